This is an optimization exercise on Yosys and OpenROAD, whose aim is small area, not a production implementation. Only simulation tests tie the RTL to the original design; equivalence was not proved. The runs stand in the order in which they began. Some may have run side by side, so a run need not build on the results above it, and the first need not be the original design. The series may have gaps, and a smaller design here may also do less where the tests do not look. No activity file was given, so power comes from the tool's default toggle rates.

## flow/design.v

```verilog
`timescale 1ns / 1ns
`timescale 1ns / 1ns
module can_register
( data_in,
  data_out,
  we,
  clk
);
parameter WIDTH = 8;  
input [WIDTH-1:0] data_in;
input             we;
input             clk;
output [WIDTH-1:0] data_out;
reg    [WIDTH-1:0] data_out;
always @ (posedge clk)
begin
  if (we)                         
    data_out<= data_in;
end
endmodule
`timescale 1ns / 1ns
module can_register_asyn
( data_in,
  data_out,
  we,
  clk,
  rst
);
parameter WIDTH = 8;  
parameter RESET_VALUE = 0;
input [WIDTH-1:0] data_in;
input             we;
input             clk;
input             rst;
output [WIDTH-1:0] data_out;
reg    [WIDTH-1:0] data_out;
always @ (posedge clk or posedge rst)
begin
  if (rst)                             
    data_out<= RESET_VALUE;
  else if (we)                         
    data_out<= data_in;
end
endmodule
`timescale 1ns / 1ns
module can_register_asyn_syn
( data_in,
  data_out,
  we,
  clk,
  rst,
  rst_sync
);
parameter WIDTH = 8;  
parameter RESET_VALUE = 0;
input [WIDTH-1:0] data_in;
input             we;
input             clk;
input             rst;
input             rst_sync;
output [WIDTH-1:0] data_out;
reg    [WIDTH-1:0] data_out;
always @ (posedge clk or posedge rst)
begin
  if(rst)
    data_out<= RESET_VALUE;
  else if (rst_sync)                   
    data_out<= RESET_VALUE;
  else if (we)                         
    data_out<= data_in;
end
endmodule
`timescale 1ns / 1ns
module can_registers
( 
  clk,
  rst,
  cs,
  we,
  addr,
  data_in,
  data_out,
  irq_n,
  sample_point,
  transmitting,
  set_reset_mode,
  node_bus_off,
  error_status,
  rx_err_cnt,
  tx_err_cnt,
  transmit_status,
  receive_status,
  tx_successful,
  need_to_tx,
  overrun,
  info_empty,
  set_bus_error_irq,
  set_arbitration_lost_irq,
  arbitration_lost_capture,
  node_error_passive,
  node_error_active,
  rx_message_counter,
  reset_mode,
  listen_only_mode,
  acceptance_filter_mode,
  self_test_mode,
  clear_data_overrun,
  release_buffer,
  abort_tx,
  tx_request,
  self_rx_request,
  single_shot_transmission,
  tx_state,
  tx_state_q,
  overload_request,
  overload_frame,
  read_arbitration_lost_capture_reg,
  read_error_code_capture_reg,
  error_capture_code,
  baud_r_presc,
  sync_jump_width,
  time_segment1,
  time_segment2,
  triple_sampling,
  error_warning_limit,
  we_rx_err_cnt,
  we_tx_err_cnt,
  extended_mode,
  clkout,
  acceptance_code_0,
  acceptance_mask_0,
  acceptance_code_1,
  acceptance_code_2,
  acceptance_code_3,
  acceptance_mask_1,
  acceptance_mask_2,
  acceptance_mask_3,
  tx_data_0,
  tx_data_1,
  tx_data_2,
  tx_data_3,
  tx_data_4,
  tx_data_5,
  tx_data_6,
  tx_data_7,
  tx_data_8,
  tx_data_9,
  tx_data_10,
  tx_data_11,
  tx_data_12
);
parameter Tp = 1;
input         clk;
input         rst;
input         cs;
input         we;
input   [7:0] addr;
input   [7:0] data_in;
output  [7:0] data_out;
reg     [7:0] data_out;
output        irq_n;
input         sample_point;
input         transmitting;
input         set_reset_mode;
input         node_bus_off;
input         error_status;
input   [7:0] rx_err_cnt;
input   [7:0] tx_err_cnt;
input         transmit_status;
input         receive_status;
input         tx_successful;
input         need_to_tx;
input         overrun;
input         info_empty;
input         set_bus_error_irq;
input         set_arbitration_lost_irq;
input   [4:0] arbitration_lost_capture;
input         node_error_passive;
input         node_error_active;
input   [6:0] rx_message_counter;
output        reset_mode;
output        listen_only_mode;
output        acceptance_filter_mode;
output        self_test_mode;
output        clear_data_overrun;
output        release_buffer;
output        abort_tx;
output        tx_request;
output        self_rx_request;
output        single_shot_transmission;
input         tx_state;
input         tx_state_q;
output        overload_request;
input         overload_frame;
output        read_arbitration_lost_capture_reg;
output        read_error_code_capture_reg;
input   [7:0] error_capture_code;
output  [5:0] baud_r_presc;
output  [1:0] sync_jump_width;
output  [3:0] time_segment1;
output  [2:0] time_segment2;
output        triple_sampling;
output  [7:0] error_warning_limit;
output        we_rx_err_cnt;
output        we_tx_err_cnt;
output        extended_mode;
output        clkout;
output  [7:0] acceptance_code_0;
output  [7:0] acceptance_mask_0;
output  [7:0] acceptance_code_1;
output  [7:0] acceptance_code_2;
output  [7:0] acceptance_code_3;
output  [7:0] acceptance_mask_1;
output  [7:0] acceptance_mask_2;
output  [7:0] acceptance_mask_3;
output  [7:0] tx_data_0;
output  [7:0] tx_data_1;
output  [7:0] tx_data_2;
output  [7:0] tx_data_3;
output  [7:0] tx_data_4;
output  [7:0] tx_data_5;
output  [7:0] tx_data_6;
output  [7:0] tx_data_7;
output  [7:0] tx_data_8;
output  [7:0] tx_data_9;
output  [7:0] tx_data_10;
output  [7:0] tx_data_11;
output  [7:0] tx_data_12;
reg           tx_successful_q;
reg           overrun_q;
reg           overrun_status;
reg           transmission_complete;
reg           transmit_buffer_status_q;
reg           receive_buffer_status;
reg           error_status_q;
reg           node_bus_off_q;
reg           node_error_passive_q;
reg           transmit_buffer_status;
reg           single_shot_transmission;
reg           self_rx_request;
reg           irq_n;
wire          data_overrun_irq_en;
wire          error_warning_irq_en;
wire          transmit_irq_en;
wire          receive_irq_en;
wire    [7:0] irq_reg;
wire          irq;
wire we_mode                  = cs & we & (addr == 8'd0);
wire we_command               = cs & we & (addr == 8'd1);
wire we_bus_timing_0          = cs & we & (addr == 8'd6) & reset_mode;
wire we_bus_timing_1          = cs & we & (addr == 8'd7) & reset_mode;
wire we_clock_divider_low     = cs & we & (addr == 8'd31);
wire we_clock_divider_hi      = we_clock_divider_low & reset_mode;
wire read = cs & (~we);
wire read_irq_reg = read & (addr == 8'd3);
assign read_arbitration_lost_capture_reg = read & extended_mode & (addr == 8'd11);
assign read_error_code_capture_reg = read & extended_mode & (addr == 8'd12);
wire we_acceptance_code_0       = cs & we &   reset_mode  & ((~extended_mode) & (addr == 8'd4)  | extended_mode & (addr == 8'd16));
wire we_acceptance_mask_0       = cs & we &   reset_mode  & ((~extended_mode) & (addr == 8'd5)  | extended_mode & (addr == 8'd20));
wire we_tx_data_0               = cs & we & (~reset_mode) & ((~extended_mode) & (addr == 8'd10) | extended_mode & (addr == 8'd16)) & transmit_buffer_status;
wire we_tx_data_1               = cs & we & (~reset_mode) & ((~extended_mode) & (addr == 8'd11) | extended_mode & (addr == 8'd17)) & transmit_buffer_status;
wire we_tx_data_2               = cs & we & (~reset_mode) & ((~extended_mode) & (addr == 8'd12) | extended_mode & (addr == 8'd18)) & transmit_buffer_status;
wire we_tx_data_3               = cs & we & (~reset_mode) & ((~extended_mode) & (addr == 8'd13) | extended_mode & (addr == 8'd19)) & transmit_buffer_status;
wire we_tx_data_4               = cs & we & (~reset_mode) & ((~extended_mode) & (addr == 8'd14) | extended_mode & (addr == 8'd20)) & transmit_buffer_status;
wire we_tx_data_5               = cs & we & (~reset_mode) & ((~extended_mode) & (addr == 8'd15) | extended_mode & (addr == 8'd21)) & transmit_buffer_status;
wire we_tx_data_6               = cs & we & (~reset_mode) & ((~extended_mode) & (addr == 8'd16) | extended_mode & (addr == 8'd22)) & transmit_buffer_status;
wire we_tx_data_7               = cs & we & (~reset_mode) & ((~extended_mode) & (addr == 8'd17) | extended_mode & (addr == 8'd23)) & transmit_buffer_status;
wire we_tx_data_8               = cs & we & (~reset_mode) & ((~extended_mode) & (addr == 8'd18) | extended_mode & (addr == 8'd24)) & transmit_buffer_status;
wire we_tx_data_9               = cs & we & (~reset_mode) & ((~extended_mode) & (addr == 8'd19) | extended_mode & (addr == 8'd25)) & transmit_buffer_status;
wire we_tx_data_10              = cs & we & (~reset_mode) & (                                     extended_mode & (addr == 8'd26)) & transmit_buffer_status;
wire we_tx_data_11              = cs & we & (~reset_mode) & (                                     extended_mode & (addr == 8'd27)) & transmit_buffer_status;
wire we_tx_data_12              = cs & we & (~reset_mode) & (                                     extended_mode & (addr == 8'd28)) & transmit_buffer_status;
wire   we_interrupt_enable      = cs & we & (addr == 8'd4)  & extended_mode;
wire   we_error_warning_limit   = cs & we & (addr == 8'd13) & reset_mode & extended_mode;
assign we_rx_err_cnt            = cs & we & (addr == 8'd14) & reset_mode & extended_mode;
assign we_tx_err_cnt            = cs & we & (addr == 8'd15) & reset_mode & extended_mode;
wire   we_acceptance_code_1     = cs & we & (addr == 8'd17) & reset_mode & extended_mode;
wire   we_acceptance_code_2     = cs & we & (addr == 8'd18) & reset_mode & extended_mode;
wire   we_acceptance_code_3     = cs & we & (addr == 8'd19) & reset_mode & extended_mode;
wire   we_acceptance_mask_1     = cs & we & (addr == 8'd21) & reset_mode & extended_mode;
wire   we_acceptance_mask_2     = cs & we & (addr == 8'd22) & reset_mode & extended_mode;
wire   we_acceptance_mask_3     = cs & we & (addr == 8'd23) & reset_mode & extended_mode;
always @ (posedge clk)
begin
  tx_successful_q           <= tx_successful;
  overrun_q                 <= overrun;
  transmit_buffer_status_q  <= transmit_buffer_status;
  error_status_q            <= error_status;
  node_bus_off_q            <= node_bus_off;
  node_error_passive_q      <= node_error_passive;
end
wire   [0:0] mode;
wire   [4:1] mode_basic;
wire   [3:1] mode_ext;
wire         receive_irq_en_basic;
wire         transmit_irq_en_basic;
wire         error_irq_en_basic;
wire         overrun_irq_en_basic;
can_register_asyn_syn #(1, 1'h1) MODE_REG0
( .data_in(data_in[0]),
  .data_out(mode[0]),
  .we(we_mode),
  .clk(clk),
  .rst(rst),
  .rst_sync(set_reset_mode)
);
can_register_asyn #(4, 0) MODE_REG_BASIC
( .data_in(data_in[4:1]),
  .data_out(mode_basic[4:1]),
  .we(we_mode),
  .clk(clk),
  .rst(rst)
);
can_register_asyn #(3, 0) MODE_REG_EXT
( .data_in(data_in[3:1]),
  .data_out(mode_ext[3:1]),
  .we(we_mode & reset_mode),
  .clk(clk),
  .rst(rst)
);
assign reset_mode             = mode[0];
assign listen_only_mode       = extended_mode & mode_ext[1];
assign self_test_mode         = extended_mode & mode_ext[2];
assign acceptance_filter_mode = extended_mode & mode_ext[3];
assign receive_irq_en_basic  = mode_basic[1];
assign transmit_irq_en_basic = mode_basic[2];
assign error_irq_en_basic    = mode_basic[3];
assign overrun_irq_en_basic  = mode_basic[4];
wire   [4:0] command;
can_register_asyn_syn #(1, 1'h0) COMMAND_REG0
( .data_in(data_in[0]),
  .data_out(command[0]),
  .we(we_command),
  .clk(clk),
  .rst(rst),
  .rst_sync(command[0] & sample_point | reset_mode)
);
can_register_asyn_syn #(1, 1'h0) COMMAND_REG1
( .data_in(data_in[1]),
  .data_out(command[1]),
  .we(we_command),
  .clk(clk),
  .rst(rst),
  .rst_sync(sample_point & (tx_request | (abort_tx & ~transmitting)) | reset_mode)
);
can_register_asyn_syn #(2, 2'h0) COMMAND_REG
( .data_in(data_in[3:2]),
  .data_out(command[3:2]),
  .we(we_command),
  .clk(clk),
  .rst(rst),
  .rst_sync(|command[3:2] | reset_mode)
);
can_register_asyn_syn #(1, 1'h0) COMMAND_REG4
( .data_in(data_in[4]),
  .data_out(command[4]),
  .we(we_command),
  .clk(clk),
  .rst(rst),
  .rst_sync(command[4] & sample_point | reset_mode)
);
always @ (posedge clk or posedge rst)
begin
  if (rst)
    self_rx_request <= 1'b0;
  else if (command[4] & (~command[0]))
    self_rx_request <= 1'b1;
  else if ((~tx_state) & tx_state_q)
    self_rx_request <= 1'b0;
end
assign clear_data_overrun = command[3];
assign release_buffer = command[2];
assign tx_request = command[0] | command[4];
assign abort_tx = command[1] & (~tx_request);
always @ (posedge clk or posedge rst)
begin
  if (rst)
    single_shot_transmission <= 1'b0;
  else if (tx_request & command[1] & sample_point)
    single_shot_transmission <= 1'b1;
  else if ((~tx_state) & tx_state_q)
    single_shot_transmission <= 1'b0;
end
assign overload_request = 0;   
wire   [7:0] status;
assign status[7] = node_bus_off;
assign status[6] = error_status;
assign status[5] = transmit_status;
assign status[4] = receive_status;
assign status[3] = transmission_complete;
assign status[2] = transmit_buffer_status;
assign status[1] = overrun_status;
assign status[0] = receive_buffer_status;
always @ (posedge clk or posedge rst)
begin
  if (rst)
    transmission_complete <= 1'b1;
  else if (tx_successful & (~tx_successful_q) | abort_tx)
    transmission_complete <= 1'b1;
  else if (tx_request)
    transmission_complete <= 1'b0;
end
always @ (posedge clk or posedge rst)
begin
  if (rst)
    transmit_buffer_status <= 1'b1;
  else if (tx_request)
    transmit_buffer_status <= 1'b0;
  else if (reset_mode || !need_to_tx)
    transmit_buffer_status <= 1'b1;
end
always @ (posedge clk or posedge rst)
begin
  if (rst)
    overrun_status <= 1'b0;
  else if (overrun & (~overrun_q))
    overrun_status <= 1'b1;
  else if (reset_mode || clear_data_overrun)
    overrun_status <= 1'b0;
end
always @ (posedge clk or posedge rst)
begin
  if (rst)
    receive_buffer_status <= 1'b0;
  else if (reset_mode || release_buffer)
    receive_buffer_status <= 1'b0;
  else if (~info_empty)
    receive_buffer_status <= 1'b1;
end
wire   [7:0] irq_en_ext;
wire         bus_error_irq_en;
wire         arbitration_lost_irq_en;
wire         error_passive_irq_en;
wire         data_overrun_irq_en_ext;
wire         error_warning_irq_en_ext;
wire         transmit_irq_en_ext;
wire         receive_irq_en_ext;
can_register #(8) IRQ_EN_REG
( .data_in(data_in),
  .data_out(irq_en_ext),
  .we(we_interrupt_enable),
  .clk(clk)
);
assign bus_error_irq_en             = irq_en_ext[7];
assign arbitration_lost_irq_en      = irq_en_ext[6];
assign error_passive_irq_en         = irq_en_ext[5];
assign data_overrun_irq_en_ext      = irq_en_ext[3];
assign error_warning_irq_en_ext     = irq_en_ext[2];
assign transmit_irq_en_ext          = irq_en_ext[1];
assign receive_irq_en_ext           = irq_en_ext[0];
wire   [7:0] bus_timing_0;
can_register #(8) BUS_TIMING_0_REG
( .data_in(data_in),
  .data_out(bus_timing_0),
  .we(we_bus_timing_0),
  .clk(clk)
);
assign baud_r_presc = bus_timing_0[5:0];
assign sync_jump_width = bus_timing_0[7:6];
wire   [7:0] bus_timing_1;
can_register #(8) BUS_TIMING_1_REG
( .data_in(data_in),
  .data_out(bus_timing_1),
  .we(we_bus_timing_1),
  .clk(clk)
);
assign time_segment1 = bus_timing_1[3:0];
assign time_segment2 = bus_timing_1[6:4];
assign triple_sampling = bus_timing_1[7];
can_register_asyn #(8, 96) ERROR_WARNING_REG
( .data_in(data_in),
  .data_out(error_warning_limit),
  .we(we_error_warning_limit),
  .clk(clk),
  .rst(rst)
);
wire   [7:0] clock_divider;
wire         clock_off;
wire   [2:0] cd;
reg    [2:0] clkout_div;
reg    [2:0] clkout_cnt;
reg          clkout_tmp;
can_register_asyn #(1, 0) CLOCK_DIVIDER_REG_7
( .data_in(data_in[7]),
  .data_out(clock_divider[7]),
  .we(we_clock_divider_hi),
  .clk(clk),
  .rst(rst)
);
assign clock_divider[6:4] = 3'h0;
can_register_asyn #(1, 0) CLOCK_DIVIDER_REG_3
( .data_in(data_in[3]),
  .data_out(clock_divider[3]),
  .we(we_clock_divider_hi),
  .clk(clk),
  .rst(rst)
);
can_register_asyn #(3, 0) CLOCK_DIVIDER_REG_LOW
( .data_in(data_in[2:0]),
  .data_out(clock_divider[2:0]),
  .we(we_clock_divider_low),
  .clk(clk),
  .rst(rst)
);
assign extended_mode = clock_divider[7];
assign clock_off     = clock_divider[3];
assign cd[2:0]       = clock_divider[2:0];
always @ (cd)
begin
  case (cd)                         
    3'b000 : clkout_div = 3'd0;
    3'b001 : clkout_div = 3'd1;
    3'b010 : clkout_div = 3'd2;
    3'b011 : clkout_div = 3'd3;
    3'b100 : clkout_div = 3'd4;
    3'b101 : clkout_div = 3'd5;
    3'b110 : clkout_div = 3'd6;
    3'b111 : clkout_div = 3'd0;
  endcase
end
always @ (posedge clk or posedge rst)
begin
  if (rst)
    clkout_cnt <= 3'h0;
  else if (clkout_cnt == clkout_div)
    clkout_cnt <= 3'h0;
  else
    clkout_cnt <= clkout_cnt + 1'b1;
end
always @ (posedge clk or posedge rst)
begin
  if (rst)
    clkout_tmp <= 1'b0;
  else if (clkout_cnt == clkout_div)
    clkout_tmp <= ~clkout_tmp;
end
assign clkout = clock_off ? 1'b1 : clkout_tmp;   
can_register #(8) ACCEPTANCE_CODE_REG0
( .data_in(data_in),
  .data_out(acceptance_code_0),
  .we(we_acceptance_code_0),
  .clk(clk)
);
can_register #(8) ACCEPTANCE_MASK_REG0
( .data_in(data_in),
  .data_out(acceptance_mask_0),
  .we(we_acceptance_mask_0),
  .clk(clk)
);
can_register #(8) TX_DATA_REG0
( .data_in(data_in),
  .data_out(tx_data_0),
  .we(we_tx_data_0),
  .clk(clk)
);
can_register #(8) TX_DATA_REG1
( .data_in(data_in),
  .data_out(tx_data_1),
  .we(we_tx_data_1),
  .clk(clk)
);
can_register #(8) TX_DATA_REG2
( .data_in(data_in),
  .data_out(tx_data_2),
  .we(we_tx_data_2),
  .clk(clk)
);
can_register #(8) TX_DATA_REG3
( .data_in(data_in),
  .data_out(tx_data_3),
  .we(we_tx_data_3),
  .clk(clk)
);
can_register #(8) TX_DATA_REG4
( .data_in(data_in),
  .data_out(tx_data_4),
  .we(we_tx_data_4),
  .clk(clk)
);
can_register #(8) TX_DATA_REG5
( .data_in(data_in),
  .data_out(tx_data_5),
  .we(we_tx_data_5),
  .clk(clk)
);
can_register #(8) TX_DATA_REG6
( .data_in(data_in),
  .data_out(tx_data_6),
  .we(we_tx_data_6),
  .clk(clk)
);
can_register #(8) TX_DATA_REG7
( .data_in(data_in),
  .data_out(tx_data_7),
  .we(we_tx_data_7),
  .clk(clk)
);
can_register #(8) TX_DATA_REG8
( .data_in(data_in),
  .data_out(tx_data_8),
  .we(we_tx_data_8),
  .clk(clk)
);
can_register #(8) TX_DATA_REG9
( .data_in(data_in),
  .data_out(tx_data_9),
  .we(we_tx_data_9),
  .clk(clk)
);
can_register #(8) TX_DATA_REG10
( .data_in(data_in),
  .data_out(tx_data_10),
  .we(we_tx_data_10),
  .clk(clk)
);
can_register #(8) TX_DATA_REG11
( .data_in(data_in),
  .data_out(tx_data_11),
  .we(we_tx_data_11),
  .clk(clk)
);
can_register #(8) TX_DATA_REG12
( .data_in(data_in),
  .data_out(tx_data_12),
  .we(we_tx_data_12),
  .clk(clk)
);
can_register #(8) ACCEPTANCE_CODE_REG1
( .data_in(data_in),
  .data_out(acceptance_code_1),
  .we(we_acceptance_code_1),
  .clk(clk)
);
can_register #(8) ACCEPTANCE_CODE_REG2
( .data_in(data_in),
  .data_out(acceptance_code_2),
  .we(we_acceptance_code_2),
  .clk(clk)
);
can_register #(8) ACCEPTANCE_CODE_REG3
( .data_in(data_in),
  .data_out(acceptance_code_3),
  .we(we_acceptance_code_3),
  .clk(clk)
);
can_register #(8) ACCEPTANCE_MASK_REG1
( .data_in(data_in),
  .data_out(acceptance_mask_1),
  .we(we_acceptance_mask_1),
  .clk(clk)
);
can_register #(8) ACCEPTANCE_MASK_REG2
( .data_in(data_in),
  .data_out(acceptance_mask_2),
  .we(we_acceptance_mask_2),
  .clk(clk)
);
can_register #(8) ACCEPTANCE_MASK_REG3
( .data_in(data_in),
  .data_out(acceptance_mask_3),
  .we(we_acceptance_mask_3),
  .clk(clk)
);
always @ ( addr or extended_mode or mode or bus_timing_0 or bus_timing_1 or clock_divider or
           acceptance_code_0 or acceptance_code_1 or acceptance_code_2 or acceptance_code_3 or
           acceptance_mask_0 or acceptance_mask_1 or acceptance_mask_2 or acceptance_mask_3 or
           reset_mode or tx_data_0 or tx_data_1 or tx_data_2 or tx_data_3 or tx_data_4 or 
           tx_data_5 or tx_data_6 or tx_data_7 or tx_data_8 or tx_data_9 or status or 
           error_warning_limit or rx_err_cnt or tx_err_cnt or irq_en_ext or irq_reg or mode_ext or
           arbitration_lost_capture or rx_message_counter or mode_basic or error_capture_code
         )
begin
  case({extended_mode, addr[4:0]})    
    {1'h1, 5'd00} :  data_out = {4'b0000, mode_ext[3:1], mode[0]};       
    {1'h1, 5'd01} :  data_out = 8'h0;                                    
    {1'h1, 5'd02} :  data_out = status;                                  
    {1'h1, 5'd03} :  data_out = irq_reg;                                 
    {1'h1, 5'd04} :  data_out = irq_en_ext;                              
    {1'h1, 5'd06} :  data_out = bus_timing_0;                            
    {1'h1, 5'd07} :  data_out = bus_timing_1;                            
    {1'h1, 5'd11} :  data_out = {3'h0, arbitration_lost_capture[4:0]};   
    {1'h1, 5'd12} :  data_out = error_capture_code;                      
    {1'h1, 5'd13} :  data_out = error_warning_limit;                     
    {1'h1, 5'd14} :  data_out = rx_err_cnt;                              
    {1'h1, 5'd15} :  data_out = tx_err_cnt;                              
    {1'h1, 5'd16} :  data_out = acceptance_code_0;                       
    {1'h1, 5'd17} :  data_out = acceptance_code_1;                       
    {1'h1, 5'd18} :  data_out = acceptance_code_2;                       
    {1'h1, 5'd19} :  data_out = acceptance_code_3;                       
    {1'h1, 5'd20} :  data_out = acceptance_mask_0;                       
    {1'h1, 5'd21} :  data_out = acceptance_mask_1;                       
    {1'h1, 5'd22} :  data_out = acceptance_mask_2;                       
    {1'h1, 5'd23} :  data_out = acceptance_mask_3;                       
    {1'h1, 5'd24} :  data_out = 8'h0;                                    
    {1'h1, 5'd25} :  data_out = 8'h0;                                    
    {1'h1, 5'd26} :  data_out = 8'h0;                                    
    {1'h1, 5'd27} :  data_out = 8'h0;                                    
    {1'h1, 5'd28} :  data_out = 8'h0;                                    
    {1'h1, 5'd29} :  data_out = {1'b0, rx_message_counter};              
    {1'h1, 5'd31} :  data_out = clock_divider;                           
    {1'h0, 5'd00} :  data_out = {3'b001, mode_basic[4:1], mode[0]};      
    {1'h0, 5'd01} :  data_out = 8'hff;                                   
    {1'h0, 5'd02} :  data_out = status;                                  
    {1'h0, 5'd03} :  data_out = {4'he, irq_reg[3:0]};                    
    {1'h0, 5'd04} :  data_out = reset_mode? acceptance_code_0 : 8'hff;   
    {1'h0, 5'd05} :  data_out = reset_mode? acceptance_mask_0 : 8'hff;   
    {1'h0, 5'd06} :  data_out = reset_mode? bus_timing_0 : 8'hff;        
    {1'h0, 5'd07} :  data_out = reset_mode? bus_timing_1 : 8'hff;        
    {1'h0, 5'd10} :  data_out = reset_mode? 8'hff : tx_data_0;           
    {1'h0, 5'd11} :  data_out = reset_mode? 8'hff : tx_data_1;           
    {1'h0, 5'd12} :  data_out = reset_mode? 8'hff : tx_data_2;           
    {1'h0, 5'd13} :  data_out = reset_mode? 8'hff : tx_data_3;           
    {1'h0, 5'd14} :  data_out = reset_mode? 8'hff : tx_data_4;           
    {1'h0, 5'd15} :  data_out = reset_mode? 8'hff : tx_data_5;           
    {1'h0, 5'd16} :  data_out = reset_mode? 8'hff : tx_data_6;           
    {1'h0, 5'd17} :  data_out = reset_mode? 8'hff : tx_data_7;           
    {1'h0, 5'd18} :  data_out = reset_mode? 8'hff : tx_data_8;           
    {1'h0, 5'd19} :  data_out = reset_mode? 8'hff : tx_data_9;           
    {1'h0, 5'd31} :  data_out = clock_divider;                           
    default :  data_out = 8'h0;                                    
  endcase
end
assign data_overrun_irq_en  = extended_mode ? data_overrun_irq_en_ext  : overrun_irq_en_basic;
assign error_warning_irq_en = extended_mode ? error_warning_irq_en_ext : error_irq_en_basic;
assign transmit_irq_en      = extended_mode ? transmit_irq_en_ext      : transmit_irq_en_basic;
assign receive_irq_en       = extended_mode ? receive_irq_en_ext       : receive_irq_en_basic;
reg data_overrun_irq;
always @ (posedge clk or posedge rst)
begin
  if (rst)
    data_overrun_irq <= 1'b0;
  else if (overrun & (~overrun_q) & data_overrun_irq_en)
    data_overrun_irq <= 1'b1;
  else if (reset_mode || read_irq_reg)
    data_overrun_irq <= 1'b0;
end
reg transmit_irq;
always @ (posedge clk or posedge rst)
begin
  if (rst)
    transmit_irq <= 1'b0;
  else if (reset_mode || read_irq_reg)
    transmit_irq <= 1'b0;
  else if (transmit_buffer_status & (~transmit_buffer_status_q) & transmit_irq_en)
    transmit_irq <= 1'b1;
end
reg receive_irq;
always @ (posedge clk or posedge rst)
begin
  if (rst)
    receive_irq <= 1'b0;
  else if ((~info_empty) & (~receive_irq) & receive_irq_en)
    receive_irq <= 1'b1;
  else if (reset_mode || release_buffer)
    receive_irq <= 1'b0;
end
reg error_irq;
always @ (posedge clk or posedge rst)
begin
  if (rst)
    error_irq <= 1'b0;
  else if (((error_status ^ error_status_q) | (node_bus_off ^ node_bus_off_q)) & error_warning_irq_en)
    error_irq <= 1'b1;
  else if (read_irq_reg)
    error_irq <= 1'b0;
end
reg bus_error_irq;
always @ (posedge clk or posedge rst)
begin
  if (rst)
    bus_error_irq <= 1'b0;
  else if (set_bus_error_irq & bus_error_irq_en)
    bus_error_irq <= 1'b1;
  else if (reset_mode || read_irq_reg)
    bus_error_irq <= 1'b0;
end
reg arbitration_lost_irq;
always @ (posedge clk or posedge rst)
begin
  if (rst)
    arbitration_lost_irq <= 1'b0;
  else if (set_arbitration_lost_irq & arbitration_lost_irq_en)
    arbitration_lost_irq <= 1'b1;
  else if (reset_mode || read_irq_reg)
    arbitration_lost_irq <= 1'b0;
end
reg error_passive_irq;
always @ (posedge clk or posedge rst)
begin
  if (rst)
    error_passive_irq <= 1'b0;
  else if ((node_error_passive & (~node_error_passive_q) | (~node_error_passive) & node_error_passive_q & node_error_active) & error_passive_irq_en)
    error_passive_irq <= 1'b1;
  else if (reset_mode || read_irq_reg)
    error_passive_irq <= 1'b0;
end
assign irq_reg = {bus_error_irq, arbitration_lost_irq, error_passive_irq, 1'b0, data_overrun_irq, error_irq, transmit_irq, receive_irq};
assign irq = data_overrun_irq | transmit_irq | receive_irq | error_irq | bus_error_irq | arbitration_lost_irq | error_passive_irq;
always @ (posedge clk or posedge rst)
begin
  if (rst)
    irq_n <= 1'b1;
  else if (read_irq_reg || release_buffer)
    irq_n <= 1'b1;
  else if (irq)
    irq_n <= 1'b0;
end
endmodule
`timescale 1ns / 1ns
module can_btl
( 
  clk,
  rst,
  rx,
  tx,
  baud_r_presc,
  sync_jump_width,
  time_segment1,
  time_segment2,
  triple_sampling,
  sample_point,
  sampled_bit,
  sampled_bit_q,
  tx_point,
  hard_sync,
  rx_idle,
  rx_inter,
  transmitting,
  transmitter,
  go_rx_inter,
  tx_next,
  go_overload_frame,
  go_error_frame,
  go_tx,
  send_ack,
  node_error_passive
);
parameter Tp = 1;
input         clk;
input         rst;
input         rx;
input         tx;
input   [5:0] baud_r_presc;
input   [1:0] sync_jump_width;
input   [3:0] time_segment1;
input   [2:0] time_segment2;
input         triple_sampling;
input         rx_idle;
input         rx_inter;
input         transmitting;
input         transmitter;
input         go_rx_inter;
input         tx_next;
input         go_overload_frame;
input         go_error_frame;
input         go_tx;
input         send_ack;
input         node_error_passive;
output        sample_point;
output        sampled_bit;
output        sampled_bit_q;
output        tx_point;
output        hard_sync;
reg     [6:0] clk_cnt;
reg           clk_en;
reg           clk_en_q;
reg           sync_blocked;
reg           hard_sync_blocked;
reg           sampled_bit;
reg           sampled_bit_q;
reg     [4:0] quant_cnt;
reg     [3:0] delay;
reg           sync;
reg           seg1;
reg           seg2;
reg           resync_latched;
reg           sample_point;
reg     [1:0] sample;
reg           tx_point;
reg           tx_next_sp;
wire          go_sync;
wire          go_seg1;
wire          go_seg2;
wire [7:0]    preset_cnt;
wire          sync_window;
wire          resync;
assign preset_cnt = (baud_r_presc + 1'b1)<<1;         
assign hard_sync  =   (rx_idle | rx_inter)    & (~rx) & sampled_bit & (~hard_sync_blocked);   
assign resync     =  (~rx_idle) & (~rx_inter) & (~rx) & sampled_bit & (~sync_blocked);        
always @ (posedge clk or posedge rst)
begin
  if (rst)
    clk_cnt <= 7'h0;
  else if (clk_cnt >= (preset_cnt-1'b1))
    clk_cnt <= 7'h0;
  else
    clk_cnt <= clk_cnt + 1'b1;
end
always @ (posedge clk or posedge rst)
begin
  if (rst)
    clk_en  <= 1'b0;
  else if ({1'b0, clk_cnt} == (preset_cnt-1'b1))
    clk_en  <= 1'b1;
  else
    clk_en  <= 1'b0;
end
always @ (posedge clk or posedge rst)
begin
  if (rst)
    clk_en_q  <= 1'b0;
  else
    clk_en_q  <= clk_en;
end
assign go_sync = clk_en_q & seg2 & (quant_cnt[2:0] == time_segment2) & (~hard_sync) & (~resync);
assign go_seg1 = clk_en_q & (sync | hard_sync | (resync & seg2 & sync_window) | (resync_latched & sync_window));
assign go_seg2 = clk_en_q & (seg1 & (~hard_sync) & (quant_cnt == (time_segment1 + delay)));
always @ (posedge clk or posedge rst)
begin
  if (rst)
    tx_point <= 1'b0;
  else
    tx_point <= ~tx_point & seg2 & (  clk_en & (quant_cnt[2:0] == time_segment2)
                                       | (clk_en | clk_en_q) & (resync | hard_sync)
                                      );     
end
always @ (posedge clk or posedge rst)
begin
  if (rst)
    resync_latched <= 1'b0;
  else if (resync & seg2 & (~sync_window))
    resync_latched <= 1'b1;
  else if (go_seg1)
    resync_latched <= 1'b0;
end
always @ (posedge clk or posedge rst)
begin
  if (rst)
    sync <= 1'b0;
  else if (clk_en_q)
    sync <= go_sync;
end
always @ (posedge clk or posedge rst)
begin
  if (rst)
    seg1 <= 1'b1;
  else if (go_seg1)
    seg1 <= 1'b1;
  else if (go_seg2)
    seg1 <= 1'b0;
end
always @ (posedge clk or posedge rst)
begin
  if (rst)
    seg2 <= 1'b0;
  else if (go_seg2)
    seg2 <= 1'b1;
  else if (go_sync | go_seg1)
    seg2 <= 1'b0;
end
always @ (posedge clk or posedge rst)
begin
  if (rst)
    quant_cnt <= 5'h0;
  else if (go_sync | go_seg1 | go_seg2)
    quant_cnt <= 5'h0;
  else if (clk_en_q)
    quant_cnt <= quant_cnt + 1'b1;
end
always @ (posedge clk or posedge rst)
begin
  if (rst)
    delay <= 4'h0;
  else if (resync & seg1 & (~transmitting | transmitting & (tx_next_sp | (tx & (~rx)))))   
    delay <= (quant_cnt > {3'h0, sync_jump_width})? ({2'h0, sync_jump_width} + 1'b1) : (quant_cnt + 1'b1);
  else if (go_sync | go_seg1)
    delay <= 4'h0;
end
assign sync_window = ((time_segment2 - quant_cnt[2:0]) < ( sync_jump_width + 1'b1));
always @ (posedge clk or posedge rst)
begin
  if (rst)
    sample <= 2'b11;
  else if (clk_en_q)
    sample <= {sample[0], rx};
end
always @ (posedge clk or posedge rst)
begin
  if (rst)
    begin
      sampled_bit <= 1'b1;
      sampled_bit_q <= 1'b1;
      sample_point <= 1'b0;
    end
  else if (go_error_frame)
    begin
      sampled_bit_q <= sampled_bit;
      sample_point <= 1'b0;
    end
  else if (clk_en_q & (~hard_sync))
    begin
      if (seg1 & (quant_cnt == (time_segment1 + delay)))
        begin
          sample_point <= 1'b1;
          sampled_bit_q <= sampled_bit;
          if (triple_sampling)
            sampled_bit <= (sample[0] & sample[1]) | ( sample[0] & rx) | (sample[1] & rx);
          else
            sampled_bit <= rx;
        end
    end
  else
    sample_point <= 1'b0;
end
always @ (posedge clk or posedge rst)
begin
  if (rst)
    tx_next_sp <= 1'b0;
  else if (go_overload_frame | (go_error_frame & (~node_error_passive)) | go_tx | send_ack)
    tx_next_sp <= 1'b0;
  else if (go_error_frame & node_error_passive)
    tx_next_sp <= 1'b1;
  else if (sample_point)
    tx_next_sp <= tx_next;
end
always @ (posedge clk or posedge rst)
begin
  if (rst)
    sync_blocked <= 1'b1;
  else if (clk_en_q)
    begin
      if (resync)
        sync_blocked <= 1'b1;
      else if (go_seg2)
        sync_blocked <= 1'b0;
    end
end
always @ (posedge clk or posedge rst)
begin
  if (rst)
    hard_sync_blocked <= 1'b0;
  else if (hard_sync & clk_en_q | (transmitting & transmitter | go_tx) & tx_point & (~tx_next))
    hard_sync_blocked <= 1'b1;
  else if (go_rx_inter | (rx_idle | rx_inter) & sample_point & sampled_bit)   
    hard_sync_blocked <= 1'b0;
end
endmodule
`timescale 1ns / 1ns
module can_crc (clk, data, enable, initialize, crc);
parameter Tp = 1;
input         clk;
input         data;
input         enable;
input         initialize;
output [14:0] crc;
reg    [14:0] crc;
wire          crc_next;
wire   [14:0] crc_tmp;
assign crc_next = data ^ crc[14];
assign crc_tmp = {crc[13:0], 1'b0};
always @ (posedge clk)
begin
  if(initialize)
    crc <= 15'h0;
  else if (enable)
    begin
      if (crc_next)
        crc <= crc_tmp ^ 15'h4599;
      else
        crc <= crc_tmp;
    end    
end
endmodule
`timescale 1ns / 1ns
module can_acf
( 
  clk,
  rst,
  id,
  reset_mode,
  acceptance_filter_mode,
  extended_mode,
  acceptance_code_0,
  acceptance_code_1,
  acceptance_code_2,
  acceptance_code_3,
  acceptance_mask_0,
  acceptance_mask_1,
  acceptance_mask_2,
  acceptance_mask_3,
  go_rx_crc_lim,
  go_rx_inter,
  go_error_frame,
  data0,
  data1,
  rtr1,
  rtr2,
  ide,
  no_byte0,
  no_byte1,
  id_ok
);
parameter Tp = 1;
input         clk;
input         rst;
input  [28:0] id;
input         reset_mode;
input         acceptance_filter_mode;
input         extended_mode;
input   [7:0] acceptance_code_0;
input   [7:0] acceptance_code_1;
input   [7:0] acceptance_code_2;
input   [7:0] acceptance_code_3;
input   [7:0] acceptance_mask_0;
input   [7:0] acceptance_mask_1;
input   [7:0] acceptance_mask_2;
input   [7:0] acceptance_mask_3;
input         go_rx_crc_lim;
input         go_rx_inter;
input         go_error_frame;
input   [7:0] data0;
input   [7:0] data1;
input         rtr1;
input         rtr2;
input         ide;
input         no_byte0;
input         no_byte1;
output        id_ok;
reg           id_ok;
wire          match;
wire          match_sf_std;
wire          match_sf_ext;
wire          match_df_std;
wire          match_df_ext;
assign match =        ( (id[3]  == acceptance_code_0[0] | acceptance_mask_0[0] ) &
                        (id[4]  == acceptance_code_0[1] | acceptance_mask_0[1] ) &
                        (id[5]  == acceptance_code_0[2] | acceptance_mask_0[2] ) &
                        (id[6]  == acceptance_code_0[3] | acceptance_mask_0[3] ) &
                        (id[7]  == acceptance_code_0[4] | acceptance_mask_0[4] ) &
                        (id[8]  == acceptance_code_0[5] | acceptance_mask_0[5] ) &
                        (id[9]  == acceptance_code_0[6] | acceptance_mask_0[6] ) &
                        (id[10] == acceptance_code_0[7] | acceptance_mask_0[7] )
                      );
assign match_sf_std = ( (id[3]  == acceptance_code_0[0] | acceptance_mask_0[0] ) &
                        (id[4]  == acceptance_code_0[1] | acceptance_mask_0[1] ) &
                        (id[5]  == acceptance_code_0[2] | acceptance_mask_0[2] ) &
                        (id[6]  == acceptance_code_0[3] | acceptance_mask_0[3] ) &
                        (id[7]  == acceptance_code_0[4] | acceptance_mask_0[4] ) &
                        (id[8]  == acceptance_code_0[5] | acceptance_mask_0[5] ) &
                        (id[9]  == acceptance_code_0[6] | acceptance_mask_0[6] ) &
                        (id[10] == acceptance_code_0[7] | acceptance_mask_0[7] ) &
                        (rtr1   == acceptance_code_1[4] | acceptance_mask_1[4] ) &
                        (id[0]  == acceptance_code_1[5] | acceptance_mask_1[5] ) &
                        (id[1]  == acceptance_code_1[6] | acceptance_mask_1[6] ) &
                        (id[2]  == acceptance_code_1[7] | acceptance_mask_1[7] ) &
                        (data0[0]  == acceptance_code_2[0] | acceptance_mask_2[0] | no_byte0) &
                        (data0[1]  == acceptance_code_2[1] | acceptance_mask_2[1] | no_byte0) &
                        (data0[2]  == acceptance_code_2[2] | acceptance_mask_2[2] | no_byte0) &
                        (data0[3]  == acceptance_code_2[3] | acceptance_mask_2[3] | no_byte0) &
                        (data0[4]  == acceptance_code_2[4] | acceptance_mask_2[4] | no_byte0) &
                        (data0[5]  == acceptance_code_2[5] | acceptance_mask_2[5] | no_byte0) &
                        (data0[6]  == acceptance_code_2[6] | acceptance_mask_2[6] | no_byte0) &
                        (data0[7]  == acceptance_code_2[7] | acceptance_mask_2[7] | no_byte0) &
                        (data1[0]  == acceptance_code_3[0] | acceptance_mask_3[0] | no_byte1) &
                        (data1[1]  == acceptance_code_3[1] | acceptance_mask_3[1] | no_byte1) &
                        (data1[2]  == acceptance_code_3[2] | acceptance_mask_3[2] | no_byte1) &
                        (data1[3]  == acceptance_code_3[3] | acceptance_mask_3[3] | no_byte1) &
                        (data1[4]  == acceptance_code_3[4] | acceptance_mask_3[4] | no_byte1) &
                        (data1[5]  == acceptance_code_3[5] | acceptance_mask_3[5] | no_byte1) &
                        (data1[6]  == acceptance_code_3[6] | acceptance_mask_3[6] | no_byte1) &
                        (data1[7]  == acceptance_code_3[7] | acceptance_mask_3[7] | no_byte1)
                      );
assign match_sf_ext = ( (id[21]  == acceptance_code_0[0] | acceptance_mask_0[0] ) &
                        (id[22]  == acceptance_code_0[1] | acceptance_mask_0[1] ) &
                        (id[23]  == acceptance_code_0[2] | acceptance_mask_0[2] ) &
                        (id[24]  == acceptance_code_0[3] | acceptance_mask_0[3] ) &
                        (id[25]  == acceptance_code_0[4] | acceptance_mask_0[4] ) &
                        (id[26]  == acceptance_code_0[5] | acceptance_mask_0[5] ) &
                        (id[27]  == acceptance_code_0[6] | acceptance_mask_0[6] ) &
                        (id[28]  == acceptance_code_0[7] | acceptance_mask_0[7] ) &
                        (id[13]  == acceptance_code_1[0] | acceptance_mask_1[0] ) &
                        (id[14]  == acceptance_code_1[1] | acceptance_mask_1[1] ) &
                        (id[15]  == acceptance_code_1[2] | acceptance_mask_1[2] ) &
                        (id[16]  == acceptance_code_1[3] | acceptance_mask_1[3] ) &
                        (id[17]  == acceptance_code_1[4] | acceptance_mask_1[4] ) &
                        (id[18]  == acceptance_code_1[5] | acceptance_mask_1[5] ) &
                        (id[19]  == acceptance_code_1[6] | acceptance_mask_1[6] ) &
                        (id[20]  == acceptance_code_1[7] | acceptance_mask_1[7] ) &
                        (id[5]  == acceptance_code_2[0] | acceptance_mask_2[0] ) &
                        (id[6]  == acceptance_code_2[1] | acceptance_mask_2[1] ) &
                        (id[7]  == acceptance_code_2[2] | acceptance_mask_2[2] ) &
                        (id[8]  == acceptance_code_2[3] | acceptance_mask_2[3] ) &
                        (id[9]  == acceptance_code_2[4] | acceptance_mask_2[4] ) &
                        (id[10] == acceptance_code_2[5] | acceptance_mask_2[5] ) &
                        (id[11] == acceptance_code_2[6] | acceptance_mask_2[6] ) &
                        (id[12] == acceptance_code_2[7] | acceptance_mask_2[7] ) &
                        (rtr2   == acceptance_code_3[2] | acceptance_mask_3[2] ) &
                        (id[0]  == acceptance_code_3[3] | acceptance_mask_3[3] ) &
                        (id[1]  == acceptance_code_3[4] | acceptance_mask_3[4] ) &
                        (id[2]  == acceptance_code_3[5] | acceptance_mask_3[5] ) &
                        (id[3]  == acceptance_code_3[6] | acceptance_mask_3[6] ) &
                        (id[4]  == acceptance_code_3[7] | acceptance_mask_3[7] )
                      );
assign match_df_std = (((id[3]  == acceptance_code_0[0] | acceptance_mask_0[0] ) &
                        (id[4]  == acceptance_code_0[1] | acceptance_mask_0[1] ) &
                        (id[5]  == acceptance_code_0[2] | acceptance_mask_0[2] ) &
                        (id[6]  == acceptance_code_0[3] | acceptance_mask_0[3] ) &
                        (id[7]  == acceptance_code_0[4] | acceptance_mask_0[4] ) &
                        (id[8]  == acceptance_code_0[5] | acceptance_mask_0[5] ) &
                        (id[9]  == acceptance_code_0[6] | acceptance_mask_0[6] ) &
                        (id[10] == acceptance_code_0[7] | acceptance_mask_0[7] ) &
                        (rtr1   == acceptance_code_1[4] | acceptance_mask_1[4] ) &
                        (id[0]  == acceptance_code_1[5] | acceptance_mask_1[5] ) &
                        (id[1]  == acceptance_code_1[6] | acceptance_mask_1[6] ) &
                        (id[2]  == acceptance_code_1[7] | acceptance_mask_1[7] ) &
                        (data0[0] == acceptance_code_3[0] | acceptance_mask_3[0] | no_byte0) &
                        (data0[1] == acceptance_code_3[1] | acceptance_mask_3[1] | no_byte0) &
                        (data0[2] == acceptance_code_3[2] | acceptance_mask_3[2] | no_byte0) &
                        (data0[3] == acceptance_code_3[3] | acceptance_mask_3[3] | no_byte0) &
                        (data0[4] == acceptance_code_1[0] | acceptance_mask_1[0] | no_byte0) &
                        (data0[5] == acceptance_code_1[1] | acceptance_mask_1[1] | no_byte0) &
                        (data0[6] == acceptance_code_1[2] | acceptance_mask_1[2] | no_byte0) &
                        (data0[7] == acceptance_code_1[3] | acceptance_mask_1[3] | no_byte0) )
                       |
                       ((id[3]  == acceptance_code_2[0] | acceptance_mask_2[0] ) &
                        (id[4]  == acceptance_code_2[1] | acceptance_mask_2[1] ) &
                        (id[5]  == acceptance_code_2[2] | acceptance_mask_2[2] ) &
                        (id[6]  == acceptance_code_2[3] | acceptance_mask_2[3] ) &
                        (id[7]  == acceptance_code_2[4] | acceptance_mask_2[4] ) &
                        (id[8]  == acceptance_code_2[5] | acceptance_mask_2[5] ) &
                        (id[9]  == acceptance_code_2[6] | acceptance_mask_2[6] ) &
                        (id[10] == acceptance_code_2[7] | acceptance_mask_2[7] ) &
                        (rtr1   == acceptance_code_3[4] | acceptance_mask_3[4] ) &
                        (id[0]  == acceptance_code_3[5] | acceptance_mask_3[5] ) &
                        (id[1]  == acceptance_code_3[6] | acceptance_mask_3[6] ) &
                        (id[2]  == acceptance_code_3[7] | acceptance_mask_3[7] ) )
                      );
assign match_df_ext = (((id[21]  == acceptance_code_0[0] | acceptance_mask_0[0] ) &
                        (id[22]  == acceptance_code_0[1] | acceptance_mask_0[1] ) &
                        (id[23]  == acceptance_code_0[2] | acceptance_mask_0[2] ) &
                        (id[24]  == acceptance_code_0[3] | acceptance_mask_0[3] ) &
                        (id[25]  == acceptance_code_0[4] | acceptance_mask_0[4] ) &
                        (id[26]  == acceptance_code_0[5] | acceptance_mask_0[5] ) &
                        (id[27]  == acceptance_code_0[6] | acceptance_mask_0[6] ) &
                        (id[28]  == acceptance_code_0[7] | acceptance_mask_0[7] ) &
                        (id[13]  == acceptance_code_1[0] | acceptance_mask_1[0] ) &
                        (id[14]  == acceptance_code_1[1] | acceptance_mask_1[1] ) &
                        (id[15]  == acceptance_code_1[2] | acceptance_mask_1[2] ) &
                        (id[16]  == acceptance_code_1[3] | acceptance_mask_1[3] ) &
                        (id[17]  == acceptance_code_1[4] | acceptance_mask_1[4] ) &
                        (id[18]  == acceptance_code_1[5] | acceptance_mask_1[5] ) &
                        (id[19]  == acceptance_code_1[6] | acceptance_mask_1[6] ) &
                        (id[20]  == acceptance_code_1[7] | acceptance_mask_1[7] ) )
                       |
                       ((id[21]  == acceptance_code_2[0] | acceptance_mask_2[0] ) &
                        (id[22]  == acceptance_code_2[1] | acceptance_mask_2[1] ) &
                        (id[23]  == acceptance_code_2[2] | acceptance_mask_2[2] ) &
                        (id[24]  == acceptance_code_2[3] | acceptance_mask_2[3] ) &
                        (id[25]  == acceptance_code_2[4] | acceptance_mask_2[4] ) &
                        (id[26]  == acceptance_code_2[5] | acceptance_mask_2[5] ) &
                        (id[27]  == acceptance_code_2[6] | acceptance_mask_2[6] ) &
                        (id[28]  == acceptance_code_2[7] | acceptance_mask_2[7] ) &
                        (id[13]  == acceptance_code_3[0] | acceptance_mask_3[0] ) &
                        (id[14]  == acceptance_code_3[1] | acceptance_mask_3[1] ) &
                        (id[15]  == acceptance_code_3[2] | acceptance_mask_3[2] ) &
                        (id[16]  == acceptance_code_3[3] | acceptance_mask_3[3] ) &
                        (id[17]  == acceptance_code_3[4] | acceptance_mask_3[4] ) &
                        (id[18]  == acceptance_code_3[5] | acceptance_mask_3[5] ) &
                        (id[19]  == acceptance_code_3[6] | acceptance_mask_3[6] ) &
                        (id[20]  == acceptance_code_3[7] | acceptance_mask_3[7] ) )
                      );
always @ (posedge clk or posedge rst)
begin
  if (rst)
    id_ok <= 1'b0;
  else if (go_rx_crc_lim)                    
    begin
      if (extended_mode)
        begin
          if (~acceptance_filter_mode)       
            begin
              if (ide)                       
                id_ok <= match_df_ext;
              else                           
                id_ok <= match_df_std;
            end           
          else                               
            begin
              if (ide)                       
                id_ok <= match_sf_ext;
              else                           
                id_ok <= match_sf_std;
            end
        end
      else      
        id_ok <= match;
    end
  else if (reset_mode | go_rx_inter | go_error_frame)         
    id_ok <= 1'b0;
end
endmodule
module can_ibo
( 
  di,
  dout
);
input   [7:0] di;
output  [7:0] dout; 
assign dout[0] = di[7];
assign dout[1] = di[6];
assign dout[2] = di[5];
assign dout[3] = di[4];
assign dout[4] = di[3];
assign dout[5] = di[2];
assign dout[6] = di[1];
assign dout[7] = di[0];
endmodule
`timescale 1ns / 1ns
module can_fifo
( 
  clk,
  rst,
  wr,
  data_in,
  addr,
  data_out,
  fifo_selected,
  reset_mode,
  release_buffer,
  extended_mode,
  overrun,
  info_empty,
  info_cnt
);
parameter Tp = 1;
input         clk;
input         rst;
input         wr;
input   [7:0] data_in;
input   [5:0] addr;
input         reset_mode;
input         release_buffer;
input         extended_mode;
input         fifo_selected;
output  [7:0] data_out;
output        overrun;
output        info_empty;
output  [6:0] info_cnt;
  reg     [7:0] fifo [0:63];
  reg     [3:0] length_fifo[0:63];
  reg           overrun_info[0:63];
reg     [5:0] rd_pointer;
reg     [5:0] wr_pointer;
reg     [5:0] read_address;
reg     [5:0] wr_info_pointer;
reg     [5:0] rd_info_pointer;
reg           wr_q;
reg     [3:0] len_cnt;
reg     [6:0] fifo_cnt;
reg     [6:0] info_cnt;
reg           latch_overrun;
reg           initialize_memories;
wire    [3:0] length_info;
wire          write_length_info;
wire          fifo_empty;
wire          fifo_full;
wire          info_full;
assign write_length_info = (~wr) & wr_q;
always @ (posedge clk or posedge rst)
begin
  if (rst)
    wr_q <= 1'b0;
  else if (reset_mode)
    wr_q <= 1'b0;
  else
    wr_q <= wr;
end
always @ (posedge clk or posedge rst)
begin
  if (rst)
    len_cnt <= 4'h0;
  else if (reset_mode | write_length_info)
    len_cnt <= 4'h0;
  else if (wr & (~fifo_full))
    len_cnt <= len_cnt + 1'b1;
end
always @ (posedge clk or posedge rst)
begin
  if (rst)
    wr_info_pointer <= 6'h0;
  else if (write_length_info & (~info_full) | initialize_memories)
    wr_info_pointer <= wr_info_pointer + 1'b1;
  else if (reset_mode)
    wr_info_pointer <= rd_info_pointer;
end
always @ (posedge clk or posedge rst)
begin
  if (rst)
    rd_info_pointer <= 6'h0;
  else if (release_buffer & (~info_full))
    rd_info_pointer <= rd_info_pointer + 1'b1;
end
always @ (posedge clk or posedge rst)
begin
  if (rst)
    rd_pointer <= 5'h0;
  else if (release_buffer & (~fifo_empty))
    rd_pointer <= rd_pointer + {2'h0, length_info};
end
always @ (posedge clk or posedge rst)
begin
  if (rst)
    wr_pointer <= 5'h0;
  else if (reset_mode)
    wr_pointer <= rd_pointer;
  else if (wr & (~fifo_full))
    wr_pointer <= wr_pointer + 1'b1;
end
always @ (posedge clk or posedge rst)
begin
  if (rst)
    latch_overrun <= 1'b0;
  else if (reset_mode | write_length_info)
    latch_overrun <= 1'b0;
  else if (wr & fifo_full)
    latch_overrun <= 1'b1;
end
always @ (posedge clk or posedge rst)
begin
  if (rst)
    fifo_cnt <= 7'h0;
  else if (reset_mode)
    fifo_cnt <= 7'h0;
  else if (wr & (~release_buffer) & (~fifo_full))
    fifo_cnt <= fifo_cnt + 1'b1;
  else if ((~wr) & release_buffer & (~fifo_empty))
    fifo_cnt <= fifo_cnt - {3'h0, length_info};
  else if (wr & release_buffer & (~fifo_full) & (~fifo_empty))
    fifo_cnt <= fifo_cnt - {3'h0, length_info} + 1'b1;
end
assign fifo_full = fifo_cnt == 7'd64;
assign fifo_empty = fifo_cnt == 7'd0;
always @ (posedge clk or posedge rst)
begin
  if (rst)
    info_cnt <= 7'h0;
  else if (reset_mode)
    info_cnt <= 7'h0;
  else if (write_length_info ^ release_buffer)
    begin
      if (release_buffer & (~info_empty))
        info_cnt <= info_cnt - 1'b1;
      else if (write_length_info & (~info_full))
        info_cnt <= info_cnt + 1'b1;
    end
end
assign info_full = info_cnt == 7'd64;
assign info_empty = info_cnt == 7'd0;
always @ (extended_mode or rd_pointer or addr)
begin
  if (extended_mode)       
    read_address = rd_pointer + (addr - 6'd16);
  else                     
    read_address = rd_pointer + (addr - 6'd20);
end
always @ (posedge clk or posedge rst)
begin
  if (rst)
    initialize_memories <= 1'b1;
  else if (&wr_info_pointer)
    initialize_memories <= 1'b0;
end
  always @ (posedge clk)
  begin
    if (wr & (~fifo_full))
      fifo[wr_pointer] <= data_in;
  end
  assign data_out = fifo[read_address];
  always @ (posedge clk)
  begin
    if (write_length_info & (~info_full) | initialize_memories)
      length_fifo[wr_info_pointer] <= len_cnt & {4{~initialize_memories}};
  end
  assign length_info = length_fifo[rd_info_pointer];
  always @ (posedge clk)
  begin
    if (write_length_info & (~info_full) | initialize_memories)
      overrun_info[wr_info_pointer] <= (latch_overrun | (wr & fifo_full)) & (~initialize_memories);
  end
  assign overrun = overrun_info[rd_info_pointer];
endmodule
`timescale 1ns / 1ns
module can_bsp
( 
  clk,
  rst,
  sample_point,
  sampled_bit,
  sampled_bit_q,
  tx_point,
  hard_sync,
  addr,
  data_in,
  data_out,
  fifo_selected,
  reset_mode,
  listen_only_mode,
  acceptance_filter_mode,
  self_test_mode,
  release_buffer,
  tx_request,
  abort_tx,
  self_rx_request,
  single_shot_transmission,
  tx_state,
  tx_state_q,
  overload_request,
  overload_frame,
  read_arbitration_lost_capture_reg,
  read_error_code_capture_reg,
  error_capture_code,
  error_warning_limit,
  we_rx_err_cnt,
  we_tx_err_cnt,
  extended_mode,
  rx_idle,
  transmitting,
  transmitter,
  go_rx_inter,
  not_first_bit_of_inter,
  rx_inter,
  set_reset_mode,
  node_bus_off,
  error_status,
  rx_err_cnt,
  tx_err_cnt,
  transmit_status,
  receive_status,
  tx_successful,
  need_to_tx,
  overrun,
  info_empty,
  set_bus_error_irq,
  set_arbitration_lost_irq,
  arbitration_lost_capture,
  node_error_passive,
  node_error_active,
  rx_message_counter,
  acceptance_code_0,
  acceptance_mask_0,
  acceptance_code_1,
  acceptance_code_2,
  acceptance_code_3,
  acceptance_mask_1,
  acceptance_mask_2,
  acceptance_mask_3,
  tx_data_0,
  tx_data_1,
  tx_data_2,
  tx_data_3,
  tx_data_4,
  tx_data_5,
  tx_data_6,
  tx_data_7,
  tx_data_8,
  tx_data_9,
  tx_data_10,
  tx_data_11,
  tx_data_12,
  tx,
  tx_next,
  bus_off_on,
  go_overload_frame,
  go_error_frame,
  go_tx,
  send_ack
);
parameter Tp = 1;
input         clk;
input         rst;
input         sample_point;
input         sampled_bit;
input         sampled_bit_q;
input         tx_point;
input         hard_sync;
input   [7:0] addr;
input   [7:0] data_in;
output  [7:0] data_out;
input         fifo_selected;
input         reset_mode;
input         listen_only_mode;
input         acceptance_filter_mode;
input         extended_mode;
input         self_test_mode;
input         release_buffer;
input         tx_request;
input         abort_tx;
input         self_rx_request;
input         single_shot_transmission;
output        tx_state;
output        tx_state_q;
input         overload_request;      
output        overload_frame;        
input         read_arbitration_lost_capture_reg;
input         read_error_code_capture_reg;
output  [7:0] error_capture_code;
input   [7:0] error_warning_limit;
input         we_rx_err_cnt;
input         we_tx_err_cnt;
output        rx_idle;
output        transmitting;
output        transmitter;
output        go_rx_inter;
output        not_first_bit_of_inter;
output        rx_inter;
output        set_reset_mode;
output        node_bus_off;
output        error_status;
output  [8:0] rx_err_cnt;
output  [8:0] tx_err_cnt;
output        transmit_status;
output        receive_status;
output        tx_successful;
output        need_to_tx;
output        overrun;
output        info_empty;
output        set_bus_error_irq;
output        set_arbitration_lost_irq;
output  [4:0] arbitration_lost_capture;
output        node_error_passive;
output        node_error_active;
output  [6:0] rx_message_counter;
input   [7:0] acceptance_code_0;
input   [7:0] acceptance_mask_0;
input   [7:0] acceptance_code_1;
input   [7:0] acceptance_code_2;
input   [7:0] acceptance_code_3;
input   [7:0] acceptance_mask_1;
input   [7:0] acceptance_mask_2;
input   [7:0] acceptance_mask_3;
input   [7:0] tx_data_0;
input   [7:0] tx_data_1;
input   [7:0] tx_data_2;
input   [7:0] tx_data_3;
input   [7:0] tx_data_4;
input   [7:0] tx_data_5;
input   [7:0] tx_data_6;
input   [7:0] tx_data_7;
input   [7:0] tx_data_8;
input   [7:0] tx_data_9;
input   [7:0] tx_data_10;
input   [7:0] tx_data_11;
input   [7:0] tx_data_12;
output        tx;
output        tx_next;
output        bus_off_on;
output        go_overload_frame;
output        go_error_frame;
output        go_tx;
output        send_ack;
reg           reset_mode_q;
reg     [5:0] bit_cnt;
reg     [3:0] data_len;
reg    [28:0] id;
reg     [2:0] bit_stuff_cnt;
reg     [2:0] bit_stuff_cnt_tx;
reg           tx_point_q;
reg           rx_idle;
reg           rx_id1;
reg           rx_rtr1;
reg           rx_ide;
reg           rx_id2;
reg           rx_rtr2;
reg           rx_r1;
reg           rx_r0;
reg           rx_dlc;
reg           rx_data;
reg           rx_crc;
reg           rx_crc_lim;
reg           rx_ack;
reg           rx_ack_lim;
reg           rx_eof;
reg           rx_inter;
reg           go_early_tx_latched;
reg           rtr1;
reg           ide;
reg           rtr2;
reg    [14:0] crc_in;
reg     [7:0] tmp_data;
reg     [7:0] tmp_fifo [0:7];
reg           write_data_to_tmp_fifo;
reg     [2:0] byte_cnt;
reg           bit_stuff_cnt_en;
reg           crc_enable;
reg     [2:0] eof_cnt;
reg     [2:0] passive_cnt;
reg           transmitting;
reg           error_frame;
reg           enable_error_cnt2;
reg     [2:0] error_cnt1;
reg     [2:0] error_cnt2;
reg     [2:0] delayed_dominant_cnt;
reg           enable_overload_cnt2;
reg           overload_frame;
reg           overload_frame_blocked;
reg     [1:0] overload_request_cnt;
reg     [2:0] overload_cnt1;
reg     [2:0] overload_cnt2;
reg           tx;
reg           crc_err;
reg           arbitration_lost;
reg           arbitration_lost_q;
reg           arbitration_field_d;
reg     [4:0] arbitration_lost_capture;
reg     [4:0] arbitration_cnt;
reg           arbitration_blocked;
reg           tx_q;
reg           need_to_tx;    
reg     [3:0] data_cnt;      
reg     [2:0] header_cnt;    
reg           wr_fifo;       
reg     [7:0] data_for_fifo; 
reg     [5:0] tx_pointer;
reg           tx_bit;
reg           tx_state;
reg           tx_state_q;
reg           transmitter;
reg           finish_msg;
reg     [8:0] rx_err_cnt;
reg     [8:0] tx_err_cnt;
reg     [3:0] bus_free_cnt;
reg           bus_free_cnt_en;
reg           bus_free;
reg           waiting_for_bus_free;
reg           node_error_passive;
reg           node_bus_off;
reg           node_bus_off_q;
reg           ack_err_latched;
reg           bit_err_latched;
reg           stuff_err_latched;
reg           form_err_latched;
reg           rule3_exc1_1;
reg           rule3_exc1_2;
reg           suspend;
reg           susp_cnt_en;
reg     [2:0] susp_cnt;
reg           error_flag_over_latched;
reg     [7:0] error_capture_code;
reg     [7:6] error_capture_code_type;
reg           error_capture_code_blocked;
reg           tx_next;
reg           first_compare_bit;
wire    [4:0] error_capture_code_segment;
wire          error_capture_code_direction;
wire          bit_de_stuff;
wire          bit_de_stuff_tx;
wire          rule5;
wire          go_rx_idle;
wire          go_rx_id1;
wire          go_rx_rtr1;
wire          go_rx_ide;
wire          go_rx_id2;
wire          go_rx_rtr2;
wire          go_rx_r1;
wire          go_rx_r0;
wire          go_rx_dlc;
wire          go_rx_data;
wire          go_rx_crc;
wire          go_rx_crc_lim;
wire          go_rx_ack;
wire          go_rx_ack_lim;
wire          go_rx_eof;
wire          go_rx_inter;
wire          last_bit_of_inter;
wire          go_crc_enable;
wire          rst_crc_enable;
wire          bit_de_stuff_set;
wire          bit_de_stuff_reset;
wire          go_early_tx;
wire   [14:0] calculated_crc;
wire   [15:0] r_calculated_crc;
wire          remote_rq;
wire    [3:0] limited_data_len;
wire          form_err;
wire          error_frame_ended;
wire          overload_frame_ended;
wire          bit_err;
wire          ack_err;
wire          stuff_err;
wire          id_ok;                 
wire          no_byte0;              
wire          no_byte1;              
wire    [2:0] header_len;
wire          storing_header;
wire    [3:0] limited_data_len_minus1;
wire          reset_wr_fifo;
wire          err;
wire          arbitration_field;
wire   [18:0] basic_chain;
wire   [63:0] basic_chain_data;
wire   [18:0] extended_chain_std;
wire   [38:0] extended_chain_ext;
wire   [63:0] extended_chain_data_std;
wire   [63:0] extended_chain_data_ext;
wire          rst_tx_pointer;
wire    [7:0] r_tx_data_0;
wire    [7:0] r_tx_data_1;
wire    [7:0] r_tx_data_2;
wire    [7:0] r_tx_data_3;
wire    [7:0] r_tx_data_4;
wire    [7:0] r_tx_data_5;
wire    [7:0] r_tx_data_6;
wire    [7:0] r_tx_data_7;
wire    [7:0] r_tx_data_8;
wire    [7:0] r_tx_data_9;
wire    [7:0] r_tx_data_10;
wire    [7:0] r_tx_data_11;
wire    [7:0] r_tx_data_12;
wire          send_ack;
wire          bit_err_exc1;
wire          bit_err_exc2;
wire          bit_err_exc3;
wire          bit_err_exc4;
wire          bit_err_exc5;
wire          bit_err_exc6;
wire          error_flag_over;
wire          overload_flag_over;
wire    [5:0] limited_tx_cnt_ext;
wire    [5:0] limited_tx_cnt_std;
assign go_rx_idle     =                   sample_point &  sampled_bit & last_bit_of_inter | bus_free & (~node_bus_off);
assign go_rx_id1      =                   sample_point &  (~sampled_bit) & (rx_idle | last_bit_of_inter);
assign go_rx_rtr1     = (~bit_de_stuff) & sample_point &  rx_id1  & (bit_cnt[3:0] == 4'd10);
assign go_rx_ide      = (~bit_de_stuff) & sample_point &  rx_rtr1;
assign go_rx_id2      = (~bit_de_stuff) & sample_point &  rx_ide  &   sampled_bit;
assign go_rx_rtr2     = (~bit_de_stuff) & sample_point &  rx_id2  & (bit_cnt[4:0] == 5'd17);
assign go_rx_r1       = (~bit_de_stuff) & sample_point &  rx_rtr2;
assign go_rx_r0       = (~bit_de_stuff) & sample_point & (rx_ide  & (~sampled_bit) | rx_r1);
assign go_rx_dlc      = (~bit_de_stuff) & sample_point &  rx_r0;
assign go_rx_data     = (~bit_de_stuff) & sample_point &  rx_dlc  & (bit_cnt[1:0] == 2'd3) &  (sampled_bit   |   (|data_len[2:0])) & (~remote_rq);
assign go_rx_crc      = (~bit_de_stuff) & sample_point & (rx_dlc  & (bit_cnt[1:0] == 2'd3) & ((~sampled_bit) & (~(|data_len[2:0])) | remote_rq) |
                                                          rx_data & (bit_cnt[5:0] == ((limited_data_len<<3) - 1'b1)));   
assign go_rx_crc_lim  = (~bit_de_stuff) & sample_point &  rx_crc  & (bit_cnt[3:0] == 4'd14);
assign go_rx_ack      = (~bit_de_stuff) & sample_point &  rx_crc_lim;
assign go_rx_ack_lim  =                   sample_point &  rx_ack;
assign go_rx_eof      =                   sample_point &  rx_ack_lim;
assign go_rx_inter    =                 ((sample_point &  rx_eof  & (eof_cnt == 3'd6)) | error_frame_ended | overload_frame_ended) & (~overload_request);
assign go_error_frame = (form_err | stuff_err | bit_err | ack_err | (crc_err & go_rx_eof));
assign error_frame_ended = (error_cnt2 == 3'd7) & tx_point;
assign overload_frame_ended = (overload_cnt2 == 3'd7) & tx_point;
assign go_overload_frame = (     sample_point & ((~sampled_bit) | overload_request) & (rx_eof & (~transmitter) & (eof_cnt == 3'd6) | error_frame_ended | overload_frame_ended) | 
                                 sample_point & (~sampled_bit) & rx_inter & (bit_cnt[1:0] < 2'd2)                                                            |
                                 sample_point & (~sampled_bit) & ((error_cnt2 == 3'd7) | (overload_cnt2 == 3'd7))
                           )
                           & (~overload_frame_blocked)
                           ;
assign go_crc_enable  = hard_sync | go_tx;
assign rst_crc_enable = go_rx_crc;
assign bit_de_stuff_set   = go_rx_id1 & (~go_error_frame);
assign bit_de_stuff_reset = go_rx_ack | go_error_frame | go_overload_frame;
assign remote_rq = ((~ide) & rtr1) | (ide & rtr2);
assign limited_data_len = (data_len < 4'h8)? data_len : 4'h8;
assign ack_err = rx_ack & sample_point & sampled_bit & tx_state & (~self_test_mode);
assign bit_err = (tx_state | error_frame | overload_frame | rx_ack) & sample_point & (tx != sampled_bit) & (~bit_err_exc1) & (~bit_err_exc2) & (~bit_err_exc3) & (~bit_err_exc4) & (~bit_err_exc5) & (~bit_err_exc6) & (~reset_mode);
assign bit_err_exc1 = tx_state & arbitration_field & tx;
assign bit_err_exc2 = rx_ack & tx;
assign bit_err_exc3 = error_frame & node_error_passive & (error_cnt1 < 3'd7);
assign bit_err_exc4 = (error_frame & (error_cnt1 == 3'd7) & (~enable_error_cnt2)) | (overload_frame & (overload_cnt1 == 3'd7) & (~enable_overload_cnt2));
assign bit_err_exc5 = (error_frame & (error_cnt2 == 3'd7)) | (overload_frame & (overload_cnt2 == 3'd7));
assign bit_err_exc6 = (eof_cnt == 3'd6) & rx_eof & (~transmitter); 
assign arbitration_field = rx_id1 | rx_rtr1 | rx_ide | rx_id2 | rx_rtr2;
assign last_bit_of_inter = rx_inter & (bit_cnt[1:0] == 2'd2);
assign not_first_bit_of_inter = rx_inter & (bit_cnt[1:0] != 2'd0);
always @ (posedge clk or posedge rst)
begin
  if (rst)
    rx_idle <= 1'b0;
  else if (go_rx_id1 | go_error_frame)
    rx_idle <= 1'b0;
  else if (go_rx_idle)
    rx_idle <= 1'b1;
end
always @ (posedge clk or posedge rst)
begin
  if (rst)
    rx_id1 <= 1'b0;
  else if (go_rx_rtr1 | go_error_frame)
    rx_id1 <= 1'b0;
  else if (go_rx_id1)
    rx_id1 <= 1'b1;
end
always @ (posedge clk or posedge rst)
begin
  if (rst)
    rx_rtr1 <= 1'b0;
  else if (go_rx_ide | go_error_frame)
    rx_rtr1 <= 1'b0;
  else if (go_rx_rtr1)
    rx_rtr1 <= 1'b1;
end
always @ (posedge clk or posedge rst)
begin
  if (rst)
    rx_ide <= 1'b0;
  else if (go_rx_r0 | go_rx_id2 | go_error_frame)
    rx_ide <= 1'b0;
  else if (go_rx_ide)
    rx_ide <= 1'b1;
end
always @ (posedge clk or posedge rst)
begin
  if (rst)
    rx_id2 <= 1'b0;
  else if (go_rx_rtr2 | go_error_frame)
    rx_id2 <= 1'b0;
  else if (go_rx_id2)
    rx_id2 <= 1'b1;
end
always @ (posedge clk or posedge rst)
begin
  if (rst)
    rx_rtr2 <= 1'b0;
  else if (go_rx_r1 | go_error_frame)
    rx_rtr2 <= 1'b0;
  else if (go_rx_rtr2)
    rx_rtr2 <= 1'b1;
end
always @ (posedge clk or posedge rst)
begin
  if (rst)
    rx_r1 <= 1'b0;
  else if (go_rx_r0 | go_error_frame)
    rx_r1 <= 1'b0;
  else if (go_rx_r1)
    rx_r1 <= 1'b1;
end
always @ (posedge clk or posedge rst)
begin
  if (rst)
    rx_r0 <= 1'b0;
  else if (go_rx_dlc | go_error_frame)
    rx_r0 <= 1'b0;
  else if (go_rx_r0)
    rx_r0 <= 1'b1;
end
always @ (posedge clk or posedge rst)
begin
  if (rst)
    rx_dlc <= 1'b0;
  else if (go_rx_data | go_rx_crc | go_error_frame)
    rx_dlc <= 1'b0;
  else if (go_rx_dlc)
    rx_dlc <= 1'b1;
end
always @ (posedge clk or posedge rst)
begin
  if (rst)
    rx_data <= 1'b0;
  else if (go_rx_crc | go_error_frame)
    rx_data <= 1'b0;
  else if (go_rx_data)
    rx_data <= 1'b1;
end
always @ (posedge clk or posedge rst)
begin
  if (rst)
    rx_crc <= 1'b0;
  else if (go_rx_crc_lim | go_error_frame)
    rx_crc <= 1'b0;
  else if (go_rx_crc)
    rx_crc <= 1'b1;
end
always @ (posedge clk or posedge rst)
begin
  if (rst)
    rx_crc_lim <= 1'b0;
  else if (go_rx_ack | go_error_frame)
    rx_crc_lim <= 1'b0;
  else if (go_rx_crc_lim)
    rx_crc_lim <= 1'b1;
end
always @ (posedge clk or posedge rst)
begin
  if (rst)
    rx_ack <= 1'b0;
  else if (go_rx_ack_lim | go_error_frame)
    rx_ack <= 1'b0;
  else if (go_rx_ack)
    rx_ack <= 1'b1;
end
always @ (posedge clk or posedge rst)
begin
  if (rst)
    rx_ack_lim <= 1'b0;
  else if (go_rx_eof | go_error_frame)
    rx_ack_lim <= 1'b0;
  else if (go_rx_ack_lim)
    rx_ack_lim <= 1'b1;
end
always @ (posedge clk or posedge rst)
begin
  if (rst)
    rx_eof <= 1'b0;
  else if (go_rx_inter | go_error_frame | go_overload_frame)
    rx_eof <= 1'b0;
  else if (go_rx_eof)
    rx_eof <= 1'b1;
end
always @ (posedge clk or posedge rst)
begin
  if (rst)
    rx_inter <= 1'b0;
  else if (go_rx_idle | go_rx_id1 | go_overload_frame | go_error_frame)
    rx_inter <= 1'b0;
  else if (go_rx_inter)
    rx_inter <= 1'b1;
end
always @ (posedge clk or posedge rst)
begin
  if (rst)
    id <= 29'h0;
  else if (sample_point & (rx_id1 | rx_id2) & (~bit_de_stuff))
    id <= {id[27:0], sampled_bit};
end
always @ (posedge clk or posedge rst)
begin
  if (rst)
    rtr1 <= 1'b0;
  else if (sample_point & rx_rtr1 & (~bit_de_stuff))
    rtr1 <= sampled_bit;
end
always @ (posedge clk or posedge rst)
begin
  if (rst)
    rtr2 <= 1'b0;
  else if (sample_point & rx_rtr2 & (~bit_de_stuff))
    rtr2 <= sampled_bit;
end
always @ (posedge clk or posedge rst)
begin
  if (rst)
    ide <= 1'b0;
  else if (sample_point & rx_ide & (~bit_de_stuff))
    ide <= sampled_bit;
end
always @ (posedge clk or posedge rst)
begin
  if (rst)
    data_len <= 4'b0;
  else if (sample_point & rx_dlc & (~bit_de_stuff))
    data_len <= {data_len[2:0], sampled_bit};
end
always @ (posedge clk or posedge rst)
begin
  if (rst)
    tmp_data <= 8'h0;
  else if (sample_point & rx_data & (~bit_de_stuff))
    tmp_data <= {tmp_data[6:0], sampled_bit};
end
always @ (posedge clk or posedge rst)
begin
  if (rst)
    write_data_to_tmp_fifo <= 1'b0;
  else if (sample_point & rx_data & (~bit_de_stuff) & (&bit_cnt[2:0]))
    write_data_to_tmp_fifo <= 1'b1;
  else
    write_data_to_tmp_fifo <= 1'b0;
end
always @ (posedge clk or posedge rst)
begin
  if (rst)
    byte_cnt <= 3'h0;
  else if (write_data_to_tmp_fifo)
    byte_cnt <= byte_cnt + 1'b1;
  else if (sample_point & go_rx_crc_lim)
    byte_cnt <= 3'h0;
end
always @ (posedge clk)
begin
  if (write_data_to_tmp_fifo)
    tmp_fifo[byte_cnt] <= tmp_data;
end
always @ (posedge clk or posedge rst)
begin
  if (rst)
    crc_in <= 15'h0;
  else if (sample_point & rx_crc & (~bit_de_stuff))
    crc_in <= {crc_in[13:0], sampled_bit};
end
always @ (posedge clk or posedge rst)
begin
  if (rst)
    bit_cnt <= 6'd0;
  else if (go_rx_id1 | go_rx_id2 | go_rx_dlc | go_rx_data | go_rx_crc | 
           go_rx_ack | go_rx_eof | go_rx_inter | go_error_frame | go_overload_frame)
    bit_cnt <= 6'd0;
  else if (sample_point & (~bit_de_stuff))
    bit_cnt <= bit_cnt + 1'b1;
end
always @ (posedge clk or posedge rst)
begin
  if (rst)
    eof_cnt <= 3'd0;
  else if (sample_point)
    begin
      if (go_rx_inter | go_error_frame | go_overload_frame)
        eof_cnt <= 3'd0;
      else if (rx_eof)
        eof_cnt <= eof_cnt + 1'b1;
    end
end
always @ (posedge clk or posedge rst)
begin
  if (rst)
    bit_stuff_cnt_en <= 1'b0;
  else if (bit_de_stuff_set)
    bit_stuff_cnt_en <= 1'b1;
  else if (bit_de_stuff_reset)
    bit_stuff_cnt_en <= 1'b0;
end
always @ (posedge clk or posedge rst)
begin
  if (rst)
    bit_stuff_cnt <= 3'h1;
  else if (bit_de_stuff_reset)
    bit_stuff_cnt <= 3'h1;
  else if (sample_point & bit_stuff_cnt_en)
    begin
      if (bit_stuff_cnt == 3'h5)
        bit_stuff_cnt <= 3'h1;
      else if (sampled_bit == sampled_bit_q)
        bit_stuff_cnt <= bit_stuff_cnt + 1'b1;
      else
        bit_stuff_cnt <= 3'h1;
    end
end
always @ (posedge clk or posedge rst)
begin
  if (rst)
    bit_stuff_cnt_tx <= 3'h1;
  else if (reset_mode || bit_de_stuff_reset)
    bit_stuff_cnt_tx <= 3'h1;
  else if (tx_point_q & bit_stuff_cnt_en)
    begin
      if (bit_stuff_cnt_tx == 3'h5)
        bit_stuff_cnt_tx <= 3'h1;
      else if (tx == tx_q)
        bit_stuff_cnt_tx <= bit_stuff_cnt_tx + 1'b1;
      else
        bit_stuff_cnt_tx <= 3'h1;
    end
end
assign bit_de_stuff = bit_stuff_cnt == 3'h5;
assign bit_de_stuff_tx = bit_stuff_cnt_tx == 3'h5;
assign stuff_err = sample_point & bit_stuff_cnt_en & bit_de_stuff & (sampled_bit == sampled_bit_q);
always @ (posedge clk or posedge rst)
begin
  if (rst)
    begin
      reset_mode_q <= 1'b0;
      node_bus_off_q <= 1'b0;
    end
  else
    begin
      reset_mode_q <= reset_mode;
      node_bus_off_q <= node_bus_off;
    end
end
always @ (posedge clk or posedge rst)
begin
  if (rst)
    crc_enable <= 1'b0;
  else if (rst_crc_enable)
    crc_enable <= 1'b0;
  else if (go_crc_enable)
    crc_enable <= 1'b1;
end
always @ (posedge clk or posedge rst)
begin
  if (rst)
    crc_err <= 1'b0;
  else if (reset_mode | error_frame_ended)
    crc_err <= 1'b0;
  else if (go_rx_ack)
    crc_err <= crc_in != calculated_crc;
end
assign form_err = sample_point & ( ((~bit_de_stuff) & rx_crc_lim & (~sampled_bit)                  ) |
                                   (                  rx_ack_lim & (~sampled_bit)                  ) |
                                   ((eof_cnt < 3'd6)& rx_eof     & (~sampled_bit) & (~transmitter) ) |
                                   (                & rx_eof     & (~sampled_bit) &   transmitter  )
                                 );
always @ (posedge clk or posedge rst)
begin
  if (rst)
    ack_err_latched <= 1'b0;
  else if (reset_mode | error_frame_ended | go_overload_frame)
    ack_err_latched <= 1'b0;
  else if (ack_err)
    ack_err_latched <= 1'b1;
end
always @ (posedge clk or posedge rst)
begin
  if (rst)
    bit_err_latched <= 1'b0;
  else if (reset_mode | error_frame_ended | go_overload_frame)
    bit_err_latched <= 1'b0;
  else if (bit_err)
    bit_err_latched <= 1'b1;
end
assign rule5 = bit_err &  ( (~node_error_passive) & error_frame    & (error_cnt1    < 3'd7)
                            | 
                                                    overload_frame & (overload_cnt1 < 3'd7)
                          );
always @ (posedge clk or posedge rst)
begin
  if (rst)
    rule3_exc1_1 <= 1'b0;
  else if (error_flag_over | rule3_exc1_2)
    rule3_exc1_1 <= 1'b0;
  else if (transmitter & node_error_passive & ack_err)
    rule3_exc1_1 <= 1'b1;
end
always @ (posedge clk or posedge rst)
begin
  if (rst)
    rule3_exc1_2 <= 1'b0;
  else if (go_error_frame | rule3_exc1_2)
    rule3_exc1_2 <= 1'b0;
  else if (rule3_exc1_1 & (error_cnt1 < 3'd7) & sample_point & (~sampled_bit))
    rule3_exc1_2 <= 1'b1;
end
always @ (posedge clk or posedge rst)
begin
  if (rst)
    stuff_err_latched <= 1'b0;
  else if (reset_mode | error_frame_ended | go_overload_frame)
    stuff_err_latched <= 1'b0;
  else if (stuff_err)
    stuff_err_latched <= 1'b1;
end
always @ (posedge clk or posedge rst)
begin
  if (rst)
    form_err_latched <= 1'b0;
  else if (reset_mode | error_frame_ended | go_overload_frame)
    form_err_latched <= 1'b0;
  else if (form_err)
    form_err_latched <= 1'b1;
end
can_crc i_can_crc_rx 
(
  .clk(clk),
  .data(sampled_bit),
  .enable(crc_enable & sample_point & (~bit_de_stuff)),
  .initialize(go_crc_enable),
  .crc(calculated_crc)
);
assign no_byte0 = rtr1 | (data_len<4'h1);
assign no_byte1 = rtr1 | (data_len<4'h2);
can_acf i_can_acf
(
  .clk(clk),
  .rst(rst),
  .id(id),
  .reset_mode(reset_mode),
  .acceptance_filter_mode(acceptance_filter_mode),
  .extended_mode(extended_mode),
  .acceptance_code_0(acceptance_code_0),
  .acceptance_mask_0(acceptance_mask_0),
  .acceptance_code_1(acceptance_code_1),
  .acceptance_code_2(acceptance_code_2),
  .acceptance_code_3(acceptance_code_3),
  .acceptance_mask_1(acceptance_mask_1),
  .acceptance_mask_2(acceptance_mask_2),
  .acceptance_mask_3(acceptance_mask_3),
  .go_rx_crc_lim(go_rx_crc_lim),
  .go_rx_inter(go_rx_inter),
  .go_error_frame(go_error_frame),
  .data0(tmp_fifo[0]),
  .data1(tmp_fifo[1]),
  .rtr1(rtr1),
  .rtr2(rtr2),
  .ide(ide),
  .no_byte0(no_byte0),
  .no_byte1(no_byte1),
  .id_ok(id_ok)
);
assign header_len[2:0] = extended_mode ? (ide? (3'h5) : (3'h3)) : 3'h2;
assign storing_header = header_cnt < header_len;
assign limited_data_len_minus1[3:0] = remote_rq? 4'hf : ((data_len < 4'h8)? (data_len -1'b1) : 4'h7);    
assign reset_wr_fifo = (data_cnt == (limited_data_len_minus1 + {1'b0, header_len})) || reset_mode;
assign err = form_err | stuff_err | bit_err | ack_err | form_err_latched | stuff_err_latched | bit_err_latched | ack_err_latched | crc_err;
always @ (posedge clk or posedge rst)
begin
  if (rst)
    wr_fifo <= 1'b0;
  else if (reset_wr_fifo)
    wr_fifo <= 1'b0;
  else if (go_rx_inter & id_ok & (~error_frame_ended) & ((~tx_state) | self_rx_request))
    wr_fifo <= 1'b1;
end
always @ (posedge clk or posedge rst)
begin
  if (rst)
    header_cnt <= 3'h0;
  else if (reset_wr_fifo)
    header_cnt <= 3'h0;
  else if (wr_fifo & storing_header)
    header_cnt <= header_cnt + 1'h1;
end
always @ (posedge clk or posedge rst)
begin
  if (rst)
    data_cnt <= 4'h0;
  else if (reset_wr_fifo)
    data_cnt <= 4'h0;
  else if (wr_fifo)
    data_cnt <= data_cnt + 4'h1;
end
always @ (extended_mode or ide or data_cnt or header_cnt or  header_len or 
          storing_header or id or rtr1 or rtr2 or data_len or
          tmp_fifo[0] or tmp_fifo[2] or tmp_fifo[4] or tmp_fifo[6] or 
          tmp_fifo[1] or tmp_fifo[3] or tmp_fifo[5] or tmp_fifo[7])
begin
  casex ({storing_header, extended_mode, ide, header_cnt})   
    6'b1_1_1_000  : data_for_fifo = {1'b1, rtr2, 2'h0, data_len};   
    6'b1_1_1_001  : data_for_fifo = id[28:21];                      
    6'b1_1_1_010  : data_for_fifo = id[20:13];                      
    6'b1_1_1_011  : data_for_fifo = id[12:5];                       
    6'b1_1_1_100  : data_for_fifo = {id[4:0], 3'h0};                
    6'b1_1_0_000  : data_for_fifo = {1'b0, rtr1, 2'h0, data_len};   
    6'b1_1_0_001  : data_for_fifo = id[10:3];                       
    6'b1_1_0_010  : data_for_fifo = {id[2:0], rtr1, 4'h0};          
    6'b1_0_x_000  : data_for_fifo = id[10:3];                       
    6'b1_0_x_001  : data_for_fifo = {id[2:0], rtr1, data_len};      
    default       : data_for_fifo = tmp_fifo[data_cnt - {1'b0, header_len}];  
  endcase
end
can_fifo i_can_fifo
( 
  .clk(clk),
  .rst(rst),
  .wr(wr_fifo),
  .data_in(data_for_fifo),
  .addr(addr[5:0]),
  .data_out(data_out),
  .fifo_selected(fifo_selected),
  .reset_mode(reset_mode),
  .release_buffer(release_buffer),
  .extended_mode(extended_mode),
  .overrun(overrun),
  .info_empty(info_empty),
  .info_cnt(rx_message_counter)
);
always @ (posedge clk or posedge rst)
begin
  if (rst)
    error_frame <= 1'b0;
  else if (set_reset_mode || error_frame_ended || go_overload_frame)
    error_frame <= 1'b0;
  else if (go_error_frame)
    error_frame <= 1'b1;
end
always @ (posedge clk or posedge rst)
begin
  if (rst)
    error_cnt1 <= 3'd0;
  else if (error_frame_ended | go_error_frame | go_overload_frame)
    error_cnt1 <= 3'd0;
  else if (error_frame & tx_point & (error_cnt1 < 3'd7))
    error_cnt1 <= error_cnt1 + 1'b1;
end
assign error_flag_over = ((~node_error_passive) & sample_point & (error_cnt1 == 3'd7) | node_error_passive  & sample_point & (passive_cnt == 3'h6)) & (~enable_error_cnt2);
always @ (posedge clk or posedge rst)
begin
  if (rst)
    error_flag_over_latched <= 1'b0;
  else if (error_frame_ended | go_error_frame | go_overload_frame)
    error_flag_over_latched <= 1'b0;
  else if (error_flag_over)
    error_flag_over_latched <= 1'b1;
end
always @ (posedge clk or posedge rst)
begin
  if (rst)
    enable_error_cnt2 <= 1'b0;
  else if (error_frame_ended | go_error_frame | go_overload_frame)
    enable_error_cnt2 <= 1'b0;
  else if (error_frame & (error_flag_over & sampled_bit))
    enable_error_cnt2 <= 1'b1;
end
always @ (posedge clk or posedge rst)
begin
  if (rst)
    error_cnt2 <= 3'd0;
  else if (error_frame_ended | go_error_frame | go_overload_frame)
    error_cnt2 <= 3'd0;
  else if (enable_error_cnt2 & tx_point)
    error_cnt2 <= error_cnt2 + 1'b1;
end
always @ (posedge clk or posedge rst)
begin
  if (rst)
    delayed_dominant_cnt <= 3'h0;
  else if (enable_error_cnt2 | go_error_frame | enable_overload_cnt2 | go_overload_frame)
    delayed_dominant_cnt <= 3'h0;
  else if (sample_point & (~sampled_bit) & ((error_cnt1 == 3'd7) | (overload_cnt1 == 3'd7)))
    delayed_dominant_cnt <= delayed_dominant_cnt + 1'b1;
end
always @ (posedge clk or posedge rst)
begin
  if (rst)
    passive_cnt <= 3'h1;
  else if (error_frame_ended | go_error_frame | go_overload_frame | first_compare_bit)
    passive_cnt <= 3'h1;
  else if (sample_point & (passive_cnt < 3'h6))
    begin
      if (error_frame & (~enable_error_cnt2) & (sampled_bit == sampled_bit_q))
        passive_cnt <= passive_cnt + 1'b1;
      else
        passive_cnt <= 3'h1;
    end
end
always @ (posedge clk or posedge rst)
begin
  if (rst)
    first_compare_bit <= 1'b0;
  else if (go_error_frame)
    first_compare_bit <= 1'b1;
  else if (sample_point)
    first_compare_bit <= 1'b0;
end
always @ (posedge clk or posedge rst)
begin
  if (rst)
    overload_frame <= 1'b0;
  else if (overload_frame_ended | go_error_frame)
    overload_frame <= 1'b0;
  else if (go_overload_frame)
    overload_frame <= 1'b1;
end
always @ (posedge clk or posedge rst)
begin
  if (rst)
    overload_cnt1 <= 3'd0;
  else if (overload_frame_ended | go_error_frame | go_overload_frame)
    overload_cnt1 <= 3'd0;
  else if (overload_frame & tx_point & (overload_cnt1 < 3'd7))
    overload_cnt1 <= overload_cnt1 + 1'b1;
end
assign overload_flag_over = sample_point & (overload_cnt1 == 3'd7) & (~enable_overload_cnt2);
always @ (posedge clk or posedge rst)
begin
  if (rst)
    enable_overload_cnt2 <= 1'b0;
  else if (overload_frame_ended | go_error_frame | go_overload_frame)
    enable_overload_cnt2 <= 1'b0;
  else if (overload_frame & (overload_flag_over & sampled_bit))
    enable_overload_cnt2 <= 1'b1;
end
always @ (posedge clk or posedge rst)
begin
  if (rst)
    overload_cnt2 <= 3'd0;
  else if (overload_frame_ended | go_error_frame | go_overload_frame)
    overload_cnt2 <= 3'd0;
  else if (enable_overload_cnt2 & tx_point)
    overload_cnt2 <= overload_cnt2 + 1'b1;
end
always @ (posedge clk or posedge rst)
begin
  if (rst)
    overload_request_cnt <= 2'b0;
  else if (go_error_frame | go_rx_id1)
    overload_request_cnt <= 2'b0;
  else if (overload_request & overload_frame)
    overload_request_cnt <= overload_request_cnt + 1'b1;
end
always @ (posedge clk or posedge rst)
begin
  if (rst)
    overload_frame_blocked <= 1'b0;
  else if (go_error_frame | go_rx_id1)
    overload_frame_blocked <= 1'b0;
  else if (overload_request & overload_frame & overload_request_cnt == 2'h2)    
    overload_frame_blocked <= 1'b1;
end
assign send_ack = (~tx_state) & rx_ack & (~err) & (~listen_only_mode);
always @ (reset_mode or node_bus_off or tx_state or go_tx or bit_de_stuff_tx or tx_bit or tx_q or
          send_ack or go_overload_frame or overload_frame or overload_cnt1 or
          go_error_frame or error_frame or error_cnt1 or node_error_passive)
begin
  if (reset_mode | node_bus_off)                                                 
    tx_next = 1'b1;
  else
    begin
      if (go_error_frame | error_frame)                                          
        begin
          if (error_cnt1 < 3'd6)
            begin
              if (node_error_passive)
                tx_next = 1'b1;
              else
                tx_next = 1'b0;
            end
          else
            tx_next = 1'b1;
        end
      else if (go_overload_frame | overload_frame)                               
        begin
          if (overload_cnt1 < 3'd6)
            tx_next = 1'b0;
          else
            tx_next = 1'b1;
        end
      else if (go_tx | tx_state)                                                         
        tx_next = ((~bit_de_stuff_tx) & tx_bit) | (bit_de_stuff_tx & (~tx_q));
      else if (send_ack)                                                         
        tx_next = 1'b0;
      else
        tx_next = 1'b1;
    end
end
always @ (posedge clk or posedge rst)
begin
  if (rst)
    tx <= 1'b1;
  else if (reset_mode)
    tx <= 1'b1;
  else if (tx_point)
    tx <= tx_next;
end
always @ (posedge clk or posedge rst)
begin
  if (rst)
    tx_q <= 1'b0;
  else if (reset_mode)
    tx_q <= 1'b0;
  else if (tx_point)
    tx_q <= tx & (~go_early_tx_latched);
end
always @ (posedge clk or posedge rst)
begin
  if (rst)
    tx_point_q <= 1'b0;
  else if (reset_mode)
    tx_point_q <= 1'b0;
  else
    tx_point_q <= tx_point;
end
can_ibo i_ibo_tx_data_0  (.di(tx_data_0),  .dout(r_tx_data_0));
can_ibo i_ibo_tx_data_1  (.di(tx_data_1),  .dout(r_tx_data_1));
can_ibo i_ibo_tx_data_2  (.di(tx_data_2),  .dout(r_tx_data_2));
can_ibo i_ibo_tx_data_3  (.di(tx_data_3),  .dout(r_tx_data_3));
can_ibo i_ibo_tx_data_4  (.di(tx_data_4),  .dout(r_tx_data_4));
can_ibo i_ibo_tx_data_5  (.di(tx_data_5),  .dout(r_tx_data_5));
can_ibo i_ibo_tx_data_6  (.di(tx_data_6),  .dout(r_tx_data_6));
can_ibo i_ibo_tx_data_7  (.di(tx_data_7),  .dout(r_tx_data_7));
can_ibo i_ibo_tx_data_8  (.di(tx_data_8),  .dout(r_tx_data_8));
can_ibo i_ibo_tx_data_9  (.di(tx_data_9),  .dout(r_tx_data_9));
can_ibo i_ibo_tx_data_10 (.di(tx_data_10), .dout(r_tx_data_10));
can_ibo i_ibo_tx_data_11 (.di(tx_data_11), .dout(r_tx_data_11));
can_ibo i_ibo_tx_data_12 (.di(tx_data_12), .dout(r_tx_data_12));
can_ibo i_calculated_crc0 (.di(calculated_crc[14:7]), .dout(r_calculated_crc[7:0]));
can_ibo i_calculated_crc1 (.di({calculated_crc[6:0], 1'b0}), .dout(r_calculated_crc[15:8]));
assign basic_chain = {r_tx_data_1[7:4], 2'h0, r_tx_data_1[3:0], r_tx_data_0[7:0], 1'b0};
assign basic_chain_data = {r_tx_data_9, r_tx_data_8, r_tx_data_7, r_tx_data_6, r_tx_data_5, r_tx_data_4, r_tx_data_3, r_tx_data_2};
assign extended_chain_std = {r_tx_data_0[7:4], 2'h0, r_tx_data_0[1], r_tx_data_2[2:0], r_tx_data_1[7:0], 1'b0};
assign extended_chain_ext = {r_tx_data_0[7:4], 2'h0, r_tx_data_0[1], r_tx_data_4[4:0], r_tx_data_3[7:0], r_tx_data_2[7:3], 1'b1, 1'b1, r_tx_data_2[2:0], r_tx_data_1[7:0], 1'b0};
assign extended_chain_data_std = {r_tx_data_10, r_tx_data_9, r_tx_data_8, r_tx_data_7, r_tx_data_6, r_tx_data_5, r_tx_data_4, r_tx_data_3};
assign extended_chain_data_ext = {r_tx_data_12, r_tx_data_11, r_tx_data_10, r_tx_data_9, r_tx_data_8, r_tx_data_7, r_tx_data_6, r_tx_data_5};
always @ (extended_mode or rx_data or tx_pointer or extended_chain_data_std or extended_chain_data_ext or rx_crc or r_calculated_crc or
          r_tx_data_0   or extended_chain_ext or extended_chain_std or basic_chain_data or basic_chain or
          finish_msg)
begin
  if (extended_mode)
    begin
      if (rx_data)   
        if (r_tx_data_0[0])     
          tx_bit = extended_chain_data_ext[tx_pointer];
        else
          tx_bit = extended_chain_data_std[tx_pointer];
      else if (rx_crc)
        tx_bit = r_calculated_crc[tx_pointer];
      else if (finish_msg)
        tx_bit = 1'b1;
      else
        begin
          if (r_tx_data_0[0])     
            tx_bit = extended_chain_ext[tx_pointer];
          else
            tx_bit = extended_chain_std[tx_pointer];
        end
    end
  else   
    begin
      if (rx_data)   
        tx_bit = basic_chain_data[tx_pointer];
      else if (rx_crc)
        tx_bit = r_calculated_crc[tx_pointer];
      else if (finish_msg)
        tx_bit = 1'b1;
      else
        tx_bit = basic_chain[tx_pointer];
    end
end
assign limited_tx_cnt_ext = tx_data_0[3] ? 6'h3f : ((tx_data_0[2:0] <<3) - 1'b1);
assign limited_tx_cnt_std = tx_data_1[3] ? 6'h3f : ((tx_data_1[2:0] <<3) - 1'b1);
assign rst_tx_pointer = ((~bit_de_stuff_tx) & tx_point & (~rx_data) &   extended_mode  &   r_tx_data_0[0]   & tx_pointer == 6'd38             ) |    
                        ((~bit_de_stuff_tx) & tx_point & (~rx_data) &   extended_mode  & (~r_tx_data_0[0])  & tx_pointer == 6'd18             ) |    
                        ((~bit_de_stuff_tx) & tx_point & (~rx_data) & (~extended_mode)                      & tx_pointer == 6'd18             ) |    
                        ((~bit_de_stuff_tx) & tx_point &   rx_data  &   extended_mode                       & tx_pointer == limited_tx_cnt_ext) |    
                        ((~bit_de_stuff_tx) & tx_point &   rx_data  & (~extended_mode)                      & tx_pointer == limited_tx_cnt_std) |    
                        (                     tx_point &   rx_crc_lim                                                                         ) |    
                        (go_rx_idle                                                                                                           ) |    
                        (reset_mode                                                                                                           ) |
                        (overload_frame                                                                                                       ) |
                        (error_frame                                                                                                          ) ;
always @ (posedge clk or posedge rst)
begin
  if (rst)
    tx_pointer <= 6'h0;
  else if (rst_tx_pointer)
    tx_pointer <= 6'h0;
  else if (go_early_tx | (tx_point & (tx_state | go_tx) & (~bit_de_stuff_tx)))
    tx_pointer <= tx_pointer + 1'b1;
end
assign tx_successful = transmitter & go_rx_inter & (~go_error_frame) & (~error_frame_ended) & (~overload_frame_ended) & (~arbitration_lost);
always @ (posedge clk or posedge rst)
begin
  if (rst)
    need_to_tx <= 1'b0;
  else if (tx_successful | reset_mode | (abort_tx & (~transmitting)) | ((~tx_state) & tx_state_q & single_shot_transmission))
    need_to_tx <= 1'h0;
  else if (tx_request & sample_point)
    need_to_tx <= 1'b1;
end
assign go_early_tx = (~listen_only_mode) & need_to_tx & (~tx_state) & (~suspend | (susp_cnt == 3'h7)) & sample_point & (~sampled_bit) & (rx_idle | last_bit_of_inter);
assign go_tx       = (~listen_only_mode) & need_to_tx & (~tx_state) & (~suspend | (sample_point & (susp_cnt == 3'h7))) & (go_early_tx | rx_idle);
always @ (posedge clk or posedge rst)
begin
  if (rst)
    go_early_tx_latched <= 1'b0;
  else if (reset_mode || tx_point)
    go_early_tx_latched <= 1'b0;
  else if (go_early_tx)
    go_early_tx_latched <= 1'b1;
end
always @ (posedge clk or posedge rst)
begin
  if (rst)
    tx_state <= 1'b0;
  else if (reset_mode | go_rx_inter | error_frame | arbitration_lost)
    tx_state <= 1'b0;
  else if (go_tx)
    tx_state <= 1'b1;
end
always @ (posedge clk or posedge rst)
begin
  if (rst)
    tx_state_q <= 1'b0;
  else if (reset_mode)
    tx_state_q <= 1'b0;
  else
    tx_state_q <= tx_state;
end
always @ (posedge clk or posedge rst)
begin
  if (rst)
    transmitter <= 1'b0;
  else if (go_tx)
    transmitter <= 1'b1;
  else if (reset_mode | go_rx_idle | suspend & go_rx_id1)
    transmitter <= 1'b0;
end
always @ (posedge clk or posedge rst)
begin
  if (rst)
    transmitting <= 1'b0;
  else if (go_error_frame | go_overload_frame | go_tx | send_ack)
    transmitting <= 1'b1;
  else if (reset_mode | go_rx_idle | (go_rx_id1 & (~tx_state)) | (arbitration_lost & tx_state))
    transmitting <= 1'b0;
end
always @ (posedge clk or posedge rst)
begin
  if (rst)
    suspend <= 1'b0;
  else if (reset_mode | (sample_point & (susp_cnt == 3'h7)))
    suspend <= 1'b0;
  else if (not_first_bit_of_inter & transmitter & node_error_passive)
    suspend <= 1'b1;
end
always @ (posedge clk or posedge rst)
begin
  if (rst)
    susp_cnt_en <= 1'b0;
  else if (reset_mode | (sample_point & (susp_cnt == 3'h7)))
    susp_cnt_en <= 1'b0;
  else if (suspend & sample_point & last_bit_of_inter)
    susp_cnt_en <= 1'b1;
end
always @ (posedge clk or posedge rst)
begin
  if (rst)
    susp_cnt <= 3'h0;
  else if (reset_mode | (sample_point & (susp_cnt == 3'h7)))
    susp_cnt <= 3'h0;
  else if (susp_cnt_en & sample_point)
    susp_cnt <= susp_cnt + 1'b1;
end
always @ (posedge clk or posedge rst)
begin
  if (rst)
    finish_msg <= 1'b0;
  else if (go_rx_idle | go_rx_id1 | error_frame | reset_mode)
    finish_msg <= 1'b0;
  else if (go_rx_crc_lim)
    finish_msg <= 1'b1;
end
always @ (posedge clk or posedge rst)
begin
  if (rst)
    arbitration_lost <= 1'b0;
  else if (go_rx_idle | error_frame_ended)
    arbitration_lost <= 1'b0;
  else if (transmitter & sample_point & tx & arbitration_field & ~sampled_bit)
    arbitration_lost <= 1'b1;
end
always @ (posedge clk or posedge rst)
begin
  if (rst)
    arbitration_lost_q <= 1'b0;
  else
    arbitration_lost_q <= arbitration_lost;
end
always @ (posedge clk or posedge rst)
begin
  if (rst)
    arbitration_field_d <= 1'b0;
  else if (sample_point)
    arbitration_field_d <= arbitration_field;
end
assign set_arbitration_lost_irq = arbitration_lost & (~arbitration_lost_q) & (~arbitration_blocked);
always @ (posedge clk or posedge rst)
begin
  if (rst)
    arbitration_cnt <= 5'h0;
  else if (sample_point && !bit_de_stuff)
    if (arbitration_field_d)
      arbitration_cnt <= arbitration_cnt + 1'b1;
    else
      arbitration_cnt <= 5'h0;
end
always @ (posedge clk or posedge rst)
begin
  if (rst)
    arbitration_lost_capture <= 5'h0;
  else if (set_arbitration_lost_irq)
    arbitration_lost_capture <= arbitration_cnt;
end
always @ (posedge clk or posedge rst)
begin
  if (rst)
    arbitration_blocked <= 1'b0;
  else if (read_arbitration_lost_capture_reg)
    arbitration_blocked <= 1'b0;
  else if (set_arbitration_lost_irq)
    arbitration_blocked <= 1'b1;
end
always @ (posedge clk or posedge rst)
begin
  if (rst)
    rx_err_cnt <= 9'h0;
  else if (we_rx_err_cnt & (~node_bus_off))
    rx_err_cnt <= {1'b0, data_in};
  else if (set_reset_mode)
    rx_err_cnt <= 9'h0;
  else
    begin
      if ((~listen_only_mode) & (~transmitter | arbitration_lost))
        begin
          if (go_rx_ack_lim & (~go_error_frame) & (~crc_err) & (rx_err_cnt > 9'h0))
            begin
              if (rx_err_cnt > 9'd127)
                rx_err_cnt <= 9'd127;
              else
                rx_err_cnt <= rx_err_cnt - 1'b1;
            end
          else if (rx_err_cnt < 9'd128)
            begin
              if (go_error_frame & (~rule5))                                                                                           
                rx_err_cnt <= rx_err_cnt + 1'b1;
              else if ( (error_flag_over & (~error_flag_over_latched) & sample_point & (~sampled_bit) & (error_cnt1 == 3'd7)     ) |   
                        (go_error_frame & rule5                                                                                  ) |   
                        (sample_point & (~sampled_bit) & (delayed_dominant_cnt == 3'h7)                            )                   
                      )
                rx_err_cnt <= rx_err_cnt + 4'h8;
            end
        end
    end
end
always @ (posedge clk or posedge rst)
begin
  if (rst)
    tx_err_cnt <= 9'h0;
  else if (we_tx_err_cnt)
    tx_err_cnt <= {1'b0, data_in};
  else
    begin
      if (set_reset_mode)
        tx_err_cnt <= 9'd128;
      else if ((tx_err_cnt > 9'd0) & (tx_successful | bus_free))
        tx_err_cnt <= tx_err_cnt - 1'h1;
      else if (transmitter & (~arbitration_lost))
        begin
          if ( (sample_point & (~sampled_bit) & (delayed_dominant_cnt == 3'h7)                                          ) |        
               (go_error_frame & rule5                                                                                  ) |        
               (go_error_frame & (~(transmitter & node_error_passive & ack_err)) & (~(transmitter & stuff_err & 
                arbitration_field & sample_point & tx & (~sampled_bit)))                                                ) |        
               (error_frame & rule3_exc1_2                                                                              )          
             )
            tx_err_cnt <= tx_err_cnt + 4'h8;
        end
    end
end
always @ (posedge clk or posedge rst)
begin
  if (rst)
    node_error_passive <= 1'b0;
  else if ((rx_err_cnt < 128) & (tx_err_cnt < 9'd128))
    node_error_passive <= 1'b0;
  else if (((rx_err_cnt >= 128) | (tx_err_cnt >= 9'd128)) & (error_frame_ended | go_error_frame | (~reset_mode) & reset_mode_q) & (~node_bus_off))
    node_error_passive <= 1'b1;
end
assign node_error_active = ~(node_error_passive | node_bus_off);
always @ (posedge clk or posedge rst)
begin
  if (rst)
    node_bus_off <= 1'b0;
  else if ((rx_err_cnt == 9'h0) & (tx_err_cnt == 9'd0) & (~reset_mode) | (we_tx_err_cnt & (data_in < 8'd255)))
    node_bus_off <= 1'b0;
  else if ((tx_err_cnt >= 9'd256) | (we_tx_err_cnt & (data_in == 8'd255)))
    node_bus_off <= 1'b1;
end
always @ (posedge clk or posedge rst)
begin
  if (rst)
    bus_free_cnt <= 4'h0;
  else if (sample_point)
    begin
      if (sampled_bit & bus_free_cnt_en & (bus_free_cnt < 4'd10))
        bus_free_cnt <= bus_free_cnt + 1'b1;
      else
        bus_free_cnt <= 4'h0;
    end
end
always @ (posedge clk or posedge rst)
begin
  if (rst)
    bus_free_cnt_en <= 1'b0;
  else if ((~reset_mode) & reset_mode_q | node_bus_off_q & (~reset_mode))
    bus_free_cnt_en <= 1'b1;
  else if (sample_point & sampled_bit & (bus_free_cnt==4'd10) & (~node_bus_off))
    bus_free_cnt_en <= 1'b0;
end
always @ (posedge clk or posedge rst)
begin
  if (rst)
    bus_free <= 1'b0;
  else if (sample_point & sampled_bit & (bus_free_cnt==4'd10) && waiting_for_bus_free)
    bus_free <= 1'b1;
  else
    bus_free <= 1'b0;
end
always @ (posedge clk or posedge rst)
begin
  if (rst)
    waiting_for_bus_free <= 1'b1;
  else if (bus_free & (~node_bus_off))
    waiting_for_bus_free <= 1'b0;
  else if (node_bus_off_q & (~reset_mode))
    waiting_for_bus_free <= 1'b1;
end
assign bus_off_on = ~node_bus_off;
assign set_reset_mode = node_bus_off & (~node_bus_off_q);
assign error_status = extended_mode? ((rx_err_cnt >= error_warning_limit) | (tx_err_cnt >= error_warning_limit))    :
                                     ((rx_err_cnt >= 9'd96) | (tx_err_cnt >= 9'd96))                                ;
assign transmit_status = transmitting  || (extended_mode && waiting_for_bus_free);
assign receive_status  = extended_mode ? (waiting_for_bus_free || (!rx_idle) && (!transmitting)) : 
                                         ((!waiting_for_bus_free) && (!rx_idle) && (!transmitting));
always @ (posedge clk or posedge rst)
begin
  if (rst)
    error_capture_code <= 8'h0;
  else if (read_error_code_capture_reg)
    error_capture_code <= 8'h0;
  else if (set_bus_error_irq)
    error_capture_code <= {error_capture_code_type[7:6], error_capture_code_direction, error_capture_code_segment[4:0]};
end
assign error_capture_code_segment[0] = rx_idle | rx_ide | (rx_id2 & (bit_cnt<6'd13)) | rx_r1 | rx_r0 | rx_dlc | rx_ack | rx_ack_lim | error_frame & node_error_active;
assign error_capture_code_segment[1] = rx_idle | rx_id1 | rx_id2 | rx_dlc | rx_data | rx_ack_lim | rx_eof | rx_inter | error_frame & node_error_passive;
assign error_capture_code_segment[2] = (rx_id1 & (bit_cnt>6'd7)) | rx_rtr1 | rx_ide | rx_id2 | rx_rtr2 | rx_r1 | error_frame & node_error_passive | overload_frame;
assign error_capture_code_segment[3] = (rx_id2 & (bit_cnt>6'd4)) | rx_rtr2 | rx_r1 | rx_r0 | rx_dlc | rx_data | rx_crc | rx_crc_lim | rx_ack | rx_ack_lim | rx_eof | overload_frame;
assign error_capture_code_segment[4] = rx_crc_lim | rx_ack | rx_ack_lim | rx_eof | rx_inter | error_frame | overload_frame;
assign error_capture_code_direction  = ~transmitting;
always @ (bit_err or form_err or stuff_err)
begin
  if (bit_err)
    error_capture_code_type[7:6] = 2'b00;
  else if (form_err)
    error_capture_code_type[7:6] = 2'b01;
  else if (stuff_err)
    error_capture_code_type[7:6] = 2'b10;
  else
    error_capture_code_type[7:6] = 2'b11;
end
assign set_bus_error_irq = go_error_frame & (~error_capture_code_blocked);
always @ (posedge clk or posedge rst)
begin
  if (rst)
    error_capture_code_blocked <= 1'b0;
  else if (read_error_code_capture_reg)
    error_capture_code_blocked <= 1'b0;
  else if (set_bus_error_irq)
    error_capture_code_blocked <= 1'b1;
end
endmodule
`timescale 1ns / 1ns
module can_top
( 
    wb_clk_i,
    wb_rst_i,
    wb_dat_i,
    wb_dat_o,
    wb_cyc_i,
    wb_stb_i,
    wb_we_i,
    wb_adr_i,
    wb_ack_o,
  clk_i,
  rx_i,
  tx_o,
  bus_off_on,
  irq_on,
  clkout_o,
  self_test_ctrl_o
);
parameter Tp = 1;
  input        wb_clk_i;
  input        wb_rst_i;
  input  [7:0] wb_dat_i;
  output [7:0] wb_dat_o;
  input        wb_cyc_i;
  input        wb_stb_i;
  input        wb_we_i;
  input  [7:0] wb_adr_i;
  output       wb_ack_o;
  reg          wb_ack_o;
  reg          cs_sync1;
  reg          cs_sync2;
  reg          cs_sync3;
  reg          cs_ack1;
  reg          cs_ack2;
  reg          cs_ack3;
  reg          cs_sync_rst1;
  reg          cs_sync_rst2;
  wire         cs_can_i;
input        clk_i;
input        rx_i;
output       tx_o;
output       bus_off_on;
output       irq_on;
output       clkout_o;
output       self_test_ctrl_o;
reg          data_out_fifo_selected;
wire   [7:0] data_out_fifo;
wire   [7:0] data_out_regs;
wire         reset_mode;
wire         listen_only_mode;
wire         acceptance_filter_mode;
wire         self_test_mode;
wire         release_buffer;
wire         tx_request;
wire         abort_tx;
wire         self_rx_request;
wire         single_shot_transmission;
wire         tx_state;
wire         tx_state_q;
wire         overload_request;
wire         overload_frame;
wire         read_arbitration_lost_capture_reg;
wire         read_error_code_capture_reg;
wire   [7:0] error_capture_code;
wire   [5:0] baud_r_presc;
wire   [1:0] sync_jump_width;
wire   [3:0] time_segment1;
wire   [2:0] time_segment2;
wire         triple_sampling;
wire   [7:0] error_warning_limit;
wire         we_rx_err_cnt;
wire         we_tx_err_cnt;
wire         extended_mode;
wire   [7:0] acceptance_code_0;
wire   [7:0] acceptance_mask_0;
wire   [7:0] acceptance_code_1;
wire   [7:0] acceptance_code_2;
wire   [7:0] acceptance_code_3;
wire   [7:0] acceptance_mask_1;
wire   [7:0] acceptance_mask_2;
wire   [7:0] acceptance_mask_3;
wire   [7:0] tx_data_0;
wire   [7:0] tx_data_1;
wire   [7:0] tx_data_2;
wire   [7:0] tx_data_3;
wire   [7:0] tx_data_4;
wire   [7:0] tx_data_5;
wire   [7:0] tx_data_6;
wire   [7:0] tx_data_7;
wire   [7:0] tx_data_8;
wire   [7:0] tx_data_9;
wire   [7:0] tx_data_10;
wire   [7:0] tx_data_11;
wire   [7:0] tx_data_12;
wire         cs;
wire         sample_point;
wire         sampled_bit;
wire         sampled_bit_q;
wire         tx_point;
wire         hard_sync;
wire         rx_idle;
wire         transmitting;
wire         transmitter;
wire         go_rx_inter;
wire         not_first_bit_of_inter;
wire         set_reset_mode;
wire         node_bus_off;
wire         error_status;
wire   [7:0] rx_err_cnt;
wire   [7:0] tx_err_cnt;
wire         rx_err_cnt_dummy;   
wire         tx_err_cnt_dummy;   
wire         transmit_status;
wire         receive_status;
wire         tx_successful;
wire         need_to_tx;
wire         overrun;
wire         info_empty;
wire         set_bus_error_irq;
wire         set_arbitration_lost_irq;
wire   [4:0] arbitration_lost_capture;
wire         node_error_passive;
wire         node_error_active;
wire   [6:0] rx_message_counter;
wire         tx_next;
wire         go_overload_frame;
wire         go_error_frame;
wire         go_tx;
wire         send_ack;
wire         rst;
wire         we;
wire   [7:0] addr;
wire   [7:0] data_in;
reg    [7:0] data_out;
reg          rx_sync_tmp;
reg          rx_sync;
can_registers i_can_registers
( 
  .clk(clk_i),
  .rst(rst),
  .cs(cs),
  .we(we),
  .addr(addr),
  .data_in(data_in),
  .data_out(data_out_regs),
  .irq_n(irq_on),
  .sample_point(sample_point),
  .transmitting(transmitting),
  .set_reset_mode(set_reset_mode),
  .node_bus_off(node_bus_off),
  .error_status(error_status),
  .rx_err_cnt(rx_err_cnt),
  .tx_err_cnt(tx_err_cnt),
  .transmit_status(transmit_status),
  .receive_status(receive_status),
  .tx_successful(tx_successful),
  .need_to_tx(need_to_tx),
  .overrun(overrun),
  .info_empty(info_empty),
  .set_bus_error_irq(set_bus_error_irq),
  .set_arbitration_lost_irq(set_arbitration_lost_irq),
  .arbitration_lost_capture(arbitration_lost_capture),
  .node_error_passive(node_error_passive),
  .node_error_active(node_error_active),
  .rx_message_counter(rx_message_counter),
  .reset_mode(reset_mode),
  .listen_only_mode(listen_only_mode),
  .acceptance_filter_mode(acceptance_filter_mode),
  .self_test_mode(self_test_mode),
  .clear_data_overrun(),
  .release_buffer(release_buffer),
  .abort_tx(abort_tx),
  .tx_request(tx_request),
  .self_rx_request(self_rx_request),
  .single_shot_transmission(single_shot_transmission),
  .tx_state(tx_state),
  .tx_state_q(tx_state_q),
  .overload_request(overload_request),
  .overload_frame(overload_frame),
  .read_arbitration_lost_capture_reg(read_arbitration_lost_capture_reg),
  .read_error_code_capture_reg(read_error_code_capture_reg),
  .error_capture_code(error_capture_code),
  .baud_r_presc(baud_r_presc),
  .sync_jump_width(sync_jump_width),
  .time_segment1(time_segment1),
  .time_segment2(time_segment2),
  .triple_sampling(triple_sampling),
  .error_warning_limit(error_warning_limit),
  .we_rx_err_cnt(we_rx_err_cnt),
  .we_tx_err_cnt(we_tx_err_cnt),
  .extended_mode(extended_mode),
  .clkout(clkout_o),
  .acceptance_code_0(acceptance_code_0),
  .acceptance_mask_0(acceptance_mask_0),
  .acceptance_code_1(acceptance_code_1),
  .acceptance_code_2(acceptance_code_2),
  .acceptance_code_3(acceptance_code_3),
  .acceptance_mask_1(acceptance_mask_1),
  .acceptance_mask_2(acceptance_mask_2),
  .acceptance_mask_3(acceptance_mask_3),
  .tx_data_0(tx_data_0),
  .tx_data_1(tx_data_1),
  .tx_data_2(tx_data_2),
  .tx_data_3(tx_data_3),
  .tx_data_4(tx_data_4),
  .tx_data_5(tx_data_5),
  .tx_data_6(tx_data_6),
  .tx_data_7(tx_data_7),
  .tx_data_8(tx_data_8),
  .tx_data_9(tx_data_9),
  .tx_data_10(tx_data_10),
  .tx_data_11(tx_data_11),
  .tx_data_12(tx_data_12)
);
can_btl i_can_btl
( 
  .clk(clk_i),
  .rst(rst),
  .rx(rx_sync), 
  .tx(tx_o),
  .baud_r_presc(baud_r_presc),
  .sync_jump_width(sync_jump_width),
  .time_segment1(time_segment1),
  .time_segment2(time_segment2),
  .triple_sampling(triple_sampling),
  .sample_point(sample_point),
  .sampled_bit(sampled_bit),
  .sampled_bit_q(sampled_bit_q),
  .tx_point(tx_point),
  .hard_sync(hard_sync),
  .rx_idle(rx_idle),
  .rx_inter(rx_inter),
  .transmitting(transmitting),
  .transmitter(transmitter),
  .go_rx_inter(go_rx_inter),
  .tx_next(tx_next),
  .go_overload_frame(go_overload_frame),
  .go_error_frame(go_error_frame),
  .go_tx(go_tx),
  .send_ack(send_ack),
  .node_error_passive(node_error_passive)
);
can_bsp i_can_bsp
(
  .clk(clk_i),
  .rst(rst),
  .sample_point(sample_point),
  .sampled_bit(sampled_bit),
  .sampled_bit_q(sampled_bit_q),
  .tx_point(tx_point),
  .hard_sync(hard_sync),
  .addr(addr),
  .data_in(data_in),
  .data_out(data_out_fifo),
  .fifo_selected(data_out_fifo_selected),
  .reset_mode(reset_mode),
  .listen_only_mode(listen_only_mode),
  .acceptance_filter_mode(acceptance_filter_mode),
  .self_test_mode(self_test_mode),
  .release_buffer(release_buffer),
  .tx_request(tx_request),
  .abort_tx(abort_tx),
  .self_rx_request(self_rx_request),
  .single_shot_transmission(single_shot_transmission),
  .tx_state(tx_state),
  .tx_state_q(tx_state_q),
  .overload_request(overload_request),
  .overload_frame(overload_frame),
  .read_arbitration_lost_capture_reg(read_arbitration_lost_capture_reg),
  .read_error_code_capture_reg(read_error_code_capture_reg),
  .error_capture_code(error_capture_code),
  .error_warning_limit(error_warning_limit),
  .we_rx_err_cnt(we_rx_err_cnt),
  .we_tx_err_cnt(we_tx_err_cnt),
  .extended_mode(extended_mode),
  .rx_idle(rx_idle),
  .transmitting(transmitting),
  .transmitter(transmitter),
  .go_rx_inter(go_rx_inter),
  .not_first_bit_of_inter(not_first_bit_of_inter),
  .rx_inter(rx_inter),
  .set_reset_mode(set_reset_mode),
  .node_bus_off(node_bus_off),
  .error_status(error_status),
  .rx_err_cnt({rx_err_cnt_dummy, rx_err_cnt[7:0]}),    
  .tx_err_cnt({tx_err_cnt_dummy, tx_err_cnt[7:0]}),    
  .transmit_status(transmit_status),
  .receive_status(receive_status),
  .tx_successful(tx_successful),
  .need_to_tx(need_to_tx),
  .overrun(overrun),
  .info_empty(info_empty),
  .set_bus_error_irq(set_bus_error_irq),
  .set_arbitration_lost_irq(set_arbitration_lost_irq),
  .arbitration_lost_capture(arbitration_lost_capture),
  .node_error_passive(node_error_passive),
  .node_error_active(node_error_active),
  .rx_message_counter(rx_message_counter),
  .acceptance_code_0(acceptance_code_0),
  .acceptance_mask_0(acceptance_mask_0),
  .acceptance_code_1(acceptance_code_1),
  .acceptance_code_2(acceptance_code_2),
  .acceptance_code_3(acceptance_code_3),
  .acceptance_mask_1(acceptance_mask_1),
  .acceptance_mask_2(acceptance_mask_2),
  .acceptance_mask_3(acceptance_mask_3),
  .tx_data_0(tx_data_0),
  .tx_data_1(tx_data_1),
  .tx_data_2(tx_data_2),
  .tx_data_3(tx_data_3),
  .tx_data_4(tx_data_4),
  .tx_data_5(tx_data_5),
  .tx_data_6(tx_data_6),
  .tx_data_7(tx_data_7),
  .tx_data_8(tx_data_8),
  .tx_data_9(tx_data_9),
  .tx_data_10(tx_data_10),
  .tx_data_11(tx_data_11),
  .tx_data_12(tx_data_12),
  .tx(tx_o),
  .tx_next(tx_next),
  .bus_off_on(bus_off_on),
  .go_overload_frame(go_overload_frame),
  .go_error_frame(go_error_frame),
  .go_tx(go_tx),
  .send_ack(send_ack)
);
assign self_test_ctrl_o = self_rx_request;
always @ (extended_mode or addr or reset_mode)
begin
  if (extended_mode & (~reset_mode) & ((addr >= 8'd16) && (addr <= 8'd28)) | (~extended_mode) & ((addr >= 8'd20) && (addr <= 8'd29)))
    data_out_fifo_selected = 1'b1;
  else
    data_out_fifo_selected = 1'b0;
end
always @ (posedge clk_i)
begin
  if (cs & (~we))
    begin
      if (data_out_fifo_selected)
        data_out <= data_out_fifo;
      else
        data_out <= data_out_regs;
    end
end
always @ (posedge clk_i or posedge rst)
begin
  if (rst)
    begin
      rx_sync_tmp <= 1'b1;
      rx_sync     <= 1'b1;
    end
  else
    begin
      rx_sync_tmp <= rx_i;
      rx_sync     <= rx_sync_tmp;
    end
end
  assign cs_can_i = 1'b1;
  always @ (posedge clk_i or posedge rst)
  begin
    if (rst)
      begin
        cs_sync1     <= 1'b0;
        cs_sync2     <= 1'b0;
        cs_sync3     <= 1'b0;
        cs_sync_rst1 <= 1'b0;
        cs_sync_rst2 <= 1'b0;
      end
    else
      begin
        cs_sync1     <= wb_cyc_i & wb_stb_i & (~cs_sync_rst2) & cs_can_i;
        cs_sync2     <= cs_sync1            & (~cs_sync_rst2);
        cs_sync3     <= cs_sync2            & (~cs_sync_rst2);
        cs_sync_rst1 <= cs_ack3;
        cs_sync_rst2 <= cs_sync_rst1;
      end
  end
  assign cs = wb_stb_i;
  always @ (posedge wb_clk_i)
  begin
    cs_ack1 <= cs_sync3;
    cs_ack2 <= cs_ack1;
    cs_ack3 <= cs_ack2;
  end
  always @ (posedge wb_clk_i)
  begin
    wb_ack_o <= (wb_stb_i & (~cs_sync1));
  end
  assign rst      = wb_rst_i;
  assign we       = wb_we_i;
  assign addr     = wb_adr_i;
  assign data_in  = wb_dat_i;
  assign wb_dat_o = data_out;
endmodule
module can_ctrl
(
  input        clk,
  input        rst,
  input  [7:0] wb_dat_i,
  output [7:0] wb_dat_o,
  input        wb_cyc_i,
  input        wb_stb_i,
  input        wb_we_i,
  input  [7:0] wb_adr_i,
  output       wb_ack_o,
  input        rx_i,
  output       tx_o,
  output       bus_off_on,
  output       irq_on,
  output       clkout_o,
  output       self_test_ctrl_o
);
can_top u_can_top
(
  .wb_clk_i         (clk),
  .wb_rst_i         (rst),
  .wb_dat_i         (wb_dat_i),
  .wb_dat_o         (wb_dat_o),
  .wb_cyc_i         (wb_cyc_i),
  .wb_stb_i         (wb_stb_i),
  .wb_we_i          (wb_we_i),
  .wb_adr_i         (wb_adr_i),
  .wb_ack_o         (wb_ack_o),
  .clk_i            (clk),
  .rx_i             (rx_i),
  .tx_o             (tx_o),
  .bus_off_on       (bus_off_on),
  .irq_on           (irq_on),
  .clkout_o         (clkout_o),
  .self_test_ctrl_o (self_test_ctrl_o)
);
endmodule
```

## flow/run.sh

```bash
#!/bin/bash
# synth_recipe.tcl (not shown) runs the flow's synth.tcl, then flattens the netlist and writes it again
# the make line also repeats each setting of config.mk as NAME=value (left out here)
make -C /OpenROAD-flow-scripts/flow DESIGN_CONFIG=/design/flow/config.mk WORK_HOME=/design/flow/orfs CLKGATE_MAP_FILE= SYNTH_SCRIPT=/design/flow/synth_recipe.tcl finish
```

## flow/config.mk

```make
export PLATFORM = sky130hd
export DESIGN_NAME = can_ctrl
export DESIGN_NICKNAME = can_ctrl
export VERILOG_FILES = /design/flow/design.v
export SDC_FILE = /design/flow/constraint.sdc
export NUM_CORES = 4
export LEC_CHECK = 0
export CAP_MARGIN = 20
export CORE_MARGIN = 2
export CORE_UTILIZATION = 40
export PLACE_DENSITY = 0.6
export SLEW_MARGIN = 20
```

## flow/constraint.sdc

```tcl
create_clock -name core_clock -period 10.0 [get_ports {clk}]
set_input_delay 2.0000 -clock core_clock [delete_from_list [all_inputs] [get_ports {clk}]]
set_output_delay 2.0000 -clock core_clock [all_outputs]
set_load 0.01 [all_outputs]
```

==> impl_metrics.tcl, run 1 <==
set metrics [dict create \
    final_setup_skew_ps 38.79 \
    critPathMaxFanout 47 \
    switching_power_w 0.002877 \
    synthDistinctLibCells 91 \
    finalMaxSlewViolations 0 \
    dpl.hpwl_um 137100 \
    fp.dieW_um 414.3 \
    critical-path-max-stage-delay_ps 920 \
    gr_ovfl_total 0 \
    die_y_um 414.3 \
    synthArstFlopShare_pct 23.06 \
    maximum_number_of_pins_on_one_net_before_global_route_repair 109 \
    ff_latch_area_mm2 0.04186 \
    ioPinCount 36 \
    worst_setup_path_end_kind "flop" \
    drt-initial-drc-count 5029 \
    fp.dieArea_mm2 0.1716 \
    cellLeakagePower_nw 23.79 \
    placeableCoreArea_mm2 0.1672 \
    critical_path_launch_point_type "primary input" \
    seqPwrFrac_pct 50.9 \
    worst-endpoint-arrival_ps 6750 \
    intPower_w 0.009990 \
    global_route_wire_length_before_repair_um 297000 \
    finalCritPeriodShare_pct 62.06 \
    multiInputGateArea_mm2 0.02429 \
    drive_gt1_share_pct 15.74 \
    clk-insertion-delay-late_ps 830 \
    synth_nets 5039 \
    start_util_pct 40.27 \
    htree_num_levels 4 \
    share_comb_of_total_power_pct 3.7 \
    syn_std_cell_area_mm2 0.06734 \
    fill_count 14770 \
    total_power_divided_by_cell_area_mw_per_mm2 170.5 \
    whs_ps 327.6 \
    antenna_violating_nets_post_route 0 \
    power_frac_clock_pct 45.4 \
    cts_tree "yes" \
    drtPass1Iterations 7 \
    ys.flop_type "sky130_fd_sc_hd__edfxtp_1" \
    fin_crit_ps 6206 \
    criticalPathCategory "in -> reg" \
    worstMarginPinSlew_ps 1171 \
    vias_per_cell 6.015 \
    vdd_drop_max_v 0.0001817 \
    fin_nets 5050 \
    synth-seq-cells 1457 \
    clkSinkCount 1457 \
    timing.critical_path.slowest_stage_cell "sky130_fd_sc_hd__ha_4" \
    first_global_vias 42580 \
    area_growth_syn_to_layout_pct 12.06 \
    synth_edf_count 1096 \
    final_sum_of_negative_setup_slack_ps 0 \
    clock_pin_slew_of_the_registers_on_the_worst_case_setup_and_hold_paths_ps 70 \
    cts_root_buf "sky130_fd_sc_hd__clkbuf_16" \
    rsz0062_at_grt "false" \
    finalWirelength_um 201400 \
    maxCapViolCount 0 \
    synth.yosys.warnings 16 \
    grt_use_total_pct 23.26 \
    cts_setup_buffers 0 \
    maxClockFrequency_ghz 0.1611 \
    antenna_found_initial 7 \
    netSwitchingFraction_pct 22.36 \
    largest_buffer_count_on_any_clock_path 3 \
    cts_repair_resize_count 0 \
    seq_area_frac_synth_pct 62.14 \
    routabilityCongestion 1.019 \
    syn_area_per_cell_um2 13.80 \
    run_status "no timing/DRC/antenna violations" \
    route.vias.total 43500 \
    synthCells 4881 \
    worstPathCellList "clkdlybuf4s50_1, ha_4, ha_4, buf_4, mux4_2, and2_1, a211oi_1, a31oi_1, a211o_1, a21oi_1, a31oi_1" \
    finalHoldViolCount 0 \
    cts_hold_buffers 0 \
    setup_viol 0 \
    timing.max_slew.rel_slack_pct 21.62 \
    wl_per_cell_um 27.85 \
    number_of_buffers_added_by_the_clock_tree_synthesis_step 158 \
    post-route-util_pct 45.13 \
    layout_common_cells "sky130_fd_sc_hd__edfxtp_1, sky130_fd_sc_hd__nand2_1, sky130_fd_sc_hd__nor2_1" \
    min_path_type "reg -> reg" \
    core.rowCount 150 \
    leading_cell_type_in_the_layout_fill_and_taps_excluded "sky130_fd_sc_hd__edfxtp_1" \
    port_buffers 35 \
    required_time_at_the_endpoint_of_the_critical_path_ps 10550 \
    drcViolationCount 0 \
]
[flip-flops by register name, indices dropped and copies added (netlist names), 9 cells and up]
signal                                       cells
u_can_top.i_can_bsp.i_can_fifo.length_fifo     256
u_can_top.i_can_bsp.crc_in                      15
u_can_top.i_can_bsp.id                          29
u_can_top.i_can_bsp.tmp_fifo                    64
u_can_top.i_can_bsp.i_can_crc_rx.crc            15
u_can_top.i_can_bsp.rx_err_cnt                   9
u_can_top.i_can_bsp.i_can_fifo.overrun_info     64
u_can_top.i_can_bsp.tx_err_cnt                   9
u_can_top.i_can_bsp.i_can_fifo.fifo            512
[synthesized netlist by cell type, drive strengths merged (9+ instances only)]
master	number	area (µm²)
a211o	10	87.58
a211oi	42	315.3
a21o	21	157.7
a21oi	206	1050
a221oi	25	219.0
a222oi	13	130.1
a22o	24	210.2
a22oi	54	405.4
a311oi	12	105.1
a31oi	45	281.5
a32oi	9	78.83
and2	32	200.2
and3	24	150.1
buf	71	311.5
clkbuf	194	728.2
dfrtp	316	7908
dfstp	20	525.5
dfxtp	25	500.5
edfxtp	1096	32910
fa	9	180.2
ha	127	1589
inv	106	397.9
mux2	86	968.4
mux2i	57	570.6
mux4	300	6756
nand2	429	1610
nand2b	40	250.2
nand3	115	580.6
nand3b	18	135.1
nand4	49	306.5
nor2	435	1645
nor2b	47	294.0
nor3	92	465.5
nor3b	13	97.59
nor4	39	250.2
o211ai	34	255.2
o21a	14	105.1
o21ai	181	905.9
o22ai	54	337.8
o31ai	21	157.7
or2	23	143.9
or3	15	93.84
or4	9	67.56
xnor2	162	1419
xor2	66	578.1
[path summary, 6_finish.rpt]
kind                            cells past startpoint  slack [ps]                 startpoint                                                      to
worst min-delay path                                0         330  u_can_top.cs_ack3$_DFF_P_                        u_can_top.cs_sync_rst1$_DFF_PP0_
worst max-delay path                               11        3790                wb_adr_i[0]                         u_can_top.data_out[3]$_DFFE_PP_
max in group asynchronous                           4        6620                        rst                              asynchronous set/reset pin
worst min register to register                      0         330  u_can_top.cs_ack3$_DFF_P_                        u_can_top.cs_sync_rst1$_DFF_PP0_
worst max register to register                     15        4240                       flop  u_can_top.i_can_bsp.i_can_fifo.fifo_cnt[6]$_DFFE_PP0P_
min in group asynchronous                           2        1440                        rst                            u_can_top.cs_sync1$_DFF_PP0_
[kinds of logic (layout without fill, tap and decap cells)]
| logic type | Yosys count | count (layout) | synth area share, % |
|---|---|---|---|
| other cells | 0 | 4 | 0 |
| flops | 1457 | 1457 | 62.14 |
| simple gates | 1403 | 1403 | 9.651 |
| mux | 443 | 443 | 12.32 |
| fa+ha+maj | 136 | 136 | 2.627 |
| compound gates | 841 | 841 | 8.151 |
| xor+xnor | 228 | 228 | 2.965 |
| buf+inv | 373 | 516 | 2.146 |
[final cells by class]
cell class	instances	share of cell area, %
Multi-Input combinational cell	3051	32.18
Timing Repair Buffer	116	1.278
Sequential cell	1457	55.47
Tap cell	2204	3.654
Clock inverter	102	1.444
Inverter	108	0.5422
Clock buffer	190	5.412
Antenna cell	4	0.01326
[worst max-delay path: cells and delay by family]
kind | cells | cell delay [ps]
buffers and inverters | 2 | 1470
adders and majority gates | 2 | 1320
AOI/OAI and AO/OA | 5 | 1190
muxes | 1 | 560
and+or+nand+nor | 1 | 170
[layer usage]
metal | wire length (µm) | GRT usage [%] | share of wire [%] | vias to the layer above
met3 | 16640 | 4.713 | 8.3 | 385
met2 | 92460 | 36.01 | 46 | 1951
met1 | 84640 | 32.44 | 42 | 22400
met5 | 13 | 0 | 0.0065 | -
met4 | 7688 | 8.679 | 3.8 | 2
li1 | - | - | - | 18760
[power by group through the flow]
stage               registers [W]  logic, W  clock network [W]
detailed placement        0.00667  0.000473                  0
CTS                       0.00655  0.000475            0.00595
finish                    0.00655  0.000473            0.00584
global placement          0.00667  0.000465                  0
global route              0.00655  0.000515            0.00618
floorplan                 0.00665  0.000297                  0
[per-stage QoR]
step / cell area, µm² / setup WS (ps) / total power, W / std cells
global placement: 70240 / 2821 / 0.007139 / 6935
floorplan: 67340 / 3526 / 0.006942 / 4881
detailed placement: 70260 / 2792 / 0.007146 / 6936
global route: 75460 / 3381 / 0.01325 / 7229
finish: 75460 / 3794 / 0.01287 / 7232
CTS: 75430 / 3725 / 0.01297 / 7228
==> run 2, diff against run 1 <==
--- a/flow/config.mk
+++ b/flow/config.mk
@@ -9,4 +9,5 @@
 export CORE_MARGIN = 2
-export CORE_UTILIZATION = 40
-export PLACE_DENSITY = 0.6
+export CORE_UTILIZATION = 70
+export CTS_BUF_LIST = sky130_fd_sc_hd__clkbuf_4 sky130_fd_sc_hd__clkbuf_8
+export PLACE_DENSITY = 0.8
 export SLEW_MARGIN = 20
==> run 2 against run 1 <==
Global-route usage rose by 22 points. Sequential share of layout area rose by 1.2 points. Worst hold slack improved by 6.3 ps. Utilization rose by 33 points. Final cell count fell by 11%. Non-clock buffer count fell by 1. Sequential power barely moved. Largest power group unchanged.
==> impl_metrics.tcl, run 2 <==
set metrics [dict create \
    run_status "no timing/DRC/antenna violations" \
    yosys.cell_count.top_type "sky130_fd_sc_hd__edfxtp_1" \
    timing.max_slew.rel_slack_pct 19.47 \
    netSwitchingFraction_pct 23.40 \
    wl_per_cell_um 34.06 \
    leading_cell_type_in_the_layout_fill_and_taps_excluded "sky130_fd_sc_hd__edfxtp_1" \
    drtPass1Iterations 8 \
    fill_count 5134 \
    final_power_w 0.01236 \
    htree_num_levels 4 \
    synthDistinctLibCells 91 \
    timing.final.ws_setup_ps 3677 \
    largest-register "u_can_top.i_can_bsp.i_can_fifo.fifo" \
    synth_edf_count 1096 \
    placeableCoreArea_mm2 0.09515 \
    synth_nets 5039 \
    criticalPathCategory "reg -> reg" \
    maximum_number_of_pins_on_one_net_before_global_route_repair 164 \
    place_inst 5996 \
    min_to "u_can_top.cs_sync_rst1$_DFF_PP0_" \
    min_path_type "reg -> reg" \
    layout_common_cells "sky130_fd_sc_hd__edfxtp_1, sky130_fd_sc_hd__nand2_1, sky130_fd_sc_hd__nor2_1" \
    cellLeakagePower_nw 23.82 \
    first_global_vias 46860 \
    seq_area_frac_synth_pct 62.14 \
    intPower_w 0.009464 \
    core.rowCount 113 \
    syn_std_cell_area_mm2 0.06734 \
    required_time_at_the_endpoint_of_the_critical_path_ps 10840 \
    finalHoldViolCount 0 \
    worstPathCellList "buf_4, mux4_2, mux4_2, mux4_2, inv_1, ha_1, nor2b_1, o21ai_0, a21boi_0, nor4b_1, mux2i_1, nand4b_1, a311oi_1, a41oi_1, o21ai_1" \
    fin_crit_ps 6323 \
    post_synth_most_frequent_cells "sky130_fd_sc_hd__edfxtp_1, sky130_fd_sc_hd__nor2_1, sky130_fd_sc_hd__nand2_1, sky130_fd_sc_hd__dfrtp_1, sky130_fd_sc_hd__mux4_2" \
    ioPinCount 36 \
    gr_ovfl_total 0 \
    routabilityCongestion 1.074 \
    fp.dieArea_mm2 0.09870 \
    port_buffers 35 \
    r2r_end "u_can_top.i_can_bsp.i_can_fifo.fifo_cnt[6]$_DFFE_PP0P_" \
    clock_pin_slew_of_the_registers_on_the_worst_case_setup_and_hold_paths_ps 60 \
    vdd_drop_max_v 0.0001790 \
    ys_top_cells_by_area "sky130_fd_sc_hd__edfxtp_1, sky130_fd_sc_hd__dfrtp_1, sky130_fd_sc_hd__mux4_2, sky130_fd_sc_hd__nor2_1, sky130_fd_sc_hd__nand2_1" \
    synthCells 4881 \
    final_sum_of_negative_setup_slack_ps 0 \
    worst-r2r-cell-count 15 \
    dp_slack_ps 3186 \
    drive_gt1_share_pct 18.33 \
    cts_repair_resize_count 0 \
    cts_root_buf "sky130_fd_sc_hd__clkbuf_8" \
    vias_per_cell 7.464 \
    seqPwrFrac_pct 53.0 \
    grt_use_total_pct 44.93 \
    route.vias.total 47860 \
    timing.critical_path.slowest_stage_cell "sky130_fd_sc_hd__dfrtp_4" \
    clk-insertion-delay-late_ps 960 \
    maxClockFrequency_ghz 0.1581 \
    fin_nets 5112 \
    share_of_the_synthesized_area_in_the_top_cell_type_pct 48.87 \
    finalCritPeriodShare_pct 63.23 \
    cts_hold_buffers 0 \
    critPathMaxFanout 47 \
    cts_tree "yes" \
    rsz0062_at_grt "false" \
    cts_setup_buffers 0 \
    total_power_divided_by_cell_area_mw_per_mm2 167.1 \
    final_setup_skew_ps 67.01 \
    die_y_um 314.2 \
    setup_viol 0 \
    start_util_pct 70.77 \
    power_frac_clock_pct 43.0 \
    antenna_found_initial 10 \
    switching_power_w 0.002891 \
    synth-seq-cells 1457 \
    worstHoldStart "u_can_top.cs_ack3$_DFF_P_" \
    critical_path_launch_point_type "flop" \
    largest_buffer_count_on_any_clock_path 3 \
    number_of_buffers_added_by_the_clock_tree_synthesis_step 221 \
    rrSetupSlack_ps 3680 \
    maxCapViolCount 0 \
    global_route_wire_length_before_repair_um 319500 \
    drcViolationCount 0 \
    ys.flop_type "sky130_fd_sc_hd__edfxtp_1" \
    finalMaxSlewViolations 0 \
    hold-path-cell-count 0 \
    synth.yosys.warnings 16 \
    dpl.hpwl_um 141600 \
    final_cells 6412 \
    cpMostUsedCell "sky130_fd_sc_hd__mux4_2" \
    syn_area_per_cell_um2 13.80 \
    worst_setup_path_end_kind "flop" \
    worstMarginPinSlew_ps 1201 \
    share_comb_of_total_power_pct 3.9 \
    antenna_violating_nets_post_route 0 \
    area_growth_syn_to_layout_pct 9.777 \
    synthDominantAreaCellType "sky130_fd_sc_hd__edfxtp_1" \
    largest_register_ffs 512 \
    worst-endpoint-arrival_ps 7170 \
    finalWirelength_um 218400 \
    synthArstFlopShare_pct 23.06 \
    critical-path-max-stage-delay_ps 940 \
    reg_top3 "u_can_top.i_can_bsp.i_can_fifo.fifo: 512 flops, u_can_top.i_can_bsp.i_can_fifo.length_fifo: 256 flops" \
    ff_latch_area_mm2 0.04186 \
    drt-initial-drc-count 8496 \
    post-route-util_pct 77.69 \
    multiInputGateArea_mm2 0.02431 \
    clkSinkCount 1457 \
    fp.dieW_um 314.2 \
]
run 2: cell types whose count changed in the layout (fill, tap and decap cells not counted), sizes merged:
cell and change:
buf -1, diode -2, clkinvlp -2, bufinv -4, clkbuf +124, clkinv +4
run 2: power by group through the flow:
stage | registers, W | clock network [W] | logic [W]
2_1_floorplan | 0.00665 | 0 | 0.000297
3_3_place_gp | 0.00667 | 0 | 0.000444
3_5_place_dp | 0.00667 | 0 | 0.000462
4_1_cts | 0.00655 | 0.00531 | 0.000470
5_1_grt | 0.00655 | 0.00554 | 0.000516
6_report | 0.00655 | 0.00532 | 0.000483
run 2: how the worst max path moves through the flow:
stage / endpoint / depth (start not counted)
global placement: u_can_top.data_out[4]$_DFFE_PP_ / 11
global route: u_can_top.i_can_bsp.i_can_fifo.fifo_cnt[6]$_DFFE_PP0P_ / 15
floorplan: u_can_top.cs_sync1$_DFF_PP0_ / 1
finish: u_can_top.i_can_bsp.i_can_fifo.fifo_cnt[6]$_DFFE_PP0P_ / 15
CTS: u_can_top.i_can_bsp.i_can_fifo.fifo_cnt[6]$_DFFE_PP0P_ / 15
detailed placement: u_can_top.data_out[4]$_DFFE_PP_ / 11
run 2: critical path, delay by kind of cell (launching register included):
kind	cells	cell delay, ps
compound gates	5	1020
mux	4	1980
buf+inv	2	1010
simple gates	3	1000
flops	1	940
fa+ha+maj	1	250
run 2: cells by family (layout without fill, tap and decap cells):
kind of cell	count (synthesis)	after routing	share of synthesized area, %
flip-flops	1457	1457	62.14
AND/OR/NAND/NOR	1403	1403	9.651
AO/OA/AOI/OAI	841	841	8.151
multiplexers	443	443	12.32
buffers and inverters	373	637	2.146
XOR/XNOR	228	228	2.965
adder cells (fa/ha/maj)	136	136	2.627
other	0	2	0
run 2: per-layer routing:
layer	global-route usage (%)	routed length, µm	vias to the layer above
met4	25.09	15930	16
met3	10.34	27020	1032
met1	58.56	73340	23430
met5	0	109	-
met2	70.84	102000	4477
li1	-	-	18910
run 2: area by class of cell:
class	instances	area share, %
inverter	108	0.5535
clock buffer	314	5.237
multi-input combinational	3051	32.88
antenna	2	0.006770
timing repair buffer	115	1.368
clock inverter	100	1.185
sequential	1457	56.63
tap	1265	2.141
run 2: stage by stage:
stage          instance area, µm²  hold WS (ps)
6_report                    73920         333.9
5_1_grt                     73920         338.5
4_1_cts                     73880         334.5
2_1_floorplan               67340         309.6
3_5_place_dp                69130         322.5
3_3_place_gp                69080         313.4
==> run 3, diff against run 2 <==
--- a/flow/design.v
+++ b/flow/design.v
@@ -1704,4 +1704,3 @@
 reg           overload_frame;
-reg           overload_frame_blocked;
-reg     [1:0] overload_request_cnt;
+wire          overload_frame_blocked = 1'b0;
 reg     [2:0] overload_cnt1;
@@ -1719,3 +1718,2 @@
 reg     [3:0] data_cnt;      
-reg     [2:0] header_cnt;    
 reg           wr_fifo;       
@@ -2287,3 +2285,3 @@
 assign header_len[2:0] = extended_mode ? (ide? (3'h5) : (3'h3)) : 3'h2;
-assign storing_header = header_cnt < header_len;
+assign storing_header = data_cnt < {1'b0, header_len};    
 assign limited_data_len_minus1[3:0] = remote_rq? 4'hf : ((data_len < 4'h8)? (data_len -1'b1) : 4'h7);    
@@ -2303,11 +2301,2 @@
   if (rst)
-    header_cnt <= 3'h0;
-  else if (reset_wr_fifo)
-    header_cnt <= 3'h0;
-  else if (wr_fifo & storing_header)
-    header_cnt <= header_cnt + 1'h1;
-end
-always @ (posedge clk or posedge rst)
-begin
-  if (rst)
     data_cnt <= 4'h0;
@@ -2318,3 +2307,3 @@
 end
-always @ (extended_mode or ide or data_cnt or header_cnt or  header_len or 
+always @ (extended_mode or ide or data_cnt or header_len or 
           storing_header or id or rtr1 or rtr2 or data_len or
@@ -2323,3 +2312,3 @@
 begin
-  casex ({storing_header, extended_mode, ide, header_cnt})   
+  casex ({storing_header, extended_mode, ide, data_cnt[2:0]})   
     6'b1_1_1_000  : data_for_fifo = {1'b1, rtr2, 2'h0, data_len};   
@@ -2468,20 +2457,2 @@
 end
-always @ (posedge clk or posedge rst)
-begin
-  if (rst)
-    overload_request_cnt <= 2'b0;
-  else if (go_error_frame | go_rx_id1)
-    overload_request_cnt <= 2'b0;
-  else if (overload_request & overload_frame)
-    overload_request_cnt <= overload_request_cnt + 1'b1;
-end
-always @ (posedge clk or posedge rst)
-begin
-  if (rst)
-    overload_frame_blocked <= 1'b0;
-  else if (go_error_frame | go_rx_id1)
-    overload_frame_blocked <= 1'b0;
-  else if (overload_request & overload_frame & overload_request_cnt == 2'h2)    
-    overload_frame_blocked <= 1'b1;
-end
 assign send_ack = (~tx_state) & rx_ack & (~err) & (~listen_only_mode);
@@ -3266,9 +3237,6 @@
 begin
-  if (cs & (~we))
-    begin
-      if (data_out_fifo_selected)
-        data_out <= data_out_fifo;
-      else
-        data_out <= data_out_regs;
-    end
+  if (data_out_fifo_selected)
+    data_out <= data_out_fifo;
+  else
+    data_out <= data_out_regs;
 end
@@ -3287,22 +3255,2 @@
 end
-  assign cs_can_i = 1'b1;
-  always @ (posedge clk_i or posedge rst)
-  begin
-    if (rst)
-      begin
-        cs_sync1     <= 1'b0;
-        cs_sync2     <= 1'b0;
-        cs_sync3     <= 1'b0;
-        cs_sync_rst1 <= 1'b0;
-        cs_sync_rst2 <= 1'b0;
-      end
-    else
-      begin
-        cs_sync1     <= wb_cyc_i & wb_stb_i & (~cs_sync_rst2) & cs_can_i;
-        cs_sync2     <= cs_sync1            & (~cs_sync_rst2);
-        cs_sync3     <= cs_sync2            & (~cs_sync_rst2);
-        cs_sync_rst1 <= cs_ack3;
-        cs_sync_rst2 <= cs_sync_rst1;
-      end
-  end
   assign cs = wb_stb_i;
@@ -3310,9 +3258,3 @@
   begin
-    cs_ack1 <= cs_sync3;
-    cs_ack2 <= cs_ack1;
-    cs_ack3 <= cs_ack2;
-  end
-  always @ (posedge wb_clk_i)
-  begin
-    wb_ack_o <= (wb_stb_i & (~cs_sync1));
+    wb_ack_o <= wb_stb_i;
   end
==> flow/flow/run.sh (new file) <==
#!/bin/bash
# Own layout flow: the standard ORFS flow (standard.sh, with its standard synthesis script
# synth_recipe.tcl) with two changes in how the layout is made:
#  - Yosys's ABC technology-mapping step uses an area-oriented script (flow/abc_map.script)
#    instead of ORFS's delay-oriented abc_speed.script; registers are mapped before ABC runs,
#    so the registers, their names and cell types are those of the standard synthesis;
#  - clock tree synthesis inserts no dummy loads and clusters more sinks per buffer.
# Each tool's full output goes to the ORFS logs under orfs/logs, and make's to make.log.
set -euo pipefail
W=$(pwd)
rm -rf "$W/scripts"
cp -r "$FLOW_HOME/scripts" "$W/scripts"
cp "$W/flow/abc_map.script" "$W/scripts/abc_speed.script"
export CTS_ARGS="-sink_clustering_enable -repair_clock_nets -dont_use_dummy_load -sink_clustering_size 20 -sink_clustering_max_diameter 90 -buf_list sky130_fd_sc_hd__clkbuf_16"
bash "$W/standard.sh" SCRIPTS_DIR="$W/scripts" finish > "$W/make.log" 2>&1
==> flow/flow/abc_map.script (new file) <==
strash
&get -n
&st
&deepsyn -T 60
&put
dch -f
amap
topo
==> flow/standard.sh (new file) <==
#!/bin/bash
# synth_recipe.tcl (not shown) runs the flow's synth.tcl, then flattens the netlist and writes it again
# the make line also repeats each setting of config.mk as NAME=value (left out here)
make -C /OpenROAD-flow-scripts/flow DESIGN_CONFIG=/design/flow/config.mk WORK_HOME=/design/flow/orfs CLKGATE_MAP_FILE= SYNTH_SCRIPT=/design/flow/synth_recipe.tcl "${@:-finish}"
--- a/flow/config.mk
+++ b/flow/config.mk
@@ -9,5 +9,4 @@
 export CORE_MARGIN = 2
-export CORE_UTILIZATION = 70
-export CTS_BUF_LIST = sky130_fd_sc_hd__clkbuf_4 sky130_fd_sc_hd__clkbuf_8
-export PLACE_DENSITY = 0.8
+export CORE_UTILIZATION = 60
+export PLACE_DENSITY = 0.7
 export SLEW_MARGIN = 20
removed: flow/run.sh
==> run 3 against run 2 <==
Routed wire length decreased by 9.6%. Design area decreased by 8.7%. Maximum frequency decreased by 14%. Area after synthesis decreased by 7.4%. Global-route usage decreased by 8.1 points. Register-to-register slack got worse by 50 ps. Clock power decreased by 37%. Critical path depth increased by 5. Final cell count increased by 6.1%. Total power decreased by 17%. Die area increased by 8.0%. Combinational power increased by 0.8%. Critical endpoint is now u_can_top.data_out[3]$_DFF_P_. Largest cell class unchanged. Largest power group unchanged.
==> impl_metrics.tcl, run 3 <==
set metrics [dict create \
    min_to "u_can_top.rx_sync$_DFF_PP1_" \
    drcViolationCount 0 \
    wl_per_cell_um 29.02 \
    route.vias.total 46710 \
    syn_std_cell_area_mm2 0.06239 \
    synthDominantAreaCellType "sky130_fd_sc_hd__edfxtp_1" \
    gr-usage-met3_pct 8.307 \
    cellLeakagePower_nw 20.56 \
    timing.max_slew.rel_slack_pct 15.74 \
    r2r_end "u_can_top.i_can_bsp.i_can_fifo.fifo_cnt[6]$_DFFE_PP0P_" \
    run_status "no timing/DRC/antenna violations" \
    routabilityCongestion 1.036 \
    fill_count 7953 \
    whs_ps 359.5 \
    start_util_pct 60.37 \
    synthDistinctLibCells 61 \
    port_buffers 34 \
    dpl.hpwl_um 137100 \
    vias_per_cell 6.869 \
    antenna_found_initial 12 \
    maxClockFrequency_ghz 0.1365 \
    fin_nets 5574 \
    syn_area_per_cell_um2 12.00 \
    cts_tree "yes" \
    antenna_violating_nets_post_route 0 \
    fp.dieArea_mm2 0.1066 \
    drive_gt1_share_pct 4.394 \
    cts_repair_resize_count 0 \
    worst-r2r-cell-count 20 \
    core.rowCount 118 \
    synth-seq-cells 1446 \
    cts_hold_buffers 0 \
    worstMarginPinSlew_ps 1232 \
    critPathMaxFanout 16 \
    largest_buffer_count_on_any_clock_path 3 \
    finalMaxSlewViolations 0 \
    setup_viol 0 \
    drtPass1Iterations 9 \
    min_path_type "reg -> reg" \
    cts_root_buf "sky130_fd_sc_hd__clkbuf_16" \
    finalCritPeriodShare_pct 73.28 \
    area_growth_syn_to_layout_pct 8.195 \
    cts_setup_buffers 0 \
    ys_top_cells_by_area "sky130_fd_sc_hd__edfxtp_1, sky130_fd_sc_hd__dfrtp_1, sky130_fd_sc_hd__nor2_1, sky130_fd_sc_hd__o22ai_1, sky130_fd_sc_hd__clkinv_1" \
    rsz0062_at_grt "false" \
    grt_use_total_pct 36.79 \
    synth_edf_count 1088 \
    maxCapViolCount 0 \
    layout_common_cells "sky130_fd_sc_hd__edfxtp_1, sky130_fd_sc_hd__nor2_1, sky130_fd_sc_hd__clkinv_1" \
    finalHoldViolCount 0 \
    final_sum_of_negative_setup_slack_ps 0 \
    clkSinkCount 1446 \
    grt_use_met2_pct 54.31 \
    rrSetupSlack_ps 3630 \
    fin_crit_ps 7328 \
    worst-endpoint-arrival_ps 7840 \
    final_power_w 0.01030 \
    vdd_drop_max_v 0.0001852 \
    clock_pin_slew_of_the_registers_on_the_worst_case_setup_and_hold_paths_ps 80 \
    clk-insertion-delay-late_ps 710 \
    synth_nets 5354 \
    synthCells 5198 \
    grt_busiest_layer "met1" \
    critical_path_launch_point_type "primary input" \
    placeableCoreArea_mm2 0.1033 \
    die_y_um 326.5 \
    leading_cell_type_in_the_layout_fill_and_taps_excluded "sky130_fd_sc_hd__edfxtp_1" \
    worst_setup_path_end_kind "flop" \
    largest_register_ffs 512 \
    total_power_divided_by_cell_area_mw_per_mm2 152.6 \
    post_synth_most_frequent_cells "sky130_fd_sc_hd__edfxtp_1, sky130_fd_sc_hd__nor2_1, sky130_fd_sc_hd__clkinv_1, sky130_fd_sc_hd__o22ai_1, sky130_fd_sc_hd__dfrtp_1" \
    gr_ovfl_total 0 \
    ioPinCount 36 \
    reg_top3 "u_can_top.i_can_bsp.i_can_fifo.fifo: 512 flops, u_can_top.i_can_bsp.i_can_fifo.length_fifo: 256 flops" \
    groute.layer.met1.usage_pct 54.43 \
    seq_area_frac_synth_pct 66.53 \
    yosys.cell_count.top_type "sky130_fd_sc_hd__edfxtp_1" \
    required_time_at_the_endpoint_of_the_critical_path_ps 10520 \
    largest-register "u_can_top.i_can_bsp.i_can_fifo.fifo" \
    finalWirelength_um 197300 \
    synthArstFlopShare_pct 22.68 \
    hold-path-cell-count 0 \
    htree_num_levels 3 \
    final_setup_skew_ps 61.56 \
    worstHoldStart "u_can_top.rx_sync_tmp$_DFF_PP1_" \
    global_route_wire_length_before_repair_um 290400 \
    first_global_vias 43930 \
    fp.dieW_um 326.5 \
    ys.flop_type "sky130_fd_sc_hd__edfxtp_1" \
    number_of_buffers_added_by_the_clock_tree_synthesis_step 83 \
    startpoint "wb_adr_i[3]" \
    share_of_the_synthesized_area_in_the_top_cell_type_pct 52.37 \
    drt-initial-drc-count 7174 \
    criticalPathCategory "in -> reg" \
    maximum_number_of_pins_on_one_net_before_global_route_repair 128 \
    synth.yosys.warnings 16 \
]
-- run 3: area by class of cell --
type                            count  area, µm²  share of cell area, %
Antenna cell                        4      10.01                0.01483
Clock buffer                       83       2077                  3.077
Inverter                          589       2218                  3.287
Multi-Input combinational cell   3163      18840                  27.92
Sequential cell                  1446      41500                  61.49
Tap cell                         1380       1727                  2.558
Timing Repair Buffer              135       1119                  1.657
-- run 3: power by group --
group / total [W] / internal (W) / leakage [nW] / switching (W)
Sequential: 0.00648 / 0.00644 / 12.5 / 0.0000478
Combinational: 0.000487 / 0.000153 / 7.04 / 0.000334
Clock: 0.00333 / 0.00148 / 1.02 / 0.00185
Total: 0.0103 / 0.00807 / 20.6 / 0.00224
-- run 3: critical path, cell delays in order --
cell and delay (ps):
sky130_fd_sc_hd__clkdlybuf4s50_1 800, sky130_fd_sc_hd__clkinv_1 450, sky130_fd_sc_hd__ha_1 440, sky130_fd_sc_hd__ha_1 290, sky130_fd_sc_hd__clkinv_1 90, sky130_fd_sc_hd__nor2_1 160
sky130_fd_sc_hd__a21oi_1 60, sky130_fd_sc_hd__o22ai_1 180, sky130_fd_sc_hd__buf_4 270, sky130_fd_sc_hd__clkinv_1 170, sky130_fd_sc_hd__nor2_2 150, sky130_fd_sc_hd__clkinv_1 630
sky130_fd_sc_hd__nor2_1 580, sky130_fd_sc_hd__clkinv_1 340, sky130_fd_sc_hd__nor2_1 170, sky130_fd_sc_hd__nor4_1 80, sky130_fd_sc_hd__o221ai_1 90, sky130_fd_sc_hd__nor3_1 80
sky130_fd_sc_hd__nor3_1 690, sky130_fd_sc_hd__a41oi_1 70
-- run 3: logic make-up (layout without fill, tap and decap cells) --
family | count (synthesis) | in the layout | share of synthesized area [%]
other | 0 | 4 | 0
buffers and inverters | 589 | 807 | 3.544
AOI/OAI and AO/OA | 1435 | 1435 | 15.90
and+or+nand+nor | 1594 | 1594 | 11.23
DFF | 1446 | 1446 | 66.53
adders and majority gates | 134 | 134 | 2.796
-- run 3: worst max-delay path by stage --
stage | to | slack, ps | cells after the start
after CTS | u_can_top.data_out[3]$_DFF_P_ | 2810 | 21
after floorplan | u_can_top.i_can_bsp.ack_err_latched$_DFFE_PP0P_ | 1950 | 1
after global routing | u_can_top.data_out[3]$_DFF_P_ | 2470 | 21
final | u_can_top.data_out[3]$_DFF_P_ | 2670 | 20
after detailed placement | u_can_top.data_out[3]$_DFF_P_ | 2120 | 21
after global placement | u_can_top.data_out[3]$_DFF_P_ | 2210 | 21
-- run 3: routing by layer --
layer | share of wire [%] | wire [µm] | vias to the layer above
met1 | 40 | 78940 | 22890
met5 | 0.057 | 113 | -
met3 | 13 | 24820 | 422
met4 | 3.7 | 7317 | 16
li1 | - | - | 20320
met2 | 44 | 86130 | 3072
-- run 3: stage by stage --
step                worst slack (ps)  area [µm²]  instances  utilization (%)
floorplan                       1945       62390       5198                -
finish                          2672       67500       6800            65.31
global placement                2208       65350       6712            63.23
global route                    2466       67490       6796            65.30
CTS                             2811       67440       6795            65.25
detailed placement              2118       65360       6712            63.24
==> run 4, diff against run 3 <==
--- a/flow/flow/run.sh
+++ b/flow/flow/run.sh
@@ -13,3 +13,3 @@
 cp "$W/flow/abc_map.script" "$W/scripts/abc_speed.script"
-export CTS_ARGS="-sink_clustering_enable -repair_clock_nets -dont_use_dummy_load -sink_clustering_size 20 -sink_clustering_max_diameter 90 -buf_list sky130_fd_sc_hd__clkbuf_16"
+export CTS_ARGS="-sink_clustering_enable -repair_clock_nets -dont_use_dummy_load -sink_clustering_size 18 -sink_clustering_max_diameter 80 -buf_list sky130_fd_sc_hd__clkbuf_16"
 bash "$W/standard.sh" SCRIPTS_DIR="$W/scripts" finish > "$W/make.log" 2>&1
--- a/flow/config.mk
+++ b/flow/config.mk
@@ -7,6 +7,7 @@
 export LEC_CHECK = 0
-export CAP_MARGIN = 20
+export CAP_MARGIN = 10
 export CORE_MARGIN = 2
 export CORE_UTILIZATION = 60
+export GPL_TIMING_DRIVEN = 0
 export PLACE_DENSITY = 0.7
-export SLEW_MARGIN = 20
+export SLEW_MARGIN = 10
==> run 4 against run 3 <==
Still clean on timing, DRC and antenna. Sequential power barely moved. Routed wire length rose by 1.4%. First-iteration DRC count is 1.5% higher. Clock power increased by 5%. Worst setup slack lost 2200 ps. Critical path type unchanged. Highest routed layer unchanged.
==> impl_metrics.tcl, run 4 <==
set metrics [dict create \
    run_status "no timing/DRC/antenna violations" \
    die_y_um 326.5 \
    fp.dieW_um 326.5 \
    synth_nets 5354 \
    post-route-util_pct 65.83 \
    critical_path_launch_point_type "primary input" \
    netSwitchingFraction_pct 21.95 \
    antenna_violating_nets_post_route 0 \
    cts_repair_resize_count 0 \
    intPower_w 0.008191 \
    maxClockFrequency_ghz 0.1051 \
    clkSinkCount 1446 \
    final_power_w 0.01049 \
    route.vias.total 46920 \
    seq_area_frac_synth_pct 66.53 \
    ys_top_cells_by_area "sky130_fd_sc_hd__edfxtp_1, sky130_fd_sc_hd__dfrtp_1, sky130_fd_sc_hd__nor2_1, sky130_fd_sc_hd__o22ai_1, sky130_fd_sc_hd__clkinv_1" \
    yosys.cell_count.top_type "sky130_fd_sc_hd__edfxtp_1" \
    worstMarginPinSlew_ps 1337 \
    synthCells 5198 \
    core.rowCount 118 \
    antenna_found_initial 9 \
    grt_use_total_pct 37.34 \
    area_growth_syn_to_layout_pct 9.051 \
    finalCritPeriodShare_pct 95.12 \
    layout_common_cells "sky130_fd_sc_hd__edfxtp_1, sky130_fd_sc_hd__nor2_1, sky130_fd_sc_hd__clkinv_1" \
    fp.dieArea_mm2 0.1066 \
    start_util_pct 60.37 \
    dpl.hpwl_um 140800 \
    synth_edf_count 1088 \
    synth-seq-cells 1446 \
    vias_per_cell 6.933 \
    htree_num_levels 3 \
    port_buffers 34 \
    ys.flop_type "sky130_fd_sc_hd__edfxtp_1" \
    syn_area_per_cell_um2 12.00 \
    startpoint "wb_adr_i[3]" \
    synthDominantAreaCellType "sky130_fd_sc_hd__edfxtp_1" \
    drtPass1Iterations 9 \
    cts_tree "yes" \
    total_power_divided_by_cell_area_mw_per_mm2 154.2 \
    worst-r2r-cell-count 14 \
    placeableCoreArea_mm2 0.1033 \
    hold-path-cell-count 0 \
    required_time_at_the_endpoint_of_the_critical_path_ps 10370 \
    drt-initial-drc-count 7280 \
    min_path_type "reg -> reg" \
    placement.cell_area_mm2 0.06573 \
    cellLeakagePower_nw 20.66 \
    worst-endpoint-arrival_ps 9880 \
    share_comb_of_total_power_pct 4.8 \
    gr_ovfl_total 0 \
    wl_per_cell_um 29.57 \
    cts_root_buf "sky130_fd_sc_hd__clkbuf_16" \
    synth_xor_xnor_area_share_pct 0 \
    synthDistinctLibCells 61 \
    drive_gt1_share_pct 4.366 \
    number_of_buffers_added_by_the_clock_tree_synthesis_step 90 \
    first_global_vias 44220 \
    synth_top_family_by_area "compound AO/OA/AOI/OAI gates" \
    maxCapViolCount 0 \
    rsz0062_at_grt "false" \
    post_synth_and_or_nand_nor_area_fraction_pct 11.23 \
    worst_setup_path_end_kind "flop" \
    setup_viol 0 \
    syn_std_cell_area_mm2 0.06239 \
    seqPwrFrac_pct 61.8 \
    largest-register "u_can_top.i_can_bsp.i_can_fifo.fifo" \
    multiplexer_area_fraction_after_synthesis_pct 0 \
    finalHoldViolCount 0 \
    global_route_wire_length_before_repair_um 294700 \
    critPathMaxFanout 21 \
    synth-compound-area-share_pct 15.90 \
    synth.yosys.warnings 16 \
    vdd_drop_max_v 0.0001760 \
    fin_crit_ps 9512 \
    synthArstFlopShare_pct 22.68 \
    clock_pin_slew_of_the_registers_on_the_worst_case_setup_and_hold_paths_ps 70 \
    routabilityCongestion 1.026 \
    reg_top3 "u_can_top.i_can_bsp.i_can_fifo.fifo: 512 flops, u_can_top.i_can_bsp.i_can_fifo.length_fifo: 256 flops" \
    clk-insertion-delay-late_ps 700 \
    criticalPathCategory "in -> reg" \
    r2r_end "u_can_top.data_out[3]$_DFF_P_" \
    final_sum_of_negative_setup_slack_ps 0 \
    drcViolationCount 0 \
    ioPinCount 36 \
    cts_setup_buffers 0 \
    power_frac_clock_pct 33.4 \
    worstSetupEndpoint "u_can_top.data_out[3]$_DFF_P_" \
    post-route-cell-area_mm2 0.06803 \
    maximum_number_of_pins_on_one_net_before_global_route_repair 85 \
    timing.max_slew.rel_slack_pct 10.29 \
    leading_cell_type_in_the_layout_fill_and_taps_excluded "sky130_fd_sc_hd__edfxtp_1" \
    switching_power_w 0.002303 \
    rrSetupSlack_ps 1290 \
    whs_ps 364.1 \
    largest_register_ffs 512 \
    post_synth_most_frequent_cells "sky130_fd_sc_hd__edfxtp_1, sky130_fd_sc_hd__nor2_1, sky130_fd_sc_hd__clkinv_1, sky130_fd_sc_hd__o22ai_1, sky130_fd_sc_hd__dfrtp_1" \
    finalWirelength_um 200100 \
    fin_nets 5541 \
    finalMaxSlewViolations 0 \
    largest_buffer_count_on_any_clock_path 3 \
    share_of_the_synthesized_area_in_the_top_cell_type_pct 52.37 \
    final_setup_skew_ps 56.70 \
    cts_hold_buffers 0 \
    synth-adder-area-share_pct 2.796 \
]
-- run 4: worst min-delay path by stage --
stage | to | slack (ps) | start
floorplan | u_can_top.rx_sync$_DFF_PP1_ | 350 | u_can_top.rx_sync_tmp$_DFF_PP1_
global placement | u_can_top.rx_sync$_DFF_PP1_ | 350 | u_can_top.rx_sync_tmp$_DFF_PP1_
detailed placement | u_can_top.rx_sync$_DFF_PP1_ | 350 | u_can_top.rx_sync_tmp$_DFF_PP1_
CTS | u_can_top.rx_sync$_DFF_PP1_ | 360 | u_can_top.rx_sync_tmp$_DFF_PP1_
global route | u_can_top.rx_sync$_DFF_PP1_ | 370 | u_can_top.rx_sync_tmp$_DFF_PP1_
finish | u_can_top.rx_sync$_DFF_PP1_ | 360 | u_can_top.rx_sync_tmp$_DFF_PP1_
-- run 4: power groups by stage --
stage	logic, W	registers (W)	clock network, W
final	0.000503	0.00649	0.00350
after global routing	0.000546	0.00649	0.00371
after CTS	0.000496	0.00649	0.00351
after detailed placement	0.000493	0.00662	0
after global placement	0.000461	0.00662	0
after floorplan	0.000273	0.00660	0
-- run 4: per-layer routing --
metal	track usage (%)	wire, µm
met1	55.94	80580
met2	56.20	89190
met3	7.560	24170
met4	10.14	6150
met5	0	37
-- run 4: layout make-up --
cell class                 instances  area, µm²
sequential                      1446      41510
fill                            7887      35320
multi-input combinational       3163      18910
clock buffer                      90       2252
inverter                         589       2226
tap                             1380       1727
timing repair buffer              95       1404
antenna                            5      12.51
-- run 4: stage by stage --
stage | std cells | setup WS (ps)
after floorplan | 5198 | 1945
after global routing | 6763 | 339.9
after CTS | 6763 | 874.2
final | 6768 | 487.8
after detailed placement | 6673 | 191.4
after global placement | 6612 | -4361
-- run 4: worst max-delay path, cell delays in order --
cell                              delay, ps
sky130_fd_sc_hd__clkdlybuf4s50_1        800
sky130_fd_sc_hd__clkinv_1               510
sky130_fd_sc_hd__ha_1                   460
sky130_fd_sc_hd__ha_1                   290
sky130_fd_sc_hd__clkinv_1                90
sky130_fd_sc_hd__nor2_1                 190
sky130_fd_sc_hd__a21oi_1                 90
sky130_fd_sc_hd__o22ai_2                670
sky130_fd_sc_hd__clkinv_1               380
sky130_fd_sc_hd__nor2_2                 590
sky130_fd_sc_hd__buf_8                  250
sky130_fd_sc_hd__clkinv_1               850
sky130_fd_sc_hd__nor2_1                 720
sky130_fd_sc_hd__clkinv_1               410
sky130_fd_sc_hd__o32ai_1                220
sky130_fd_sc_hd__nor4_1                 120
sky130_fd_sc_hd__nor3_1                 800
sky130_fd_sc_hd__a41oi_1                400
-- run 4: logic make-up (layout without fill, tap and decap cells) --
family	Yosys count	in the layout
flops	1446	1446
simple gates	1594	1594
other cells	0	5
fa+ha+maj	134	134
buf+inv	589	774
compound gates	1435	1435
==> run 5, diff against run 4 <==
==> flow/flow/run.sh (replaced) <==
#!/bin/bash
# Own layout flow: the standard ORFS flow (standard.sh, with its standard synthesis script
# synth_recipe.tcl) with these changes in how the layout is made:
#  - Yosys's ABC technology-mapping step uses an area-oriented script (flow/abc_map.script)
#    instead of ORFS's delay-oriented abc_speed.script, and adders are left to ABC as plain
#    logic (ADDER_MAP_FILE empty) instead of being mapped to half/full-adder cells. Registers
#    are mapped before ABC runs, so the registers, their names and cell types are those of the
#    standard synthesis;
#  - port buffers use the smallest buffer cell (buf_1);
#  - clock tree synthesis inserts no dummy loads and clusters more sinks per buffer.
# Each tool's full output goes to its ORFS log under orfs/logs; make's output goes to make.log.
set -euo pipefail
W=$(pwd)
rm -rf "$W/scripts"
cp -r "$FLOW_HOME/scripts" "$W/scripts"
cp "$W/flow/abc_map.script" "$W/scripts/abc_speed.script"
export BUFFER_PORTS_ARGS="-buffer_cell sky130_fd_sc_hd__buf_1"
export CTS_ARGS="-sink_clustering_enable -repair_clock_nets -dont_use_dummy_load -sink_clustering_size 20 -sink_clustering_max_diameter 90 -buf_list sky130_fd_sc_hd__clkbuf_16"
bash "$W/standard.sh" SCRIPTS_DIR="$W/scripts" ADDER_MAP_FILE= finish > "$W/make.log" 2>&1
==> flow/flow/abc_map.script (replaced) <==
strash
&get -n
&st
&deepsyn -T 60
&dch -f
&nf -R 1000 -p -F 8 -A 4
&put
topo
--- a/flow/config.mk
+++ b/flow/config.mk
@@ -7,7 +7,6 @@
 export LEC_CHECK = 0
-export CAP_MARGIN = 10
+export CAP_MARGIN = 20
 export CORE_MARGIN = 2
 export CORE_UTILIZATION = 60
-export GPL_TIMING_DRIVEN = 0
 export PLACE_DENSITY = 0.7
-export SLEW_MARGIN = 10
+export SLEW_MARGIN = 20
==> run 5 against run 4 <==
Still clean on timing, DRC and antenna. Design area decreased by 4.5%. Sequential cell count is the same. Clock-buffer cell count down 8. Non-clock buffer count up 65. Die area is 3.9% lower. Final cell count shrank 8.8%. Global-route usage fell by 0.26 points. Sequential share of layout area up 2.9 points. Critical path depth down 3. Clock skew down 13 ps. Combinational power is 0.8% lower. Worst setup slack improved by 3100 ps. Critical path type unchanged. Largest power group unchanged.
==> impl_metrics.tcl, run 5 <==
set metrics [dict create \
    run_status "no timing/DRC/antenna violations" \
    finalWirelength_um 190700 \
    path_buf_inv 2 \
    synth-seq-cells 1446 \
    finalMaxSlewViolations 0 \
    syn_std_cell_area_mm2 0.05991 \
    routabilityCongestion 1.023 \
    route.vias.total 44110 \
    post_synth_most_frequent_cells "sky130_fd_sc_hd__edfxtp_1, sky130_fd_sc_hd__nor2_1, sky130_fd_sc_hd__nand2_1, sky130_fd_sc_hd__dfrtp_1, sky130_fd_sc_hd__o22ai_1" \
    yosys.cell_count.top_type "sky130_fd_sc_hd__edfxtp_1" \
    final_power_w 0.01031 \
    ioPinCount 36 \
    number_of_buffers_added_by_the_clock_tree_synthesis_step 82 \
    fin_crit_ps 6375 \
    dpl.hpwl_um 128400 \
    synth_nets 4663 \
    timing.critical_path.slowest_stage_cell "sky130_fd_sc_hd__and2_0" \
    hold-path-cell-count 0 \
    cellLeakagePower_nw 20.01 \
    seq_area_frac_synth_pct 69.27 \
    critical_path_launch_point_type "primary input" \
    drive_gt1_share_pct 5.673 \
    global_route_wire_length_before_repair_um 278000 \
    drcViolationCount 0 \
    worstHoldStart "u_can_top.rx_sync_tmp$_DFF_PP1_" \
    cts_repair_resize_count 0 \
    criticalPathCategory "in -> reg" \
    worst_setup_path_end_kind "flop" \
    core.rowCount 115 \
    intPower_w 0.008058 \
    syn_area_per_cell_um2 12.91 \
    synth.yosys.warnings 16 \
    total_power_divided_by_cell_area_mw_per_mm2 158.7 \
    synthArstFlopShare_pct 22.68 \
    area_growth_syn_to_layout_pct 8.387 \
    leading_cell_type_in_the_layout_fill_and_taps_excluded "sky130_fd_sc_hd__edfxtp_1" \
    min_path_type "reg -> reg" \
    worstPathCellList "buf_1, xor2_1, xnor2_1, o21ai_0, nor3_1, a21oi_1, xor2_1, xnor2_2, buf_4, and2_0, nand2_1, o22ai_1, nor4_1, a211oi_1, nor4_1" \
    synth_edf_count 1088 \
    dp_slack_ps 3021 \
    cts_setup_buffers 0 \
    cts_tree "yes" \
    largest_buffer_count_on_any_clock_path 3 \
    reg_top3 "u_can_top.i_can_bsp.i_can_fifo.fifo: 512 flops, u_can_top.i_can_bsp.i_can_fifo.length_fifo: 256 flops" \
    worstMarginPinSlew_ps 1226 \
    layout_common_cells "sky130_fd_sc_hd__edfxtp_1, sky130_fd_sc_hd__nor2_1, sky130_fd_sc_hd__nand2_1" \
    final_sum_of_negative_setup_slack_ps 0 \
    rsz0062_at_grt "false" \
    antenna_found_initial 6 \
    first_global_vias 40990 \
    switching_power_w 0.002250 \
    power_frac_clock_pct 32.0 \
    timing.max_slew.rel_slack_pct 17.96 \
    setup_viol 0 \
    clock_pin_slew_of_the_registers_on_the_worst_case_setup_and_hold_paths_ps 90 \
    seqPwrFrac_pct 63.2 \
    placeableCoreArea_mm2 0.09871 \
    maximum_number_of_pins_on_one_net_before_global_route_repair 112 \
    finalCritPeriodShare_pct 63.75 \
    cts_hold_buffers 0 \
    die_y_um 320 \
    synthDistinctLibCells 67 \
    maxCapViolCount 0 \
    r2r_end "u_can_top.i_can_bsp.rx_err_cnt[5]$_DFFE_PP0P_" \
    netSwitchingFraction_pct 21.83 \
    grt_use_total_pct 37.07 \
    rrSetupSlack_ps 4090 \
    share_of_the_synthesized_area_in_the_top_cell_type_pct 54.53 \
    maxClockFrequency_ghz 0.1569 \
    required_time_at_the_endpoint_of_the_critical_path_ps 10530 \
    vdd_drop_max_v 0.0001459 \
    final_setup_skew_ps 43.49 \
    largest-register "u_can_top.i_can_bsp.i_can_fifo.fifo" \
    start_util_pct 60.70 \
    drtPass1Iterations 11 \
    ys_top_cells_by_area "sky130_fd_sc_hd__edfxtp_1, sky130_fd_sc_hd__dfrtp_1, sky130_fd_sc_hd__nor2_1, sky130_fd_sc_hd__o22ai_1, sky130_fd_sc_hd__nand2_1" \
    largest_register_ffs 512 \
    share_comb_of_total_power_pct 4.8 \
    r2r_start "u_can_top.i_can_btl.sampled_bit$_DFFE_PP1P_" \
    clkSinkCount 1446 \
    fp.dieArea_mm2 0.1024 \
    finalHoldViolCount 0 \
    drt-initial-drc-count 7753 \
    fp.dieW_um 320 \
    htree_num_levels 3 \
    gr_ovfl_total 0 \
    fin_nets 4907 \
    port_buffers 34 \
    worst-r2r-cell-count 15 \
    dominant_delay_contributor_by_cell_family_on_the_critical_path "simple AND/OR/NAND/NOR gates" \
    cts_root_buf "sky130_fd_sc_hd__clkbuf_16" \
    synthDominantAreaCellType "sky130_fd_sc_hd__edfxtp_1" \
    min_to "u_can_top.rx_sync$_DFF_PP1_" \
    worst-endpoint-arrival_ps 6910 \
    synthCells 4641 \
    critical-path-max-stage-delay_ps 780 \
    vias_per_cell 7.147 \
    clk-insertion-delay-late_ps 690 \
    ys.flop_type "sky130_fd_sc_hd__edfxtp_1" \
    timing.final.ws_setup_ps 3625 \
    wl_per_cell_um 30.90 \
    antenna_violating_nets_post_route 0 \
    critPathMaxFanout 23 \
]
## run 5: worst max path at each step
stage	from	to	slack, ps	depth (start not counted)
after global routing	wb_adr_i[1]	u_can_top.data_out[5]$_DFF_P_	3360	18
after floorplan	rst	u_can_top.i_can_bsp.ack_err_latched$_DFFE_PP0P_	1950	1
after detailed placement	wb_adr_i[1]	u_can_top.data_out[5]$_DFF_P_	3020	16
after CTS	wb_adr_i[1]	u_can_top.data_out[5]$_DFF_P_	3740	18
final	wb_adr_i[2]	u_can_top.data_out[5]$_DFF_P_	3620	15
after global placement	wb_adr_i[1]	u_can_top.data_out[5]$_DFF_P_	3100	16
## run 5: kinds of logic after synthesis
family	after synthesis	share of synthesized area [%]
simple gates	1594	12.22
flops	1446	69.27
compound gates	1319	14.84
xor+xnor	122	1.783
buf+inv	87	0.5451
mux	64	1.186
fa+ha+maj	9	0.1504
## run 5: cell type report
cell class                      instances  area [µm²]
Sequential cell                      1446       41500
Multi-Input combinational cell       3108       18360
Fill cell                            7340       33770
Tap cell                             1287        1610
Antenna cell                            1       2.502
Timing Repair Buffer                  160        1079
Clock buffer                           82        2052
Inverter                               87       334.1
## run 5: layer usage
| layer | part of all wire [%] | routed length (µm) | global-route usage, % | vias up |
|---|---|---|---|---|
| met3 | 14 | 26190 | 9.587 | 408 |
| met5 | 0.012 | 22 | 0 | - |
| met4 | 3.6 | 6827 | 11.35 | 4 |
| met2 | 43 | 81900 | 53.56 | 3113 |
| li1 | - | - | - | 18830 |
| met1 | 40 | 75740 | 55.62 | 21750 |
## run 5: power by group through the flow
stage                     combinational [W]  clock (W)  sequential, W
after global routing               0.000536    0.00351        0.00652
final                              0.000499    0.00330        0.00651
after detailed placement           0.000488          0        0.00664
after CTS                          0.000490    0.00331        0.00651
after floorplan                    0.000287          0        0.00663
after global placement             0.000480          0        0.00664
## run 5: metrics by stage
stage	instance area [µm²]	instances	util (%)	hold slack [ps]
2_1_floorplan	59910	4641	-	345.2
3_3_place_gp	62840	6087	63.66	346.6
3_5_place_dp	62840	6087	63.67	351.1
4_1_cts	64890	6169	65.74	363.5
5_1_grt	64940	6170	65.79	368.6
6_report	64940	6171	65.79	362.1
==> run 6, diff against run 5 <==
--- a/flow/flow/run.sh
+++ b/flow/flow/run.sh
@@ -17,3 +17,3 @@
 export BUFFER_PORTS_ARGS="-buffer_cell sky130_fd_sc_hd__buf_1"
-export CTS_ARGS="-sink_clustering_enable -repair_clock_nets -dont_use_dummy_load -sink_clustering_size 20 -sink_clustering_max_diameter 90 -buf_list sky130_fd_sc_hd__clkbuf_16"
+export CTS_ARGS="-sink_clustering_enable -repair_clock_nets -dont_use_dummy_load -sink_clustering_size 25 -sink_clustering_max_diameter 100 -buf_list sky130_fd_sc_hd__clkbuf_16"
 bash "$W/standard.sh" SCRIPTS_DIR="$W/scripts" ADDER_MAP_FILE= finish > "$W/make.log" 2>&1
==> run 6 against run 5 <==
Total power is 2.8% lower. Largest cell class unchanged. First-iteration DRC count is 2.6% lower. Synthesized cell count stayed put. Sequential power hardly changed. Worst setup slack worse by 150 ps. Critical endpoint unchanged. Still clean on timing, DRC and antenna.
==> impl_metrics.tcl, run 6 <==
set metrics [dict create \
    run_status "no timing/DRC/antenna violations" \
    largest_buffer_count_on_any_clock_path 3 \
    criticalPathCategory "in -> reg" \
    die_y_um 320 \
    layout_common_cells "sky130_fd_sc_hd__edfxtp_1, sky130_fd_sc_hd__nor2_1, sky130_fd_sc_hd__nand2_1" \
    synth_nets 4663 \
    synth.yosys.warnings 16 \
    placeableCoreArea_mm2 0.09871 \
    synthDominantAreaCellType "sky130_fd_sc_hd__edfxtp_1" \
    ys.flop_type "sky130_fd_sc_hd__edfxtp_1" \
    dpl.hpwl_um 128400 \
    fp.dieArea_mm2 0.1024 \
    clock_pin_slew_of_the_registers_on_the_worst_case_setup_and_hold_paths_ps 100 \
    finalWirelength_um 190300 \
    vias_per_cell 7.110 \
    maxCapViolCount 0 \
    hold-path-cell-count 0 \
    setup_viol 0 \
    timing.final.ws_setup_ps 3479 \
    required_time_at_the_endpoint_of_the_critical_path_ps 10530 \
    htree_num_levels 3 \
    finalMaxSlewViolations 0 \
    fin_nets 4893 \
    clkSinkCount 1446 \
    cts_repair_resize_count 0 \
    final_setup_skew_ps 56.10 \
    finalHoldViolCount 0 \
    largest-register "u_can_top.i_can_bsp.i_can_fifo.fifo" \
    startpoint "wb_adr_i[2]" \
    gr_ovfl_total 0 \
    synth_edf_count 1088 \
    drcViolationCount 0 \
    drive_gt1_share_pct 5.402 \
    number_of_buffers_added_by_the_clock_tree_synthesis_step 68 \
    worstHoldStart "u_can_top.rx_sync_tmp$_DFF_PP1_" \
    share_of_the_synthesized_area_in_the_top_cell_type_pct 54.53 \
    cellLeakagePower_nw 19.84 \
    cts_tree "yes" \
    min_path_type "reg -> reg" \
    reg_top3 "u_can_top.i_can_bsp.i_can_fifo.fifo: 512 flops, u_can_top.i_can_bsp.i_can_fifo.length_fifo: 256 flops" \
    yosys.cell_count.top_type "sky130_fd_sc_hd__edfxtp_1" \
    vdd_drop_max_v 0.0001536 \
    critPathMaxFanout 23 \
    grt_use_total_pct 37.01 \
    clk-insertion-delay-late_ps 680 \
    synth-seq-cells 1446 \
    r2r_start "u_can_top.i_can_btl.sampled_bit$_DFFE_PP1P_" \
    synthDistinctLibCells 67 \
    whs_ps 363.4 \
    cts_setup_buffers 0 \
    port_buffers 34 \
    worst_setup_path_end_kind "flop" \
    ioPinCount 36 \
    critical_path_launch_point_type "primary input" \
    route.vias.total 43780 \
    cts_hold_buffers 0 \
    post-route-util_pct 65.44 \
    synthCells 4641 \
    core.rowCount 115 \
    cts_root_buf "sky130_fd_sc_hd__clkbuf_16" \
    drtPass1Iterations 10 \
    drt-initial-drc-count 7554 \
    final_sum_of_negative_setup_slack_ps 0 \
    syn_area_per_cell_um2 12.91 \
    global_route_wire_length_before_repair_um 277300 \
    timing.max_slew.rel_slack_pct 17.38 \
    wl_per_cell_um 30.91 \
    antenna_found_initial 3 \
    start_util_pct 60.70 \
    total_power_divided_by_cell_area_mw_per_mm2 155.1 \
    worst-r2r-cell-count 15 \
    rsz0062_at_grt "false" \
    final_power_w 0.01002 \
    leading_cell_type_in_the_layout_fill_and_taps_excluded "sky130_fd_sc_hd__edfxtp_1" \
    routabilityCongestion 1.023 \
    worstMarginPinSlew_ps 1235 \
    antenna_violating_nets_post_route 0 \
    synthArstFlopShare_pct 22.68 \
    dp_slack_ps 3021 \
    worst-endpoint-arrival_ps 7050 \
    syn_std_cell_area_mm2 0.05991 \
    finalCritPeriodShare_pct 65.21 \
    fin_crit_ps 6521 \
    seq_area_frac_synth_pct 69.27 \
    first_global_vias 40680 \
    maximum_number_of_pins_on_one_net_before_global_route_repair 112 \
    ys_top_cells_by_area "sky130_fd_sc_hd__edfxtp_1, sky130_fd_sc_hd__dfrtp_1, sky130_fd_sc_hd__nor2_1, sky130_fd_sc_hd__o22ai_1, sky130_fd_sc_hd__nand2_1" \
    largest_register_ffs 512 \
    maxClockFrequency_ghz 0.1533 \
    post_synth_most_frequent_cells "sky130_fd_sc_hd__edfxtp_1, sky130_fd_sc_hd__nor2_1, sky130_fd_sc_hd__nand2_1, sky130_fd_sc_hd__dfrtp_1, sky130_fd_sc_hd__o22ai_1" \
    fp.dieW_um 320 \
    area_growth_syn_to_layout_pct 7.806 \
]
run 6: cell counts after synthesis:
No cell type changed its count.
run 6: final timing paths:
kind / end / slack (ps)
min in group asynchronous: u_can_top.i_can_bsp.enable_overload_cnt2$_DFFE_PP0P_ / 1480
hold / removal: u_can_top.rx_sync$_DFF_PP1_ / 360
max in group asynchronous: u_can_top.i_can_bsp.arbitration_lost_capture[3]$_DFFE_PP0P_ / 6670
setup / recovery: u_can_top.data_out[5]$_DFF_P_ / 3480
hold reg to reg: u_can_top.rx_sync$_DFF_PP1_ / 360
setup reg to reg: u_can_top.i_can_bsp.rx_err_cnt[5]$_DFFE_PP0P_ / 4150
run 6: worst max-delay path: stages:
cell                       delay, ps
sky130_fd_sc_hd__buf_1           430
sky130_fd_sc_hd__xor2_1          160
sky130_fd_sc_hd__xnor2_1         400
sky130_fd_sc_hd__o21ai_0         200
sky130_fd_sc_hd__nor3_1          170
sky130_fd_sc_hd__a21oi_1          80
sky130_fd_sc_hd__xor2_1          280
sky130_fd_sc_hd__xnor2_2         150
sky130_fd_sc_hd__buf_4           380
sky130_fd_sc_hd__and2_0          780
sky130_fd_sc_hd__nand2_1         650
sky130_fd_sc_hd__o22ai_1         350
sky130_fd_sc_hd__nor4_1          110
sky130_fd_sc_hd__a211oi_1        720
sky130_fd_sc_hd__nor4_1          160
run 6: power by group:
group / leakage [nW] / switching [W] / total [W] / internal, W
Combinational: 6.44 / 0.000343 / 0.000499 / 0.000156
Sequential: 12.6 / 0.0000700 / 0.00651 / 0.00644
Clock: 0.838 / 0.00178 / 0.00301 / 0.00122
run 6: cells by family after synthesis:
| group | share of synthesized area (%) |
|---|---|
| compound gates | 14.84 |
| simple gates | 12.22 |
| xor+xnor | 1.783 |
| flops | 69.27 |
| buf+inv | 0.5451 |
| mux | 1.186 |
| fa+ha+maj | 0.1504 |
run 6: area by class of cell:
cell class,instances,area (µm²)
clock buffers,68,1702
well taps,1287,1610
inverters,87,334.1
fillers,7368,34120
flip-flops and latches,1446,41500
repair buffers,160,1079
multi-input cells,3108,18360
diodes,2,5.005
run 6: per-layer routing:
layer / up-vias / track usage, % / part of all wire (%)
li1: 18760 / - / -
met1: 21670 / 55.09 / 40
met2: 2963 / 53.16 / 43
met3: 392 / 10.23 / 13
met4: 2 / 11.94 / 3.7
met5: - / 0 / 0.0068
run 6: metrics by stage:
step / area, µm² / std cells
6_report: 64590 / 6158
2_1_floorplan: 59910 / 4641
3_5_place_dp: 62840 / 6087
3_3_place_gp: 62840 / 6087
4_1_cts: 64540 / 6155
5_1_grt: 64590 / 6156
==> run 7, diff against run 6 <==
--- a/flow/design.v
+++ b/flow/design.v
@@ -1319,3 +1319,3 @@
 module can_fifo
-( 
+(
   clk,
@@ -1334,3 +1334,2 @@
 );
-parameter Tp = 1;
 input         clk;
@@ -1348,8 +1347,7 @@
 output  [6:0] info_cnt;
-  reg     [7:0] fifo [0:63];
-  reg     [3:0] length_fifo[0:63];
-  reg           overrun_info[0:63];
+reg     [7:0] fifo [0:63];
+reg     [3:0] length_fifo [0:63];
+reg           overrun_info [0:63];
 reg     [5:0] rd_pointer;
 reg     [5:0] wr_pointer;
-reg     [5:0] read_address;
 reg     [5:0] wr_info_pointer;
@@ -1367,2 +1365,3 @@
 wire          info_full;
+wire    [5:0] read_address;
 assign write_length_info = (~wr) & wr_q;
@@ -1405,3 +1404,3 @@
   if (rst)
-    rd_pointer <= 5'h0;
+    rd_pointer <= 6'h0;
   else if (release_buffer & (~fifo_empty))
@@ -1412,3 +1411,3 @@
   if (rst)
-    wr_pointer <= 5'h0;
+    wr_pointer <= 6'h0;
   else if (reset_mode)
@@ -1458,9 +1457,3 @@
 assign info_empty = info_cnt == 7'd0;
-always @ (extended_mode or rd_pointer or addr)
-begin
-  if (extended_mode)       
-    read_address = rd_pointer + (addr - 6'd16);
-  else                     
-    read_address = rd_pointer + (addr - 6'd20);
-end
+assign read_address = rd_pointer + (extended_mode ? (addr - 6'd16) : (addr - 6'd20));
 always @ (posedge clk or posedge rst)
@@ -1472,20 +1465,40 @@
 end
-  always @ (posedge clk)
-  begin
-    if (wr & (~fifo_full))
-      fifo[wr_pointer] <= data_in;
-  end
-  assign data_out = fifo[read_address];
-  always @ (posedge clk)
-  begin
-    if (write_length_info & (~info_full) | initialize_memories)
-      length_fifo[wr_info_pointer] <= len_cnt & {4{~initialize_memories}};
-  end
-  assign length_info = length_fifo[rd_info_pointer];
-  always @ (posedge clk)
-  begin
-    if (write_length_info & (~info_full) | initialize_memories)
-      overrun_info[wr_info_pointer] <= (latch_overrun | (wr & fifo_full)) & (~initialize_memories);
-  end
-  assign overrun = overrun_info[rd_info_pointer];
+wire       wr_data = wr & (~fifo_full);
+wire       wr_info = write_length_info & (~info_full) | initialize_memories;
+wire [3:0] info_len_in = len_cnt & {4{~initialize_memories}};
+wire       info_ovr_in = (latch_overrun | (wr & fifo_full)) & (~initialize_memories);
+wire [63:0] rd_sel   = 64'd1 << read_address;
+wire [63:0] info_sel = 64'd1 << rd_info_pointer;
+integer i;
+always @ (posedge clk)
+begin
+  if (wr_data)
+    fifo[wr_pointer] <= data_in;
+end
+always @ (posedge clk)
+begin
+  if (wr_info)
+    begin
+      length_fifo[wr_info_pointer] <= info_len_in;
+      overrun_info[wr_info_pointer] <= info_ovr_in;
+    end
+end
+reg [7:0] data_out_r;
+reg [3:0] length_info_r;
+reg       overrun_r;
+always @ (*)
+begin
+  data_out_r = 8'h0;
+  length_info_r = 4'h0;
+  overrun_r = 1'b0;
+  for (i = 0; i < 64; i = i + 1)
+    begin
+      data_out_r    = data_out_r    | ({8{rd_sel[i]}}   & fifo[i]);
+      length_info_r = length_info_r | ({4{info_sel[i]}} & length_fifo[i]);
+      overrun_r     = overrun_r     | (info_sel[i]      & overrun_info[i]);
+    end
+end
+assign data_out = data_out_r;
+assign length_info = length_info_r;
+assign overrun = overrun_r;
 endmodule
==> flow/flow/abc_map.script (replaced) <==
strash
&get -n
&st
&deepsyn -T 60
&dch -f
&nf -R 1000 -p -F 16 -A 8 -C 32
&put
topo
==> run 7 against run 6 <==
Non-clock buffer count is 9 higher. Worst hold slack better by 2.4 ps. Final cell count is 3.2% lower. Critical path depth is 5 higher. Largest cell class unchanged. Register-to-register slack better by 100 ps. Synthesized cell count is 4.4% lower. Still clean on timing, DRC and antenna. Highest routed layer is now met4. Clock power hardly changed. Clock skew is 14 ps lower. Critical path type unchanged. Utilization is 0.17 points lower. Sequential share of layout area is 0.35 points higher.
==> impl_metrics.tcl, run 7 <==
set metrics [dict create \
    cts_root_buf "sky130_fd_sc_hd__clkbuf_16" \
    die_y_um 319.2 \
    seq_area_frac_synth_pct 69.64 \
    worst_setup_path_end_kind "flop" \
    clk-insertion-delay-late_ps 690 \
    syn_area_per_cell_um2 13.43 \
    synth.yosys.warnings 16 \
    fin_crit_ps 7784 \
    core.rowCount 115 \
    finalWirelength_um 203500 \
    cts_tree "yes" \
    criticalPathCategory "in -> reg" \
    clock_pin_slew_of_the_registers_on_the_worst_case_setup_and_hold_paths_ps 100 \
    synth_top_family_by_area "compound AO/OA/AOI/OAI gates" \
    vdd_drop_max_v 0.0001540 \
    maximum_number_of_pins_on_one_net_before_global_route_repair 71 \
    syn_std_cell_area_mm2 0.05960 \
    critical_path_launch_point_type "primary input" \
    worst-endpoint-arrival_ps 8340 \
    largest_buffer_count_on_any_clock_path 3 \
    cts_hold_buffers 0 \
    synth-compound-area-share_pct 14.12 \
    final_setup_skew_ps 42.49 \
    fp.dieArea_mm2 0.1019 \
    synth_nets 4459 \
    min_path_type "reg -> reg" \
    htree_num_levels 3 \
    rsz0062_at_grt "false" \
    area_growth_syn_to_layout_pct 7.780 \
    fill_count 7302 \
    routabilityCongestion 1.038 \
    cts_setup_buffers 0 \
    fin_nets 4698 \
    setup_viol 0 \
    required_time_at_the_endpoint_of_the_critical_path_ps 10550 \
    ioPinCount 36 \
    post_synth_most_frequent_cells "sky130_fd_sc_hd__edfxtp_1, sky130_fd_sc_hd__nor2_1, sky130_fd_sc_hd__nand2_1, sky130_fd_sc_hd__dfrtp_1, sky130_fd_sc_hd__a22oi_1" \
    route.vias.total 44000 \
    grt_use_total_pct 39.59 \
    fp.dieW_um 319.2 \
    vias_per_cell 7.379 \
    drive_gt1_share_pct 5.370 \
    final_cells 5962 \
    run_status "no timing/DRC/antenna violations" \
    post_synth_and_or_nand_nor_area_fraction_pct 12.16 \
    place_inst 5893 \
    synthArstFlopShare_pct 22.68 \
    start_util_pct 60.56 \
    port_buffers 34 \
    synthDominantAreaCellType "sky130_fd_sc_hd__edfxtp_1" \
    cts_repair_resize_count 0 \
    drcViolationCount 0 \
    leading_cell_type_in_the_layout_fill_and_taps_excluded "sky130_fd_sc_hd__edfxtp_1" \
    clkSinkCount 1446 \
    worstMarginPinSlew_ps 1261 \
    global_route_wire_length_before_repair_um 291000 \
    dp_slack_ps 1715 \
    synth_edf_count 1088 \
    number_of_buffers_added_by_the_clock_tree_synthesis_step 68 \
    first_global_vias 40840 \
    finalCritPeriodShare_pct 77.84 \
    antenna_violating_nets_post_route 0 \
    cellLeakagePower_nw 19.92 \
    timing.final.ws_setup_ps 2216 \
    critPathMaxFanout 13 \
    gr_ovfl_total 0 \
    ys_top_cells_by_area "sky130_fd_sc_hd__edfxtp_1, sky130_fd_sc_hd__dfrtp_1, sky130_fd_sc_hd__nor2_1, sky130_fd_sc_hd__a22oi_1, sky130_fd_sc_hd__a222oi_1" \
    yosys.cell_count.top_type "sky130_fd_sc_hd__edfxtp_1" \
    drt-initial-drc-count 8722 \
    synth-adder-area-share_pct 0.1847 \
    final_sum_of_negative_setup_slack_ps 0 \
    synth_xor_xnor_area_share_pct 1.822 \
    dpl.hpwl_um 142400 \
    synthDistinctLibCells 65 \
    placeableCoreArea_mm2 0.09842 \
    total_power_divided_by_cell_area_mw_per_mm2 153.9 \
    synth-seq-cells 1446 \
    maxCapViolCount 0 \
    finalMaxSlewViolations 0 \
    synthCells 4437 \
    largest-register "u_can_top.i_can_bsp.i_can_fifo.fifo" \
    ys.flop_type "sky130_fd_sc_hd__edfxtp_1" \
    layout_common_cells "sky130_fd_sc_hd__edfxtp_1, sky130_fd_sc_hd__nor2_1, sky130_fd_sc_hd__nand2_1" \
    largest_register_ffs 512 \
    timing.max_slew.rel_slack_pct 15.78 \
    finalHoldViolCount 0 \
    wl_per_cell_um 34.14 \
    share_of_the_synthesized_area_in_the_top_cell_type_pct 54.82 \
    antenna_found_initial 1 \
    maxClockFrequency_ghz 0.1285 \
    drtPass1Iterations 11 \
    multiplexer_area_fraction_after_synthesis_pct 1.583 \
    reg_top3 "u_can_top.i_can_bsp.i_can_fifo.fifo: 512 flops, u_can_top.i_can_bsp.i_can_fifo.length_fifo: 256 flops" \
]
==> run 7: kinds of logic (layout without fill, tap and decap cells) <==
logic type,Yosys count,count (layout)
and+or+nand+nor,1546,1546
buffers and inverters,77,314
AOI/OAI and AO/OA,1148,1148
DFF,1446,1446
xor gates and xnor gates,124,124
muxes,85,85
other,0,1
adders and majority gates,11,11
==> run 7: metrics by stage <==
step	hold WS (ps)	instance area, µm²	power (W)	util (%)
global placement	350.5	62500	0.006977	63.50
floorplan	345.2	59600	0.006817	-
global route	372.0	64240	0.01011	65.27
finish	365.8	64240	0.009887	65.27
detailed placement	349.7	62510	0.006985	63.52
CTS	367.7	64210	0.009890	65.24
==> run 7: worst max-delay path, cell delays in order <==
cell                       delay, ps
sky130_fd_sc_hd__buf_1           650
sky130_fd_sc_hd__or2_0           770
sky130_fd_sc_hd__nand3_1         190
sky130_fd_sc_hd__and3_1          240
sky130_fd_sc_hd__or2_0           220
sky130_fd_sc_hd__nor2_1          150
sky130_fd_sc_hd__nand2_1         110
sky130_fd_sc_hd__and3_1          260
sky130_fd_sc_hd__nand2_1          80
sky130_fd_sc_hd__nand3_1         120
sky130_fd_sc_hd__nand2_1         200
sky130_fd_sc_hd__a21oi_1         130
sky130_fd_sc_hd__a22oi_1         710
sky130_fd_sc_hd__nor2_1          440
sky130_fd_sc_hd__a222oi_1        470
sky130_fd_sc_hd__nand4_1         220
sky130_fd_sc_hd__nor4_1          560
sky130_fd_sc_hd__nand3_1         210
sky130_fd_sc_hd__nor4_1          520
sky130_fd_sc_hd__a31oi_1          70
==> run 7: layer usage <==
metal,global-route usage (%),wire length (µm),share of wire (%),vias to the layer above
met2,58.08,88170,43,3463
met3,10.05,28280,14,560
met5,0,0,0,-
met4,15.63,10530,5.2,0
li1,-,-,-,18180
met1,57.20,76530,38,21790
==> run 7: power by group <==
| group | total, W | internal [W] | leakage, nW | switching [W] |
|---|---|---|---|---|
| Combinational | 0.000371 | 0.000115 | 6.51 | 0.000256 |
| Sequential | 0.00649 | 0.00644 | 12.6 | 0.0000534 |
| Clock | 0.00303 | 0.00123 | 0.838 | 0.00180 |
| Total | 0.00989 | 0.00778 | 19.9 | 0.00211 |
==> run 7: area by class of cell <==
type | instances | area (µm²) | share of cell area [%]
Tap cell | 1287 | 1610 | 2.507
Multi-Input combinational cell | 2914 | 17970 | 27.98
Antenna cell | 1 | 2.502 | 0.003896
Clock buffer | 68 | 1702 | 2.649
Sequential cell | 1446 | 41510 | 64.61
Inverter | 77 | 296.5 | 0.4616
Timing Repair Buffer | 169 | 1149 | 1.788
==> run 7: path summary, 6_finish.rpt <==
check,slack (ps),end,start,cells past startpoint
setup / recovery,2220,u_can_top.data_out[3]$_DFF_P_,wb_adr_i[0],20
hold / removal,370,u_can_top.rx_sync$_DFF_PP1_,u_can_top.rx_sync_tmp$_DFF_PP1_,0
setup reg to reg,4250,u_can_top.data_out[3]$_DFF_P_,u_can_top.i_can_bsp.i_can_fifo.rd_pointer[0]$_DFFE_PP0P_,19
hold reg to reg,370,u_can_top.rx_sync$_DFF_PP1_,u_can_top.rx_sync_tmp$_DFF_PP1_,0
max in group asynchronous,6540,u_can_top.i_can_bsp.id[19]$_DFFE_PP0P_,rst,4
min in group asynchronous,1390,u_can_top.i_can_bsp.error_cnt2[0]$_DFFE_PP0P_,rst,2
==> run 8, diff against run 7 <==
--- a/flow/config.mk
+++ b/flow/config.mk
@@ -9,4 +9,4 @@
 export CORE_MARGIN = 2
-export CORE_UTILIZATION = 60
-export PLACE_DENSITY = 0.7
+export CORE_UTILIZATION = 70
+export PLACE_DENSITY = 0.8
 export SLEW_MARGIN = 20
==> run 8 against run 7 <==
Still clean. Maximum frequency increased by 3.7%. Sequential cell count unchanged. Synthesized cell count unchanged. Critical path depth unchanged. Worst setup slack improved by 280 ps. Sequential power about the same. Register-to-register slack got worse by 130 ps. Worst hold slack got worse by 3.0 ps. Clock power decreased by 1%.
==> impl_metrics.tcl, run 8 <==
set metrics [dict create \
    reg_top3 "u_can_top.i_can_bsp.i_can_fifo.fifo: 512 flops, u_can_top.i_can_bsp.i_can_fifo.length_fifo: 256 flops" \
    vias_per_cell 7.811 \
    antenna_violating_nets_post_route 0 \
    critPathMaxFanout 12 \
    worst-endpoint-arrival_ps 8030 \
    ys.flop_type "sky130_fd_sc_hd__edfxtp_1" \
    finalCritPeriodShare_pct 75.06 \
    largest-register "u_can_top.i_can_bsp.i_can_fifo.fifo" \
    wl_per_cell_um 34.17 \
    layout_common_cells "sky130_fd_sc_hd__edfxtp_1, sky130_fd_sc_hd__nor2_1, sky130_fd_sc_hd__nand2_1" \
    maxCapViolCount 0 \
    finalWirelength_um 198400 \
    startpoint "wb_adr_i[1]" \
    finalHoldViolCount 0 \
    multiInputGateArea_mm2 0.01796 \
    synthDominantAreaCellType "sky130_fd_sc_hd__edfxtp_1" \
    htree_num_levels 3 \
    total_power_divided_by_cell_area_mw_per_mm2 154.2 \
    final_cells 5807 \
    seq_area_frac_synth_pct 69.64 \
    fp.dieW_um 295.8 \
    routabilityCongestion 1.089 \
    die_y_um 295.8 \
    area_growth_syn_to_layout_pct 7.243 \
    maxClockFrequency_ghz 0.1332 \
    post_synth_most_frequent_cells "sky130_fd_sc_hd__edfxtp_1, sky130_fd_sc_hd__nor2_1, sky130_fd_sc_hd__nand2_1, sky130_fd_sc_hd__dfrtp_1, sky130_fd_sc_hd__a22oi_1" \
    cts_hold_buffers 0 \
    fill_count 5403 \
    ff_latch_area_mm2 0.04151 \
    synth-seq-cells 1446 \
    route.vias.total 45360 \
    final_sum_of_negative_setup_slack_ps 0 \
    start_util_pct 70.33 \
    gr-usage-met3_pct 14.06 \
    gr_ovfl_total 0 \
    grt_use_met2_pct 65.02 \
    cts_tree "yes" \
    fin_crit_ps 7506 \
    ioPinCount 36 \
    placeableCoreArea_mm2 0.08475 \
    worst-r2r-cell-count 19 \
    drive_gt1_share_pct 4.917 \
    worst_setup_path_end_kind "flop" \
    clock_pin_slew_of_the_registers_on_the_worst_case_setup_and_hold_paths_ps 100 \
    synth_edf_count 1088 \
    cts_root_buf "sky130_fd_sc_hd__clkbuf_16" \
    core.rowCount 107 \
    first_global_vias 41670 \
    yosys.cell_count.top_type "sky130_fd_sc_hd__edfxtp_1" \
    clk-insertion-delay-late_ps 690 \
    share_of_the_synthesized_area_in_the_top_cell_type_pct 54.82 \
    worstMarginPinSlew_ps 1225 \
    synthCells 4437 \
    worstSetupEndpoint "u_can_top.data_out[3]$_DFF_P_" \
    number_of_buffers_added_by_the_clock_tree_synthesis_step 67 \
    ys_top_cells_by_area "sky130_fd_sc_hd__edfxtp_1, sky130_fd_sc_hd__dfrtp_1, sky130_fd_sc_hd__nor2_1, sky130_fd_sc_hd__a22oi_1, sky130_fd_sc_hd__a222oi_1" \
    groute.layer.met1.usage_pct 63.11 \
    dpl.hpwl_um 136200 \
    critical_path_launch_point_type "primary input" \
    synthDistinctLibCells 65 \
    grt_use_total_pct 45.19 \
    rsz0062_at_grt "false" \
    whs_ps 362.8 \
    drcViolationCount 0 \
    r2r_end "u_can_top.data_out[3]$_DFF_P_" \
    port_buffers 34 \
    run_status "no timing/DRC/antenna violations" \
    drtPass1Iterations 10 \
    post-route-util_pct 75.42 \
    min_path_type "reg -> reg" \
    cts_repair_resize_count 0 \
    rrSetupSlack_ps 4120 \
    cts_setup_buffers 0 \
    hold-path-cell-count 0 \
    global_route_wire_length_before_repair_um 284400 \
    synth.yosys.warnings 16 \
    finalMaxSlewViolations 0 \
    fin_nets 4681 \
    timing.max_slew.rel_slack_pct 18.17 \
    cellLeakagePower_nw 19.83 \
    largest_register_ffs 512 \
    setup_viol 0 \
    drt-initial-drc-count 9965 \
    syn_area_per_cell_um2 13.43 \
    final_setup_skew_ps 84.05 \
    r2r_start "u_can_top.i_can_bsp.i_can_fifo.rd_pointer[0]$_DFFE_PP0P_" \
    grt_busiest_layer "met2" \
    fp.dieArea_mm2 0.08749 \
    vdd_drop_max_v 0.0002079 \
    clkSinkCount 1446 \
    criticalPathCategory "in -> reg" \
    required_time_at_the_endpoint_of_the_critical_path_ps 10530 \
    syn_std_cell_area_mm2 0.05960 \
    synthArstFlopShare_pct 22.68 \
    place_inst 5732 \
    largest_buffer_count_on_any_clock_path 3 \
    maximum_number_of_pins_on_one_net_before_global_route_repair 171 \
    leading_cell_type_in_the_layout_fill_and_taps_excluded "sky130_fd_sc_hd__edfxtp_1" \
    synth_nets 4459 \
    antenna_found_initial 7 \
]
==> run 8: cell counts after synthesis <==
Identical to the previous run, type by type.
==> run 8: cell families after synthesis <==
group,Yosys count,synth area share [%]
buffers and inverters,77,0.4849
DFF,1446,69.64
xor gates and xnor gates,124,1.822
muxes,85,1.583
adders and majority gates,11,0.1847
AOI/OAI and AO/OA,1148,14.12
and+or+nand+nor,1546,12.16
==> run 8: layout make-up <==
| class | count | share of cell area [%] |
|---|---|---|
| diodes | 6 | 0.02349 |
| inverters | 77 | 0.4639 |
| well taps | 1144 | 2.239 |
| clock buffers | 67 | 2.623 |
| multi-input cells | 2914 | 28.10 |
| repair buffers | 153 | 1.613 |
| flip-flops and latches | 1446 | 64.94 |
==> run 8: power by group <==
group	switching (W)	total (W)	leakage (nW)	internal, W
sequential	0.0000573	0.00649	12.6	0.00644
clock	0.00179	0.00299	0.826	0.00121
combinational	0.000254	0.000369	6.43	0.000115
==> run 8: worst min-delay path by stage <==
| stage | from | to | slack [ps] |
|---|---|---|---|
| 3_5_place_dp | u_can_top.rx_sync_tmp$_DFF_PP1_ | u_can_top.rx_sync$_DFF_PP1_ | 350 |
| 3_3_place_gp | u_can_top.rx_sync_tmp$_DFF_PP1_ | u_can_top.rx_sync$_DFF_PP1_ | 350 |
| 4_1_cts | u_can_top.rx_sync_tmp$_DFF_PP1_ | u_can_top.rx_sync$_DFF_PP1_ | 360 |
| 5_1_grt | u_can_top.rx_sync_tmp$_DFF_PP1_ | u_can_top.rx_sync$_DFF_PP1_ | 370 |
| 2_1_floorplan | u_can_top.rx_sync_tmp$_DFF_PP1_ | u_can_top.rx_sync$_DFF_PP1_ | 350 |
| 6_report | u_can_top.rx_sync_tmp$_DFF_PP1_ | u_can_top.rx_sync$_DFF_PP1_ | 360 |
==> run 8: per-stage QoR <==
stage               power (W)  cell area [µm²]  setup slack, ps
floorplan            0.006817            59600             1945
global placement     0.006965            62190             2440
detailed placement   0.006980            62200             2235
CTS                  0.009810            63880             2882
global route          0.01002            63910             2324
finish               0.009857            63920             2494
==> run 8: metal layers <==
metal	up-vias	part of all wire (%)
met5	-	0.014
met4	4	6.6
met3	878	17
met2	4412	42
met1	21900	34
li1	18170	-
==> run 8: worst max-delay path, stage by stage <==
cell and delay (ps):
sky130_fd_sc_hd__buf_1 450, sky130_fd_sc_hd__nand2_1 480, sky130_fd_sc_hd__nand3_1 220, sky130_fd_sc_hd__and3_1 200, sky130_fd_sc_hd__or2_0 150, sky130_fd_sc_hd__nor2_1 60
sky130_fd_sc_hd__nand2_1 110, sky130_fd_sc_hd__and3_1 180, sky130_fd_sc_hd__nand2_1 80, sky130_fd_sc_hd__a21o_1 240, sky130_fd_sc_hd__nor3_1 330, sky130_fd_sc_hd__a21oi_1 140
sky130_fd_sc_hd__a22oi_1 710, sky130_fd_sc_hd__nor2_1 480, sky130_fd_sc_hd__a222oi_1 580, sky130_fd_sc_hd__nand4_1 290, sky130_fd_sc_hd__nor4_1 510, sky130_fd_sc_hd__nand3_1 150
sky130_fd_sc_hd__nor4_1 560, sky130_fd_sc_hd__a31oi_1 70
==> run 9, diff against run 8 <==
--- a/flow/config.mk
+++ b/flow/config.mk
@@ -7,3 +7,3 @@
 export LEC_CHECK = 0
-export CAP_MARGIN = 20
+export CAP_MARGIN = 5
 export CORE_MARGIN = 2
@@ -11,2 +11,2 @@
 export PLACE_DENSITY = 0.8
-export SLEW_MARGIN = 20
+export SLEW_MARGIN = 5
==> run 9 against run 8 <==
Still clean on timing, DRC and antenna. First-iteration DRC count is 2.8% higher. Via count is 0.60% lower. Total power is 0.40% lower. Critical path depth is 1 lower. Worst hold slack better by 27 ps. Clock-buffer cell count stayed put. Sequential share of layout area is 0.49 points higher. Global-route usage is 0.22 points higher. Clock power hardly changed. Utilization is 0.26 points higher. Largest cell class unchanged. Largest power group unchanged.
==> impl_metrics.tcl, run 9 <==
set metrics [dict create \
    post-route-util_pct 75.69 \
    ioPinCount 36 \
    hold-path-cell-count 0 \
    ys.flop_type "sky130_fd_sc_hd__edfxtp_1" \
    fp.dieArea_mm2 0.08725 \
    die_y_um 295.4 \
    critical_path_launch_point_type "primary input" \
    timing.final.ws_setup_ps 2122 \
    synth.yosys.warnings 16 \
    first_global_vias 41700 \
    finalWirelength_um 198100 \
    drtPass1Iterations 14 \
    routabilityCongestion 1.056 \
    vdd_drop_max_v 0.0001641 \
    min_path_type "reg -> reg" \
    clock_pin_slew_of_the_registers_on_the_worst_case_setup_and_hold_paths_ps 100 \
    synthDominantAreaCellType "sky130_fd_sc_hd__edfxtp_1" \
    worst-r2r-cell-count 19 \
    clkSinkCount 1446 \
    grt_use_total_pct 45.40 \
    fin_nets 4642 \
    fp.dieW_um 295.4 \
    htree_num_levels 3 \
    place_inst 5685 \
    seq_area_frac_synth_pct 69.83 \
    share_of_the_synthesized_area_in_the_top_cell_type_pct 54.97 \
    finalMaxSlewViolations 0 \
    maximum_number_of_pins_on_one_net_before_global_route_repair 132 \
    number_of_buffers_added_by_the_clock_tree_synthesis_step 67 \
    rsz0062_at_grt "false" \
    maxClockFrequency_ghz 0.1269 \
    maxCapViolCount 0 \
    cts_root_buf "sky130_fd_sc_hd__clkbuf_16" \
    antenna_violating_nets_post_route 0 \
    drive_gt1_share_pct 4.158 \
    yosys.cell_count.top_type "sky130_fd_sc_hd__edfxtp_1" \
    synth-seq-cells 1446 \
    cts_repair_resize_count 0 \
    final_cells 5762 \
    timing.max_slew.rel_slack_pct 10.05 \
    synth_nets 4453 \
    cts_hold_buffers 0 \
    critPathMaxFanout 16 \
    worst_setup_path_end_kind "flop" \
    synthArstFlopShare_pct 22.68 \
    worst-endpoint-arrival_ps 8350 \
    worstMarginPinSlew_ps 1344 \
    drt-initial-drc-count 10240 \
    leading_cell_type_in_the_layout_fill_and_taps_excluded "sky130_fd_sc_hd__edfxtp_1" \
    criticalPathCategory "in -> reg" \
    port_buffers 34 \
    setup_viol 0 \
    route.vias.total 45090 \
    global_route_wire_length_before_repair_um 284300 \
    drcViolationCount 0 \
    largest_buffer_count_on_any_clock_path 3 \
    antenna_found_initial 11 \
    placeableCoreArea_mm2 0.08382 \
    core.rowCount 106 \
    layout_common_cells "sky130_fd_sc_hd__edfxtp_1, sky130_fd_sc_hd__nor2_1, sky130_fd_sc_hd__nand2_1" \
    synthCells 4431 \
    r2r_end "u_can_top.data_out[3]$_DFF_P_" \
    run_status "no timing/DRC/antenna violations" \
    area_growth_syn_to_layout_pct 6.745 \
    required_time_at_the_endpoint_of_the_critical_path_ps 10470 \
    cts_setup_buffers 0 \
    fin_crit_ps 7878 \
    post_synth_most_frequent_cells "sky130_fd_sc_hd__edfxtp_1, sky130_fd_sc_hd__nor2_1, sky130_fd_sc_hd__nand2_1, sky130_fd_sc_hd__dfrtp_1, sky130_fd_sc_hd__a22oi_1" \
    ys_top_cells_by_area "sky130_fd_sc_hd__edfxtp_1, sky130_fd_sc_hd__dfrtp_1, sky130_fd_sc_hd__nor2_1, sky130_fd_sc_hd__a222oi_1, sky130_fd_sc_hd__a22oi_1" \
    final_sum_of_negative_setup_slack_ps 0 \
    finalCritPeriodShare_pct 78.78 \
    cellLeakagePower_nw 19.55 \
    gr_ovfl_total 0 \
    wl_per_cell_um 34.38 \
    syn_area_per_cell_um2 13.41 \
    reg_top3 "u_can_top.i_can_bsp.i_can_fifo.fifo: 512 flops, u_can_top.i_can_bsp.i_can_fifo.length_fifo: 256 flops" \
    finalHoldViolCount 0 \
    largest-register "u_can_top.i_can_bsp.i_can_fifo.fifo" \
    dp_slack_ps 2081 \
    clk-insertion-delay-late_ps 690 \
    cts_tree "yes" \
    dpl.hpwl_um 135700 \
    total_power_divided_by_cell_area_mw_per_mm2 154.8 \
    min_to "u_can_top.rx_sync$_DFF_PP1_" \
    largest_register_ffs 512 \
    syn_std_cell_area_mm2 0.05943 \
    worstHoldStart "u_can_top.rx_sync_tmp$_DFF_PP1_" \
    start_util_pct 70.91 \
    final_setup_skew_ps 76.76 \
    synthDistinctLibCells 64 \
    synth_edf_count 1088 \
    rrSetupSlack_ps 3360 \
    vias_per_cell 7.825 \
]
==> run 9: cell types whose count changed after synthesis, moves of 13 or more <==
cell                       previous run  this run
sky130_fd_sc_hd__a222oi_1           144       198
sky130_fd_sc_hd__nor3_1             137        97
sky130_fd_sc_hd__a22oi_1            241       210
sky130_fd_sc_hd__a21oi_1            183       207
sky130_fd_sc_hd__a221oi_1            79        56
sky130_fd_sc_hd__a22o_1              63        40
sky130_fd_sc_hd__nand4_1            114        95
sky130_fd_sc_hd__nand3_1             79        97
sky130_fd_sc_hd__nor2_1             563       581
sky130_fd_sc_hd__o21ai_0            145       161
sky130_fd_sc_hd__and3_1              36        23
==> run 9: power breakdown <==
group	switching [W]	total [W]	internal, W
Sequential	0.0000571	0.00649	0.00644
Combinational	0.000243	0.000344	0.000101
Clock	0.00177	0.00298	0.00121
Total	0.00207	0.00982	0.00775
==> run 9: cell families after synthesis <==
family                     Yosys count  share of synthesized area [%]
adders and majority gates           10                         0.1684
xor gates and xnor gates           106                          1.562
AOI/OAI and AO/OA                 1177                          14.41
muxes                               81                          1.516
and+or+nand+nor                   1534                          12.02
DFF                               1446                          69.83
buffers and inverters               77                         0.4863
==> run 9: stage by stage <==
stage / cell area (µm²) / power, W / hold slack [ps]
final: 63440 / 0.009818 / 389.4
after global routing: 63440 / 0.009995 / 390.2
after CTS: 63420 / 0.009775 / 386.2
after detailed placement: 61740 / 0.006957 / 372.1
after global placement: 61740 / 0.006945 / 361.5
after floorplan: 59430 / 0.006804 / 345.2
==> run 9: metal layers <==
layer / track usage (%) / vias up / wire [µm]
li1: - / 18090 / -
met1: 63.40 / 21720 / 68060
met2: 65.64 / 4489 / 84850
met3: 14.70 / 786 / 32690
met4: 21.15 / 6 / 12380
met5: 0.05543 / - / 127
==> run 9: worst max-delay path by stage <==
stage | end | slack [ps] | from | cells after the start
after detailed placement | u_can_top.data_out[3]$_DFF_P_ | 2080 | wb_adr_i[2] | 19
after global routing | u_can_top.data_out[3]$_DFF_P_ | 2080 | wb_adr_i[2] | 19
after floorplan | u_can_top.i_can_bsp.ack_err_latched$_DFFE_PP0P_ | 1950 | rst | 1
final | u_can_top.data_out[3]$_DFF_P_ | 2120 | wb_adr_i[2] | 19
after global placement | u_can_top.data_out[3]$_DFF_P_ | 2140 | wb_adr_i[2] | 19
after CTS | u_can_top.data_out[3]$_DFF_P_ | 2460 | wb_adr_i[2] | 19
==> run 9: critical path: stages <==
cell and delay, ps:
sky130_fd_sc_hd__buf_1 730, sky130_fd_sc_hd__nor2_1 170, sky130_fd_sc_hd__nand2b_1 250, sky130_fd_sc_hd__xnor2_1 380, sky130_fd_sc_hd__nand2_1 90, sky130_fd_sc_hd__o21ai_0 110, sky130_fd_sc_hd__or3_1 170, sky130_fd_sc_hd__nand2_1 60
sky130_fd_sc_hd__o21ai_0 580, sky130_fd_sc_hd__or3_1 270, sky130_fd_sc_hd__nor3_1 60, sky130_fd_sc_hd__a31oi_1 670, sky130_fd_sc_hd__nor2_1 460, sky130_fd_sc_hd__a222oi_1 400, sky130_fd_sc_hd__nand4_1 170, sky130_fd_sc_hd__a2111oi_0 690
sky130_fd_sc_hd__nand4_1 470, sky130_fd_sc_hd__nor4_1 540, sky130_fd_sc_hd__a41oi_1 70
==> run 9: final cells by class <==
cell class,instances,area [µm²]
fill,5236,20380
inverter,77,296.5
clock buffer,67,1677
multi-input combinational,2908,17740
tap,1134,1419
antenna,10,25.02
sequential,1446,41510
timing repair buffer,120,779.5
==> run 10, diff against run 9 <==
--- a/flow/design.v
+++ b/flow/design.v
@@ -2027,42 +2027,30 @@
 end
-always @ (posedge clk or posedge rst)
+always @ (posedge clk)
 begin
-  if (rst)
-    id <= 29'h0;
-  else if (sample_point & (rx_id1 | rx_id2) & (~bit_de_stuff))
+  if (sample_point & (rx_id1 | rx_id2) & (~bit_de_stuff))
     id <= {id[27:0], sampled_bit};
 end
-always @ (posedge clk or posedge rst)
+always @ (posedge clk)
 begin
-  if (rst)
-    rtr1 <= 1'b0;
-  else if (sample_point & rx_rtr1 & (~bit_de_stuff))
+  if (sample_point & rx_rtr1 & (~bit_de_stuff))
     rtr1 <= sampled_bit;
 end
-always @ (posedge clk or posedge rst)
+always @ (posedge clk)
 begin
-  if (rst)
-    rtr2 <= 1'b0;
-  else if (sample_point & rx_rtr2 & (~bit_de_stuff))
+  if (sample_point & rx_rtr2 & (~bit_de_stuff))
     rtr2 <= sampled_bit;
 end
-always @ (posedge clk or posedge rst)
+always @ (posedge clk)
 begin
-  if (rst)
-    ide <= 1'b0;
-  else if (sample_point & rx_ide & (~bit_de_stuff))
+  if (sample_point & rx_ide & (~bit_de_stuff))
     ide <= sampled_bit;
 end
-always @ (posedge clk or posedge rst)
+always @ (posedge clk)
 begin
-  if (rst)
-    data_len <= 4'b0;
-  else if (sample_point & rx_dlc & (~bit_de_stuff))
+  if (sample_point & rx_dlc & (~bit_de_stuff))
     data_len <= {data_len[2:0], sampled_bit};
 end
-always @ (posedge clk or posedge rst)
+always @ (posedge clk)
 begin
-  if (rst)
-    tmp_data <= 8'h0;
-  else if (sample_point & rx_data & (~bit_de_stuff))
+  if (sample_point & rx_data & (~bit_de_stuff))
     tmp_data <= {tmp_data[6:0], sampled_bit};
@@ -2092,7 +2080,5 @@
 end
-always @ (posedge clk or posedge rst)
+always @ (posedge clk)
 begin
-  if (rst)
-    crc_in <= 15'h0;
-  else if (sample_point & rx_crc & (~bit_de_stuff))
+  if (sample_point & rx_crc & (~bit_de_stuff))
     crc_in <= {crc_in[13:0], sampled_bit};
--- a/flow/config.mk
+++ b/flow/config.mk
@@ -7,3 +7,3 @@
 export LEC_CHECK = 0
-export CAP_MARGIN = 5
+export CAP_MARGIN = 20
 export CORE_MARGIN = 2
@@ -11,2 +11,2 @@
 export PLACE_DENSITY = 0.8
-export SLEW_MARGIN = 5
+export SLEW_MARGIN = 20
==> run 10 against run 9 <==
Critical endpoint is now u_can_top.data_out[4]$_DFF_P_. Worst hold slack got worse by 28 ps. Highest routed layer unchanged. Non-clock buffer count increased by 17. Still clean on timing, DRC and antenna. Utilization decreased by 0.16 points. Sequential cell count unchanged.
==> impl_metrics.tcl, run 10 <==
set metrics [dict create \
    antenna_found_initial 11 \
    global_route_wire_length_before_repair_um 278600 \
    leading_cell_type_in_the_layout_fill_and_taps_excluded "sky130_fd_sc_hd__edfxtp_1" \
    synthDistinctLibCells 68 \
    clk-insertion-delay-late_ps 660 \
    ys.flop_type "sky130_fd_sc_hd__edfxtp_1" \
    largest_buffer_count_on_any_clock_path 3 \
    worst_setup_path_end_kind "flop" \
    finalCritPeriodShare_pct 71.36 \
    vias_per_cell 7.894 \
    synth_top_family_by_area "compound AO/OA/AOI/OAI gates" \
    fp.dieW_um 294.2 \
    maximum_number_of_pins_on_one_net_before_global_route_repair 173 \
    synthArstFlopShare_pct 18.60 \
    timing.max_slew.rel_slack_pct 17.68 \
    synth_nets 4340 \
    synthDominantAreaCellType "sky130_fd_sc_hd__edfxtp_1" \
    clkSinkCount 1446 \
    required_time_at_the_endpoint_of_the_critical_path_ps 10430 \
    clock_pin_slew_of_the_registers_on_the_worst_case_setup_and_hold_paths_ps 100 \
    worst-endpoint-arrival_ps 7570 \
    drcViolationCount 0 \
    finalWirelength_um 194800 \
    post-route-cell-area_mm2 0.06311 \
    largest-register "u_can_top.i_can_bsp.i_can_fifo.fifo" \
    grt_use_total_pct 44.90 \
    drt-initial-drc-count 9897 \
    cts_root_buf "sky130_fd_sc_hd__clkbuf_16" \
    gr_ovfl_total 0 \
    die_y_um 294.2 \
    number_of_buffers_added_by_the_clock_tree_synthesis_step 68 \
    worstMarginPinSlew_ps 1230 \
    min_path_type "reg -> reg" \
    cts_hold_buffers 0 \
    cellLeakagePower_nw 19.11 \
    synth.yosys.warnings 16 \
    synth-seq-cells 1446 \
    multiplexer_area_fraction_after_synthesis_pct 0.5412 \
    final_setup_skew_ps 92.78 \
    synth_xor_xnor_area_share_pct 1.649 \
    vdd_drop_max_v 0.0001855 \
    port_buffers 34 \
    finalHoldViolCount 0 \
    post-route-util_pct 75.53 \
    antenna_violating_nets_post_route 0 \
    largest_register_ffs 512 \
    area_growth_syn_to_layout_pct 7.053 \
    final_sum_of_negative_setup_slack_ps 0 \
    cts_repair_resize_count 0 \
    first_global_vias 41130 \
    ys_top_cells_by_area "sky130_fd_sc_hd__edfxtp_1, sky130_fd_sc_hd__dfrtp_1, sky130_fd_sc_hd__a222oi_1, sky130_fd_sc_hd__nor2_1, sky130_fd_sc_hd__a22oi_1" \
    total_power_divided_by_cell_area_mw_per_mm2 156.5 \
    maxClockFrequency_ghz 0.1401 \
    htree_num_levels 3 \
    critical_path_launch_point_type "primary input" \
    syn_std_cell_area_mm2 0.05895 \
    yosys.cell_count.top_type "sky130_fd_sc_hd__edfxtp_1" \
    syn_area_per_cell_um2 13.65 \
    layout_common_cells "sky130_fd_sc_hd__edfxtp_1, sky130_fd_sc_hd__nor2_1, sky130_fd_sc_hd__nand2_1" \
    synth-compound-area-share_pct 14.27 \
    run_status "no timing/DRC/antenna violations" \
    placeableCoreArea_mm2 0.08356 \
    criticalPathCategory "in -> reg" \
    rsz0062_at_grt "false" \
    setup_viol 0 \
    core.rowCount 106 \
    reg_top3 "u_can_top.i_can_bsp.i_can_fifo.fifo: 512 flops, u_can_top.i_can_bsp.i_can_fifo.length_fifo: 256 flops" \
    drive_gt1_share_pct 5.063 \
    fin_crit_ps 7136 \
    cts_setup_buffers 0 \
    synth_edf_count 1147 \
    post_synth_and_or_nand_nor_area_fraction_pct 12.09 \
    routabilityCongestion 1.115 \
    wl_per_cell_um 34.73 \
    synthCells 4318 \
    cts_tree "yes" \
    ioPinCount 36 \
    seq_area_frac_synth_pct 70.90 \
    start_util_pct 70.56 \
    synth-adder-area-share_pct 0.1019 \
    fp.dieArea_mm2 0.08656 \
    maxCapViolCount 0 \
    dpl.hpwl_um 134300 \
    post_synth_most_frequent_cells "sky130_fd_sc_hd__edfxtp_1, sky130_fd_sc_hd__nor2_1, sky130_fd_sc_hd__nand2_1, sky130_fd_sc_hd__dfrtp_1, sky130_fd_sc_hd__a222oi_1" \
    finalMaxSlewViolations 0 \
    critPathMaxFanout 14 \
    route.vias.total 44280 \
    share_of_the_synthesized_area_in_the_top_cell_type_pct 58.42 \
    fin_nets 4547 \
    placement.cell_area_mm2 0.06134 \
    drtPass1Iterations 12 \
]
[run 10: changes by cell type after synthesis, sizes merged, moves of 21 or more]
cell / previous run / this run
nand3: 97 / 76
mux2: 72 / 23
edfxtp: 1088 / 1147
a222oi: 198 / 222
o21ai: 161 / 135
dfrtp: 308 / 249
a22oi: 210 / 180
[run 10: final cells by class]
| class | instances | area (µm²) |
|---|---|---|
| well taps | 1080 | 1351 |
| inverters | 70 | 270.3 |
| multi-input cells | 2802 | 17040 |
| flip-flops and latches | 1446 | 41800 |
| clock buffers | 68 | 1702 |
| diodes | 6 | 15.01 |
| fillers | 5221 | 20440 |
| repair buffers | 137 | 928.4 |
[run 10: path summary, 6_finish.rpt]
kind,slack (ps),cells past startpoint,end,startpoint
worst min register to register,360,0,u_can_top.rx_sync$_DFF_PP1_,u_can_top.rx_sync_tmp$_DFF_PP1_
worst min-delay path,360,0,u_can_top.rx_sync$_DFF_PP1_,u_can_top.rx_sync_tmp$_DFF_PP1_
min in group asynchronous,1480,2,u_can_top.i_can_bsp.error_cnt2[2]$_DFFE_PP0P_,rst
worst max-delay path,2860,15,u_can_top.data_out[4]$_DFF_P_,wb_adr_i[2]
max in group asynchronous,7080,3,u_can_top.i_can_bsp.i_can_fifo.info_cnt[4]$_DFFE_PP0P_,rst
worst max register to register,4020,14,u_can_top.data_out[4]$_DFF_P_,flop
[run 10: logic make-up (layout without fill, tap and decap cells)]
family / count (synthesis) / in the layout
other: 0 / 6
DFF: 1446 / 1446
adders and majority gates: 6 / 6
buffers and inverters: 70 / 275
AOI/OAI and AO/OA: 1128 / 1128
muxes: 29 / 29
and+or+nand+nor: 1528 / 1528
xor gates and xnor gates: 111 / 111
[run 10: power breakdown]
group	internal (W)	switching, W	leakage, nW	total (W)
clock network	0.00122	0.00174	0.838	0.00297
logic	0.000108	0.000252	5.83	0.000360
registers	0.00649	0.0000608	12.4	0.00655
total	0.00782	0.00206	19.1	0.00987
[run 10: layer usage]
layer | global-route usage [%] | vias up | share of wire (%)
li1 | - | 17790 | -
met1 | 62.86 | 21230 | 35
met2 | 63.50 | 4421 | 42
met3 | 17.27 | 825 | 18
met4 | 19.15 | 14 | 5.9
met5 | 0 | - | 0.045
[run 10: metrics by stage]
| stage | hold slack, ps | total power (W) | instances | setup slack [ps] |
|---|---|---|---|---|
| 2_1_floorplan | 345.2 | 0.006862 | 4318 | 3078 |
| 3_3_place_gp | 350.0 | 0.007005 | 5531 | 2904 |
| 3_5_place_dp | 347.3 | 0.007023 | 5534 | 2688 |
| 4_1_cts | 362.8 | 0.009838 | 5602 | 3265 |
| 5_1_grt | 371.9 | 0.01007 | 5603 | 2762 |
| 6_report | 361.7 | 0.009874 | 5609 | 2864 |
[run 10: worst max-delay path, cell delays in order]
cell and delay, ps:
sky130_fd_sc_hd__buf_1 240, sky130_fd_sc_hd__xnor2_1 570, sky130_fd_sc_hd__xor2_1 330, sky130_fd_sc_hd__nand2_1 110
sky130_fd_sc_hd__o22ai_1 310, sky130_fd_sc_hd__a21oi_1 160, sky130_fd_sc_hd__nor2b_1 180, sky130_fd_sc_hd__a31oi_1 720
sky130_fd_sc_hd__nor2_1 430, sky130_fd_sc_hd__a22o_1 340, sky130_fd_sc_hd__a221oi_1 320, sky130_fd_sc_hd__nand4_1 230
sky130_fd_sc_hd__or4_1 660, sky130_fd_sc_hd__nor4_1 800, sky130_fd_sc_hd__a41oi_1 140
==> run 11, diff against run 10 <==
--- a/flow/config.mk
+++ b/flow/config.mk
@@ -7,3 +7,3 @@
 export LEC_CHECK = 0
-export CAP_MARGIN = 20
+export CAP_MARGIN = 5
 export CORE_MARGIN = 2
@@ -11,2 +11,2 @@
 export PLACE_DENSITY = 0.8
-export SLEW_MARGIN = 20
+export SLEW_MARGIN = 5
==> run 11 against run 10 <==
Now fails the layout checks on capacitance limit, slew limit. Sequential power hardly changed. Highest routed layer unchanged. Routed wire length grew 4.8%. Area after synthesis is 0.38% higher. Utilization rose by 0.42 points. Clock power barely moved. Non-clock buffer count grew 19. Via count grew 2.8%. Design area rose by 0.72%. Total power rose by 0.72%. Clock skew decreased by 12 ps.
==> impl_metrics.tcl, run 11 <==
set metrics [dict create \
    run_status "failed layout checks" \
    so.violations "capacitance limit, slew limit" \
    final_sum_of_negative_setup_slack_ps 0 \
    synthDominantAreaCellType "sky130_fd_sc_hd__edfxtp_1" \
    required_time_at_the_endpoint_of_the_critical_path_ps 10470 \
    antenna_found_initial 7 \
    core.rowCount 106 \
    ys_top_cells_by_area "sky130_fd_sc_hd__edfxtp_1, sky130_fd_sc_hd__dfrtp_1, sky130_fd_sc_hd__a222oi_1, sky130_fd_sc_hd__nor2_1, sky130_fd_sc_hd__a22oi_1" \
    number_of_buffers_added_by_the_clock_tree_synthesis_step 67 \
    post-route-util_pct 75.95 \
    synth-seq-cells 1446 \
    maxClockFrequency_ghz 0.1368 \
    share_of_the_synthesized_area_in_the_top_cell_type_pct 58.20 \
    largest_buffer_count_on_any_clock_path 3 \
    synth_edf_count 1147 \
    placeableCoreArea_mm2 0.08369 \
    cellLeakagePower_nw 19.60 \
    drt-initial-drc-count 10560 \
    worst-endpoint-arrival_ps 7780 \
    r2r_end "u_can_top.data_out[6]$_DFF_P_" \
    post_synth_most_frequent_cells "sky130_fd_sc_hd__edfxtp_1, sky130_fd_sc_hd__nor2_1, sky130_fd_sc_hd__nand2_1, sky130_fd_sc_hd__dfrtp_1, sky130_fd_sc_hd__a22oi_1" \
    drtPass1Iterations 13 \
    synthCells 4340 \
    critical_path_depth 16 \
    final_setup_skew_ps 80.34 \
    ys.flop_type "sky130_fd_sc_hd__edfxtp_1" \
    dominant_delay_contributor_by_cell_family_on_the_critical_path "simple AND/OR/NAND/NOR gates" \
    total_power_divided_by_cell_area_mw_per_mm2 156.5 \
    synthArstFlopShare_pct 18.60 \
    cts_hold_buffers 0 \
    port_buffers 34 \
    post-route-cell-area_mm2 0.06356 \
    largest_register_ffs 512 \
    worstPathCellList "buf_1, buf_4, xnor2_1, xnor2_1, a21oi_1, nand2_1, o21ai_0, o21ai_0, nor2b_1, a21oi_1, nor2_1, a222oi_1, nand4_1, or4_1, nor4_1, nor2_1" \
    synth_nets 4362 \
    timing.max_slew.rel_slack_pct -0.1491 \
    grt_use_total_pct 47.08 \
    startpoint "wb_adr_i[2]" \
    htree_num_levels 3 \
    seq_area_frac_synth_pct 70.63 \
    cts_repair_resize_count 0 \
    clock_pin_slew_of_the_registers_on_the_worst_case_setup_and_hold_paths_ps 100 \
    vias_per_cell 7.986 \
    clk-insertion-delay-late_ps 700 \
    synth.yosys.warnings 16 \
    first_global_vias 42130 \
    layout_common_cells "sky130_fd_sc_hd__edfxtp_1, sky130_fd_sc_hd__nor2_1, sky130_fd_sc_hd__nand2_1" \
    maxCapViolCount 2 \
    reg_top3 "u_can_top.i_can_bsp.i_can_fifo.fifo: 512 flops, u_can_top.i_can_bsp.i_can_fifo.length_fifo: 256 flops" \
    syn_area_per_cell_um2 13.64 \
    antenna_violating_nets_post_route 0 \
    area_growth_syn_to_layout_pct 7.413 \
    worstSetupEndpoint "u_can_top.data_out[6]$_DFF_P_" \
    dpl.hpwl_um 138100 \
    start_util_pct 70.71 \
    critical_path_launch_point_type "primary input" \
    worst-r2r-cell-count 14 \
    cts_root_buf "sky130_fd_sc_hd__clkbuf_16" \
    rsz0062_at_grt "false" \
    gr_ovfl_total 0 \
    drcViolationCount 0 \
    finalWirelength_um 204100 \
    critPathMaxFanout 15 \
    worstMarginPinSlew_ps 1497 \
    worst_setup_path_end_kind "flop" \
    finalHoldViolCount 0 \
    critical-path-max-stage-delay_ps 820 \
    fp.dieW_um 294.8 \
    wl_per_cell_um 35.80 \
    leading_cell_type_in_the_layout_fill_and_taps_excluded "sky130_fd_sc_hd__edfxtp_1" \
    ioPinCount 36 \
    rrSetupSlack_ps 3480 \
    placement.cell_area_mm2 0.06183 \
    criticalPathCategory "in -> reg" \
    fp.dieArea_mm2 0.08688 \
    yosys.cell_count.top_type "sky130_fd_sc_hd__edfxtp_1" \
    timing.critical_path.slowest_stage_cell "sky130_fd_sc_hd__nor4_1" \
    vdd_drop_max_v 0.0002238 \
    routabilityCongestion 1.079 \
    cts_setup_buffers 0 \
    path_buf_inv 2 \
    cts_tree "yes" \
    largest-register "u_can_top.i_can_bsp.i_can_fifo.fifo" \
    die_y_um 294.8 \
    synthDistinctLibCells 70 \
    min_path_type "reg -> reg" \
    clkSinkCount 1446 \
    fin_crit_ps 7311 \
    global_route_wire_length_before_repair_um 291900 \
    route.vias.total 45530 \
    drive_gt1_share_pct 5.260 \
    finalMaxSlewViolations 1 \
    maximum_number_of_pins_on_one_net_before_global_route_repair 153 \
    syn_std_cell_area_mm2 0.05918 \
    setup_viol 0 \
    fin_nets 4587 \
    finalCritPeriodShare_pct 73.11 \
]
## run 11: cell types whose count changed after synthesis, sizes merged, moves of 8 or more
| cell | previous run | this run |
|---|---|---|
| a21oi | 197 | 189 |
| a22oi | 180 | 224 |
| a221oi | 56 | 46 |
| nor3b | 13 | 21 |
| xor2 | 39 | 47 |
| a222oi | 222 | 203 |
| a21o | 6 | 15 |
| o21bai | 10 | 18 |
| a22o | 56 | 42 |
| nand3 | 76 | 88 |
| nor2 | 589 | 541 |
| a31oi | 22 | 35 |
| nor4 | 53 | 65 |
## run 11: final cells by class
cell class / instances / area [µm²]
antenna: 4 / 10.01
clock buffer: 67 / 1677
fill: 5147 / 20120
inverter: 72 / 277.8
multi-input combinational: 2822 / 17300
sequential: 1446 / 41800
tap: 1134 / 1419
timing repair buffer: 156 / 1081
## run 11: kinds of logic after synthesis
kind of cell | count (synthesis) | share of synthesized area, %
and+or+nand+nor | 1512 | 12.04
DFF | 1446 | 70.63
AOI/OAI and AO/OA | 1149 | 14.33
xor gates and xnor gates | 112 | 1.658
buffers and inverters | 72 | 0.4567
muxes | 38 | 0.6956
adders and majority gates | 11 | 0.1861
## run 11: power breakdown
group          leakage, nW  total (W)  internal, W  switching [W]
registers             12.8    0.00656      0.00650      0.0000577
clock network        0.826    0.00298      0.00121        0.00177
logic                 5.99   0.000409     0.000114       0.000295
total                 19.6    0.00995      0.00782        0.00212
## run 11: routing by layer
metal,routed length (µm),GRT usage [%],vias up
met4,17620,30.23,10
li1,-,-,17930
met5,78,0,-
met1,66090,61.63,21760
met3,33520,15.94,1095
met2,86810,67.94,4736
## run 11: worst min path at each step
stage | startpoint | to | slack [ps] | cells after the start
after global placement | u_can_top.rx_sync_tmp$_DFF_PP1_ | u_can_top.rx_sync$_DFF_PP1_ | 350 | 0
after global routing | u_can_top.rx_sync_tmp$_DFF_PP1_ | u_can_top.rx_sync$_DFF_PP1_ | 380 | 0
final | u_can_top.rx_sync_tmp$_DFF_PP1_ | u_can_top.rx_sync$_DFF_PP1_ | 370 | 0
after detailed placement | u_can_top.rx_sync_tmp$_DFF_PP1_ | u_can_top.rx_sync$_DFF_PP1_ | 350 | 0
after CTS | u_can_top.rx_sync_tmp$_DFF_PP1_ | u_can_top.rx_sync$_DFF_PP1_ | 370 | 0
after floorplan | u_can_top.rx_sync_tmp$_DFF_PP1_ | u_can_top.rx_sync$_DFF_PP1_ | 350 | 0
## run 11: stage by stage
stage               total power (W)  hold slack (ps)  std cells  setup slack, ps
global placement           0.007063            345.5       5628             2705
CTS                        0.009886            366.8       5695             3220
global route                0.01011            375.5       5698             2707
floorplan                  0.006895            345.2       4340             3078
detailed placement         0.007078            353.1       5628             2558
finish                     0.009946            366.7       5701             2689

separate check: timing with driven ports:
No port has a modelled driver above. Below, the same layouts with a new extraction and two added sets of constraints. Step 1: set_driving_cell puts a clkbuf_16 on clk and a buf_2 on each other input, an assumption about the parent block. Step 2 also shifts input and output timing later by t, the mid clock arrival at the registers, as if the neighbouring blocks saw the same clock. a / b / c = ideal / step 1 / step 2; a / b = the first two.
run	t (ns)	setup slack, ns	hold WS [ns]	worst register clock-pin slew, ns	worst data-port slew with drivers (ns)
run 1	0.881	3.794 / 3.737 / 2.856	0.328 / 0.328 / 0.328	0.07 / 0.07	0.14
run 2	0.998	3.677 / 3.677 / 2.755	0.334 / 0.334 / 0.334	0.08 / 0.08	0.14
run 3	0.750	2.672 / 2.576 / 1.826	0.359 / 0.359 / 0.359	0.09 / 0.09	0.17
run 4	0.748	0.488 / 0.383 / -0.364	0.364 / 0.364 / 0.364	0.09 / 0.09	0.18
run 5	0.737	3.625 / 3.620 / 2.883	0.362 / 0.362 / 0.362	0.10 / 0.10	0.07
run 6	0.730	3.479 / 3.480 / 2.750	0.363 / 0.363 / 0.363	0.10 / 0.10	0.07
run 7	0.748	2.216 / 2.231 / 1.483	0.366 / 0.366 / 0.366	0.11 / 0.11	0.14
run 8	0.713	2.494 / 2.374 / 1.661	0.363 / 0.363 / 0.363	0.11 / 0.11	0.20
run 9	0.722	2.122 / 2.162 / 1.441	0.389 / 0.389 / 0.389	0.11 / 0.11	0.15
run 10	0.684	2.864 / 2.855 / 2.171	0.362 / 0.362 / 0.362	0.11 / 0.11	0.14
run 11	0.732	2.689 / 2.739 / 2.007	0.367 / 0.367 / 0.367	0.11 / 0.11	0.09
Met with ideal ports but missed after step 2: setup timing in run 4. The setup slack of run 1, which loses most, moves by -0.057 ns with the drivers and by -0.938 ns with both steps.
